Background: an optimization exercise with open tools, aiming at small area. Do not read the settings as production practice. In this exercise RTL edits were held to simulation tests only and were not proved equivalent to the original. Runs are listed by start time; runs that overlapped did not see each other's results, and the first one shown may already differ from the original design. Some runs may be left out. An edit can pass the tests and still lose a function that they never use. No activity file was given, so power comes from the tool's default toggle rates.

<file path="design/flow/design.v">
module CSR(
  input         clock,
  input         reset,
  input         io_stall,
  input  [2:0]  io_cmd,
  input  [31:0] io_in,
  output [31:0] io_out,
  input  [31:0] io_pc,
  input  [31:0] io_addr,
  input  [31:0] io_inst,
  input         io_illegal,
  input  [1:0]  io_st_type,
  input  [2:0]  io_ld_type,
  input         io_pc_check,
  output        io_expt,
  output [31:0] io_evec,
  output [31:0] io_epc
);
  wire [11:0] csr_addr = io_inst[31:20];  
  wire [4:0] rs1_addr = io_inst[19:15];  
  reg [31:0] time_;  
  reg [31:0] timeh;  
  reg [31:0] cycle;  
  reg [31:0] cycleh;  
  reg [31:0] instret;  
  reg [31:0] instreth;  
  reg [1:0] PRV;  
  reg [1:0] PRV1;  
  reg  IE;  
  reg  IE1;  
  wire [31:0] mstatus = {22'h0,3'h0,1'h0,PRV1,IE1,PRV,IE};  
  reg  MTIP;  
  reg  MTIE;  
  reg  MSIP;  
  reg  MSIE;  
  wire [31:0] mip = {24'h0,MTIP,1'h0,2'h0,MSIP,1'h0,2'h0};  
  wire [31:0] mie = {24'h0,MTIE,1'h0,2'h0,MSIE,1'h0,2'h0};  
  reg [31:0] mtimecmp;  
  reg [31:0] mscratch;  
  reg [31:0] mepc;  
  reg [31:0] mcause;  
  reg [31:0] mbadaddr;  
  reg [31:0] mtohost;  
  reg [31:0] mfromhost;  
  wire  _io_out_T_1 = 12'hc00 == csr_addr;  
  wire  _io_out_T_3 = 12'hc01 == csr_addr;  
  wire  _io_out_T_5 = 12'hc02 == csr_addr;  
  wire  _io_out_T_7 = 12'hc80 == csr_addr;  
  wire  _io_out_T_9 = 12'hc81 == csr_addr;  
  wire  _io_out_T_11 = 12'hc82 == csr_addr;  
  wire  _io_out_T_13 = 12'h900 == csr_addr;  
  wire  _io_out_T_15 = 12'h901 == csr_addr;  
  wire  _io_out_T_17 = 12'h902 == csr_addr;  
  wire  _io_out_T_19 = 12'h980 == csr_addr;  
  wire  _io_out_T_21 = 12'h981 == csr_addr;  
  wire  _io_out_T_23 = 12'h982 == csr_addr;  
  wire  _io_out_T_25 = 12'hf00 == csr_addr;  
  wire  _io_out_T_27 = 12'hf01 == csr_addr;  
  wire  _io_out_T_29 = 12'hf10 == csr_addr;  
  wire  _io_out_T_31 = 12'h301 == csr_addr;  
  wire  _io_out_T_33 = 12'h302 == csr_addr;  
  wire  _io_out_T_35 = 12'h304 == csr_addr;  
  wire  _io_out_T_37 = 12'h321 == csr_addr;  
  wire  _io_out_T_39 = 12'h701 == csr_addr;  
  wire  _io_out_T_41 = 12'h741 == csr_addr;  
  wire  _io_out_T_43 = 12'h340 == csr_addr;  
  wire  _io_out_T_45 = 12'h341 == csr_addr;  
  wire  _io_out_T_47 = 12'h342 == csr_addr;  
  wire  _io_out_T_49 = 12'h343 == csr_addr;  
  wire  _io_out_T_51 = 12'h344 == csr_addr;  
  wire  _io_out_T_53 = 12'h780 == csr_addr;  
  wire  _io_out_T_55 = 12'h781 == csr_addr;  
  wire  _io_out_T_57 = 12'h300 == csr_addr;  
  wire [31:0] _io_out_T_58 = _io_out_T_57 ? mstatus : 32'h0;  
  wire [31:0] _io_out_T_59 = _io_out_T_55 ? mfromhost : _io_out_T_58;  
  wire [31:0] _io_out_T_60 = _io_out_T_53 ? mtohost : _io_out_T_59;  
  wire [31:0] _io_out_T_61 = _io_out_T_51 ? mip : _io_out_T_60;  
  wire [31:0] _io_out_T_62 = _io_out_T_49 ? mbadaddr : _io_out_T_61;  
  wire [31:0] _io_out_T_63 = _io_out_T_47 ? mcause : _io_out_T_62;  
  wire [31:0] _io_out_T_64 = _io_out_T_45 ? mepc : _io_out_T_63;  
  wire [31:0] _io_out_T_65 = _io_out_T_43 ? mscratch : _io_out_T_64;  
  wire [31:0] _io_out_T_66 = _io_out_T_41 ? timeh : _io_out_T_65;  
  wire [31:0] _io_out_T_67 = _io_out_T_39 ? time_ : _io_out_T_66;  
  wire [31:0] _io_out_T_68 = _io_out_T_37 ? mtimecmp : _io_out_T_67;  
  wire [31:0] _io_out_T_69 = _io_out_T_35 ? mie : _io_out_T_68;  
  wire [31:0] _io_out_T_70 = _io_out_T_33 ? 32'h0 : _io_out_T_69;  
  wire [31:0] _io_out_T_71 = _io_out_T_31 ? 32'h100 : _io_out_T_70;  
  wire [31:0] _io_out_T_72 = _io_out_T_29 ? 32'h0 : _io_out_T_71;  
  wire [31:0] _io_out_T_73 = _io_out_T_27 ? 32'h0 : _io_out_T_72;  
  wire [31:0] _io_out_T_74 = _io_out_T_25 ? 32'h100100 : _io_out_T_73;  
  wire [31:0] _io_out_T_75 = _io_out_T_23 ? instreth : _io_out_T_74;  
  wire [31:0] _io_out_T_76 = _io_out_T_21 ? timeh : _io_out_T_75;  
  wire [31:0] _io_out_T_77 = _io_out_T_19 ? cycleh : _io_out_T_76;  
  wire [31:0] _io_out_T_78 = _io_out_T_17 ? instret : _io_out_T_77;  
  wire [31:0] _io_out_T_79 = _io_out_T_15 ? time_ : _io_out_T_78;  
  wire [31:0] _io_out_T_80 = _io_out_T_13 ? cycle : _io_out_T_79;  
  wire [31:0] _io_out_T_81 = _io_out_T_11 ? instreth : _io_out_T_80;  
  wire [31:0] _io_out_T_82 = _io_out_T_9 ? timeh : _io_out_T_81;  
  wire [31:0] _io_out_T_83 = _io_out_T_7 ? cycleh : _io_out_T_82;  
  wire [31:0] _io_out_T_84 = _io_out_T_5 ? instret : _io_out_T_83;  
  wire [31:0] _io_out_T_85 = _io_out_T_3 ? time_ : _io_out_T_84;  
  wire  privValid = csr_addr[9:8] <= PRV;  
  wire  privInst = io_cmd == 3'h4;  
  wire  _isEcall_T_2 = privInst & ~csr_addr[0];  
  wire  _isEcall_T_4 = ~csr_addr[8];  
  wire  isEcall = privInst & ~csr_addr[0] & ~csr_addr[8];  
  wire  isEbreak = privInst & csr_addr[0] & _isEcall_T_4;  
  wire  isEret = _isEcall_T_2 & csr_addr[8];  
  wire  csrValid = _io_out_T_1 | _io_out_T_3 | _io_out_T_5 | _io_out_T_7 | _io_out_T_9 | _io_out_T_11 | _io_out_T_13 |
    _io_out_T_15 | _io_out_T_17 | _io_out_T_19 | _io_out_T_21 | _io_out_T_23 | _io_out_T_25 | _io_out_T_27 |
    _io_out_T_29 | _io_out_T_31 | _io_out_T_33 | _io_out_T_35 | _io_out_T_37 | _io_out_T_39 | _io_out_T_41 |
    _io_out_T_43 | _io_out_T_45 | _io_out_T_47 | _io_out_T_49 | _io_out_T_51 | _io_out_T_53 | _io_out_T_55 |
    _io_out_T_57;  
  wire  csrRO = &csr_addr[11:10] | csr_addr == 12'h301 | csr_addr == 12'h302;  
  wire  wen = io_cmd == 3'h1 | io_cmd[1] & |rs1_addr;  
  wire [31:0] _wdata_T = io_out | io_in;  
  wire [31:0] _wdata_T_1 = ~io_in;  
  wire [31:0] _wdata_T_2 = io_out & _wdata_T_1;  
  wire [31:0] _wdata_T_4 = 3'h1 == io_cmd ? io_in : 32'h0;  
  wire [31:0] _wdata_T_6 = 3'h2 == io_cmd ? _wdata_T : _wdata_T_4;  
  wire [31:0] wdata = 3'h3 == io_cmd ? _wdata_T_2 : _wdata_T_6;  
  wire  iaddrInvalid = io_pc_check & io_addr[1];  
  wire  _laddrInvalid_T_1 = |io_addr[1:0];  
  wire  _laddrInvalid_T_7 = 3'h2 == io_ld_type ? io_addr[0] : 3'h1 == io_ld_type & _laddrInvalid_T_1;  
  wire  laddrInvalid = 3'h4 == io_ld_type ? io_addr[0] : _laddrInvalid_T_7;  
  wire  saddrInvalid = 2'h2 == io_st_type ? io_addr[0] : 2'h1 == io_st_type & _laddrInvalid_T_1;  
  wire  _io_expt_T_6 = ~privValid;  
  wire  _io_expt_T_8 = |io_cmd[1:0] & (~csrValid | ~privValid);  
  wire  _io_expt_T_9 = io_illegal | iaddrInvalid | laddrInvalid | saddrInvalid | _io_expt_T_8;  
  wire  _io_expt_T_13 = privInst & _io_expt_T_6;  
  wire  _io_expt_T_14 = _io_expt_T_9 | wen & csrRO | _io_expt_T_13;  
  wire [7:0] _io_evec_T = {PRV, 6'h0};  
  wire [31:0] _GEN_260 = {{24'd0}, _io_evec_T};  
  wire [31:0] _time_T_1 = time_ + 32'h1;  
  wire [31:0] _timeh_T_1 = timeh + 32'h1;  
  wire [31:0] _GEN_1 = &time_ ? _timeh_T_1 : timeh;  
  wire [31:0] _cycle_T_1 = cycle + 32'h1;  
  wire [31:0] _cycleh_T_1 = cycleh + 32'h1;  
  wire [31:0] _GEN_2 = &cycle ? _cycleh_T_1 : cycleh;  
  wire  _isInstRet_T_5 = ~io_stall;  
  wire  isInstRet = io_inst != 32'h13 & (~io_expt | isEcall | isEbreak) & ~io_stall;  
  wire [31:0] _instret_T_1 = instret + 32'h1;  
  wire [31:0] _GEN_3 = isInstRet ? _instret_T_1 : instret;  
  wire [31:0] _instreth_T_1 = instreth + 32'h1;  
  wire [31:0] _GEN_4 = isInstRet & &instret ? _instreth_T_1 : instreth;  
  wire [31:0] _mepc_T_1 = {io_pc[31:2], 2'h0};  
  wire [3:0] _GEN_261 = {{2'd0}, PRV};  
  wire [3:0] _mcause_T_1 = 4'h8 + _GEN_261;  
  wire [1:0] _mcause_T_2 = isEbreak ? 2'h3 : 2'h2;  
  wire [3:0] _mcause_T_3 = isEcall ? _mcause_T_1 : {{2'd0}, _mcause_T_2};  
  wire [3:0] _mcause_T_4 = saddrInvalid ? 4'h6 : _mcause_T_3;  
  wire [3:0] _mcause_T_5 = laddrInvalid ? 4'h4 : _mcause_T_4;  
  wire [3:0] _mcause_T_6 = iaddrInvalid ? 4'h0 : _mcause_T_5;  
  wire [31:0] _mepc_T_2 = {{2'd0}, wdata[31:2]};  
  wire [33:0] _GEN_263 = {_mepc_T_2, 2'h0};  
  wire [34:0] _mepc_T_3 = {{1'd0}, _GEN_263};  
  wire [31:0] _mcause_T_7 = wdata & 32'h8000000f;  
  wire [31:0] _GEN_6 = csr_addr == 12'h982 ? wdata : _GEN_4;  
  wire [31:0] _GEN_7 = csr_addr == 12'h981 ? wdata : _GEN_1;  
  wire [31:0] _GEN_8 = csr_addr == 12'h981 ? _GEN_4 : _GEN_6;  
  wire [31:0] _GEN_9 = csr_addr == 12'h980 ? wdata : _GEN_2;  
  wire [31:0] _GEN_10 = csr_addr == 12'h980 ? _GEN_1 : _GEN_7;  
  wire [31:0] _GEN_11 = csr_addr == 12'h980 ? _GEN_4 : _GEN_8;  
  wire [31:0] _GEN_12 = csr_addr == 12'h902 ? wdata : _GEN_3;  
  wire [31:0] _GEN_13 = csr_addr == 12'h902 ? _GEN_2 : _GEN_9;  
  wire [31:0] _GEN_14 = csr_addr == 12'h902 ? _GEN_1 : _GEN_10;  
  wire [31:0] _GEN_15 = csr_addr == 12'h902 ? _GEN_4 : _GEN_11;  
  wire [31:0] _GEN_16 = csr_addr == 12'h901 ? wdata : _time_T_1;  
  wire [31:0] _GEN_17 = csr_addr == 12'h901 ? _GEN_3 : _GEN_12;  
  wire [31:0] _GEN_18 = csr_addr == 12'h901 ? _GEN_2 : _GEN_13;  
  wire [31:0] _GEN_19 = csr_addr == 12'h901 ? _GEN_1 : _GEN_14;  
  wire [31:0] _GEN_20 = csr_addr == 12'h901 ? _GEN_4 : _GEN_15;  
  wire [31:0] _GEN_21 = csr_addr == 12'h900 ? wdata : _cycle_T_1;  
  wire [31:0] _GEN_22 = csr_addr == 12'h900 ? _time_T_1 : _GEN_16;  
  wire [31:0] _GEN_23 = csr_addr == 12'h900 ? _GEN_3 : _GEN_17;  
  wire [31:0] _GEN_24 = csr_addr == 12'h900 ? _GEN_2 : _GEN_18;  
  wire [31:0] _GEN_25 = csr_addr == 12'h900 ? _GEN_1 : _GEN_19;  
  wire [31:0] _GEN_26 = csr_addr == 12'h900 ? _GEN_4 : _GEN_20;  
  wire [31:0] _GEN_27 = csr_addr == 12'h781 ? wdata : mfromhost;  
  wire [31:0] _GEN_28 = csr_addr == 12'h781 ? _cycle_T_1 : _GEN_21;  
  wire [31:0] _GEN_29 = csr_addr == 12'h781 ? _time_T_1 : _GEN_22;  
  wire [31:0] _GEN_30 = csr_addr == 12'h781 ? _GEN_3 : _GEN_23;  
  wire [31:0] _GEN_31 = csr_addr == 12'h781 ? _GEN_2 : _GEN_24;  
  wire [31:0] _GEN_32 = csr_addr == 12'h781 ? _GEN_1 : _GEN_25;  
  wire [31:0] _GEN_33 = csr_addr == 12'h781 ? _GEN_4 : _GEN_26;  
  wire [31:0] _GEN_34 = csr_addr == 12'h780 ? wdata : mtohost;  
  wire [31:0] _GEN_35 = csr_addr == 12'h780 ? mfromhost : _GEN_27;  
  wire [31:0] _GEN_36 = csr_addr == 12'h780 ? _cycle_T_1 : _GEN_28;  
  wire [31:0] _GEN_37 = csr_addr == 12'h780 ? _time_T_1 : _GEN_29;  
  wire [31:0] _GEN_38 = csr_addr == 12'h780 ? _GEN_3 : _GEN_30;  
  wire [31:0] _GEN_39 = csr_addr == 12'h780 ? _GEN_2 : _GEN_31;  
  wire [31:0] _GEN_40 = csr_addr == 12'h780 ? _GEN_1 : _GEN_32;  
  wire [31:0] _GEN_41 = csr_addr == 12'h780 ? _GEN_4 : _GEN_33;  
  wire [31:0] _GEN_42 = csr_addr == 12'h343 ? wdata : mbadaddr;  
  wire [31:0] _GEN_43 = csr_addr == 12'h343 ? mtohost : _GEN_34;  
  wire [31:0] _GEN_44 = csr_addr == 12'h343 ? mfromhost : _GEN_35;  
  wire [31:0] _GEN_45 = csr_addr == 12'h343 ? _cycle_T_1 : _GEN_36;  
  wire [31:0] _GEN_46 = csr_addr == 12'h343 ? _time_T_1 : _GEN_37;  
  wire [31:0] _GEN_47 = csr_addr == 12'h343 ? _GEN_3 : _GEN_38;  
  wire [31:0] _GEN_48 = csr_addr == 12'h343 ? _GEN_2 : _GEN_39;  
  wire [31:0] _GEN_49 = csr_addr == 12'h343 ? _GEN_1 : _GEN_40;  
  wire [31:0] _GEN_50 = csr_addr == 12'h343 ? _GEN_4 : _GEN_41;  
  wire [31:0] _GEN_51 = csr_addr == 12'h342 ? _mcause_T_7 : mcause;  
  wire [31:0] _GEN_52 = csr_addr == 12'h342 ? mbadaddr : _GEN_42;  
  wire [31:0] _GEN_53 = csr_addr == 12'h342 ? mtohost : _GEN_43;  
  wire [31:0] _GEN_54 = csr_addr == 12'h342 ? mfromhost : _GEN_44;  
  wire [31:0] _GEN_55 = csr_addr == 12'h342 ? _cycle_T_1 : _GEN_45;  
  wire [31:0] _GEN_56 = csr_addr == 12'h342 ? _time_T_1 : _GEN_46;  
  wire [31:0] _GEN_57 = csr_addr == 12'h342 ? _GEN_3 : _GEN_47;  
  wire [31:0] _GEN_58 = csr_addr == 12'h342 ? _GEN_2 : _GEN_48;  
  wire [31:0] _GEN_59 = csr_addr == 12'h342 ? _GEN_1 : _GEN_49;  
  wire [31:0] _GEN_60 = csr_addr == 12'h342 ? _GEN_4 : _GEN_50;  
  wire [34:0] _GEN_61 = csr_addr == 12'h341 ? _mepc_T_3 : {{3'd0}, mepc};  
  wire [31:0] _GEN_62 = csr_addr == 12'h341 ? mcause : _GEN_51;  
  wire [31:0] _GEN_63 = csr_addr == 12'h341 ? mbadaddr : _GEN_52;  
  wire [31:0] _GEN_64 = csr_addr == 12'h341 ? mtohost : _GEN_53;  
  wire [31:0] _GEN_65 = csr_addr == 12'h341 ? mfromhost : _GEN_54;  
  wire [31:0] _GEN_66 = csr_addr == 12'h341 ? _cycle_T_1 : _GEN_55;  
  wire [31:0] _GEN_67 = csr_addr == 12'h341 ? _time_T_1 : _GEN_56;  
  wire [31:0] _GEN_68 = csr_addr == 12'h341 ? _GEN_3 : _GEN_57;  
  wire [31:0] _GEN_69 = csr_addr == 12'h341 ? _GEN_2 : _GEN_58;  
  wire [31:0] _GEN_70 = csr_addr == 12'h341 ? _GEN_1 : _GEN_59;  
  wire [31:0] _GEN_71 = csr_addr == 12'h341 ? _GEN_4 : _GEN_60;  
  wire [31:0] _GEN_72 = csr_addr == 12'h340 ? wdata : mscratch;  
  wire [34:0] _GEN_73 = csr_addr == 12'h340 ? {{3'd0}, mepc} : _GEN_61;  
  wire [31:0] _GEN_74 = csr_addr == 12'h340 ? mcause : _GEN_62;  
  wire [31:0] _GEN_75 = csr_addr == 12'h340 ? mbadaddr : _GEN_63;  
  wire [31:0] _GEN_76 = csr_addr == 12'h340 ? mtohost : _GEN_64;  
  wire [31:0] _GEN_77 = csr_addr == 12'h340 ? mfromhost : _GEN_65;  
  wire [31:0] _GEN_78 = csr_addr == 12'h340 ? _cycle_T_1 : _GEN_66;  
  wire [31:0] _GEN_79 = csr_addr == 12'h340 ? _time_T_1 : _GEN_67;  
  wire [31:0] _GEN_80 = csr_addr == 12'h340 ? _GEN_3 : _GEN_68;  
  wire [31:0] _GEN_81 = csr_addr == 12'h340 ? _GEN_2 : _GEN_69;  
  wire [31:0] _GEN_82 = csr_addr == 12'h340 ? _GEN_1 : _GEN_70;  
  wire [31:0] _GEN_83 = csr_addr == 12'h340 ? _GEN_4 : _GEN_71;  
  wire [31:0] _GEN_84 = csr_addr == 12'h321 ? wdata : mtimecmp;  
  wire [31:0] _GEN_85 = csr_addr == 12'h321 ? mscratch : _GEN_72;  
  wire [34:0] _GEN_86 = csr_addr == 12'h321 ? {{3'd0}, mepc} : _GEN_73;  
  wire [31:0] _GEN_87 = csr_addr == 12'h321 ? mcause : _GEN_74;  
  wire [31:0] _GEN_88 = csr_addr == 12'h321 ? mbadaddr : _GEN_75;  
  wire [31:0] _GEN_89 = csr_addr == 12'h321 ? mtohost : _GEN_76;  
  wire [31:0] _GEN_90 = csr_addr == 12'h321 ? mfromhost : _GEN_77;  
  wire [31:0] _GEN_91 = csr_addr == 12'h321 ? _cycle_T_1 : _GEN_78;  
  wire [31:0] _GEN_92 = csr_addr == 12'h321 ? _time_T_1 : _GEN_79;  
  wire [31:0] _GEN_93 = csr_addr == 12'h321 ? _GEN_3 : _GEN_80;  
  wire [31:0] _GEN_94 = csr_addr == 12'h321 ? _GEN_2 : _GEN_81;  
  wire [31:0] _GEN_95 = csr_addr == 12'h321 ? _GEN_1 : _GEN_82;  
  wire [31:0] _GEN_96 = csr_addr == 12'h321 ? _GEN_4 : _GEN_83;  
  wire [31:0] _GEN_97 = csr_addr == 12'h741 ? wdata : _GEN_95;  
  wire [31:0] _GEN_98 = csr_addr == 12'h741 ? mtimecmp : _GEN_84;  
  wire [31:0] _GEN_99 = csr_addr == 12'h741 ? mscratch : _GEN_85;  
  wire [34:0] _GEN_100 = csr_addr == 12'h741 ? {{3'd0}, mepc} : _GEN_86;  
  wire [31:0] _GEN_101 = csr_addr == 12'h741 ? mcause : _GEN_87;  
  wire [31:0] _GEN_102 = csr_addr == 12'h741 ? mbadaddr : _GEN_88;  
  wire [31:0] _GEN_103 = csr_addr == 12'h741 ? mtohost : _GEN_89;  
  wire [31:0] _GEN_104 = csr_addr == 12'h741 ? mfromhost : _GEN_90;  
  wire [31:0] _GEN_105 = csr_addr == 12'h741 ? _cycle_T_1 : _GEN_91;  
  wire [31:0] _GEN_106 = csr_addr == 12'h741 ? _time_T_1 : _GEN_92;  
  wire [31:0] _GEN_107 = csr_addr == 12'h741 ? _GEN_3 : _GEN_93;  
  wire [31:0] _GEN_108 = csr_addr == 12'h741 ? _GEN_2 : _GEN_94;  
  wire [31:0] _GEN_109 = csr_addr == 12'h741 ? _GEN_4 : _GEN_96;  
  wire [31:0] _GEN_110 = csr_addr == 12'h701 ? wdata : _GEN_106;  
  wire [31:0] _GEN_111 = csr_addr == 12'h701 ? _GEN_1 : _GEN_97;  
  wire [31:0] _GEN_112 = csr_addr == 12'h701 ? mtimecmp : _GEN_98;  
  wire [31:0] _GEN_113 = csr_addr == 12'h701 ? mscratch : _GEN_99;  
  wire [34:0] _GEN_114 = csr_addr == 12'h701 ? {{3'd0}, mepc} : _GEN_100;  
  wire [31:0] _GEN_115 = csr_addr == 12'h701 ? mcause : _GEN_101;  
  wire [31:0] _GEN_116 = csr_addr == 12'h701 ? mbadaddr : _GEN_102;  
  wire [31:0] _GEN_117 = csr_addr == 12'h701 ? mtohost : _GEN_103;  
  wire [31:0] _GEN_118 = csr_addr == 12'h701 ? mfromhost : _GEN_104;  
  wire [31:0] _GEN_119 = csr_addr == 12'h701 ? _cycle_T_1 : _GEN_105;  
  wire [31:0] _GEN_120 = csr_addr == 12'h701 ? _GEN_3 : _GEN_107;  
  wire [31:0] _GEN_121 = csr_addr == 12'h701 ? _GEN_2 : _GEN_108;  
  wire [31:0] _GEN_122 = csr_addr == 12'h701 ? _GEN_4 : _GEN_109;  
  wire  _GEN_123 = csr_addr == 12'h304 ? wdata[7] : MTIE;  
  wire  _GEN_124 = csr_addr == 12'h304 ? wdata[3] : MSIE;  
  wire [31:0] _GEN_125 = csr_addr == 12'h304 ? _time_T_1 : _GEN_110;  
  wire [31:0] _GEN_126 = csr_addr == 12'h304 ? _GEN_1 : _GEN_111;  
  wire [31:0] _GEN_127 = csr_addr == 12'h304 ? mtimecmp : _GEN_112;  
  wire [31:0] _GEN_128 = csr_addr == 12'h304 ? mscratch : _GEN_113;  
  wire [34:0] _GEN_129 = csr_addr == 12'h304 ? {{3'd0}, mepc} : _GEN_114;  
  wire [31:0] _GEN_130 = csr_addr == 12'h304 ? mcause : _GEN_115;  
  wire [31:0] _GEN_131 = csr_addr == 12'h304 ? mbadaddr : _GEN_116;  
  wire [31:0] _GEN_132 = csr_addr == 12'h304 ? mtohost : _GEN_117;  
  wire [31:0] _GEN_133 = csr_addr == 12'h304 ? mfromhost : _GEN_118;  
  wire [31:0] _GEN_134 = csr_addr == 12'h304 ? _cycle_T_1 : _GEN_119;  
  wire [31:0] _GEN_135 = csr_addr == 12'h304 ? _GEN_3 : _GEN_120;  
  wire [31:0] _GEN_136 = csr_addr == 12'h304 ? _GEN_2 : _GEN_121;  
  wire [31:0] _GEN_137 = csr_addr == 12'h304 ? _GEN_4 : _GEN_122;  
  wire  _GEN_138 = csr_addr == 12'h344 ? wdata[7] : MTIP;  
  wire  _GEN_139 = csr_addr == 12'h344 ? wdata[3] : MSIP;  
  wire  _GEN_140 = csr_addr == 12'h344 ? MTIE : _GEN_123;  
  wire  _GEN_141 = csr_addr == 12'h344 ? MSIE : _GEN_124;  
  wire [31:0] _GEN_142 = csr_addr == 12'h344 ? _time_T_1 : _GEN_125;  
  wire [31:0] _GEN_143 = csr_addr == 12'h344 ? _GEN_1 : _GEN_126;  
  wire [31:0] _GEN_144 = csr_addr == 12'h344 ? mtimecmp : _GEN_127;  
  wire [31:0] _GEN_145 = csr_addr == 12'h344 ? mscratch : _GEN_128;  
  wire [34:0] _GEN_146 = csr_addr == 12'h344 ? {{3'd0}, mepc} : _GEN_129;  
  wire [31:0] _GEN_147 = csr_addr == 12'h344 ? mcause : _GEN_130;  
  wire [31:0] _GEN_148 = csr_addr == 12'h344 ? mbadaddr : _GEN_131;  
  wire [31:0] _GEN_149 = csr_addr == 12'h344 ? mtohost : _GEN_132;  
  wire [31:0] _GEN_150 = csr_addr == 12'h344 ? mfromhost : _GEN_133;  
  wire [31:0] _GEN_151 = csr_addr == 12'h344 ? _cycle_T_1 : _GEN_134;  
  wire [31:0] _GEN_152 = csr_addr == 12'h344 ? _GEN_3 : _GEN_135;  
  wire [31:0] _GEN_153 = csr_addr == 12'h344 ? _GEN_2 : _GEN_136;  
  wire [31:0] _GEN_154 = csr_addr == 12'h344 ? _GEN_4 : _GEN_137;  
  wire [1:0] _GEN_155 = csr_addr == 12'h300 ? wdata[5:4] : PRV1;  
  wire  _GEN_156 = csr_addr == 12'h300 ? wdata[3] : IE1;  
  wire [1:0] _GEN_157 = csr_addr == 12'h300 ? wdata[2:1] : PRV;  
  wire  _GEN_158 = csr_addr == 12'h300 ? wdata[0] : IE;  
  wire  _GEN_159 = csr_addr == 12'h300 ? MTIP : _GEN_138;  
  wire  _GEN_160 = csr_addr == 12'h300 ? MSIP : _GEN_139;  
  wire  _GEN_161 = csr_addr == 12'h300 ? MTIE : _GEN_140;  
  wire  _GEN_162 = csr_addr == 12'h300 ? MSIE : _GEN_141;  
  wire [31:0] _GEN_163 = csr_addr == 12'h300 ? _time_T_1 : _GEN_142;  
  wire [31:0] _GEN_164 = csr_addr == 12'h300 ? _GEN_1 : _GEN_143;  
  wire [31:0] _GEN_165 = csr_addr == 12'h300 ? mtimecmp : _GEN_144;  
  wire [31:0] _GEN_166 = csr_addr == 12'h300 ? mscratch : _GEN_145;  
  wire [34:0] _GEN_167 = csr_addr == 12'h300 ? {{3'd0}, mepc} : _GEN_146;  
  wire [31:0] _GEN_168 = csr_addr == 12'h300 ? mcause : _GEN_147;  
  wire [31:0] _GEN_169 = csr_addr == 12'h300 ? mbadaddr : _GEN_148;  
  wire [31:0] _GEN_170 = csr_addr == 12'h300 ? mtohost : _GEN_149;  
  wire [31:0] _GEN_171 = csr_addr == 12'h300 ? mfromhost : _GEN_150;  
  wire [31:0] _GEN_172 = csr_addr == 12'h300 ? _cycle_T_1 : _GEN_151;  
  wire [31:0] _GEN_173 = csr_addr == 12'h300 ? _GEN_3 : _GEN_152;  
  wire [31:0] _GEN_174 = csr_addr == 12'h300 ? _GEN_2 : _GEN_153;  
  wire [31:0] _GEN_175 = csr_addr == 12'h300 ? _GEN_4 : _GEN_154;  
  wire [1:0] _GEN_176 = wen ? _GEN_155 : PRV1;  
  wire  _GEN_177 = wen ? _GEN_156 : IE1;  
  wire [1:0] _GEN_178 = wen ? _GEN_157 : PRV;  
  wire  _GEN_179 = wen ? _GEN_158 : IE;  
  wire  _GEN_180 = wen ? _GEN_159 : MTIP;  
  wire  _GEN_181 = wen ? _GEN_160 : MSIP;  
  wire  _GEN_182 = wen ? _GEN_161 : MTIE;  
  wire  _GEN_183 = wen ? _GEN_162 : MSIE;  
  wire [31:0] _GEN_184 = wen ? _GEN_163 : _time_T_1;  
  wire [31:0] _GEN_185 = wen ? _GEN_164 : _GEN_1;  
  wire [34:0] _GEN_188 = wen ? _GEN_167 : {{3'd0}, mepc};  
  wire [31:0] _GEN_191 = wen ? _GEN_170 : mtohost;  
  wire [31:0] _GEN_193 = wen ? _GEN_172 : _cycle_T_1;  
  wire [31:0] _GEN_194 = wen ? _GEN_173 : _GEN_3;  
  wire [31:0] _GEN_195 = wen ? _GEN_174 : _GEN_2;  
  wire [31:0] _GEN_196 = wen ? _GEN_175 : _GEN_4;  
  wire  _GEN_200 = isEret | _GEN_177;  
  wire [34:0] _GEN_209 = isEret ? {{3'd0}, mepc} : _GEN_188;  
  wire [34:0] _GEN_218 = io_expt ? {{3'd0}, _mepc_T_1} : _GEN_209;  
  wire [34:0] _GEN_239 = _isInstRet_T_5 ? _GEN_218 : {{3'd0}, mepc};  
  assign io_out = _io_out_T_1 ? cycle : _io_out_T_85;  
  assign io_expt = _io_expt_T_14 | isEcall | isEbreak;  
  assign io_evec = 32'h100 + _GEN_260;  
  assign io_epc = mepc;  
  always @(posedge clock) begin
    if (reset) begin  
      time_ <= 32'h0;  
    end else if (_isInstRet_T_5) begin  
      if (io_expt) begin  
        time_ <= _time_T_1;  
      end else if (isEret) begin  
        time_ <= _time_T_1;  
      end else begin
        time_ <= _GEN_184;
      end
    end else begin
      time_ <= _time_T_1;  
    end
    if (reset) begin  
      timeh <= 32'h0;  
    end else if (_isInstRet_T_5) begin  
      if (io_expt) begin  
        timeh <= _GEN_1;
      end else if (isEret) begin  
        timeh <= _GEN_1;
      end else begin
        timeh <= _GEN_185;
      end
    end else begin
      timeh <= _GEN_1;
    end
    if (reset) begin  
      cycle <= 32'h0;  
    end else if (_isInstRet_T_5) begin  
      if (io_expt) begin  
        cycle <= _cycle_T_1;  
      end else if (isEret) begin  
        cycle <= _cycle_T_1;  
      end else begin
        cycle <= _GEN_193;
      end
    end else begin
      cycle <= _cycle_T_1;  
    end
    if (reset) begin  
      cycleh <= 32'h0;  
    end else if (_isInstRet_T_5) begin  
      if (io_expt) begin  
        cycleh <= _GEN_2;
      end else if (isEret) begin  
        cycleh <= _GEN_2;
      end else begin
        cycleh <= _GEN_195;
      end
    end else begin
      cycleh <= _GEN_2;
    end
    if (reset) begin  
      instret <= 32'h0;  
    end else if (_isInstRet_T_5) begin  
      if (io_expt) begin  
        instret <= _GEN_3;
      end else if (isEret) begin  
        instret <= _GEN_3;
      end else begin
        instret <= _GEN_194;
      end
    end else begin
      instret <= _GEN_3;
    end
    if (reset) begin  
      instreth <= 32'h0;  
    end else if (_isInstRet_T_5) begin  
      if (io_expt) begin  
        instreth <= _GEN_4;
      end else if (isEret) begin  
        instreth <= _GEN_4;
      end else begin
        instreth <= _GEN_196;
      end
    end else begin
      instreth <= _GEN_4;
    end
    if (reset) begin  
      PRV <= 2'h3;  
    end else if (_isInstRet_T_5) begin  
      if (io_expt) begin  
        PRV <= 2'h3;  
      end else if (isEret) begin  
        PRV <= PRV1;  
      end else begin
        PRV <= _GEN_178;
      end
    end
    if (reset) begin  
      PRV1 <= 2'h3;  
    end else if (_isInstRet_T_5) begin  
      if (io_expt) begin  
        PRV1 <= PRV;  
      end else if (isEret) begin  
        PRV1 <= 2'h0;  
      end else begin
        PRV1 <= _GEN_176;
      end
    end
    if (reset) begin  
      IE <= 1'h0;  
    end else if (_isInstRet_T_5) begin  
      if (io_expt) begin  
        IE <= 1'h0;  
      end else if (isEret) begin  
        IE <= IE1;  
      end else begin
        IE <= _GEN_179;
      end
    end
    if (reset) begin  
      IE1 <= 1'h0;  
    end else if (_isInstRet_T_5) begin  
      if (io_expt) begin  
        IE1 <= IE;  
      end else begin
        IE1 <= _GEN_200;
      end
    end
    if (reset) begin  
      MTIP <= 1'h0;  
    end else if (_isInstRet_T_5) begin  
      if (!(io_expt)) begin  
        if (!(isEret)) begin  
          MTIP <= _GEN_180;
        end
      end
    end
    if (reset) begin  
      MTIE <= 1'h0;  
    end else if (_isInstRet_T_5) begin  
      if (!(io_expt)) begin  
        if (!(isEret)) begin  
          MTIE <= _GEN_182;
        end
      end
    end
    if (reset) begin  
      MSIP <= 1'h0;  
    end else if (_isInstRet_T_5) begin  
      if (!(io_expt)) begin  
        if (!(isEret)) begin  
          MSIP <= _GEN_181;
        end
      end
    end
    if (reset) begin  
      MSIE <= 1'h0;  
    end else if (_isInstRet_T_5) begin  
      if (!(io_expt)) begin  
        if (!(isEret)) begin  
          MSIE <= _GEN_183;
        end
      end
    end
    if (_isInstRet_T_5) begin  
      if (!(io_expt)) begin  
        if (!(isEret)) begin  
          if (wen) begin  
            mtimecmp <= _GEN_165;
          end
        end
      end
    end
    if (_isInstRet_T_5) begin  
      if (!(io_expt)) begin  
        if (!(isEret)) begin  
          if (wen) begin  
            mscratch <= _GEN_166;
          end
        end
      end
    end
    mepc <= _GEN_239[31:0];
    if (_isInstRet_T_5) begin  
      if (io_expt) begin  
        mcause <= {{28'd0}, _mcause_T_6};  
      end else if (!(isEret)) begin  
        if (wen) begin  
          mcause <= _GEN_168;
        end
      end
    end
    if (_isInstRet_T_5) begin  
      if (io_expt) begin  
        if (iaddrInvalid | laddrInvalid | saddrInvalid) begin  
          mbadaddr <= io_addr;  
        end
      end else if (!(isEret)) begin  
        if (wen) begin  
          mbadaddr <= _GEN_169;
        end
      end
    end
    if (reset) begin  
      mtohost <= 32'h0;  
    end else if (_isInstRet_T_5) begin  
      if (!(io_expt)) begin  
        if (!(isEret)) begin  
          mtohost <= _GEN_191;
        end
      end
    end
    if (_isInstRet_T_5) begin  
      if (!(io_expt)) begin  
        if (!(isEret)) begin  
          if (wen) begin  
            mfromhost <= _GEN_171;
          end
        end
      end
    end
  end
endmodule
module RegFile(
  input         clock,
  input  [4:0]  io_raddr1,
  input  [4:0]  io_raddr2,
  output [31:0] io_rdata1,
  output [31:0] io_rdata2,
  input         io_wen,
  input  [4:0]  io_waddr,
  input  [31:0] io_wdata
);
  reg [31:0] regs [0:31];  
  wire  regs_io_rdata1_MPORT_en;  
  wire [4:0] regs_io_rdata1_MPORT_addr;  
  wire [31:0] regs_io_rdata1_MPORT_data;  
  wire  regs_io_rdata2_MPORT_en;  
  wire [4:0] regs_io_rdata2_MPORT_addr;  
  wire [31:0] regs_io_rdata2_MPORT_data;  
  wire [31:0] regs_MPORT_data;  
  wire [4:0] regs_MPORT_addr;  
  wire  regs_MPORT_mask;  
  wire  regs_MPORT_en;  
  wire  _T = |io_waddr;  
  assign regs_io_rdata1_MPORT_en = 1'h1;
  assign regs_io_rdata1_MPORT_addr = io_raddr1;
  assign regs_io_rdata1_MPORT_data = regs[regs_io_rdata1_MPORT_addr];  
  assign regs_io_rdata2_MPORT_en = 1'h1;
  assign regs_io_rdata2_MPORT_addr = io_raddr2;
  assign regs_io_rdata2_MPORT_data = regs[regs_io_rdata2_MPORT_addr];  
  assign regs_MPORT_data = io_wdata;
  assign regs_MPORT_addr = io_waddr;
  assign regs_MPORT_mask = 1'h1;
  assign regs_MPORT_en = io_wen & _T;
  assign io_rdata1 = |io_raddr1 ? regs_io_rdata1_MPORT_data : 32'h0;  
  assign io_rdata2 = |io_raddr2 ? regs_io_rdata2_MPORT_data : 32'h0;  
  always @(posedge clock) begin
    if (regs_MPORT_en & regs_MPORT_mask) begin
      regs[regs_MPORT_addr] <= regs_MPORT_data;  
    end
  end
endmodule
module AluArea(
  input  [31:0] io_A,
  input  [31:0] io_B,
  input  [3:0]  io_alu_op,
  output [31:0] io_out,
  output [31:0] io_sum
);
  wire [31:0] _sum_T_2 = 32'h0 - io_B;  
  wire [31:0] _sum_T_3 = io_alu_op[0] ? _sum_T_2 : io_B;  
  wire [31:0] sum = io_A + _sum_T_3;  
  wire  _cmp_T_7 = io_alu_op[1] ? io_B[31] : io_A[31];  
  wire  cmp = io_A[31] == io_B[31] ? sum[31] : _cmp_T_7;  
  wire [4:0] shamt = io_B[4:0];  
  wire [31:0] _GEN_0 = {{16'd0}, io_A[31:16]};  
  wire [31:0] _shin_T_4 = _GEN_0 & 32'hffff;  
  wire [31:0] _shin_T_6 = {io_A[15:0], 16'h0};  
  wire [31:0] _shin_T_8 = _shin_T_6 & 32'hffff0000;  
  wire [31:0] _shin_T_9 = _shin_T_4 | _shin_T_8;  
  wire [31:0] _GEN_1 = {{8'd0}, _shin_T_9[31:8]};  
  wire [31:0] _shin_T_14 = _GEN_1 & 32'hff00ff;  
  wire [31:0] _shin_T_16 = {_shin_T_9[23:0], 8'h0};  
  wire [31:0] _shin_T_18 = _shin_T_16 & 32'hff00ff00;  
  wire [31:0] _shin_T_19 = _shin_T_14 | _shin_T_18;  
  wire [31:0] _GEN_2 = {{4'd0}, _shin_T_19[31:4]};  
  wire [31:0] _shin_T_24 = _GEN_2 & 32'hf0f0f0f;  
  wire [31:0] _shin_T_26 = {_shin_T_19[27:0], 4'h0};  
  wire [31:0] _shin_T_28 = _shin_T_26 & 32'hf0f0f0f0;  
  wire [31:0] _shin_T_29 = _shin_T_24 | _shin_T_28;  
  wire [31:0] _GEN_3 = {{2'd0}, _shin_T_29[31:2]};  
  wire [31:0] _shin_T_34 = _GEN_3 & 32'h33333333;  
  wire [31:0] _shin_T_36 = {_shin_T_29[29:0], 2'h0};  
  wire [31:0] _shin_T_38 = _shin_T_36 & 32'hcccccccc;  
  wire [31:0] _shin_T_39 = _shin_T_34 | _shin_T_38;  
  wire [31:0] _GEN_4 = {{1'd0}, _shin_T_39[31:1]};  
  wire [31:0] _shin_T_44 = _GEN_4 & 32'h55555555;  
  wire [31:0] _shin_T_46 = {_shin_T_39[30:0], 1'h0};  
  wire [31:0] _shin_T_48 = _shin_T_46 & 32'haaaaaaaa;  
  wire [31:0] _shin_T_49 = _shin_T_44 | _shin_T_48;  
  wire [31:0] shin = io_alu_op[3] ? io_A : _shin_T_49;  
  wire  _shiftr_T_2 = io_alu_op[0] & shin[31];  
  wire [32:0] _shiftr_T_4 = {_shiftr_T_2,shin};  
  wire [32:0] _shiftr_T_5 = $signed(_shiftr_T_4) >>> shamt;  
  wire [31:0] shiftr = _shiftr_T_5[31:0];  
  wire [31:0] _GEN_5 = {{16'd0}, shiftr[31:16]};  
  wire [31:0] _shiftl_T_3 = _GEN_5 & 32'hffff;  
  wire [31:0] _shiftl_T_5 = {shiftr[15:0], 16'h0};  
  wire [31:0] _shiftl_T_7 = _shiftl_T_5 & 32'hffff0000;  
  wire [31:0] _shiftl_T_8 = _shiftl_T_3 | _shiftl_T_7;  
  wire [31:0] _GEN_6 = {{8'd0}, _shiftl_T_8[31:8]};  
  wire [31:0] _shiftl_T_13 = _GEN_6 & 32'hff00ff;  
  wire [31:0] _shiftl_T_15 = {_shiftl_T_8[23:0], 8'h0};  
  wire [31:0] _shiftl_T_17 = _shiftl_T_15 & 32'hff00ff00;  
  wire [31:0] _shiftl_T_18 = _shiftl_T_13 | _shiftl_T_17;  
  wire [31:0] _GEN_7 = {{4'd0}, _shiftl_T_18[31:4]};  
  wire [31:0] _shiftl_T_23 = _GEN_7 & 32'hf0f0f0f;  
  wire [31:0] _shiftl_T_25 = {_shiftl_T_18[27:0], 4'h0};  
  wire [31:0] _shiftl_T_27 = _shiftl_T_25 & 32'hf0f0f0f0;  
  wire [31:0] _shiftl_T_28 = _shiftl_T_23 | _shiftl_T_27;  
  wire [31:0] _GEN_8 = {{2'd0}, _shiftl_T_28[31:2]};  
  wire [31:0] _shiftl_T_33 = _GEN_8 & 32'h33333333;  
  wire [31:0] _shiftl_T_35 = {_shiftl_T_28[29:0], 2'h0};  
  wire [31:0] _shiftl_T_37 = _shiftl_T_35 & 32'hcccccccc;  
  wire [31:0] _shiftl_T_38 = _shiftl_T_33 | _shiftl_T_37;  
  wire [31:0] _GEN_9 = {{1'd0}, _shiftl_T_38[31:1]};  
  wire [31:0] _shiftl_T_43 = _GEN_9 & 32'h55555555;  
  wire [31:0] _shiftl_T_45 = {_shiftl_T_38[30:0], 1'h0};  
  wire [31:0] _shiftl_T_47 = _shiftl_T_45 & 32'haaaaaaaa;  
  wire [31:0] shiftl = _shiftl_T_43 | _shiftl_T_47;  
  wire  _out_T_2 = io_alu_op == 4'h0 | io_alu_op == 4'h1;  
  wire  _out_T_5 = io_alu_op == 4'h5 | io_alu_op == 4'h7;  
  wire  _out_T_8 = io_alu_op == 4'h9 | io_alu_op == 4'h8;  
  wire  _out_T_9 = io_alu_op == 4'h6;  
  wire  _out_T_10 = io_alu_op == 4'h2;  
  wire [31:0] _out_T_11 = io_A & io_B;  
  wire  _out_T_12 = io_alu_op == 4'h3;  
  wire [31:0] _out_T_13 = io_A | io_B;  
  wire [31:0] _out_T_15 = io_A ^ io_B;  
  wire [31:0] _out_T_17 = io_alu_op == 4'ha ? io_A : io_B;  
  wire [31:0] _out_T_18 = io_alu_op == 4'h4 ? _out_T_15 : _out_T_17;  
  wire [31:0] _out_T_19 = _out_T_12 ? _out_T_13 : _out_T_18;  
  wire [31:0] _out_T_20 = _out_T_10 ? _out_T_11 : _out_T_19;  
  wire [31:0] _out_T_21 = _out_T_9 ? shiftl : _out_T_20;  
  wire [31:0] _out_T_22 = _out_T_8 ? shiftr : _out_T_21;  
  wire [31:0] _out_T_23 = _out_T_5 ? {{31'd0}, cmp} : _out_T_22;  
  assign io_out = _out_T_2 ? sum : _out_T_23;  
  assign io_sum = io_A + _sum_T_3;  
endmodule
module ImmGenWire(
  input  [31:0] io_inst,
  input  [2:0]  io_sel,
  output [31:0] io_out
);
  wire [11:0] Iimm = io_inst[31:20];  
  wire [11:0] Simm = {io_inst[31:25],io_inst[11:7]};  
  wire [12:0] Bimm = {io_inst[31],io_inst[7],io_inst[30:25],io_inst[11:8],1'h0};  
  wire [31:0] Uimm = {io_inst[31:12],12'h0};  
  wire [20:0] Jimm = {io_inst[31],io_inst[19:12],io_inst[20],io_inst[30:25],io_inst[24:21],1'h0};  
  wire [5:0] Zimm = {1'b0,$signed(io_inst[19:15])};  
  wire [11:0] _io_out_T_1 = $signed(Iimm) & -12'sh2;  
  wire [11:0] _io_out_T_3 = 3'h1 == io_sel ? $signed(Iimm) : $signed(_io_out_T_1);  
  wire [11:0] _io_out_T_5 = 3'h2 == io_sel ? $signed(Simm) : $signed(_io_out_T_3);  
  wire [12:0] _io_out_T_7 = 3'h5 == io_sel ? $signed(Bimm) : $signed({{1{_io_out_T_5[11]}},_io_out_T_5});  
  wire [31:0] _io_out_T_9 = 3'h3 == io_sel ? $signed(Uimm) : $signed({{19{_io_out_T_7[12]}},_io_out_T_7});  
  wire [31:0] _io_out_T_11 = 3'h4 == io_sel ? $signed({{11{Jimm[20]}},Jimm}) : $signed(_io_out_T_9);  
  assign io_out = 3'h6 == io_sel ? $signed({{26{Zimm[5]}},Zimm}) : $signed(_io_out_T_11);  
endmodule
module BrCondArea(
  input  [31:0] io_rs1,
  input  [31:0] io_rs2,
  input  [2:0]  io_br_type,
  output        io_taken
);
  wire [31:0] diff = io_rs1 - io_rs2;  
  wire  neq = |diff;  
  wire  eq = ~neq;  
  wire  isSameSign = io_rs1[31] == io_rs2[31];  
  wire  lt = isSameSign ? diff[31] : io_rs1[31];  
  wire  ltu = isSameSign ? diff[31] : io_rs2[31];  
  wire  ge = ~lt;  
  wire  geu = ~ltu;  
  wire  _io_taken_T_3 = io_br_type == 3'h6 & neq;  
  wire  _io_taken_T_4 = io_br_type == 3'h3 & eq | _io_taken_T_3;  
  wire  _io_taken_T_6 = io_br_type == 3'h2 & lt;  
  wire  _io_taken_T_7 = _io_taken_T_4 | _io_taken_T_6;  
  wire  _io_taken_T_9 = io_br_type == 3'h5 & ge;  
  wire  _io_taken_T_10 = _io_taken_T_7 | _io_taken_T_9;  
  wire  _io_taken_T_12 = io_br_type == 3'h1 & ltu;  
  wire  _io_taken_T_13 = _io_taken_T_10 | _io_taken_T_12;  
  wire  _io_taken_T_15 = io_br_type == 3'h4 & geu;  
  assign io_taken = _io_taken_T_13 | _io_taken_T_15;  
endmodule
module Datapath(
  input         clock,
  input         reset,
  output        io_icache_req_valid,
  output [31:0] io_icache_req_bits_addr,
  input         io_icache_resp_valid,
  input  [31:0] io_icache_resp_bits_data,
  output        io_dcache_abort,
  output        io_dcache_req_valid,
  output [31:0] io_dcache_req_bits_addr,
  output [31:0] io_dcache_req_bits_data,
  output [3:0]  io_dcache_req_bits_mask,
  input         io_dcache_resp_valid,
  input  [31:0] io_dcache_resp_bits_data,
  output [31:0] io_ctrl_inst,
  input  [1:0]  io_ctrl_pc_sel,
  input         io_ctrl_inst_kill,
  input         io_ctrl_A_sel,
  input         io_ctrl_B_sel,
  input  [2:0]  io_ctrl_imm_sel,
  input  [3:0]  io_ctrl_alu_op,
  input  [2:0]  io_ctrl_br_type,
  input  [1:0]  io_ctrl_st_type,
  input  [2:0]  io_ctrl_ld_type,
  input  [1:0]  io_ctrl_wb_sel,
  input         io_ctrl_wb_en,
  input  [2:0]  io_ctrl_csr_cmd,
  input         io_ctrl_illegal
);
  wire  csr_clock;  
  wire  csr_reset;  
  wire  csr_io_stall;  
  wire [2:0] csr_io_cmd;  
  wire [31:0] csr_io_in;  
  wire [31:0] csr_io_out;  
  wire [31:0] csr_io_pc;  
  wire [31:0] csr_io_addr;  
  wire [31:0] csr_io_inst;  
  wire  csr_io_illegal;  
  wire [1:0] csr_io_st_type;  
  wire [2:0] csr_io_ld_type;  
  wire  csr_io_pc_check;  
  wire  csr_io_expt;  
  wire [31:0] csr_io_evec;  
  wire [31:0] csr_io_epc;  
  wire  regFile_clock;  
  wire [4:0] regFile_io_raddr1;  
  wire [4:0] regFile_io_raddr2;  
  wire [31:0] regFile_io_rdata1;  
  wire [31:0] regFile_io_rdata2;  
  wire  regFile_io_wen;  
  wire [4:0] regFile_io_waddr;  
  wire [31:0] regFile_io_wdata;  
  wire [31:0] alu_io_A;  
  wire [31:0] alu_io_B;  
  wire [3:0] alu_io_alu_op;  
  wire [31:0] alu_io_out;  
  wire [31:0] alu_io_sum;  
  wire [31:0] immGen_io_inst;  
  wire [2:0] immGen_io_sel;  
  wire [31:0] immGen_io_out;  
  wire [31:0] brCond_io_rs1;  
  wire [31:0] brCond_io_rs2;  
  wire [2:0] brCond_io_br_type;  
  wire  brCond_io_taken;  
  reg [31:0] fe_reg_inst;  
  reg [31:0] fe_reg_pc;  
  reg [31:0] ew_reg_inst;  
  reg [31:0] ew_reg_pc;  
  reg [31:0] ew_reg_alu;  
  reg [31:0] ew_reg_csr_in;  
  reg [1:0] st_type;  
  reg [2:0] ld_type;  
  reg [1:0] wb_sel;  
  reg  wb_en;  
  reg [2:0] csr_cmd;  
  reg  illegal;  
  reg  pc_check;  
  reg  started;  
  wire  stall = ~io_icache_resp_valid | ~io_dcache_resp_valid;  
  wire [31:0] _pc_T_1 = 32'h200 - 32'h4;  
  reg [32:0] pc;  
  wire [32:0] _next_pc_T_1 = pc + 33'h4;  
  wire  _next_pc_T_2 = io_ctrl_pc_sel == 2'h3;  
  wire  _next_pc_T_3 = io_ctrl_pc_sel == 2'h1;  
  wire  _next_pc_T_4 = io_ctrl_pc_sel == 2'h1 | brCond_io_taken;  
  wire [31:0] _next_pc_T_5 = {{1'd0}, alu_io_sum[31:1]};  
  wire [32:0] _next_pc_T_6 = {_next_pc_T_5, 1'h0};  
  wire  _next_pc_T_7 = io_ctrl_pc_sel == 2'h2;  
  wire [32:0] _next_pc_T_8 = _next_pc_T_7 ? pc : _next_pc_T_1;  
  wire [32:0] _next_pc_T_9 = _next_pc_T_4 ? _next_pc_T_6 : _next_pc_T_8;  
  wire [32:0] _next_pc_T_10 = _next_pc_T_2 ? {{1'd0}, csr_io_epc} : _next_pc_T_9;  
  wire [32:0] _next_pc_T_11 = csr_io_expt ? {{1'd0}, csr_io_evec} : _next_pc_T_10;  
  wire [32:0] next_pc = stall ? pc : _next_pc_T_11;  
  wire [31:0] inst = started | io_ctrl_inst_kill | brCond_io_taken | csr_io_expt ? 32'h13 : io_icache_resp_bits_data;  
  wire  _io_icache_req_valid_T = ~stall;  
  wire [32:0] _GEN_0 = _io_icache_req_valid_T ? pc : {{1'd0}, fe_reg_pc};  
  wire [4:0] rs1_addr = fe_reg_inst[19:15];  
  wire [4:0] rs2_addr = fe_reg_inst[24:20];  
  wire [4:0] wb_rd_addr = ew_reg_inst[11:7];  
  wire  rs1hazard = wb_en & |rs1_addr & rs1_addr == wb_rd_addr;  
  wire  rs2hazard = wb_en & |rs2_addr & rs2_addr == wb_rd_addr;  
  wire  _rs1_T = wb_sel == 2'h0;  
  wire [31:0] rs1 = wb_sel == 2'h0 & rs1hazard ? ew_reg_alu : regFile_io_rdata1;  
  wire [31:0] rs2 = _rs1_T & rs2hazard ? ew_reg_alu : regFile_io_rdata2;  
  wire [31:0] _daddr_T = stall ? ew_reg_alu : alu_io_sum;  
  wire [31:0] _daddr_T_1 = {{2'd0}, _daddr_T[31:2]};  
  wire [33:0] _GEN_26 = {_daddr_T_1, 2'h0};  
  wire [34:0] daddr = {{1'd0}, _GEN_26};  
  wire [4:0] _GEN_27 = {alu_io_sum[1], 4'h0};  
  wire [7:0] _woffset_T_1 = {{3'd0}, _GEN_27};  
  wire [3:0] _woffset_T_3 = {alu_io_sum[0], 3'h0};  
  wire [7:0] _GEN_28 = {{4'd0}, _woffset_T_3};  
  wire [7:0] woffset = _woffset_T_1 | _GEN_28;  
  wire [286:0] _GEN_13 = {{255'd0}, rs2};  
  wire [286:0] _io_dcache_req_bits_data_T = _GEN_13 << woffset;  
  wire [1:0] _io_dcache_req_bits_mask_T = stall ? st_type : io_ctrl_st_type;  
  wire [4:0] _io_dcache_req_bits_mask_T_2 = 5'h3 << alu_io_sum[1:0];  
  wire [3:0] _io_dcache_req_bits_mask_T_4 = 4'h1 << alu_io_sum[1:0];  
  wire [3:0] _io_dcache_req_bits_mask_T_6 = 2'h1 == _io_dcache_req_bits_mask_T ? 4'hf : 4'h0;  
  wire [4:0] _io_dcache_req_bits_mask_T_8 = 2'h2 == _io_dcache_req_bits_mask_T ? _io_dcache_req_bits_mask_T_2 : {{1
    'd0}, _io_dcache_req_bits_mask_T_6};  
  wire [4:0] _io_dcache_req_bits_mask_T_10 = 2'h3 == _io_dcache_req_bits_mask_T ? {{1'd0}, _io_dcache_req_bits_mask_T_4}
     : _io_dcache_req_bits_mask_T_8;  
  wire  _T_6 = ~csr_io_expt;  
  wire [4:0] _GEN_29 = {ew_reg_alu[1], 4'h0};  
  wire [7:0] _loffset_T_1 = {{3'd0}, _GEN_29};  
  wire [3:0] _loffset_T_3 = {ew_reg_alu[0], 3'h0};  
  wire [7:0] _GEN_30 = {{4'd0}, _loffset_T_3};  
  wire [7:0] loffset = _loffset_T_1 | _GEN_30;  
  wire [31:0] lshift = io_dcache_resp_bits_data >> loffset;  
  wire [32:0] _load_T = {1'b0,$signed(io_dcache_resp_bits_data)};  
  wire [15:0] _load_T_2 = lshift[15:0];  
  wire [7:0] _load_T_4 = lshift[7:0];  
  wire [16:0] _load_T_6 = {1'b0,$signed(lshift[15:0])};  
  wire [8:0] _load_T_8 = {1'b0,$signed(lshift[7:0])};  
  wire [32:0] _load_T_10 = 3'h2 == ld_type ? $signed({{17{_load_T_2[15]}},_load_T_2}) : $signed(_load_T);  
  wire [32:0] _load_T_12 = 3'h3 == ld_type ? $signed({{25{_load_T_4[7]}},_load_T_4}) : $signed(_load_T_10);  
  wire [32:0] _load_T_14 = 3'h4 == ld_type ? $signed({{16{_load_T_6[16]}},_load_T_6}) : $signed(_load_T_12);  
  wire [32:0] load = 3'h5 == ld_type ? $signed({{24{_load_T_8[8]}},_load_T_8}) : $signed(_load_T_14);  
  wire [32:0] _regWrite_T = {1'b0,$signed(ew_reg_alu)};  
  wire [31:0] _regWrite_T_2 = ew_reg_pc + 32'h4;  
  wire [32:0] _regWrite_T_3 = {1'b0,$signed(_regWrite_T_2)};  
  wire [32:0] _regWrite_T_4 = {1'b0,$signed(csr_io_out)};  
  wire [32:0] _regWrite_T_6 = 2'h1 == wb_sel ? $signed(load) : $signed(_regWrite_T);  
  wire [32:0] _regWrite_T_8 = 2'h2 == wb_sel ? $signed(_regWrite_T_3) : $signed(_regWrite_T_6);  
  wire [32:0] regWrite = 2'h3 == wb_sel ? $signed(_regWrite_T_4) : $signed(_regWrite_T_8);  
  wire [32:0] _GEN_31 = reset ? 33'h0 : _GEN_0;  
  CSR csr (  
    .clock(csr_clock),
    .reset(csr_reset),
    .io_stall(csr_io_stall),
    .io_cmd(csr_io_cmd),
    .io_in(csr_io_in),
    .io_out(csr_io_out),
    .io_pc(csr_io_pc),
    .io_addr(csr_io_addr),
    .io_inst(csr_io_inst),
    .io_illegal(csr_io_illegal),
    .io_st_type(csr_io_st_type),
    .io_ld_type(csr_io_ld_type),
    .io_pc_check(csr_io_pc_check),
    .io_expt(csr_io_expt),
    .io_evec(csr_io_evec),
    .io_epc(csr_io_epc)
  );
  RegFile regFile (  
    .clock(regFile_clock),
    .io_raddr1(regFile_io_raddr1),
    .io_raddr2(regFile_io_raddr2),
    .io_rdata1(regFile_io_rdata1),
    .io_rdata2(regFile_io_rdata2),
    .io_wen(regFile_io_wen),
    .io_waddr(regFile_io_waddr),
    .io_wdata(regFile_io_wdata)
  );
  AluArea alu (  
    .io_A(alu_io_A),
    .io_B(alu_io_B),
    .io_alu_op(alu_io_alu_op),
    .io_out(alu_io_out),
    .io_sum(alu_io_sum)
  );
  ImmGenWire immGen (  
    .io_inst(immGen_io_inst),
    .io_sel(immGen_io_sel),
    .io_out(immGen_io_out)
  );
  BrCondArea brCond (  
    .io_rs1(brCond_io_rs1),
    .io_rs2(brCond_io_rs2),
    .io_br_type(brCond_io_br_type),
    .io_taken(brCond_io_taken)
  );
  assign io_icache_req_valid = ~stall;  
  assign io_icache_req_bits_addr = next_pc[31:0];  
  assign io_dcache_abort = csr_io_expt;  
  assign io_dcache_req_valid = _io_icache_req_valid_T & (|io_ctrl_st_type | |io_ctrl_ld_type);  
  assign io_dcache_req_bits_addr = daddr[31:0];  
  assign io_dcache_req_bits_data = _io_dcache_req_bits_data_T[31:0];  
  assign io_dcache_req_bits_mask = _io_dcache_req_bits_mask_T_10[3:0];  
  assign io_ctrl_inst = fe_reg_inst;  
  assign csr_clock = clock;
  assign csr_reset = reset;
  assign csr_io_stall = ~io_icache_resp_valid | ~io_dcache_resp_valid;  
  assign csr_io_cmd = csr_cmd;  
  assign csr_io_in = ew_reg_csr_in;  
  assign csr_io_pc = ew_reg_pc;  
  assign csr_io_addr = ew_reg_alu;  
  assign csr_io_inst = ew_reg_inst;  
  assign csr_io_illegal = illegal;  
  assign csr_io_st_type = st_type;  
  assign csr_io_ld_type = ld_type;  
  assign csr_io_pc_check = pc_check;  
  assign regFile_clock = clock;
  assign regFile_io_raddr1 = fe_reg_inst[19:15];  
  assign regFile_io_raddr2 = fe_reg_inst[24:20];  
  assign regFile_io_wen = wb_en & _io_icache_req_valid_T & _T_6;  
  assign regFile_io_waddr = ew_reg_inst[11:7];  
  assign regFile_io_wdata = regWrite[31:0];  
  assign alu_io_A = io_ctrl_A_sel ? rs1 : fe_reg_pc;  
  assign alu_io_B = io_ctrl_B_sel ? rs2 : immGen_io_out;  
  assign alu_io_alu_op = io_ctrl_alu_op;  
  assign immGen_io_inst = fe_reg_inst;  
  assign immGen_io_sel = io_ctrl_imm_sel;  
  assign brCond_io_rs1 = wb_sel == 2'h0 & rs1hazard ? ew_reg_alu : regFile_io_rdata1;  
  assign brCond_io_rs2 = _rs1_T & rs2hazard ? ew_reg_alu : regFile_io_rdata2;  
  assign brCond_io_br_type = io_ctrl_br_type;  
  always @(posedge clock) begin
    if (reset) begin  
      fe_reg_inst <= 32'h13;  
    end else if (_io_icache_req_valid_T) begin  
      if (inst == 32'h0) begin  
        fe_reg_inst <= 32'h13;
      end else if (started | io_ctrl_inst_kill | brCond_io_taken | csr_io_expt) begin  
        fe_reg_inst <= 32'h13;
      end else begin
        fe_reg_inst <= io_icache_resp_bits_data;
      end
    end
    fe_reg_pc <= _GEN_31[31:0];  
    if (reset) begin  
      ew_reg_inst <= 32'h13;  
    end else if (!(reset | _io_icache_req_valid_T & csr_io_expt)) begin  
      if (_io_icache_req_valid_T & ~csr_io_expt) begin  
        ew_reg_inst <= fe_reg_inst;  
      end
    end
    if (reset) begin  
      ew_reg_pc <= 32'h0;  
    end else if (!(reset | _io_icache_req_valid_T & csr_io_expt)) begin  
      if (_io_icache_req_valid_T & ~csr_io_expt) begin  
        ew_reg_pc <= fe_reg_pc;  
      end
    end
    if (reset) begin  
      ew_reg_alu <= 32'h0;  
    end else if (!(reset | _io_icache_req_valid_T & csr_io_expt)) begin  
      if (_io_icache_req_valid_T & ~csr_io_expt) begin  
        ew_reg_alu <= alu_io_out;  
      end
    end
    if (reset) begin  
      ew_reg_csr_in <= 32'h0;  
    end else if (!(reset | _io_icache_req_valid_T & csr_io_expt)) begin  
      if (_io_icache_req_valid_T & ~csr_io_expt) begin  
        if (io_ctrl_imm_sel == 3'h6) begin  
          ew_reg_csr_in <= immGen_io_out;
        end else begin
          ew_reg_csr_in <= rs1;
        end
      end
    end
    if (reset | _io_icache_req_valid_T & csr_io_expt) begin  
      st_type <= 2'h0;  
    end else if (_io_icache_req_valid_T & ~csr_io_expt) begin  
      st_type <= io_ctrl_st_type;  
    end
    if (reset | _io_icache_req_valid_T & csr_io_expt) begin  
      ld_type <= 3'h0;  
    end else if (_io_icache_req_valid_T & ~csr_io_expt) begin  
      ld_type <= io_ctrl_ld_type;  
    end
    if (!(reset | _io_icache_req_valid_T & csr_io_expt)) begin  
      if (_io_icache_req_valid_T & ~csr_io_expt) begin  
        wb_sel <= io_ctrl_wb_sel;  
      end
    end
    if (reset | _io_icache_req_valid_T & csr_io_expt) begin  
      wb_en <= 1'h0;  
    end else if (_io_icache_req_valid_T & ~csr_io_expt) begin  
      wb_en <= io_ctrl_wb_en;  
    end
    if (reset | _io_icache_req_valid_T & csr_io_expt) begin  
      csr_cmd <= 3'h0;  
    end else if (_io_icache_req_valid_T & ~csr_io_expt) begin  
      csr_cmd <= io_ctrl_csr_cmd;  
    end
    if (reset | _io_icache_req_valid_T & csr_io_expt) begin  
      illegal <= 1'h0;  
    end else if (_io_icache_req_valid_T & ~csr_io_expt) begin  
      illegal <= io_ctrl_illegal;  
    end
    if (reset | _io_icache_req_valid_T & csr_io_expt) begin  
      pc_check <= 1'h0;  
    end else if (_io_icache_req_valid_T & ~csr_io_expt) begin  
      pc_check <= _next_pc_T_3;  
    end
    started <= reset;  
    if (reset) begin  
      pc <= {{1'd0}, _pc_T_1};  
    end else if (!(stall)) begin  
      if (csr_io_expt) begin  
        pc <= {{1'd0}, csr_io_evec};
      end else if (_next_pc_T_2) begin  
        pc <= {{1'd0}, csr_io_epc};
      end else begin
        pc <= _next_pc_T_9;
      end
    end
  end
endmodule
module Control(
  input  [31:0] io_inst,
  output [1:0]  io_pc_sel,
  output        io_inst_kill,
  output        io_A_sel,
  output        io_B_sel,
  output [2:0]  io_imm_sel,
  output [3:0]  io_alu_op,
  output [2:0]  io_br_type,
  output [1:0]  io_st_type,
  output [2:0]  io_ld_type,
  output [1:0]  io_wb_sel,
  output        io_wb_en,
  output [2:0]  io_csr_cmd,
  output        io_illegal
);
  wire [31:0] _ctrlSignals_T = io_inst & 32'h7f;  
  wire  _ctrlSignals_T_1 = 32'h37 == _ctrlSignals_T;  
  wire  _ctrlSignals_T_3 = 32'h17 == _ctrlSignals_T;  
  wire  _ctrlSignals_T_5 = 32'h6f == _ctrlSignals_T;  
  wire [31:0] _ctrlSignals_T_6 = io_inst & 32'h707f;  
  wire  _ctrlSignals_T_7 = 32'h67 == _ctrlSignals_T_6;  
  wire  _ctrlSignals_T_9 = 32'h63 == _ctrlSignals_T_6;  
  wire  _ctrlSignals_T_11 = 32'h1063 == _ctrlSignals_T_6;  
  wire  _ctrlSignals_T_13 = 32'h4063 == _ctrlSignals_T_6;  
  wire  _ctrlSignals_T_15 = 32'h5063 == _ctrlSignals_T_6;  
  wire  _ctrlSignals_T_17 = 32'h6063 == _ctrlSignals_T_6;  
  wire  _ctrlSignals_T_19 = 32'h7063 == _ctrlSignals_T_6;  
  wire  _ctrlSignals_T_21 = 32'h3 == _ctrlSignals_T_6;  
  wire  _ctrlSignals_T_23 = 32'h1003 == _ctrlSignals_T_6;  
  wire  _ctrlSignals_T_25 = 32'h2003 == _ctrlSignals_T_6;  
  wire  _ctrlSignals_T_27 = 32'h4003 == _ctrlSignals_T_6;  
  wire  _ctrlSignals_T_29 = 32'h5003 == _ctrlSignals_T_6;  
  wire  _ctrlSignals_T_31 = 32'h23 == _ctrlSignals_T_6;  
  wire  _ctrlSignals_T_33 = 32'h1023 == _ctrlSignals_T_6;  
  wire  _ctrlSignals_T_35 = 32'h2023 == _ctrlSignals_T_6;  
  wire  _ctrlSignals_T_37 = 32'h13 == _ctrlSignals_T_6;  
  wire  _ctrlSignals_T_39 = 32'h2013 == _ctrlSignals_T_6;  
  wire  _ctrlSignals_T_41 = 32'h3013 == _ctrlSignals_T_6;  
  wire  _ctrlSignals_T_43 = 32'h4013 == _ctrlSignals_T_6;  
  wire  _ctrlSignals_T_45 = 32'h6013 == _ctrlSignals_T_6;  
  wire  _ctrlSignals_T_47 = 32'h7013 == _ctrlSignals_T_6;  
  wire [31:0] _ctrlSignals_T_48 = io_inst & 32'hfe00707f;  
  wire  _ctrlSignals_T_49 = 32'h1013 == _ctrlSignals_T_48;  
  wire  _ctrlSignals_T_51 = 32'h5013 == _ctrlSignals_T_48;  
  wire  _ctrlSignals_T_53 = 32'h40005013 == _ctrlSignals_T_48;  
  wire  _ctrlSignals_T_55 = 32'h33 == _ctrlSignals_T_48;  
  wire  _ctrlSignals_T_57 = 32'h40000033 == _ctrlSignals_T_48;  
  wire  _ctrlSignals_T_59 = 32'h1033 == _ctrlSignals_T_48;  
  wire  _ctrlSignals_T_61 = 32'h2033 == _ctrlSignals_T_48;  
  wire  _ctrlSignals_T_63 = 32'h3033 == _ctrlSignals_T_48;  
  wire  _ctrlSignals_T_65 = 32'h4033 == _ctrlSignals_T_48;  
  wire  _ctrlSignals_T_67 = 32'h5033 == _ctrlSignals_T_48;  
  wire  _ctrlSignals_T_69 = 32'h40005033 == _ctrlSignals_T_48;  
  wire  _ctrlSignals_T_71 = 32'h6033 == _ctrlSignals_T_48;  
  wire  _ctrlSignals_T_73 = 32'h7033 == _ctrlSignals_T_48;  
  wire [31:0] _ctrlSignals_T_74 = io_inst & 32'hf00fffff;  
  wire  _ctrlSignals_T_75 = 32'hf == _ctrlSignals_T_74;  
  wire  _ctrlSignals_T_77 = 32'h100f == io_inst;  
  wire  _ctrlSignals_T_79 = 32'h1073 == _ctrlSignals_T_6;  
  wire  _ctrlSignals_T_81 = 32'h2073 == _ctrlSignals_T_6;  
  wire  _ctrlSignals_T_83 = 32'h3073 == _ctrlSignals_T_6;  
  wire  _ctrlSignals_T_85 = 32'h5073 == _ctrlSignals_T_6;  
  wire  _ctrlSignals_T_87 = 32'h6073 == _ctrlSignals_T_6;  
  wire  _ctrlSignals_T_89 = 32'h7073 == _ctrlSignals_T_6;  
  wire  _ctrlSignals_T_91 = 32'h73 == io_inst;  
  wire  _ctrlSignals_T_93 = 32'h100073 == io_inst;  
  wire  _ctrlSignals_T_95 = 32'h10000073 == io_inst;  
  wire  _ctrlSignals_T_97 = 32'h10200073 == io_inst;  
  wire [1:0] _ctrlSignals_T_99 = _ctrlSignals_T_95 ? 2'h3 : 2'h0;  
  wire [1:0] _ctrlSignals_T_100 = _ctrlSignals_T_93 ? 2'h0 : _ctrlSignals_T_99;  
  wire [1:0] _ctrlSignals_T_101 = _ctrlSignals_T_91 ? 2'h0 : _ctrlSignals_T_100;  
  wire [1:0] _ctrlSignals_T_102 = _ctrlSignals_T_89 ? 2'h2 : _ctrlSignals_T_101;  
  wire [1:0] _ctrlSignals_T_103 = _ctrlSignals_T_87 ? 2'h2 : _ctrlSignals_T_102;  
  wire [1:0] _ctrlSignals_T_104 = _ctrlSignals_T_85 ? 2'h2 : _ctrlSignals_T_103;  
  wire [1:0] _ctrlSignals_T_105 = _ctrlSignals_T_83 ? 2'h2 : _ctrlSignals_T_104;  
  wire [1:0] _ctrlSignals_T_106 = _ctrlSignals_T_81 ? 2'h2 : _ctrlSignals_T_105;  
  wire [1:0] _ctrlSignals_T_107 = _ctrlSignals_T_79 ? 2'h2 : _ctrlSignals_T_106;  
  wire [1:0] _ctrlSignals_T_108 = _ctrlSignals_T_77 ? 2'h2 : _ctrlSignals_T_107;  
  wire [1:0] _ctrlSignals_T_109 = _ctrlSignals_T_75 ? 2'h0 : _ctrlSignals_T_108;  
  wire [1:0] _ctrlSignals_T_110 = _ctrlSignals_T_73 ? 2'h0 : _ctrlSignals_T_109;  
  wire [1:0] _ctrlSignals_T_111 = _ctrlSignals_T_71 ? 2'h0 : _ctrlSignals_T_110;  
  wire [1:0] _ctrlSignals_T_112 = _ctrlSignals_T_69 ? 2'h0 : _ctrlSignals_T_111;  
  wire [1:0] _ctrlSignals_T_113 = _ctrlSignals_T_67 ? 2'h0 : _ctrlSignals_T_112;  
  wire [1:0] _ctrlSignals_T_114 = _ctrlSignals_T_65 ? 2'h0 : _ctrlSignals_T_113;  
  wire [1:0] _ctrlSignals_T_115 = _ctrlSignals_T_63 ? 2'h0 : _ctrlSignals_T_114;  
  wire [1:0] _ctrlSignals_T_116 = _ctrlSignals_T_61 ? 2'h0 : _ctrlSignals_T_115;  
  wire [1:0] _ctrlSignals_T_117 = _ctrlSignals_T_59 ? 2'h0 : _ctrlSignals_T_116;  
  wire [1:0] _ctrlSignals_T_118 = _ctrlSignals_T_57 ? 2'h0 : _ctrlSignals_T_117;  
  wire [1:0] _ctrlSignals_T_119 = _ctrlSignals_T_55 ? 2'h0 : _ctrlSignals_T_118;  
  wire [1:0] _ctrlSignals_T_120 = _ctrlSignals_T_53 ? 2'h0 : _ctrlSignals_T_119;  
  wire [1:0] _ctrlSignals_T_121 = _ctrlSignals_T_51 ? 2'h0 : _ctrlSignals_T_120;  
  wire [1:0] _ctrlSignals_T_122 = _ctrlSignals_T_49 ? 2'h0 : _ctrlSignals_T_121;  
  wire [1:0] _ctrlSignals_T_123 = _ctrlSignals_T_47 ? 2'h0 : _ctrlSignals_T_122;  
  wire [1:0] _ctrlSignals_T_124 = _ctrlSignals_T_45 ? 2'h0 : _ctrlSignals_T_123;  
  wire [1:0] _ctrlSignals_T_125 = _ctrlSignals_T_43 ? 2'h0 : _ctrlSignals_T_124;  
  wire [1:0] _ctrlSignals_T_126 = _ctrlSignals_T_41 ? 2'h0 : _ctrlSignals_T_125;  
  wire [1:0] _ctrlSignals_T_127 = _ctrlSignals_T_39 ? 2'h0 : _ctrlSignals_T_126;  
  wire [1:0] _ctrlSignals_T_128 = _ctrlSignals_T_37 ? 2'h0 : _ctrlSignals_T_127;  
  wire [1:0] _ctrlSignals_T_129 = _ctrlSignals_T_35 ? 2'h0 : _ctrlSignals_T_128;  
  wire [1:0] _ctrlSignals_T_130 = _ctrlSignals_T_33 ? 2'h0 : _ctrlSignals_T_129;  
  wire [1:0] _ctrlSignals_T_131 = _ctrlSignals_T_31 ? 2'h0 : _ctrlSignals_T_130;  
  wire [1:0] _ctrlSignals_T_132 = _ctrlSignals_T_29 ? 2'h2 : _ctrlSignals_T_131;  
  wire [1:0] _ctrlSignals_T_133 = _ctrlSignals_T_27 ? 2'h2 : _ctrlSignals_T_132;  
  wire [1:0] _ctrlSignals_T_134 = _ctrlSignals_T_25 ? 2'h2 : _ctrlSignals_T_133;  
  wire [1:0] _ctrlSignals_T_135 = _ctrlSignals_T_23 ? 2'h2 : _ctrlSignals_T_134;  
  wire [1:0] _ctrlSignals_T_136 = _ctrlSignals_T_21 ? 2'h2 : _ctrlSignals_T_135;  
  wire [1:0] _ctrlSignals_T_137 = _ctrlSignals_T_19 ? 2'h0 : _ctrlSignals_T_136;  
  wire [1:0] _ctrlSignals_T_138 = _ctrlSignals_T_17 ? 2'h0 : _ctrlSignals_T_137;  
  wire [1:0] _ctrlSignals_T_139 = _ctrlSignals_T_15 ? 2'h0 : _ctrlSignals_T_138;  
  wire [1:0] _ctrlSignals_T_140 = _ctrlSignals_T_13 ? 2'h0 : _ctrlSignals_T_139;  
  wire [1:0] _ctrlSignals_T_141 = _ctrlSignals_T_11 ? 2'h0 : _ctrlSignals_T_140;  
  wire [1:0] _ctrlSignals_T_142 = _ctrlSignals_T_9 ? 2'h0 : _ctrlSignals_T_141;  
  wire [1:0] _ctrlSignals_T_143 = _ctrlSignals_T_7 ? 2'h1 : _ctrlSignals_T_142;  
  wire [1:0] _ctrlSignals_T_144 = _ctrlSignals_T_5 ? 2'h1 : _ctrlSignals_T_143;  
  wire [1:0] _ctrlSignals_T_145 = _ctrlSignals_T_3 ? 2'h0 : _ctrlSignals_T_144;  
  wire  _ctrlSignals_T_156 = _ctrlSignals_T_77 ? 1'h0 : _ctrlSignals_T_79 | (_ctrlSignals_T_81 | _ctrlSignals_T_83);  
  wire  _ctrlSignals_T_157 = _ctrlSignals_T_75 ? 1'h0 : _ctrlSignals_T_156;  
  wire  _ctrlSignals_T_185 = _ctrlSignals_T_19 ? 1'h0 : _ctrlSignals_T_21 | (_ctrlSignals_T_23 | (_ctrlSignals_T_25 | (
    _ctrlSignals_T_27 | (_ctrlSignals_T_29 | (_ctrlSignals_T_31 | (_ctrlSignals_T_33 | (_ctrlSignals_T_35 | (
    _ctrlSignals_T_37 | (_ctrlSignals_T_39 | (_ctrlSignals_T_41 | (_ctrlSignals_T_43 | (_ctrlSignals_T_45 | (
    _ctrlSignals_T_47 | (_ctrlSignals_T_49 | (_ctrlSignals_T_51 | (_ctrlSignals_T_53 | (_ctrlSignals_T_55 | (
    _ctrlSignals_T_57 | (_ctrlSignals_T_59 | (_ctrlSignals_T_61 | (_ctrlSignals_T_63 | (_ctrlSignals_T_65 | (
    _ctrlSignals_T_67 | (_ctrlSignals_T_69 | (_ctrlSignals_T_71 | (_ctrlSignals_T_73 | _ctrlSignals_T_157)))))))))))))))
    )))))))))));  
  wire  _ctrlSignals_T_186 = _ctrlSignals_T_17 ? 1'h0 : _ctrlSignals_T_185;  
  wire  _ctrlSignals_T_187 = _ctrlSignals_T_15 ? 1'h0 : _ctrlSignals_T_186;  
  wire  _ctrlSignals_T_188 = _ctrlSignals_T_13 ? 1'h0 : _ctrlSignals_T_187;  
  wire  _ctrlSignals_T_189 = _ctrlSignals_T_11 ? 1'h0 : _ctrlSignals_T_188;  
  wire  _ctrlSignals_T_190 = _ctrlSignals_T_9 ? 1'h0 : _ctrlSignals_T_189;  
  wire  _ctrlSignals_T_192 = _ctrlSignals_T_5 ? 1'h0 : _ctrlSignals_T_7 | _ctrlSignals_T_190;  
  wire  _ctrlSignals_T_193 = _ctrlSignals_T_3 ? 1'h0 : _ctrlSignals_T_192;  
  wire  _ctrlSignals_T_216 = _ctrlSignals_T_53 ? 1'h0 : _ctrlSignals_T_55 | (_ctrlSignals_T_57 | (_ctrlSignals_T_59 | (
    _ctrlSignals_T_61 | (_ctrlSignals_T_63 | (_ctrlSignals_T_65 | (_ctrlSignals_T_67 | (_ctrlSignals_T_69 | (
    _ctrlSignals_T_71 | _ctrlSignals_T_73))))))));  
  wire  _ctrlSignals_T_217 = _ctrlSignals_T_51 ? 1'h0 : _ctrlSignals_T_216;  
  wire  _ctrlSignals_T_218 = _ctrlSignals_T_49 ? 1'h0 : _ctrlSignals_T_217;  
  wire  _ctrlSignals_T_219 = _ctrlSignals_T_47 ? 1'h0 : _ctrlSignals_T_218;  
  wire  _ctrlSignals_T_220 = _ctrlSignals_T_45 ? 1'h0 : _ctrlSignals_T_219;  
  wire  _ctrlSignals_T_221 = _ctrlSignals_T_43 ? 1'h0 : _ctrlSignals_T_220;  
  wire  _ctrlSignals_T_222 = _ctrlSignals_T_41 ? 1'h0 : _ctrlSignals_T_221;  
  wire  _ctrlSignals_T_223 = _ctrlSignals_T_39 ? 1'h0 : _ctrlSignals_T_222;  
  wire  _ctrlSignals_T_224 = _ctrlSignals_T_37 ? 1'h0 : _ctrlSignals_T_223;  
  wire  _ctrlSignals_T_225 = _ctrlSignals_T_35 ? 1'h0 : _ctrlSignals_T_224;  
  wire  _ctrlSignals_T_226 = _ctrlSignals_T_33 ? 1'h0 : _ctrlSignals_T_225;  
  wire  _ctrlSignals_T_227 = _ctrlSignals_T_31 ? 1'h0 : _ctrlSignals_T_226;  
  wire  _ctrlSignals_T_228 = _ctrlSignals_T_29 ? 1'h0 : _ctrlSignals_T_227;  
  wire  _ctrlSignals_T_229 = _ctrlSignals_T_27 ? 1'h0 : _ctrlSignals_T_228;  
  wire  _ctrlSignals_T_230 = _ctrlSignals_T_25 ? 1'h0 : _ctrlSignals_T_229;  
  wire  _ctrlSignals_T_231 = _ctrlSignals_T_23 ? 1'h0 : _ctrlSignals_T_230;  
  wire  _ctrlSignals_T_232 = _ctrlSignals_T_21 ? 1'h0 : _ctrlSignals_T_231;  
  wire  _ctrlSignals_T_233 = _ctrlSignals_T_19 ? 1'h0 : _ctrlSignals_T_232;  
  wire  _ctrlSignals_T_234 = _ctrlSignals_T_17 ? 1'h0 : _ctrlSignals_T_233;  
  wire  _ctrlSignals_T_235 = _ctrlSignals_T_15 ? 1'h0 : _ctrlSignals_T_234;  
  wire  _ctrlSignals_T_236 = _ctrlSignals_T_13 ? 1'h0 : _ctrlSignals_T_235;  
  wire  _ctrlSignals_T_237 = _ctrlSignals_T_11 ? 1'h0 : _ctrlSignals_T_236;  
  wire  _ctrlSignals_T_238 = _ctrlSignals_T_9 ? 1'h0 : _ctrlSignals_T_237;  
  wire  _ctrlSignals_T_239 = _ctrlSignals_T_7 ? 1'h0 : _ctrlSignals_T_238;  
  wire  _ctrlSignals_T_240 = _ctrlSignals_T_5 ? 1'h0 : _ctrlSignals_T_239;  
  wire  _ctrlSignals_T_241 = _ctrlSignals_T_3 ? 1'h0 : _ctrlSignals_T_240;  
  wire [2:0] _ctrlSignals_T_246 = _ctrlSignals_T_89 ? 3'h6 : 3'h0;  
  wire [2:0] _ctrlSignals_T_247 = _ctrlSignals_T_87 ? 3'h6 : _ctrlSignals_T_246;  
  wire [2:0] _ctrlSignals_T_248 = _ctrlSignals_T_85 ? 3'h6 : _ctrlSignals_T_247;  
  wire [2:0] _ctrlSignals_T_249 = _ctrlSignals_T_83 ? 3'h0 : _ctrlSignals_T_248;  
  wire [2:0] _ctrlSignals_T_250 = _ctrlSignals_T_81 ? 3'h0 : _ctrlSignals_T_249;  
  wire [2:0] _ctrlSignals_T_251 = _ctrlSignals_T_79 ? 3'h0 : _ctrlSignals_T_250;  
  wire [2:0] _ctrlSignals_T_252 = _ctrlSignals_T_77 ? 3'h0 : _ctrlSignals_T_251;  
  wire [2:0] _ctrlSignals_T_253 = _ctrlSignals_T_75 ? 3'h0 : _ctrlSignals_T_252;  
  wire [2:0] _ctrlSignals_T_254 = _ctrlSignals_T_73 ? 3'h0 : _ctrlSignals_T_253;  
  wire [2:0] _ctrlSignals_T_255 = _ctrlSignals_T_71 ? 3'h0 : _ctrlSignals_T_254;  
  wire [2:0] _ctrlSignals_T_256 = _ctrlSignals_T_69 ? 3'h0 : _ctrlSignals_T_255;  
  wire [2:0] _ctrlSignals_T_257 = _ctrlSignals_T_67 ? 3'h0 : _ctrlSignals_T_256;  
  wire [2:0] _ctrlSignals_T_258 = _ctrlSignals_T_65 ? 3'h0 : _ctrlSignals_T_257;  
  wire [2:0] _ctrlSignals_T_259 = _ctrlSignals_T_63 ? 3'h0 : _ctrlSignals_T_258;  
  wire [2:0] _ctrlSignals_T_260 = _ctrlSignals_T_61 ? 3'h0 : _ctrlSignals_T_259;  
  wire [2:0] _ctrlSignals_T_261 = _ctrlSignals_T_59 ? 3'h0 : _ctrlSignals_T_260;  
  wire [2:0] _ctrlSignals_T_262 = _ctrlSignals_T_57 ? 3'h0 : _ctrlSignals_T_261;  
  wire [2:0] _ctrlSignals_T_263 = _ctrlSignals_T_55 ? 3'h0 : _ctrlSignals_T_262;  
  wire [2:0] _ctrlSignals_T_264 = _ctrlSignals_T_53 ? 3'h1 : _ctrlSignals_T_263;  
  wire [2:0] _ctrlSignals_T_265 = _ctrlSignals_T_51 ? 3'h1 : _ctrlSignals_T_264;  
  wire [2:0] _ctrlSignals_T_266 = _ctrlSignals_T_49 ? 3'h1 : _ctrlSignals_T_265;  
  wire [2:0] _ctrlSignals_T_267 = _ctrlSignals_T_47 ? 3'h1 : _ctrlSignals_T_266;  
  wire [2:0] _ctrlSignals_T_268 = _ctrlSignals_T_45 ? 3'h1 : _ctrlSignals_T_267;  
  wire [2:0] _ctrlSignals_T_269 = _ctrlSignals_T_43 ? 3'h1 : _ctrlSignals_T_268;  
  wire [2:0] _ctrlSignals_T_270 = _ctrlSignals_T_41 ? 3'h1 : _ctrlSignals_T_269;  
  wire [2:0] _ctrlSignals_T_271 = _ctrlSignals_T_39 ? 3'h1 : _ctrlSignals_T_270;  
  wire [2:0] _ctrlSignals_T_272 = _ctrlSignals_T_37 ? 3'h1 : _ctrlSignals_T_271;  
  wire [2:0] _ctrlSignals_T_273 = _ctrlSignals_T_35 ? 3'h2 : _ctrlSignals_T_272;  
  wire [2:0] _ctrlSignals_T_274 = _ctrlSignals_T_33 ? 3'h2 : _ctrlSignals_T_273;  
  wire [2:0] _ctrlSignals_T_275 = _ctrlSignals_T_31 ? 3'h2 : _ctrlSignals_T_274;  
  wire [2:0] _ctrlSignals_T_276 = _ctrlSignals_T_29 ? 3'h1 : _ctrlSignals_T_275;  
  wire [2:0] _ctrlSignals_T_277 = _ctrlSignals_T_27 ? 3'h1 : _ctrlSignals_T_276;  
  wire [2:0] _ctrlSignals_T_278 = _ctrlSignals_T_25 ? 3'h1 : _ctrlSignals_T_277;  
  wire [2:0] _ctrlSignals_T_279 = _ctrlSignals_T_23 ? 3'h1 : _ctrlSignals_T_278;  
  wire [2:0] _ctrlSignals_T_280 = _ctrlSignals_T_21 ? 3'h1 : _ctrlSignals_T_279;  
  wire [2:0] _ctrlSignals_T_281 = _ctrlSignals_T_19 ? 3'h5 : _ctrlSignals_T_280;  
  wire [2:0] _ctrlSignals_T_282 = _ctrlSignals_T_17 ? 3'h5 : _ctrlSignals_T_281;  
  wire [2:0] _ctrlSignals_T_283 = _ctrlSignals_T_15 ? 3'h5 : _ctrlSignals_T_282;  
  wire [2:0] _ctrlSignals_T_284 = _ctrlSignals_T_13 ? 3'h5 : _ctrlSignals_T_283;  
  wire [2:0] _ctrlSignals_T_285 = _ctrlSignals_T_11 ? 3'h5 : _ctrlSignals_T_284;  
  wire [2:0] _ctrlSignals_T_286 = _ctrlSignals_T_9 ? 3'h5 : _ctrlSignals_T_285;  
  wire [2:0] _ctrlSignals_T_287 = _ctrlSignals_T_7 ? 3'h1 : _ctrlSignals_T_286;  
  wire [2:0] _ctrlSignals_T_288 = _ctrlSignals_T_5 ? 3'h4 : _ctrlSignals_T_287;  
  wire [2:0] _ctrlSignals_T_289 = _ctrlSignals_T_3 ? 3'h3 : _ctrlSignals_T_288;  
  wire [3:0] _ctrlSignals_T_297 = _ctrlSignals_T_83 ? 4'ha : 4'hf;  
  wire [3:0] _ctrlSignals_T_298 = _ctrlSignals_T_81 ? 4'ha : _ctrlSignals_T_297;  
  wire [3:0] _ctrlSignals_T_299 = _ctrlSignals_T_79 ? 4'ha : _ctrlSignals_T_298;  
  wire [3:0] _ctrlSignals_T_300 = _ctrlSignals_T_77 ? 4'hf : _ctrlSignals_T_299;  
  wire [3:0] _ctrlSignals_T_301 = _ctrlSignals_T_75 ? 4'hf : _ctrlSignals_T_300;  
  wire [3:0] _ctrlSignals_T_302 = _ctrlSignals_T_73 ? 4'h2 : _ctrlSignals_T_301;  
  wire [3:0] _ctrlSignals_T_303 = _ctrlSignals_T_71 ? 4'h3 : _ctrlSignals_T_302;  
  wire [3:0] _ctrlSignals_T_304 = _ctrlSignals_T_69 ? 4'h9 : _ctrlSignals_T_303;  
  wire [3:0] _ctrlSignals_T_305 = _ctrlSignals_T_67 ? 4'h8 : _ctrlSignals_T_304;  
  wire [3:0] _ctrlSignals_T_306 = _ctrlSignals_T_65 ? 4'h4 : _ctrlSignals_T_305;  
  wire [3:0] _ctrlSignals_T_307 = _ctrlSignals_T_63 ? 4'h7 : _ctrlSignals_T_306;  
  wire [3:0] _ctrlSignals_T_308 = _ctrlSignals_T_61 ? 4'h5 : _ctrlSignals_T_307;  
  wire [3:0] _ctrlSignals_T_309 = _ctrlSignals_T_59 ? 4'h6 : _ctrlSignals_T_308;  
  wire [3:0] _ctrlSignals_T_310 = _ctrlSignals_T_57 ? 4'h1 : _ctrlSignals_T_309;  
  wire [3:0] _ctrlSignals_T_311 = _ctrlSignals_T_55 ? 4'h0 : _ctrlSignals_T_310;  
  wire [3:0] _ctrlSignals_T_312 = _ctrlSignals_T_53 ? 4'h9 : _ctrlSignals_T_311;  
  wire [3:0] _ctrlSignals_T_313 = _ctrlSignals_T_51 ? 4'h8 : _ctrlSignals_T_312;  
  wire [3:0] _ctrlSignals_T_314 = _ctrlSignals_T_49 ? 4'h6 : _ctrlSignals_T_313;  
  wire [3:0] _ctrlSignals_T_315 = _ctrlSignals_T_47 ? 4'h2 : _ctrlSignals_T_314;  
  wire [3:0] _ctrlSignals_T_316 = _ctrlSignals_T_45 ? 4'h3 : _ctrlSignals_T_315;  
  wire [3:0] _ctrlSignals_T_317 = _ctrlSignals_T_43 ? 4'h4 : _ctrlSignals_T_316;  
  wire [3:0] _ctrlSignals_T_318 = _ctrlSignals_T_41 ? 4'h7 : _ctrlSignals_T_317;  
  wire [3:0] _ctrlSignals_T_319 = _ctrlSignals_T_39 ? 4'h5 : _ctrlSignals_T_318;  
  wire [3:0] _ctrlSignals_T_320 = _ctrlSignals_T_37 ? 4'h0 : _ctrlSignals_T_319;  
  wire [3:0] _ctrlSignals_T_321 = _ctrlSignals_T_35 ? 4'h0 : _ctrlSignals_T_320;  
  wire [3:0] _ctrlSignals_T_322 = _ctrlSignals_T_33 ? 4'h0 : _ctrlSignals_T_321;  
  wire [3:0] _ctrlSignals_T_323 = _ctrlSignals_T_31 ? 4'h0 : _ctrlSignals_T_322;  
  wire [3:0] _ctrlSignals_T_324 = _ctrlSignals_T_29 ? 4'h0 : _ctrlSignals_T_323;  
  wire [3:0] _ctrlSignals_T_325 = _ctrlSignals_T_27 ? 4'h0 : _ctrlSignals_T_324;  
  wire [3:0] _ctrlSignals_T_326 = _ctrlSignals_T_25 ? 4'h0 : _ctrlSignals_T_325;  
  wire [3:0] _ctrlSignals_T_327 = _ctrlSignals_T_23 ? 4'h0 : _ctrlSignals_T_326;  
  wire [3:0] _ctrlSignals_T_328 = _ctrlSignals_T_21 ? 4'h0 : _ctrlSignals_T_327;  
  wire [3:0] _ctrlSignals_T_329 = _ctrlSignals_T_19 ? 4'h0 : _ctrlSignals_T_328;  
  wire [3:0] _ctrlSignals_T_330 = _ctrlSignals_T_17 ? 4'h0 : _ctrlSignals_T_329;  
  wire [3:0] _ctrlSignals_T_331 = _ctrlSignals_T_15 ? 4'h0 : _ctrlSignals_T_330;  
  wire [3:0] _ctrlSignals_T_332 = _ctrlSignals_T_13 ? 4'h0 : _ctrlSignals_T_331;  
  wire [3:0] _ctrlSignals_T_333 = _ctrlSignals_T_11 ? 4'h0 : _ctrlSignals_T_332;  
  wire [3:0] _ctrlSignals_T_334 = _ctrlSignals_T_9 ? 4'h0 : _ctrlSignals_T_333;  
  wire [3:0] _ctrlSignals_T_335 = _ctrlSignals_T_7 ? 4'h0 : _ctrlSignals_T_334;  
  wire [3:0] _ctrlSignals_T_336 = _ctrlSignals_T_5 ? 4'h0 : _ctrlSignals_T_335;  
  wire [3:0] _ctrlSignals_T_337 = _ctrlSignals_T_3 ? 4'h0 : _ctrlSignals_T_336;  
  wire [2:0] _ctrlSignals_T_377 = _ctrlSignals_T_19 ? 3'h4 : 3'h0;  
  wire [2:0] _ctrlSignals_T_378 = _ctrlSignals_T_17 ? 3'h1 : _ctrlSignals_T_377;  
  wire [2:0] _ctrlSignals_T_379 = _ctrlSignals_T_15 ? 3'h5 : _ctrlSignals_T_378;  
  wire [2:0] _ctrlSignals_T_380 = _ctrlSignals_T_13 ? 3'h2 : _ctrlSignals_T_379;  
  wire [2:0] _ctrlSignals_T_381 = _ctrlSignals_T_11 ? 3'h6 : _ctrlSignals_T_380;  
  wire [2:0] _ctrlSignals_T_382 = _ctrlSignals_T_9 ? 3'h3 : _ctrlSignals_T_381;  
  wire [2:0] _ctrlSignals_T_383 = _ctrlSignals_T_7 ? 3'h0 : _ctrlSignals_T_382;  
  wire [2:0] _ctrlSignals_T_384 = _ctrlSignals_T_5 ? 3'h0 : _ctrlSignals_T_383;  
  wire [2:0] _ctrlSignals_T_385 = _ctrlSignals_T_3 ? 3'h0 : _ctrlSignals_T_384;  
  wire  _ctrlSignals_T_388 = _ctrlSignals_T_93 ? 1'h0 : _ctrlSignals_T_95;  
  wire  _ctrlSignals_T_389 = _ctrlSignals_T_91 ? 1'h0 : _ctrlSignals_T_388;  
  wire  _ctrlSignals_T_397 = _ctrlSignals_T_75 ? 1'h0 : _ctrlSignals_T_77 | (_ctrlSignals_T_79 | (_ctrlSignals_T_81 | (
    _ctrlSignals_T_83 | (_ctrlSignals_T_85 | (_ctrlSignals_T_87 | (_ctrlSignals_T_89 | _ctrlSignals_T_389))))));  
  wire  _ctrlSignals_T_398 = _ctrlSignals_T_73 ? 1'h0 : _ctrlSignals_T_397;  
  wire  _ctrlSignals_T_399 = _ctrlSignals_T_71 ? 1'h0 : _ctrlSignals_T_398;  
  wire  _ctrlSignals_T_400 = _ctrlSignals_T_69 ? 1'h0 : _ctrlSignals_T_399;  
  wire  _ctrlSignals_T_401 = _ctrlSignals_T_67 ? 1'h0 : _ctrlSignals_T_400;  
  wire  _ctrlSignals_T_402 = _ctrlSignals_T_65 ? 1'h0 : _ctrlSignals_T_401;  
  wire  _ctrlSignals_T_403 = _ctrlSignals_T_63 ? 1'h0 : _ctrlSignals_T_402;  
  wire  _ctrlSignals_T_404 = _ctrlSignals_T_61 ? 1'h0 : _ctrlSignals_T_403;  
  wire  _ctrlSignals_T_405 = _ctrlSignals_T_59 ? 1'h0 : _ctrlSignals_T_404;  
  wire  _ctrlSignals_T_406 = _ctrlSignals_T_57 ? 1'h0 : _ctrlSignals_T_405;  
  wire  _ctrlSignals_T_407 = _ctrlSignals_T_55 ? 1'h0 : _ctrlSignals_T_406;  
  wire  _ctrlSignals_T_408 = _ctrlSignals_T_53 ? 1'h0 : _ctrlSignals_T_407;  
  wire  _ctrlSignals_T_409 = _ctrlSignals_T_51 ? 1'h0 : _ctrlSignals_T_408;  
  wire  _ctrlSignals_T_410 = _ctrlSignals_T_49 ? 1'h0 : _ctrlSignals_T_409;  
  wire  _ctrlSignals_T_411 = _ctrlSignals_T_47 ? 1'h0 : _ctrlSignals_T_410;  
  wire  _ctrlSignals_T_412 = _ctrlSignals_T_45 ? 1'h0 : _ctrlSignals_T_411;  
  wire  _ctrlSignals_T_413 = _ctrlSignals_T_43 ? 1'h0 : _ctrlSignals_T_412;  
  wire  _ctrlSignals_T_414 = _ctrlSignals_T_41 ? 1'h0 : _ctrlSignals_T_413;  
  wire  _ctrlSignals_T_415 = _ctrlSignals_T_39 ? 1'h0 : _ctrlSignals_T_414;  
  wire  _ctrlSignals_T_416 = _ctrlSignals_T_37 ? 1'h0 : _ctrlSignals_T_415;  
  wire  _ctrlSignals_T_417 = _ctrlSignals_T_35 ? 1'h0 : _ctrlSignals_T_416;  
  wire  _ctrlSignals_T_418 = _ctrlSignals_T_33 ? 1'h0 : _ctrlSignals_T_417;  
  wire  _ctrlSignals_T_419 = _ctrlSignals_T_31 ? 1'h0 : _ctrlSignals_T_418;  
  wire  _ctrlSignals_T_425 = _ctrlSignals_T_19 ? 1'h0 : _ctrlSignals_T_21 | (_ctrlSignals_T_23 | (_ctrlSignals_T_25 | (
    _ctrlSignals_T_27 | (_ctrlSignals_T_29 | _ctrlSignals_T_419))));  
  wire  _ctrlSignals_T_426 = _ctrlSignals_T_17 ? 1'h0 : _ctrlSignals_T_425;  
  wire  _ctrlSignals_T_427 = _ctrlSignals_T_15 ? 1'h0 : _ctrlSignals_T_426;  
  wire  _ctrlSignals_T_428 = _ctrlSignals_T_13 ? 1'h0 : _ctrlSignals_T_427;  
  wire  _ctrlSignals_T_429 = _ctrlSignals_T_11 ? 1'h0 : _ctrlSignals_T_428;  
  wire  _ctrlSignals_T_430 = _ctrlSignals_T_9 ? 1'h0 : _ctrlSignals_T_429;  
  wire  _ctrlSignals_T_433 = _ctrlSignals_T_3 ? 1'h0 : _ctrlSignals_T_5 | (_ctrlSignals_T_7 | _ctrlSignals_T_430);  
  wire [1:0] _ctrlSignals_T_465 = _ctrlSignals_T_35 ? 2'h1 : 2'h0;  
  wire [1:0] _ctrlSignals_T_466 = _ctrlSignals_T_33 ? 2'h2 : _ctrlSignals_T_465;  
  wire [1:0] _ctrlSignals_T_467 = _ctrlSignals_T_31 ? 2'h3 : _ctrlSignals_T_466;  
  wire [1:0] _ctrlSignals_T_468 = _ctrlSignals_T_29 ? 2'h0 : _ctrlSignals_T_467;  
  wire [1:0] _ctrlSignals_T_469 = _ctrlSignals_T_27 ? 2'h0 : _ctrlSignals_T_468;  
  wire [1:0] _ctrlSignals_T_470 = _ctrlSignals_T_25 ? 2'h0 : _ctrlSignals_T_469;  
  wire [1:0] _ctrlSignals_T_471 = _ctrlSignals_T_23 ? 2'h0 : _ctrlSignals_T_470;  
  wire [1:0] _ctrlSignals_T_472 = _ctrlSignals_T_21 ? 2'h0 : _ctrlSignals_T_471;  
  wire [1:0] _ctrlSignals_T_473 = _ctrlSignals_T_19 ? 2'h0 : _ctrlSignals_T_472;  
  wire [1:0] _ctrlSignals_T_474 = _ctrlSignals_T_17 ? 2'h0 : _ctrlSignals_T_473;  
  wire [1:0] _ctrlSignals_T_475 = _ctrlSignals_T_15 ? 2'h0 : _ctrlSignals_T_474;  
  wire [1:0] _ctrlSignals_T_476 = _ctrlSignals_T_13 ? 2'h0 : _ctrlSignals_T_475;  
  wire [1:0] _ctrlSignals_T_477 = _ctrlSignals_T_11 ? 2'h0 : _ctrlSignals_T_476;  
  wire [1:0] _ctrlSignals_T_478 = _ctrlSignals_T_9 ? 2'h0 : _ctrlSignals_T_477;  
  wire [1:0] _ctrlSignals_T_479 = _ctrlSignals_T_7 ? 2'h0 : _ctrlSignals_T_478;  
  wire [1:0] _ctrlSignals_T_480 = _ctrlSignals_T_5 ? 2'h0 : _ctrlSignals_T_479;  
  wire [1:0] _ctrlSignals_T_481 = _ctrlSignals_T_3 ? 2'h0 : _ctrlSignals_T_480;  
  wire [2:0] _ctrlSignals_T_516 = _ctrlSignals_T_29 ? 3'h4 : 3'h0;  
  wire [2:0] _ctrlSignals_T_517 = _ctrlSignals_T_27 ? 3'h5 : _ctrlSignals_T_516;  
  wire [2:0] _ctrlSignals_T_518 = _ctrlSignals_T_25 ? 3'h1 : _ctrlSignals_T_517;  
  wire [2:0] _ctrlSignals_T_519 = _ctrlSignals_T_23 ? 3'h2 : _ctrlSignals_T_518;  
  wire [2:0] _ctrlSignals_T_520 = _ctrlSignals_T_21 ? 3'h3 : _ctrlSignals_T_519;  
  wire [2:0] _ctrlSignals_T_521 = _ctrlSignals_T_19 ? 3'h0 : _ctrlSignals_T_520;  
  wire [2:0] _ctrlSignals_T_522 = _ctrlSignals_T_17 ? 3'h0 : _ctrlSignals_T_521;  
  wire [2:0] _ctrlSignals_T_523 = _ctrlSignals_T_15 ? 3'h0 : _ctrlSignals_T_522;  
  wire [2:0] _ctrlSignals_T_524 = _ctrlSignals_T_13 ? 3'h0 : _ctrlSignals_T_523;  
  wire [2:0] _ctrlSignals_T_525 = _ctrlSignals_T_11 ? 3'h0 : _ctrlSignals_T_524;  
  wire [2:0] _ctrlSignals_T_526 = _ctrlSignals_T_9 ? 3'h0 : _ctrlSignals_T_525;  
  wire [2:0] _ctrlSignals_T_527 = _ctrlSignals_T_7 ? 3'h0 : _ctrlSignals_T_526;  
  wire [2:0] _ctrlSignals_T_528 = _ctrlSignals_T_5 ? 3'h0 : _ctrlSignals_T_527;  
  wire [2:0] _ctrlSignals_T_529 = _ctrlSignals_T_3 ? 3'h0 : _ctrlSignals_T_528;  
  wire [1:0] _ctrlSignals_T_532 = _ctrlSignals_T_93 ? 2'h3 : _ctrlSignals_T_99;  
  wire [1:0] _ctrlSignals_T_533 = _ctrlSignals_T_91 ? 2'h3 : _ctrlSignals_T_532;  
  wire [1:0] _ctrlSignals_T_534 = _ctrlSignals_T_89 ? 2'h3 : _ctrlSignals_T_533;  
  wire [1:0] _ctrlSignals_T_535 = _ctrlSignals_T_87 ? 2'h3 : _ctrlSignals_T_534;  
  wire [1:0] _ctrlSignals_T_536 = _ctrlSignals_T_85 ? 2'h3 : _ctrlSignals_T_535;  
  wire [1:0] _ctrlSignals_T_537 = _ctrlSignals_T_83 ? 2'h3 : _ctrlSignals_T_536;  
  wire [1:0] _ctrlSignals_T_538 = _ctrlSignals_T_81 ? 2'h3 : _ctrlSignals_T_537;  
  wire [1:0] _ctrlSignals_T_539 = _ctrlSignals_T_79 ? 2'h3 : _ctrlSignals_T_538;  
  wire [1:0] _ctrlSignals_T_540 = _ctrlSignals_T_77 ? 2'h0 : _ctrlSignals_T_539;  
  wire [1:0] _ctrlSignals_T_541 = _ctrlSignals_T_75 ? 2'h0 : _ctrlSignals_T_540;  
  wire [1:0] _ctrlSignals_T_542 = _ctrlSignals_T_73 ? 2'h0 : _ctrlSignals_T_541;  
  wire [1:0] _ctrlSignals_T_543 = _ctrlSignals_T_71 ? 2'h0 : _ctrlSignals_T_542;  
  wire [1:0] _ctrlSignals_T_544 = _ctrlSignals_T_69 ? 2'h0 : _ctrlSignals_T_543;  
  wire [1:0] _ctrlSignals_T_545 = _ctrlSignals_T_67 ? 2'h0 : _ctrlSignals_T_544;  
  wire [1:0] _ctrlSignals_T_546 = _ctrlSignals_T_65 ? 2'h0 : _ctrlSignals_T_545;  
  wire [1:0] _ctrlSignals_T_547 = _ctrlSignals_T_63 ? 2'h0 : _ctrlSignals_T_546;  
  wire [1:0] _ctrlSignals_T_548 = _ctrlSignals_T_61 ? 2'h0 : _ctrlSignals_T_547;  
  wire [1:0] _ctrlSignals_T_549 = _ctrlSignals_T_59 ? 2'h0 : _ctrlSignals_T_548;  
  wire [1:0] _ctrlSignals_T_550 = _ctrlSignals_T_57 ? 2'h0 : _ctrlSignals_T_549;  
  wire [1:0] _ctrlSignals_T_551 = _ctrlSignals_T_55 ? 2'h0 : _ctrlSignals_T_550;  
  wire [1:0] _ctrlSignals_T_552 = _ctrlSignals_T_53 ? 2'h0 : _ctrlSignals_T_551;  
  wire [1:0] _ctrlSignals_T_553 = _ctrlSignals_T_51 ? 2'h0 : _ctrlSignals_T_552;  
  wire [1:0] _ctrlSignals_T_554 = _ctrlSignals_T_49 ? 2'h0 : _ctrlSignals_T_553;  
  wire [1:0] _ctrlSignals_T_555 = _ctrlSignals_T_47 ? 2'h0 : _ctrlSignals_T_554;  
  wire [1:0] _ctrlSignals_T_556 = _ctrlSignals_T_45 ? 2'h0 : _ctrlSignals_T_555;  
  wire [1:0] _ctrlSignals_T_557 = _ctrlSignals_T_43 ? 2'h0 : _ctrlSignals_T_556;  
  wire [1:0] _ctrlSignals_T_558 = _ctrlSignals_T_41 ? 2'h0 : _ctrlSignals_T_557;  
  wire [1:0] _ctrlSignals_T_559 = _ctrlSignals_T_39 ? 2'h0 : _ctrlSignals_T_558;  
  wire [1:0] _ctrlSignals_T_560 = _ctrlSignals_T_37 ? 2'h0 : _ctrlSignals_T_559;  
  wire [1:0] _ctrlSignals_T_561 = _ctrlSignals_T_35 ? 2'h0 : _ctrlSignals_T_560;  
  wire [1:0] _ctrlSignals_T_562 = _ctrlSignals_T_33 ? 2'h0 : _ctrlSignals_T_561;  
  wire [1:0] _ctrlSignals_T_563 = _ctrlSignals_T_31 ? 2'h0 : _ctrlSignals_T_562;  
  wire [1:0] _ctrlSignals_T_564 = _ctrlSignals_T_29 ? 2'h1 : _ctrlSignals_T_563;  
  wire [1:0] _ctrlSignals_T_565 = _ctrlSignals_T_27 ? 2'h1 : _ctrlSignals_T_564;  
  wire [1:0] _ctrlSignals_T_566 = _ctrlSignals_T_25 ? 2'h1 : _ctrlSignals_T_565;  
  wire [1:0] _ctrlSignals_T_567 = _ctrlSignals_T_23 ? 2'h1 : _ctrlSignals_T_566;  
  wire [1:0] _ctrlSignals_T_568 = _ctrlSignals_T_21 ? 2'h1 : _ctrlSignals_T_567;  
  wire [1:0] _ctrlSignals_T_569 = _ctrlSignals_T_19 ? 2'h0 : _ctrlSignals_T_568;  
  wire [1:0] _ctrlSignals_T_570 = _ctrlSignals_T_17 ? 2'h0 : _ctrlSignals_T_569;  
  wire [1:0] _ctrlSignals_T_571 = _ctrlSignals_T_15 ? 2'h0 : _ctrlSignals_T_570;  
  wire [1:0] _ctrlSignals_T_572 = _ctrlSignals_T_13 ? 2'h0 : _ctrlSignals_T_571;  
  wire [1:0] _ctrlSignals_T_573 = _ctrlSignals_T_11 ? 2'h0 : _ctrlSignals_T_572;  
  wire [1:0] _ctrlSignals_T_574 = _ctrlSignals_T_9 ? 2'h0 : _ctrlSignals_T_573;  
  wire [1:0] _ctrlSignals_T_575 = _ctrlSignals_T_7 ? 2'h2 : _ctrlSignals_T_574;  
  wire [1:0] _ctrlSignals_T_576 = _ctrlSignals_T_5 ? 2'h2 : _ctrlSignals_T_575;  
  wire [1:0] _ctrlSignals_T_577 = _ctrlSignals_T_3 ? 2'h0 : _ctrlSignals_T_576;  
  wire  _ctrlSignals_T_588 = _ctrlSignals_T_77 ? 1'h0 : _ctrlSignals_T_79 | (_ctrlSignals_T_81 | (_ctrlSignals_T_83 | (
    _ctrlSignals_T_85 | (_ctrlSignals_T_87 | _ctrlSignals_T_89))));  
  wire  _ctrlSignals_T_589 = _ctrlSignals_T_75 ? 1'h0 : _ctrlSignals_T_588;  
  wire  _ctrlSignals_T_609 = _ctrlSignals_T_35 ? 1'h0 : _ctrlSignals_T_37 | (_ctrlSignals_T_39 | (_ctrlSignals_T_41 | (
    _ctrlSignals_T_43 | (_ctrlSignals_T_45 | (_ctrlSignals_T_47 | (_ctrlSignals_T_49 | (_ctrlSignals_T_51 | (
    _ctrlSignals_T_53 | (_ctrlSignals_T_55 | (_ctrlSignals_T_57 | (_ctrlSignals_T_59 | (_ctrlSignals_T_61 | (
    _ctrlSignals_T_63 | (_ctrlSignals_T_65 | (_ctrlSignals_T_67 | (_ctrlSignals_T_69 | (_ctrlSignals_T_71 | (
    _ctrlSignals_T_73 | _ctrlSignals_T_589))))))))))))))))));  
  wire  _ctrlSignals_T_610 = _ctrlSignals_T_33 ? 1'h0 : _ctrlSignals_T_609;  
  wire  _ctrlSignals_T_611 = _ctrlSignals_T_31 ? 1'h0 : _ctrlSignals_T_610;  
  wire  _ctrlSignals_T_617 = _ctrlSignals_T_19 ? 1'h0 : _ctrlSignals_T_21 | (_ctrlSignals_T_23 | (_ctrlSignals_T_25 | (
    _ctrlSignals_T_27 | (_ctrlSignals_T_29 | _ctrlSignals_T_611))));  
  wire  _ctrlSignals_T_618 = _ctrlSignals_T_17 ? 1'h0 : _ctrlSignals_T_617;  
  wire  _ctrlSignals_T_619 = _ctrlSignals_T_15 ? 1'h0 : _ctrlSignals_T_618;  
  wire  _ctrlSignals_T_620 = _ctrlSignals_T_13 ? 1'h0 : _ctrlSignals_T_619;  
  wire  _ctrlSignals_T_621 = _ctrlSignals_T_11 ? 1'h0 : _ctrlSignals_T_620;  
  wire  _ctrlSignals_T_622 = _ctrlSignals_T_9 ? 1'h0 : _ctrlSignals_T_621;  
  wire [2:0] _ctrlSignals_T_627 = _ctrlSignals_T_95 ? 3'h4 : 3'h0;  
  wire [2:0] _ctrlSignals_T_628 = _ctrlSignals_T_93 ? 3'h4 : _ctrlSignals_T_627;  
  wire [2:0] _ctrlSignals_T_629 = _ctrlSignals_T_91 ? 3'h4 : _ctrlSignals_T_628;  
  wire [2:0] _ctrlSignals_T_630 = _ctrlSignals_T_89 ? 3'h3 : _ctrlSignals_T_629;  
  wire [2:0] _ctrlSignals_T_631 = _ctrlSignals_T_87 ? 3'h2 : _ctrlSignals_T_630;  
  wire [2:0] _ctrlSignals_T_632 = _ctrlSignals_T_85 ? 3'h1 : _ctrlSignals_T_631;  
  wire [2:0] _ctrlSignals_T_633 = _ctrlSignals_T_83 ? 3'h3 : _ctrlSignals_T_632;  
  wire [2:0] _ctrlSignals_T_634 = _ctrlSignals_T_81 ? 3'h2 : _ctrlSignals_T_633;  
  wire [2:0] _ctrlSignals_T_635 = _ctrlSignals_T_79 ? 3'h1 : _ctrlSignals_T_634;  
  wire [2:0] _ctrlSignals_T_636 = _ctrlSignals_T_77 ? 3'h0 : _ctrlSignals_T_635;  
  wire [2:0] _ctrlSignals_T_637 = _ctrlSignals_T_75 ? 3'h0 : _ctrlSignals_T_636;  
  wire [2:0] _ctrlSignals_T_638 = _ctrlSignals_T_73 ? 3'h0 : _ctrlSignals_T_637;  
  wire [2:0] _ctrlSignals_T_639 = _ctrlSignals_T_71 ? 3'h0 : _ctrlSignals_T_638;  
  wire [2:0] _ctrlSignals_T_640 = _ctrlSignals_T_69 ? 3'h0 : _ctrlSignals_T_639;  
  wire [2:0] _ctrlSignals_T_641 = _ctrlSignals_T_67 ? 3'h0 : _ctrlSignals_T_640;  
  wire [2:0] _ctrlSignals_T_642 = _ctrlSignals_T_65 ? 3'h0 : _ctrlSignals_T_641;  
  wire [2:0] _ctrlSignals_T_643 = _ctrlSignals_T_63 ? 3'h0 : _ctrlSignals_T_642;  
  wire [2:0] _ctrlSignals_T_644 = _ctrlSignals_T_61 ? 3'h0 : _ctrlSignals_T_643;  
  wire [2:0] _ctrlSignals_T_645 = _ctrlSignals_T_59 ? 3'h0 : _ctrlSignals_T_644;  
  wire [2:0] _ctrlSignals_T_646 = _ctrlSignals_T_57 ? 3'h0 : _ctrlSignals_T_645;  
  wire [2:0] _ctrlSignals_T_647 = _ctrlSignals_T_55 ? 3'h0 : _ctrlSignals_T_646;  
  wire [2:0] _ctrlSignals_T_648 = _ctrlSignals_T_53 ? 3'h0 : _ctrlSignals_T_647;  
  wire [2:0] _ctrlSignals_T_649 = _ctrlSignals_T_51 ? 3'h0 : _ctrlSignals_T_648;  
  wire [2:0] _ctrlSignals_T_650 = _ctrlSignals_T_49 ? 3'h0 : _ctrlSignals_T_649;  
  wire [2:0] _ctrlSignals_T_651 = _ctrlSignals_T_47 ? 3'h0 : _ctrlSignals_T_650;  
  wire [2:0] _ctrlSignals_T_652 = _ctrlSignals_T_45 ? 3'h0 : _ctrlSignals_T_651;  
  wire [2:0] _ctrlSignals_T_653 = _ctrlSignals_T_43 ? 3'h0 : _ctrlSignals_T_652;  
  wire [2:0] _ctrlSignals_T_654 = _ctrlSignals_T_41 ? 3'h0 : _ctrlSignals_T_653;  
  wire [2:0] _ctrlSignals_T_655 = _ctrlSignals_T_39 ? 3'h0 : _ctrlSignals_T_654;  
  wire [2:0] _ctrlSignals_T_656 = _ctrlSignals_T_37 ? 3'h0 : _ctrlSignals_T_655;  
  wire [2:0] _ctrlSignals_T_657 = _ctrlSignals_T_35 ? 3'h0 : _ctrlSignals_T_656;  
  wire [2:0] _ctrlSignals_T_658 = _ctrlSignals_T_33 ? 3'h0 : _ctrlSignals_T_657;  
  wire [2:0] _ctrlSignals_T_659 = _ctrlSignals_T_31 ? 3'h0 : _ctrlSignals_T_658;  
  wire [2:0] _ctrlSignals_T_660 = _ctrlSignals_T_29 ? 3'h0 : _ctrlSignals_T_659;  
  wire [2:0] _ctrlSignals_T_661 = _ctrlSignals_T_27 ? 3'h0 : _ctrlSignals_T_660;  
  wire [2:0] _ctrlSignals_T_662 = _ctrlSignals_T_25 ? 3'h0 : _ctrlSignals_T_661;  
  wire [2:0] _ctrlSignals_T_663 = _ctrlSignals_T_23 ? 3'h0 : _ctrlSignals_T_662;  
  wire [2:0] _ctrlSignals_T_664 = _ctrlSignals_T_21 ? 3'h0 : _ctrlSignals_T_663;  
  wire [2:0] _ctrlSignals_T_665 = _ctrlSignals_T_19 ? 3'h0 : _ctrlSignals_T_664;  
  wire [2:0] _ctrlSignals_T_666 = _ctrlSignals_T_17 ? 3'h0 : _ctrlSignals_T_665;  
  wire [2:0] _ctrlSignals_T_667 = _ctrlSignals_T_15 ? 3'h0 : _ctrlSignals_T_666;  
  wire [2:0] _ctrlSignals_T_668 = _ctrlSignals_T_13 ? 3'h0 : _ctrlSignals_T_667;  
  wire [2:0] _ctrlSignals_T_669 = _ctrlSignals_T_11 ? 3'h0 : _ctrlSignals_T_668;  
  wire [2:0] _ctrlSignals_T_670 = _ctrlSignals_T_9 ? 3'h0 : _ctrlSignals_T_669;  
  wire [2:0] _ctrlSignals_T_671 = _ctrlSignals_T_7 ? 3'h0 : _ctrlSignals_T_670;  
  wire [2:0] _ctrlSignals_T_672 = _ctrlSignals_T_5 ? 3'h0 : _ctrlSignals_T_671;  
  wire [2:0] _ctrlSignals_T_673 = _ctrlSignals_T_3 ? 3'h0 : _ctrlSignals_T_672;  
  wire  _ctrlSignals_T_674 = _ctrlSignals_T_97 ? 1'h0 : 1'h1;  
  wire  _ctrlSignals_T_675 = _ctrlSignals_T_95 ? 1'h0 : _ctrlSignals_T_674;  
  wire  _ctrlSignals_T_676 = _ctrlSignals_T_93 ? 1'h0 : _ctrlSignals_T_675;  
  wire  _ctrlSignals_T_677 = _ctrlSignals_T_91 ? 1'h0 : _ctrlSignals_T_676;  
  wire  _ctrlSignals_T_678 = _ctrlSignals_T_89 ? 1'h0 : _ctrlSignals_T_677;  
  wire  _ctrlSignals_T_679 = _ctrlSignals_T_87 ? 1'h0 : _ctrlSignals_T_678;  
  wire  _ctrlSignals_T_680 = _ctrlSignals_T_85 ? 1'h0 : _ctrlSignals_T_679;  
  wire  _ctrlSignals_T_681 = _ctrlSignals_T_83 ? 1'h0 : _ctrlSignals_T_680;  
  wire  _ctrlSignals_T_682 = _ctrlSignals_T_81 ? 1'h0 : _ctrlSignals_T_681;  
  wire  _ctrlSignals_T_683 = _ctrlSignals_T_79 ? 1'h0 : _ctrlSignals_T_682;  
  wire  _ctrlSignals_T_684 = _ctrlSignals_T_77 ? 1'h0 : _ctrlSignals_T_683;  
  wire  _ctrlSignals_T_685 = _ctrlSignals_T_75 ? 1'h0 : _ctrlSignals_T_684;  
  wire  _ctrlSignals_T_686 = _ctrlSignals_T_73 ? 1'h0 : _ctrlSignals_T_685;  
  wire  _ctrlSignals_T_687 = _ctrlSignals_T_71 ? 1'h0 : _ctrlSignals_T_686;  
  wire  _ctrlSignals_T_688 = _ctrlSignals_T_69 ? 1'h0 : _ctrlSignals_T_687;  
  wire  _ctrlSignals_T_689 = _ctrlSignals_T_67 ? 1'h0 : _ctrlSignals_T_688;  
  wire  _ctrlSignals_T_690 = _ctrlSignals_T_65 ? 1'h0 : _ctrlSignals_T_689;  
  wire  _ctrlSignals_T_691 = _ctrlSignals_T_63 ? 1'h0 : _ctrlSignals_T_690;  
  wire  _ctrlSignals_T_692 = _ctrlSignals_T_61 ? 1'h0 : _ctrlSignals_T_691;  
  wire  _ctrlSignals_T_693 = _ctrlSignals_T_59 ? 1'h0 : _ctrlSignals_T_692;  
  wire  _ctrlSignals_T_694 = _ctrlSignals_T_57 ? 1'h0 : _ctrlSignals_T_693;  
  wire  _ctrlSignals_T_695 = _ctrlSignals_T_55 ? 1'h0 : _ctrlSignals_T_694;  
  wire  _ctrlSignals_T_696 = _ctrlSignals_T_53 ? 1'h0 : _ctrlSignals_T_695;  
  wire  _ctrlSignals_T_697 = _ctrlSignals_T_51 ? 1'h0 : _ctrlSignals_T_696;  
  wire  _ctrlSignals_T_698 = _ctrlSignals_T_49 ? 1'h0 : _ctrlSignals_T_697;  
  wire  _ctrlSignals_T_699 = _ctrlSignals_T_47 ? 1'h0 : _ctrlSignals_T_698;  
  wire  _ctrlSignals_T_700 = _ctrlSignals_T_45 ? 1'h0 : _ctrlSignals_T_699;  
  wire  _ctrlSignals_T_701 = _ctrlSignals_T_43 ? 1'h0 : _ctrlSignals_T_700;  
  wire  _ctrlSignals_T_702 = _ctrlSignals_T_41 ? 1'h0 : _ctrlSignals_T_701;  
  wire  _ctrlSignals_T_703 = _ctrlSignals_T_39 ? 1'h0 : _ctrlSignals_T_702;  
  wire  _ctrlSignals_T_704 = _ctrlSignals_T_37 ? 1'h0 : _ctrlSignals_T_703;  
  wire  _ctrlSignals_T_705 = _ctrlSignals_T_35 ? 1'h0 : _ctrlSignals_T_704;  
  wire  _ctrlSignals_T_706 = _ctrlSignals_T_33 ? 1'h0 : _ctrlSignals_T_705;  
  wire  _ctrlSignals_T_707 = _ctrlSignals_T_31 ? 1'h0 : _ctrlSignals_T_706;  
  wire  _ctrlSignals_T_708 = _ctrlSignals_T_29 ? 1'h0 : _ctrlSignals_T_707;  
  wire  _ctrlSignals_T_709 = _ctrlSignals_T_27 ? 1'h0 : _ctrlSignals_T_708;  
  wire  _ctrlSignals_T_710 = _ctrlSignals_T_25 ? 1'h0 : _ctrlSignals_T_709;  
  wire  _ctrlSignals_T_711 = _ctrlSignals_T_23 ? 1'h0 : _ctrlSignals_T_710;  
  wire  _ctrlSignals_T_712 = _ctrlSignals_T_21 ? 1'h0 : _ctrlSignals_T_711;  
  wire  _ctrlSignals_T_713 = _ctrlSignals_T_19 ? 1'h0 : _ctrlSignals_T_712;  
  wire  _ctrlSignals_T_714 = _ctrlSignals_T_17 ? 1'h0 : _ctrlSignals_T_713;  
  wire  _ctrlSignals_T_715 = _ctrlSignals_T_15 ? 1'h0 : _ctrlSignals_T_714;  
  wire  _ctrlSignals_T_716 = _ctrlSignals_T_13 ? 1'h0 : _ctrlSignals_T_715;  
  wire  _ctrlSignals_T_717 = _ctrlSignals_T_11 ? 1'h0 : _ctrlSignals_T_716;  
  wire  _ctrlSignals_T_718 = _ctrlSignals_T_9 ? 1'h0 : _ctrlSignals_T_717;  
  wire  _ctrlSignals_T_719 = _ctrlSignals_T_7 ? 1'h0 : _ctrlSignals_T_718;  
  wire  _ctrlSignals_T_720 = _ctrlSignals_T_5 ? 1'h0 : _ctrlSignals_T_719;  
  wire  _ctrlSignals_T_721 = _ctrlSignals_T_3 ? 1'h0 : _ctrlSignals_T_720;  
  assign io_pc_sel = _ctrlSignals_T_1 ? 2'h0 : _ctrlSignals_T_145;  
  assign io_inst_kill = _ctrlSignals_T_1 ? 1'h0 : _ctrlSignals_T_433;  
  assign io_A_sel = _ctrlSignals_T_1 ? 1'h0 : _ctrlSignals_T_193;  
  assign io_B_sel = _ctrlSignals_T_1 ? 1'h0 : _ctrlSignals_T_241;  
  assign io_imm_sel = _ctrlSignals_T_1 ? 3'h3 : _ctrlSignals_T_289;  
  assign io_alu_op = _ctrlSignals_T_1 ? 4'hb : _ctrlSignals_T_337;  
  assign io_br_type = _ctrlSignals_T_1 ? 3'h0 : _ctrlSignals_T_385;  
  assign io_st_type = _ctrlSignals_T_1 ? 2'h0 : _ctrlSignals_T_481;  
  assign io_ld_type = _ctrlSignals_T_1 ? 3'h0 : _ctrlSignals_T_529;  
  assign io_wb_sel = _ctrlSignals_T_1 ? 2'h0 : _ctrlSignals_T_577;  
  assign io_wb_en = _ctrlSignals_T_1 | (_ctrlSignals_T_3 | (_ctrlSignals_T_5 | (_ctrlSignals_T_7 | _ctrlSignals_T_622)))
    ;  
  assign io_csr_cmd = _ctrlSignals_T_1 ? 3'h0 : _ctrlSignals_T_673;  
  assign io_illegal = _ctrlSignals_T_1 ? 1'h0 : _ctrlSignals_T_721;  
endmodule
module Core(
  input         clock,
  input         reset,
  output        io_icache_req_valid,
  output [31:0] io_icache_req_bits_addr,
  input         io_icache_resp_valid,
  input  [31:0] io_icache_resp_bits_data,
  output        io_dcache_abort,
  output        io_dcache_req_valid,
  output [31:0] io_dcache_req_bits_addr,
  output [31:0] io_dcache_req_bits_data,
  output [3:0]  io_dcache_req_bits_mask,
  input         io_dcache_resp_valid,
  input  [31:0] io_dcache_resp_bits_data
);
  wire  dpath_clock;  
  wire  dpath_reset;  
  wire  dpath_io_icache_req_valid;  
  wire [31:0] dpath_io_icache_req_bits_addr;  
  wire  dpath_io_icache_resp_valid;  
  wire [31:0] dpath_io_icache_resp_bits_data;  
  wire  dpath_io_dcache_abort;  
  wire  dpath_io_dcache_req_valid;  
  wire [31:0] dpath_io_dcache_req_bits_addr;  
  wire [31:0] dpath_io_dcache_req_bits_data;  
  wire [3:0] dpath_io_dcache_req_bits_mask;  
  wire  dpath_io_dcache_resp_valid;  
  wire [31:0] dpath_io_dcache_resp_bits_data;  
  wire [31:0] dpath_io_ctrl_inst;  
  wire [1:0] dpath_io_ctrl_pc_sel;  
  wire  dpath_io_ctrl_inst_kill;  
  wire  dpath_io_ctrl_A_sel;  
  wire  dpath_io_ctrl_B_sel;  
  wire [2:0] dpath_io_ctrl_imm_sel;  
  wire [3:0] dpath_io_ctrl_alu_op;  
  wire [2:0] dpath_io_ctrl_br_type;  
  wire [1:0] dpath_io_ctrl_st_type;  
  wire [2:0] dpath_io_ctrl_ld_type;  
  wire [1:0] dpath_io_ctrl_wb_sel;  
  wire  dpath_io_ctrl_wb_en;  
  wire [2:0] dpath_io_ctrl_csr_cmd;  
  wire  dpath_io_ctrl_illegal;  
  wire [31:0] ctrl_io_inst;  
  wire [1:0] ctrl_io_pc_sel;  
  wire  ctrl_io_inst_kill;  
  wire  ctrl_io_A_sel;  
  wire  ctrl_io_B_sel;  
  wire [2:0] ctrl_io_imm_sel;  
  wire [3:0] ctrl_io_alu_op;  
  wire [2:0] ctrl_io_br_type;  
  wire [1:0] ctrl_io_st_type;  
  wire [2:0] ctrl_io_ld_type;  
  wire [1:0] ctrl_io_wb_sel;  
  wire  ctrl_io_wb_en;  
  wire [2:0] ctrl_io_csr_cmd;  
  wire  ctrl_io_illegal;  
  Datapath dpath (  
    .clock(dpath_clock),
    .reset(dpath_reset),
    .io_icache_req_valid(dpath_io_icache_req_valid),
    .io_icache_req_bits_addr(dpath_io_icache_req_bits_addr),
    .io_icache_resp_valid(dpath_io_icache_resp_valid),
    .io_icache_resp_bits_data(dpath_io_icache_resp_bits_data),
    .io_dcache_abort(dpath_io_dcache_abort),
    .io_dcache_req_valid(dpath_io_dcache_req_valid),
    .io_dcache_req_bits_addr(dpath_io_dcache_req_bits_addr),
    .io_dcache_req_bits_data(dpath_io_dcache_req_bits_data),
    .io_dcache_req_bits_mask(dpath_io_dcache_req_bits_mask),
    .io_dcache_resp_valid(dpath_io_dcache_resp_valid),
    .io_dcache_resp_bits_data(dpath_io_dcache_resp_bits_data),
    .io_ctrl_inst(dpath_io_ctrl_inst),
    .io_ctrl_pc_sel(dpath_io_ctrl_pc_sel),
    .io_ctrl_inst_kill(dpath_io_ctrl_inst_kill),
    .io_ctrl_A_sel(dpath_io_ctrl_A_sel),
    .io_ctrl_B_sel(dpath_io_ctrl_B_sel),
    .io_ctrl_imm_sel(dpath_io_ctrl_imm_sel),
    .io_ctrl_alu_op(dpath_io_ctrl_alu_op),
    .io_ctrl_br_type(dpath_io_ctrl_br_type),
    .io_ctrl_st_type(dpath_io_ctrl_st_type),
    .io_ctrl_ld_type(dpath_io_ctrl_ld_type),
    .io_ctrl_wb_sel(dpath_io_ctrl_wb_sel),
    .io_ctrl_wb_en(dpath_io_ctrl_wb_en),
    .io_ctrl_csr_cmd(dpath_io_ctrl_csr_cmd),
    .io_ctrl_illegal(dpath_io_ctrl_illegal)
  );
  Control ctrl (  
    .io_inst(ctrl_io_inst),
    .io_pc_sel(ctrl_io_pc_sel),
    .io_inst_kill(ctrl_io_inst_kill),
    .io_A_sel(ctrl_io_A_sel),
    .io_B_sel(ctrl_io_B_sel),
    .io_imm_sel(ctrl_io_imm_sel),
    .io_alu_op(ctrl_io_alu_op),
    .io_br_type(ctrl_io_br_type),
    .io_st_type(ctrl_io_st_type),
    .io_ld_type(ctrl_io_ld_type),
    .io_wb_sel(ctrl_io_wb_sel),
    .io_wb_en(ctrl_io_wb_en),
    .io_csr_cmd(ctrl_io_csr_cmd),
    .io_illegal(ctrl_io_illegal)
  );
  assign io_icache_req_valid = dpath_io_icache_req_valid;  
  assign io_icache_req_bits_addr = dpath_io_icache_req_bits_addr;  
  assign io_dcache_abort = dpath_io_dcache_abort;  
  assign io_dcache_req_valid = dpath_io_dcache_req_valid;  
  assign io_dcache_req_bits_addr = dpath_io_dcache_req_bits_addr;  
  assign io_dcache_req_bits_data = dpath_io_dcache_req_bits_data;  
  assign io_dcache_req_bits_mask = dpath_io_dcache_req_bits_mask;  
  assign dpath_clock = clock;
  assign dpath_reset = reset;
  assign dpath_io_icache_resp_valid = io_icache_resp_valid;  
  assign dpath_io_icache_resp_bits_data = io_icache_resp_bits_data;  
  assign dpath_io_dcache_resp_valid = io_dcache_resp_valid;  
  assign dpath_io_dcache_resp_bits_data = io_dcache_resp_bits_data;  
  assign dpath_io_ctrl_pc_sel = ctrl_io_pc_sel;  
  assign dpath_io_ctrl_inst_kill = ctrl_io_inst_kill;  
  assign dpath_io_ctrl_A_sel = ctrl_io_A_sel;  
  assign dpath_io_ctrl_B_sel = ctrl_io_B_sel;  
  assign dpath_io_ctrl_imm_sel = ctrl_io_imm_sel;  
  assign dpath_io_ctrl_alu_op = ctrl_io_alu_op;  
  assign dpath_io_ctrl_br_type = ctrl_io_br_type;  
  assign dpath_io_ctrl_st_type = ctrl_io_st_type;  
  assign dpath_io_ctrl_ld_type = ctrl_io_ld_type;  
  assign dpath_io_ctrl_wb_sel = ctrl_io_wb_sel;  
  assign dpath_io_ctrl_wb_en = ctrl_io_wb_en;  
  assign dpath_io_ctrl_csr_cmd = ctrl_io_csr_cmd;  
  assign dpath_io_ctrl_illegal = ctrl_io_illegal;  
  assign ctrl_io_inst = dpath_io_ctrl_inst;  
endmodule
</file>
<file path="design/flow/run.sh">
#!/bin/bash
# synth_recipe.tcl (not shown) runs the flow's synth.tcl, then flattens the netlist and writes it again
# the make line also repeats each setting of config.mk as NAME=value (left out here)
make -C /OpenROAD-flow-scripts/flow DESIGN_CONFIG=/design/flow/config.mk WORK_HOME=/design/flow/orfs CLKGATE_MAP_FILE= SYNTH_SCRIPT=/design/flow/synth_recipe.tcl finish
</file>
<file path="design/flow/config.mk">
export PLATFORM = sky130hd
export DESIGN_NAME = Core
export DESIGN_NICKNAME = Core
export VERILOG_FILES = /design/flow/design.v
export SDC_FILE = /design/flow/constraint.sdc
export NUM_CORES = 4
export LEC_CHECK = 0
export CAP_MARGIN = 20
export CORE_MARGIN = 2
export CORE_UTILIZATION = 40
export SLEW_MARGIN = 20
</file>
<file path="design/flow/constraint.sdc">
create_clock -name core_clock -period 13.0 [get_ports {clock}]
set_input_delay 2.6000 -clock core_clock [delete_from_list [all_inputs] [get_ports {clock}]]
set_output_delay 2.6000 -clock core_clock [all_outputs]
set_load 0.01 [all_outputs]
</file>
==> summary.txt, run 1 <==
In this run the vertical extent of the chip is 492 µm. The register with the most flip-flops in the layout has 1024 of them. Routability-driven placement finished with a final weighted congestion of 1.10.

TritonCTS built the clock tree. The number of clock buffers added by TritonCTS is 181. For the aggregate routed wire length, the log shows 456 mm. The clock passes through at most 3 buffers. The detailed-placement wirelength estimate was 319 mm; the routed length per placed instance was 37.6 µm. The worst slew margin relative to its limit came out at 11.9%. After routing the design area is 108000 µm². In this run, synthesis produced a sequential element count of 1669. The worst path uses 96.1% of the clock period.

The total area of sequential cells is 45300 µm², and the number of fill cells is 21664. The clock net in this run drives a total of 1669 sinks. After floorplanning, the core was sized to cover 237000 µm².

The placed instances occupy a cell area of 102000 µm². The worst-case setup margin in the final layout came out at 0.511 ns. The total power density per cell area works out to 130 nW/µm². The worst setup path is of the register to output port kind. The Yosys step of the flow raised 3 warnings. The flow ran to the end and the layout has no timing, DRC or antenna violations. For the pin with the worst max-slew slack, the measured transition is 1.32 ns.

For this run, the slowest stage of the critical path takes 0.62 ns. Number of enable-type register cells in the synthesized netlist: 1189. The slowest stage of the critical path is the sky130_fd_sc_hd__clkdlybuf4s50_1 cell. The post-synthesis sequential area ratio was 47.6%; the number of routed nets with antenna violations was 0. The clock network fraction of design power was 38.0%; the share of cells above drive strength 1 was 15.8%. Across the routed clock network, the largest skew measured is 0.0774 ns. For the sequential group share of total power, the log shows 41.2%.

The peak ir drop on the vdd network came out at 0.139 mV. The async set or reset register ratio after synthesis is 0%. The peak fanout along the critical path was 38; the remaining global-route overflow was 0. The count of pins on the block boundary was 171; the post-cts hold buffer count was 0.

The post-synthesis instance total came out at 8699. At the end of the flow the core is filled with cells to 45.7%. The tools report the multi-input gate area in the final layout as 47200 µm². Entering global routing, the biggest net connects 97 pins.

Summed over its instances, the top area cell type makes up 37.5% of the synthesized netlist area. Data on the critical path is required at its endpoint by 10.40 ns. The fmax came out at 80.1 MHz. The most used flip-flop cell after synthesis is sky130_fd_sc_hd__edfxtp_1. The die boundary width was 492 µm; the number of I/O port buffers was 168. The DRC violations left came out at 0. The kind of path behind the tightest hold check was register to register. Summed over all nets, the switching power comes to 4490 µW. Prior to clock tree synthesis, the placed netlist has a worst setup slack of 0.862 ns. Internal power comes to 9630 µW.

The via count of the first global-routing pass is 77955. The count of final hold-check violations is 0. The run gives 20.8% as the combinational cell fraction of total power. After synthesis, the most frequently instantiated cells are 1189 x sky130_fd_sc_hd__edfxtp_1, 800 x sky130_fd_sc_hd__nor2_1, 793 x sky130_fd_sc_hd__nand2_1. The root buffer cell is sky130_fd_sc_hd__clkbuf_16. The run gives 0 as the final number of max-transition violations. The register clock-pin slew on the reported worst setup and hold paths came out at 0.06 ns.

Of all cell types, the one taking the most synthesized area is sky130_fd_sc_hd__edfxtp_1. Count of different cell masters after synthesis: 123. The shortest period the worst path allows was 12.49 ns; the count of TritonRoute iterations in the first routing pass was 12. For the worst setup path, the data arrival time is 9.89 ns.

The category of the worst setup path capture point is an output port. The number of nets at the end of the flow is 9008. Setup violations remaining at the end of the flow were counted as 0. The first global-routing pass estimated 624 mm of wire. For the number of antenna violations at the first check in global routing, the log shows 29.

Setup repair after global routing left no endpoint under its margin. The logs give 0.88 ns for the clock latency at the later pin of the worst-skew pair and 40.1% for the effective utilization at floorplan. Switching share of power: 31.8%. Summing over every cut layer, the via total after detailed routing is 83270. Largest register by flop count: dpath.regFile.regs. The die covers 242000 µm².

By area the synthesized netlist is led by sky130_fd_sc_hd__edfxtp_1 38%, sky130_fd_sc_hd__mux4_2 10%, sky130_fd_sc_hd__dfxtp_1 10%. The number of DRC violations after detailed-routing iteration 0 is 14074, and the number of levels in the clock H-tree is 4. Across the run, the number of max-cap violations was 0.

The per-instance average area after synthesis came out at 10.9 µm². The worst setup path is launched from a register. Reported leakage power: 0.0360 µW. Yosys instantiated no cell more often than sky130_fd_sc_hd__edfxtp_1. The run gives 0 ns as the final-layout setup total negative slack. After detailed routing, the number of vias per cell comes to 6.86. The logs give 179 for the standard-cell row count and 95100 µm² for the total standard cell area after synthesis.

Global routing consumed, over all layers together, 36.4% of the routing resources. The area growth from synthesis to layout is 13.8%. Overall power consumption after layout is estimated at 14100 µW.
-- routing by layer --
layer	track usage [%]	vias up	routed length, µm
met5	0	-	130
met4	25.8	18	39600
met3	10.0	1584	56800
met2	54.4	6501	198000
met1	45.4	41356	162000
li1	-	33811	-
-- cells in the final DEF, fill, tap and decap left out, types with 289 or more instances in the layout --
cell,netlist,layout
sky130_fd_sc_hd__a21oi_1,600,569
sky130_fd_sc_hd__o21ai_0,327,317
sky130_fd_sc_hd__edfxtp_1,1189,1189
sky130_fd_sc_hd__mux4_2,437,437
sky130_fd_sc_hd__a211oi_1,291,289
sky130_fd_sc_hd__mux2i_1,338,337
sky130_fd_sc_hd__dfxtp_1,480,469
sky130_fd_sc_hd__nor2_1,800,750
sky130_fd_sc_hd__buf_4,38,346
sky130_fd_sc_hd__nand2_1,793,789
-- cell type report --
class,count,share of cell area [%]
Timing Repair Buffer,546,4.53
Tap cell,3167,3.66
Clock buffer,230,4.54
Antenna cell,26,0.0601
Multi-Input combinational cell,6217,43.6
Sequential cell,1669,41.9
Clock inverter,106,1.12
Inverter,182,0.631
-- through the flow --
| step | instances | hold WS [ns] |
|---|---|---|
| 2_1_floorplan | 8732 | 0.431 |
| 3_3_place_gp | 11752 | 0.440 |
| 3_5_place_dp | 11754 | 0.444 |
| 4_1_cts | 12091 | 0.453 |
| 5_1_grt | 12119 | 0.477 |
| 6_report | 12143 | 0.453 |
-- path summary, 6_finish.rpt --
path                                      start                                 end  slack [ns]  depth (start not counted)
max                                    register          io_icache_req_bits_addr[5]        0.51                         29
min          dpath.ew_reg_inst[18]$_SDFFE_PP0P_  dpath.ew_reg_inst[18]$_SDFFE_PP0P_        0.45                          2
max reg2reg                            register                            register        3.08                         29
min reg2reg  dpath.ew_reg_inst[18]$_SDFFE_PP0P_  dpath.ew_reg_inst[18]$_SDFFE_PP0P_        0.45                          2
-- what timing repair did --
action	in CTS	in global routing
endpoints found under the hold margin	0	0
gates cloned	0	2
resized for setup	1	22
setup buffers	1	21
pin swaps	0	5
setup endpoints to repair	3	32
-- worst max-delay path, delay by kind of cell, from the launching register on --
family          cells  cell delay (ns)
buf+inv             4             1.68
mux                 1             0.32
simple gates        6             1.55
fa+ha+maj           2             0.86
flops               1             0.57
compound gates     16             3.99
-- power by group through the flow --
stage / sequential (µW) / combinational (µW) / clock, µW
floorplan: 5880 / 1510 / 0
global placement: 5930 / 2770 / 0
detailed placement: 5930 / 2750 / 0
CTS: 5810 / 2760 / 5390
global route: 5810 / 2970 / 5590
finish: 5820 / 2940 / 5360
-- logic make-up (layout without fill, tap and decap cells) --
| family | after synthesis | in the layout | synth area share [%] |
|---|---|---|---|
| other | 1 | 60 | 0.00394 |
| AOI/OAI and AO/OA | 2308 | 2308 | 16.3 |
| DFF | 1669 | 1669 | 47.6 |
| muxes | 839 | 839 | 14.9 |
| buffers and inverters | 847 | 1064 | 3.82 |
| adders and majority gates | 143 | 143 | 1.90 |
| xor gates and xnor gates | 317 | 317 | 2.92 |
| and+or+nand+nor | 2575 | 2576 | 12.5 |
==> inputs of run 2 (changes only) <==
==> design/flow/design.v (replaced) <==
module Core(
  input         clock,
  input         reset,
  output        io_icache_req_valid,
  output [31:0] io_icache_req_bits_addr,
  input         io_icache_resp_valid,
  input  [31:0] io_icache_resp_bits_data,
  output        io_dcache_abort,
  output        io_dcache_req_valid,
  output [31:0] io_dcache_req_bits_addr,
  output [31:0] io_dcache_req_bits_data,
  output [3:0]  io_dcache_req_bits_mask,
  input         io_dcache_resp_valid,
  input  [31:0] io_dcache_resp_bits_data
);
  wire go = io_icache_resp_valid & io_dcache_resp_valid;
  reg         started;
  reg  [31:1] pc;           
  reg  [31:0] fe_inst;
  reg  [31:1] fe_pc;
  reg  [11:0] ew_csr;       
  reg         ew_rs1nz;     
  reg  [2:0]  ew_f3;        
  reg  [4:0]  ew_rd;        
  reg         ew_nop;       
  reg  [31:0] ew_alu;       
  reg         ew_st;        
  reg  [1:0]  wb_sel;       
  reg         wb_en;
  reg  [2:0]  csr_cmd;
  reg         illegal;
  wire [31:0] I = fe_inst;
  wire [2:0]  f3 = I[14:12];
  wire        q11 = I[1:0] == 2'b11;
  wire [4:0]  opc = I[6:2];
  wire o_lui    = q11 & opc == 5'b01101;
  wire o_auipc  = q11 & opc == 5'b00101;
  wire o_jal    = q11 & opc == 5'b11011;
  wire o_jalr   = q11 & opc == 5'b11001;
  wire o_br     = q11 & opc == 5'b11000;
  wire o_ld     = q11 & opc == 5'b00000;
  wire o_st     = q11 & opc == 5'b01000;
  wire o_imm    = q11 & opc == 5'b00100;
  wire o_op     = q11 & opc == 5'b01100;
  wire o_mem    = q11 & opc == 5'b00011;
  wire o_sys    = q11 & opc == 5'b11100;
  wire f7z  = I[31:25] == 7'h00;
  wire f7s  = I[31:25] == 7'h20;
  wire d_jalr  = o_jalr & f3 == 3'd0;
  wire d_br    = o_br & f3[2:1] != 2'b01;
  wire d_ld    = o_ld & (f3[1:0] != 2'b11) & ~(f3[2] & f3[1]);
  wire d_st    = o_st & ~f3[2] & (f3[1:0] != 2'b11);
  wire d_imm   = o_imm & (f3 == 3'd1 ? f7z : f3 == 3'd5 ? (f7z | f7s) : 1'b1);
  wire d_op    = o_op & (f7z | (f7s & (f3 == 3'd0 | f3 == 3'd5)));
  wire d_fence = o_mem & I[31:28] == 4'h0 & I[19:0] == 20'h0000f;
  wire d_fencei= I == 32'h0000100f;
  wire d_csr   = o_sys & f3[1:0] != 2'b00;
  wire d_ecall = I == 32'h00000073;
  wire d_ebrk  = I == 32'h00100073;
  wire d_eret  = I == 32'h10000073;
  wire d_wfi   = I == 32'h10200073;
  wire legal = o_lui | o_auipc | o_jal | d_jalr | d_br | d_ld | d_st | d_imm | d_op |
               d_fence | d_fencei | d_csr | d_ecall | d_ebrk | d_eret | d_wfi;
  wire c_jump = o_jal | d_jalr;
  wire c_hold = d_ld | d_fencei | d_csr;
  wire c_kill = c_jump | c_hold | d_eret;
  wire c_wben = o_lui | o_auipc | c_jump | d_ld | d_imm | d_op | d_csr;
  wire [1:0] c_wbsel = c_jump ? 2'd2 : d_ld ? 2'd1 : d_csr ? 2'd3 : 2'd0;
  wire [2:0] c_cmd = d_csr ? {1'b0, f3[1:0]} : (d_ecall | d_ebrk | d_eret) ? 3'd4 : 3'd0;
  wire i_u = opc[0] & opc[2] & ~opc[4];          
  wire i_j = opc == 5'b11011;
  wire i_b = opc == 5'b11000;
  wire i_s = opc == 5'b01000;
  wire i_z = opc == 5'b11100;
  wire sgn = I[31];
  wire [31:0] imm;
  assign imm[31:20] = i_u ? I[31:20] : i_z ? 12'h0 : {12{sgn}};
  assign imm[19:12] = (i_u | i_j) ? I[19:12] : i_z ? 8'h0 : {8{sgn}};
  assign imm[11]    = i_u ? 1'b0 : i_j ? I[20] : i_b ? I[7] : i_z ? 1'b0 : sgn;
  assign imm[10:5]  = (i_u | i_z) ? 6'h0 : I[30:25];
  assign imm[4:1]   = i_u ? 4'h0 : i_z ? (f3[2] ? I[19:16] : 4'h0) : (i_s | i_b) ? I[11:8] : I[24:21];
  assign imm[0]     = (i_u | i_j | i_b) ? 1'b0 : i_z ? (f3[2] & I[15]) : i_s ? I[7] : I[20];
  wire [4:0] rs1a = I[19:15];
  wire [4:0] rs2a = I[24:20];
  reg  [31:0] rf [1:31];
  reg  [31:0] rf1, rf2;
  integer k;
  always @* begin
    rf1 = 32'h0; rf2 = 32'h0;
    for (k = 1; k < 32; k = k + 1) begin
      rf1 = rf1 | ({32{rs1a == k}} & rf[k]);
      rf2 = rf2 | ({32{rs2a == k}} & rf[k]);
    end
  end
  wire byp = wb_en & wb_sel == 2'd0;
  wire h1 = byp & rs1a != 5'd0 & rs1a == ew_rd;
  wire h2 = byp & rs2a != 5'd0 & rs2a == ew_rd;
  wire [31:0] rs1 = h1 ? ew_alu : rf1;
  wire [31:0] rs2 = h2 ? ew_alu : rf2;
  wire a_pc   = opc[2:0] == 3'b101 & ~opc[3] & ~opc[4] | opc == 5'b11011 | opc == 5'b11000;
  wire a_zero = opc == 5'b01101 | (opc == 5'b11100 & f3[2]);
  wire [31:0] A = a_pc ? {fe_pc, 1'b0} : a_zero ? 32'h0 : rs1;
  wire [31:0] B = o_op ? rs2 : imm;
  wire arith = o_op | o_imm;
  wire [2:0] fn = arith ? f3 : 3'd0;
  wire sub = (o_op & I[30] & f3 == 3'd0) | (arith & f3[2:1] == 2'b01);
  wire [31:0] Bx = sub ? ~B : B;
  wire [32:0] sum33 = {1'b0, A} + {1'b0, Bx} + {32'h0, sub};
  wire [31:0] sum = sum33[31:0];
  wire lt = (A[31] == B[31]) ? sum[31] : (f3[0] ? B[31] : A[31]);
  wire [4:0] sh = B[4:0];
  wire shl = ~f3[2];
  reg  [31:0] shin;
  integer j;
  always @* for (j = 0; j < 32; j = j + 1) shin[j] = shl ? A[31-j] : A[j];
  wire [32:0] shx = {I[30] & ~shl & A[31], shin};
  wire [32:0] shr33 = $signed(shx) >>> sh;
  wire [31:0] shr = shr33[31:0];
  reg  [31:0] shlo;
  always @* for (j = 0; j < 32; j = j + 1) shlo[j] = shr[31-j];
  reg  [31:0] alu;
  always @* begin
    case (fn)
      3'd0: alu = sum;
      3'd1: alu = shlo;
      3'd2, 3'd3: alu = {31'h0, lt};
      3'd4: alu = A ^ B;
      3'd5: alu = shr;
      3'd6: alu = A | B;
      default: alu = A & B;
    endcase
  end
  wire beq  = rs1 == rs2;
  wire bltu = rs1 < rs2;
  wire blt  = bltu ^ rs1[31] ^ rs2[31];
  wire taken = d_br & ((f3[2] ? (f3[1] ? bltu : blt) : beq) ^ f3[0]);
  reg  [31:0] time_, timeh, cycle, cycleh, instret, instreth;
  reg  [1:0]  PRV, PRV1;
  reg         IE, IE1, MTIP, MTIE, MSIP, MSIE;
  reg  [31:0] mtimecmp, mscratch, mbadaddr, mtohost, mfromhost;
  reg  [31:2] mepc;
  reg         mc31;
  reg  [3:0]  mc;
  wire [11:0] ca = ew_csr;
  wire is_ld  = wb_en & wb_sel == 2'd1;
  wire is_jmp = wb_en & wb_sel == 2'd2;
  wire [31:0] addr = ew_alu;
  wire iaddr_bad = is_jmp & addr[1];
  wire mis = (ew_f3[1:0] == 2'd2 & addr[1:0] != 2'd0) | (ew_f3[1:0] == 2'd1 & addr[0]);
  wire laddr_bad = is_ld & mis;
  wire saddr_bad = ew_st & mis;
  wire priv = csr_cmd == 3'd4;
  wire isEcall  = priv & ~ca[0] & ~ca[8];
  wire isEbreak = priv &  ca[0] & ~ca[8];
  wire isEret   = priv & ~ca[0] &  ca[8];
  wire privValid = ca[9:8] <= PRV;
  wire csrValid =
    ca == 12'hc00 | ca == 12'hc01 | ca == 12'hc02 | ca == 12'hc80 | ca == 12'hc81 | ca == 12'hc82 |
    ca == 12'h900 | ca == 12'h901 | ca == 12'h902 | ca == 12'h980 | ca == 12'h981 | ca == 12'h982 |
    ca == 12'hf00 | ca == 12'hf01 | ca == 12'hf10 | ca == 12'h301 | ca == 12'h302 | ca == 12'h304 |
    ca == 12'h321 | ca == 12'h701 | ca == 12'h741 | ca == 12'h340 | ca == 12'h341 | ca == 12'h342 |
    ca == 12'h343 | ca == 12'h344 | ca == 12'h780 | ca == 12'h781 | ca == 12'h300;
  wire csrRO = ca[11:10] == 2'b11 | ca == 12'h301 | ca == 12'h302;
  wire wen = csr_cmd == 3'd1 | (csr_cmd[1] & ew_rs1nz);
  wire expt = illegal | iaddr_bad | laddr_bad | saddr_bad |
              (csr_cmd[1:0] != 2'd0 & (~csrValid | ~privValid)) |
              (wen & csrRO) | (priv & ~privValid) | isEcall | isEbreak;
  wire [31:0] mstatus = {26'h0, PRV1, IE1, PRV, IE};
  reg  [31:0] cout;
  always @* begin
    if (ca[11]) begin
      if (ca[10] & ca[8])        cout = (~ca[4] & ~ca[0]) ? 32'h00100100 : 32'h0;   
      else case ({ca[7], ca[1:0]})                                                   
        3'b000: cout = cycle;
        3'b001: cout = time_;
        3'b010: cout = instret;
        3'b100: cout = cycleh;
        3'b101: cout = timeh;
        default: cout = instreth;
      endcase
    end else if (ca[10]) begin                                                       
      if (ca[7])      cout = ca[0] ? mfromhost : mtohost;
      else            cout = ca[6] ? timeh : time_;
    end else if (ca[6]) begin                                                        
      if (ca[2])      cout = {24'h0, MTIP, 3'h0, MSIP, 3'h0};
      else case (ca[1:0])
        2'd0: cout = mscratch;
        2'd1: cout = {mepc, 2'b00};
        2'd2: cout = {mc31, 27'h0, mc};
        default: cout = mbadaddr;
      endcase
    end else if (ca[5]) cout = mtimecmp;                                             
    else if (ca[2])     cout = {24'h0, MTIE, 3'h0, MSIE, 3'h0};                      
    else case (ca[1:0])                                                              
      2'd0: cout = mstatus;
      2'd1: cout = 32'h100;
      default: cout = 32'h0;
    endcase
  end
  wire [31:0] cin = ew_alu;
  wire [31:0] wdata = csr_cmd[1] ? (csr_cmd[0] ? (cout & ~cin) : (cout | cin)) : cin;
  wire wr = go & ~expt & wen;
  wire g9 = ca[11];
  wire g7 = ~ca[11] & ca[10];
  wire g3 = ~ca[11] & ~ca[10];
  wire w_cycle    = wr & g9 & ~ca[7] & ca[1:0] == 2'd0;
  wire w_time     = wr & ((g9 & ~ca[7] & ca[1:0] == 2'd1) | (g7 & ~ca[7] & ~ca[6]));
  wire w_instret  = wr & g9 & ~ca[7] & ca[1:0] == 2'd2;
  wire w_cycleh   = wr & g9 &  ca[7] & ca[1:0] == 2'd0;
  wire w_timeh    = wr & ((g9 & ca[7] & ca[1:0] == 2'd1) | (g7 & ~ca[7] & ca[6]));
  wire w_instreth = wr & g9 &  ca[7] & ca[1:0] == 2'd2;
  wire w_tohost   = wr & g7 & ca[7] & ~ca[0];
  wire w_fromhost = wr & g7 & ca[7] &  ca[0];
  wire w_mstatus  = wr & g3 & ~ca[6] & ~ca[5] & ~ca[2];
  wire w_mie      = wr & g3 & ~ca[6] & ~ca[5] &  ca[2];
  wire w_mtimecmp = wr & g3 & ~ca[6] &  ca[5];
  wire w_mscratch = wr & g3 & ca[6] & ~ca[2] & ca[1:0] == 2'd0;
  wire w_mepc     = wr & g3 & ca[6] & ~ca[2] & ca[1:0] == 2'd1;
  wire w_mcause   = wr & g3 & ca[6] & ~ca[2] & ca[1:0] == 2'd2;
  wire w_mbad     = wr & g3 & ca[6] & ~ca[2] & ca[1:0] == 2'd3;
  wire w_mip      = wr & g3 & ca[6] &  ca[2];
  wire trap = go & expt;
  wire eret = go & ~expt & isEret;
  wire isInstRet = ~ew_nop & (~expt | isEcall | isEbreak) & go;
  wire [3:0] cause = iaddr_bad ? 4'h0 : laddr_bad ? 4'h4 : saddr_bad ? 4'h6 :
                     isEcall ? {2'b10, PRV} : isEbreak ? 4'h3 : 4'h2;
  wire tcarry = &time_;
  wire ccarry = &cycle;
  wire icarry = &instret;
  wire [31:0] wdr = reset ? 32'h0 : wdata;
  always @(posedge clock) begin
    time_    <= (w_time     | reset) ? wdr : time_ + 32'h1;
    timeh    <= (w_timeh    | reset) ? wdr : timeh + {31'h0, tcarry};
    cycle    <= (w_cycle    | reset) ? wdr : cycle + 32'h1;
    cycleh   <= (w_cycleh   | reset) ? wdr : cycleh + {31'h0, ccarry};
    instret  <= (w_instret  | reset) ? wdr : instret + {31'h0, isInstRet};
    instreth <= (w_instreth | reset) ? wdr : instreth + {31'h0, isInstRet & icarry};
    if (w_tohost | reset) mtohost <= wdr;
    if (reset) begin
      PRV <= 2'h3; PRV1 <= 2'h3; IE <= 1'b0; IE1 <= 1'b0;
      MTIP <= 1'b0; MTIE <= 1'b0; MSIP <= 1'b0; MSIE <= 1'b0;
    end else begin
      if (trap) begin
        PRV <= 2'h3; PRV1 <= PRV; IE <= 1'b0; IE1 <= IE;
      end else if (eret) begin
        PRV <= PRV1; PRV1 <= 2'h0; IE <= IE1; IE1 <= 1'b1;
      end else if (w_mstatus) begin
        PRV1 <= wdata[5:4]; IE1 <= wdata[3]; PRV <= wdata[2:1]; IE <= wdata[0];
      end
      if (w_mip) begin MTIP <= wdata[7]; MSIP <= wdata[3]; end
      if (w_mie) begin MTIE <= wdata[7]; MSIE <= wdata[3]; end
    end
    if (w_mtimecmp) mtimecmp <= wdata;
    if (w_mscratch) mscratch <= wdata;
    if (w_fromhost) mfromhost <= wdata;
    if (trap) mepc <= fe_pc[31:2] - 30'h1;    
    else if (w_mepc) mepc <= wdata[31:2];
    if (trap) begin mc31 <= 1'b0; mc <= cause; end
    else if (w_mcause) begin mc31 <= wdata[31]; mc <= wdata[3:0]; end
    if (trap) begin if (iaddr_bad | laddr_bad | saddr_bad) mbadaddr <= addr; end
    else if (w_mbad) mbadaddr <= wdata;
  end
  wire [31:0] d = io_dcache_resp_bits_data;
  wire [1:0]  lo = ew_alu[1:0];
  wire [7:0]  lb = lo == 2'd0 ? d[7:0] : lo == 2'd1 ? d[15:8] : lo == 2'd2 ? d[23:16] : d[31:24];
  wire [7:0]  lh = lo == 2'd0 ? d[15:8] : lo == 2'd1 ? d[23:16] : lo == 2'd2 ? d[31:24] : 8'h0;
  wire        lmsb = ew_f3[0] ? lh[7] : lb[7];
  wire        lext = ~ew_f3[2] & lmsb;
  wire [31:0] load = ew_f3[1] ? d :
                     ew_f3[0] ? {{16{lext}}, lh, lb} : {{24{lext}}, lb};
  wire [31:1] link = fe_pc;
  wire [31:0] wbd = wb_sel == 2'd0 ? ew_alu : wb_sel == 2'd1 ? load :
                    wb_sel == 2'd2 ? {link, 1'b0} : cout;
  wire rf_we = wb_en & go & ~expt;
  genvar g;
  generate for (g = 1; g < 32; g = g + 1) begin : regs
    always @(posedge clock) if (rf_we & ew_rd == g) rf[g] <= wbd;
  end endgenerate
  wire [31:1] evec = {23'h0, 1'b1, PRV, 5'h0};           
  wire [31:1] pc4 = {pc[31:2] + 30'h1, pc[1]};
  wire [31:1] npc = expt ? evec : d_eret ? {mepc, 1'b0} :
                    (c_jump | taken) ? sum[31:1] : c_hold ? pc : pc4;
  wire kill = started | c_kill | taken | expt;
  wire [31:0] idata = io_icache_resp_bits_data;
  always @(posedge clock) begin
    started <= reset;
    if (reset) pc <= 31'h0fe;                                
    else if (go) pc <= npc;
    if (reset) fe_inst <= 32'h13;
    else if (go) fe_inst <= (kill | idata == 32'h0) ? 32'h13 : idata;
    if (go) fe_pc <= pc;
    if (reset) begin
      ew_nop <= 1'b1; ew_st <= 1'b0; wb_en <= 1'b0; csr_cmd <= 3'd0; illegal <= 1'b0;
    end else if (go & expt) begin
      ew_st <= 1'b0; wb_en <= 1'b0; csr_cmd <= 3'd0; illegal <= 1'b0;
    end else if (go) begin
      ew_nop <= fe_inst == 32'h13;
      ew_st <= d_st; wb_en <= c_wben; csr_cmd <= c_cmd; illegal <= ~legal;
    end
    if (go & ~expt) begin
      ew_csr <= I[31:20]; ew_rs1nz <= rs1a != 5'd0; ew_f3 <= f3; ew_rd <= I[11:7];
      ew_alu <= alu; wb_sel <= c_wbsel;
    end
  end
  assign io_icache_req_valid = go;
  assign io_icache_req_bits_addr = {npc, 1'b0};
  assign io_dcache_abort = expt;
  assign io_dcache_req_valid = go & (d_ld | d_st);
  assign io_dcache_req_bits_addr = {sum[31:2], 2'b00};
  wire [1:0] so = sum[1:0];
  assign io_dcache_req_bits_data = rs2 << {so, 3'b000};
  assign io_dcache_req_bits_mask = ~d_st ? 4'h0 : f3[1] ? 4'hf :
                                   f3[0] ? (4'h3 << so) : (4'h1 << so);
endmodule
--- a/design/flow/config.mk
+++ b/design/flow/config.mk
@@ -9,3 +9,4 @@
 export CORE_MARGIN = 2
 export CORE_UTILIZATION = 40
+export SETUP_SLACK_MARGIN = 0.5
 export SLEW_MARGIN = 20
==> run 2 against run 1 <==
Compared with the run above: register-to-register slack better by 1.1 ns; clock skew grew 0.0064 ns; final area fell by 11%; combinational power decreased by 46%; critical path type unchanged; critical endpoint is now io_icache_req_bits_addr[30]; highest routed layer unchanged.
==> summary.txt, run 2 <==
The run finished with no timing, DRC or antenna violations. The register clock-pin slew on the reported worst setup and hold paths was 0.07 ns (was 0.06 ns). The detailed-placement wirelength estimate came out at 309 mm (was 319 mm). Most frequent cells in the layout: 1272 x sky130_fd_sc_hd__edfxtp_1, 655 x sky130_fd_sc_hd__a22oi_1, 646 x sky130_fd_sc_hd__nor2_1 (was 1189 x sky130_fd_sc_hd__edfxtp_1, 789 x sky130_fd_sc_hd__nand2_1, 750 x sky130_fd_sc_hd__nor2_1).

The total power density per cell area works out to 127 nW/µm² (was 130 nW/µm²). The cell taking the most area after synthesis was sky130_fd_sc_hd__edfxtp_1 (unchanged). The number of enable-type register cells in the synthesized netlist is 1272 (was 1189), and the data arrival time of the worst path is 9.84 ns (was 9.89 ns). The final cycle utilization of the critical path works out to 95.7% (was 96.1%).

The tools report the post-cts hold buffer count as 0 (unchanged). For the maximum number of pins on one net before global-route repair, the log shows 135 (was 97). Most frequent cells after synthesis: 1272 x sky130_fd_sc_hd__edfxtp_1, 730 x sky130_fd_sc_hd__nor2_1, 655 x sky130_fd_sc_hd__a22oi_1 (was 1189 x sky130_fd_sc_hd__edfxtp_1, 800 x sky130_fd_sc_hd__nor2_1, 793 x sky130_fd_sc_hd__nand2_1).

The tools report the worst-case clock buffer depth as 3 (unchanged). In this run the critical register-to-register path is captured at ew_alu[28]$_DFFE_PP_. Number of buffers created by CTS: 172 (was 181). Biggest area contributors in the synthesized netlist: sky130_fd_sc_hd__edfxtp_1 45%, sky130_fd_sc_hd__dfxtp_1 6.5%, sky130_fd_sc_hd__a22oi_1 5.8% (was sky130_fd_sc_hd__edfxtp_1 38%, sky130_fd_sc_hd__mux4_2 10%, sky130_fd_sc_hd__dfxtp_1 10%). The number of buffers inserted by post-CTS setup repair is 0 (was 1), and the DRC violations left is 0 (unchanged).

The reported leakage power was 0.0344 µW (was 0.0360 µW); the final setup violation count was 0 (unchanged). Count of final hold-check violations: 0 (unchanged). The proportion of netlist area held by the largest area contributor was 45.4% (was 37.5%); the internal power was 8760 µW (was 9630 µW). The switching power summed over all nets is 3430 µW (was 4490 µW), and the switching share of power is 28.2% (was 31.8%). For the number of levels in the clock H-tree, the log shows 4 (unchanged). The minimum setup slack after placement is 1.92 ns (was 0.862 ns).

The category of the worst setup path capture point is an output port (unchanged). The run gives 620 mm (was 624 mm) as the global-route wire length before repair. For the peak ir drop on the vdd network, the log shows 0.151 mV (was 0.139 mV).

The fmax is 80.4 MHz (was 80.1 MHz), and the total standard cell area after synthesis is 84100 µm² (was 95100 µm²). The count of cells along the worst register-to-register path works out to 22 (was 29). The worst slew margin relative to its limit came out at 6.87% (was 11.9%).

The tools report the die footprint as 214000 µm² (was 242000 µm²). The number of gates resized after CTS was 0 (was 1); the count of synthesis-stage warnings from yosys was 2 (was 3). The run gives 19321 (was 21664) as the number of fill cells. The via count of the first global-routing pass is 73703 (was 77955). Critical path's slowest cell: sky130_fd_sc_hd__dfxtp_1 (was sky130_fd_sc_hd__clkdlybuf4s50_1). Routability congestion estimate: 1.05 (was 1.10).

The type of the worst setup path is register to output port (unchanged). For the post-synthesis sequential area ratio, the log shows 52.0% (was 47.6%). The logs give 45.9% (was 45.7%) for the utilization of the core after routing and 16321 (was 14074) for the number of DRC violations after detailed-routing iteration 0. The tools report the number of antenna violations at the first check in global routing as 34 (was 29). The area growth from synthesis to layout works out to 14.3% (was 13.8%).

The clock latency at the later pin of the worst-skew pair came out at 0.89 ns (was 0.88 ns). The tools report the nature of the critical path startpoint as a register (unchanged). The run gives 4.21 ns (was 3.08 ns) as the minimum setup slack among reg-to-reg paths. Last element of the critical path: io_icache_req_bits_addr[30] (was io_icache_req_bits_addr[5]). The final number of max-transition violations is 0 (unchanged). The measured slew at the worst slew-check pin was 1.39 ns (was 1.32 ns). For the standard-cell row count, the log shows 168 (was 179). The number of I/O port buffers is 167 (was 168). The fraction of the mapped netlist area in adder cells is 2.11% (was 1.90%), and the effective utilization at floorplan is 40.2% (was 40.1%). The post-synthesis mux area share was 4.57% (was 14.9%); the placed cell count was 10691 (was 11754).

The worst register-to-register path begins at fe_inst[24]$_SDFFE_PP0P_. The post-synthesis instance total is 7980 (was 8699), and the die boundary height is 462 µm (was 492 µm). The number of routed nets with antenna violations is 0 (unchanged). For the count of maximum capacitance violations, the log shows 0 (unchanged). Largest register by flop count: rf (was dpath.regFile.regs). The clock network fraction of design power is 41.2% (was 38.0%). Sink count of the clock tree: 1546 (was 1669). The remaining global-route overflow is 0 (unchanged). The first element of the critical path is fe_inst[24]$_SDFFE_PP0P_. The share of cells above drive strength 1 works out to 11.5% (was 15.8%).

Shortest period the worst path allows: 12.44 ns (was 12.49 ns). The number of nets at the end of the flow is 8271 (was 9008). The number of cells on the critical path came out at 22 (was 29). Final-layout setup total negative slack: 0 ns (unchanged). The overall routing resource usage is 41.6% (was 36.4%). Area of the placeable core: 209000 µm² (was 237000 µm²). The signal on the critical path passes through nand3b_1 > nor2_4 > buf_4 > a22oi_1 > nand3_1 > nor2_1 > a31oi_2 > a22oi_1 > xnor2_1 > ha_1 > a21oi_1 > o21ai_0 > o21a_1 > o211ai_1 > o22ai_1 > o41ai_1 > nor3_1 > nor3_1 > xnor2_1 > mux2i_1 > a21oi_1 > clkdlybuf4s50_1.

The per-instance average area after synthesis came out at 10.5 µm² (was 10.9 µm²). For the combinational cell fraction of total power, the log shows 12.9% (was 20.8%). The die boundary width was 462 µm (was 492 µm); the peak fanout along the critical path was 26 (was 38). Async set or reset register ratio after synthesis: 0% (unchanged). The count of TritonRoute iterations in the first routing pass was 14 (was 12). The maximum single-stage delay on the critical path is 1.03 ns (was 0.62 ns). For the count of pins on the block boundary, the log shows 171 (unchanged). The data required time of the worst path was 10.40 ns (about the same); the routed length per placed instance was 42.1 µm (was 37.6 µm). Buffering stage count on the worst path with inverters included: 2 (was 4).

Number of vias in the routed layout: 79542 (was 83270). The flop and latch count out of synthesis was 1546 (was 1669). The logs give 11038 (was 12143) for the number of standard cells in the final layout excluding fillers and 0.556 ns (was 0.511 ns) for the worst-case setup margin in the final layout. The most used standard cell by instance count after synthesis was sky130_fd_sc_hd__edfxtp_1 (unchanged).

The dominant register cell in the synthesized netlist is sky130_fd_sc_hd__edfxtp_1 (unchanged). The main combinational cell family by area after synthesis is compound AO/OA/AOI/OAI gates (unchanged). The sequential group share of total power came out at 45.8% (was 41.2%). The post-synthesis simple-gate area fraction is 15.5% (was 12.5%).

TritonCTS built the clock tree. The synthesized-area fraction occupied by xor and xnor cells was 3.22% (was 2.92%). The tools report the aggregate routed wire length as 465 mm (was 456 mm). The kind of path behind the tightest hold check is register to register (unchanged).

The run gives 0.0838 ns (was 0.0774 ns) as the clock skew. The detail-routed via count per cell is 7.21 (was 6.86), and the flip-flop count of the largest register, all copies and words added is 992 (was 1024). The compound-gate portion of the synthesized area is 18.7% (was 16.3%). The cell family with the largest share of critical-path delay was compound AO/OA/AOI/OAI gates (unchanged). Count of different cell masters after synthesis: 114 (was 123). Setup repair after global routing left no endpoint under its margin. Most common cell after layout, fill and taps aside: sky130_fd_sc_hd__edfxtp_1 (unchanged).

The root buffer cell is sky130_fd_sc_hd__clkbuf_16 (unchanged).
run 2: changes by cell type in the layout (fill, tap and decap cells not counted), sizes merged, moves of 148 or more:
cell   delta
dfxtp   -206
a21oi   -169
and3    +298
mux4    -388
mux2i   -148
nand2   -232
a22oi   +425
run 2: layout make-up:
cell class / count / area (µm²) / area share [%]
tap: 2805 / 3510 / 3.65
sequential: 1546 / 43700 / 45.5
timing repair buffer: 500 / 4260 / 4.43
multi-input combinational: 5639 / 38100 / 39.7
antenna: 25 / 62.6 / 0.0651
clock buffer: 215 / 4610 / 4.80
inverter: 203 / 762 / 0.793
clock inverter: 105 / 1100 / 1.14
run 2: kinds of logic after synthesis:
logic type	count (synthesis)
muxes	300
buffers and inverters	797
xor gates and xnor gates	308
DFF	1546
other	1
and+or+nand+nor	2639
AOI/OAI and AO/OA	2248
adders and majority gates	141
run 2: worst min-delay path, stage by stage (launching register included):
cell	delay (ns)
sky130_fd_sc_hd__dfxtp_1	0.31
sky130_fd_sc_hd__o21ai_0	0.07
sky130_fd_sc_hd__a21oi_1	0.07
run 2: worst min path at each step:
stage / startpoint / endpoint / slack [ns] / cells past startpoint
2_1_floorplan: fe_inst[20]$_SDFFE_PP0P_ / ew_csr[0]$_DFFE_PP_ / 0.40 / 0
3_3_place_gp: MTIE$_SDFFE_PP0P_ / MTIE$_SDFFE_PP0P_ / 0.46 / 2
3_5_place_dp: pc[31]$_SDFFE_PP0P_ / fe_pc[31]$_DFFE_PP_ / 0.47 / 0
4_1_cts: mc31$_SDFFE_PP0P_ / mc31$_SDFFE_PP0P_ / 0.48 / 2
5_1_grt: pc[31]$_SDFFE_PP0P_ / fe_pc[31]$_DFFE_PP_ / 0.50 / 0
6_report: mc31$_SDFFE_PP0P_ / mc31$_SDFFE_PP0P_ / 0.49 / 2
run 2: per-layer routing:
layer / global-route usage (%) / vias to the layer above / share of wire [%]
met5: 0 / - / 0.040
li1: - / 30946 / -
met1: 48.9 / 38609 / 34
met4: 31.9 / 22 / 9.8
met3: 15.0 / 2327 / 14
met2: 62.1 / 7638 / 42
run 2: through the flow:
stage	instance area [µm²]	hold slack [ns]	power [µW]
finish	96100	0.488	12200
global route	96100	0.499	12400
CTS	96000	0.484	12100
detailed placement	90200	0.465	7170
global placement	90200	0.460	7170
floorplan	84100	0.403	6390
run 2: power groups by stage:
| stage | sequential (µW) | clock [µW] | combinational, µW |
|---|---|---|---|
| floorplan | 5630 | 0 | 761 |
| global placement | 5680 | 0 | 1490 |
| detailed placement | 5680 | 0 | 1490 |
| CTS | 5580 | 5030 | 1500 |
| global route | 5580 | 5220 | 1600 |
| finish | 5590 | 5030 | 1580 |

[separate check: timing with driven ports]
No port has a modelled driver above. Below, the same layouts with a new extraction and two added sets of constraints.
Step 1 assumes that a clkbuf_16 drives the clock port and a buf_2 every other input.
Step 2 moves the port delays by t, midway between the first and last clock arrival at a register: inputs arrive t later, outputs are due t later. That takes back most of the time a late clock gives input paths.
a / b / c = ideal ports / drivers / drivers and shift; a / b = the first two.
run	t (ns)	setup slack, ns	worst register clock-pin slew, ns	pins driven straight from the clock port
run 1	0.942	0.511 / 0.413 / 1.354	0.08 / 0.08	1
run 2	0.941	0.556 / 0.461 / 1.402	0.07 / 0.07	1
After both steps every run listed still meets setup and hold.
